What follows belongs to an exercise in optimizing a design on an open flow for small area; a production flow would make more cautious choices. Where RTL was checked, it was by simulation tests only, not by an equivalence proof against the original. Order is by start time. A run may have started before the one above it ended, and the first run may already hold edits. The series may have gaps, and a smaller design here may also do less where the tests do not look. The RTL of run 12 was laid out without a check of its function. The clock cells of runs 8 to 16 come from the design's own scripts or RTL, not from TritonCTS. No driver is modelled on the clock port, so clock power and skew are understated where the tree is cut down; a real chip needs a root buffer or a tree.

==> design.v <==
module digit_display(number, seven_segment);
input [3:0] number;
output reg [7:0] seven_segment;
parameter ZERO = 8'b11000000, ONE = 8'b11111001, TWO = 8'b10100100 , THREE = 8'b10110000, FOUR = 8'b10011001,
FIVE = 8'b10010010, SIX = 8'b10000010, SEVEN = 8'b11111000, EIGHT = 8'b10000000, 
NINE = 8'b10010000;
always @(*) begin
  case (number)
  4'd0: begin
  seven_segment = ZERO;
  end
  4'd1: begin
  seven_segment = ONE;
  end
  4'd2: begin
  seven_segment = TWO;
  end
  4'd3: begin
  seven_segment = THREE;
  end
  4'd4: begin
  seven_segment = FOUR;
  end
  4'd5: begin
  seven_segment = FIVE;
  end
  4'd6: begin
  seven_segment = SIX;
  end
  4'd7: begin
  seven_segment = SEVEN;
  end
  4'd8: begin
  seven_segment = EIGHT;
  end
  4'd9: begin
  seven_segment = NINE;
  end
  default: begin
  seven_segment = ZERO;
  end
  endcase
end
endmodule
module detection_counter_keeper #(parameter STARTING_COUNT = 32'd0)(in_reset, in_count_increment,
displ0, displ1, displ2, displ3, displ4, displ5);
input in_reset, in_count_increment; 
output wire [7:0] displ0, displ1, displ2, displ3, displ4, displ5;
reg [3:0] dig1, dig2, dig3, dig4, dig5, dig6;
reg [31:0] counter;
always@(posedge in_count_increment or posedge in_reset) begin
    if (in_reset) begin
        counter <= STARTING_COUNT;
    end
    else begin
        counter <= ((counter + 32'd1) > 32'd999999) ? 32'd1 : counter + 32'd1;
    end
end
always@(counter) begin
    dig6 = counter / 32'd100000;
    dig5 = (counter % 32'd100000) / 32'd10000;
    dig4 = (counter % 32'd10000) / 32'd1000;
    dig3 = (counter % 32'd1000) / 32'd100;
    dig2 = (counter % 32'd100) / 32'd10;
    dig1 = (counter % 32'd10) / 32'd1;
end
digit_display d1(.number(dig1), .seven_segment(displ0));
digit_display d2(.number(dig2), .seven_segment(displ1));
digit_display d3(.number(dig3), .seven_segment(displ2));
digit_display d4(.number(dig4), .seven_segment(displ3));
digit_display d5(.number(dig5), .seven_segment(displ4));
digit_display d6(.number(dig6), .seven_segment(displ5));
endmodule    
==> run.sh <==
#!/bin/bash
# synth_recipe.tcl (not shown) runs the flow's synth.tcl, then flattens the netlist and writes it again
# the make line also repeats each setting of config.mk as NAME=value (left out here)
make -C /OpenROAD-flow-scripts/flow DESIGN_CONFIG=/design/flow/config.mk WORK_HOME=/design/flow/orfs CLKGATE_MAP_FILE= SYNTH_SCRIPT=/design/flow/synth_recipe.tcl finish
==> config.mk <==
export PLATFORM = sky130hd
export DESIGN_NAME = detection_counter_keeper
export DESIGN_NICKNAME = detection_counter_keeper
export VERILOG_FILES = /design/flow/design.v
export SDC_FILE = /design/flow/constraint.sdc
export NUM_CORES = 4
export LEC_CHECK = 0
export CAP_MARGIN = 20
export CORE_MARGIN = 2
export CORE_UTILIZATION = 40
export SLEW_MARGIN = 20
==> constraint.sdc <==
create_clock -name core_clock -period 50.0 [get_ports {in_count_increment}]
set_input_delay 10.0000 -clock core_clock [delete_from_list [all_inputs] [get_ports {in_count_increment}]]
set_output_delay 10.0000 -clock core_clock [all_outputs]
set_load 0.01 [all_outputs]
==> results of run 1 <==
[cell families (layout without fill, tap and decap cells)]
group                      after synthesis  count (layout)
AOI/OAI and AO/OA                     2171            2171
other                                    2              18
DFF                                     32              32
muxes                                  187             187
and+or+nand+nor                       2363            2363
adders and majority gates               72              72
buffers and inverters                  502             292
xor gates and xnor gates               459             459
[worst max-delay path by stage]
stage	slack, ns	endpoint	cells after the start	start
after detailed placement	9.27	displ3[3]	84	counter[31]
after global placement	9.93	displ4[3]	85	counter[29]
after global routing	5.75	displ4[4]	83	counter[29]
after CTS	8.89	displ3[3]	84	counter[31]
final	8.61	displ3[3]	84	counter[31]
after floorplan	16.27	displ3[3]	94	counter[25]
[cells in the mapped netlist (all sizes together) (29+ instances only)]
master     n  share of area (%)
and2     109                1.8
nand3    209                2.9
or3       76                1.3
nand2    566                5.7
nor3     250                3.5
o31a      38               0.89
o211a     36               0.98
a21o      69                1.4
maj3      44                1.2
a31o      31               0.72
a21oi    404                5.5
inv      158                1.6
and3      79                1.3
a2111oi   36                1.2
buf      115                1.6
o21bai    29               0.59
a21boi    36               0.73
o21a      84                1.7
o31ai     69                1.5
nor4      71                1.3
nand4     53               0.90
mux2i    131                3.5
a211oi    96                2.0
xor2      94                2.2
xnor2    361                8.6
clkbuf   224                2.3
a31oi    122                2.1
a22oi     33               0.71
a221oi    34               0.87
o2111ai   49                1.2
or4       36               0.75
nor2b     44               0.73
o22ai     52               0.97
o21ai    385                5.3
a211o     44                1.0
nand2b    70                1.2
nor2     605                6.1
or2       62                1.0
dfrtp     32                2.1
o311ai    35               0.95
nor3b     32               0.65
o211ai   124                2.5
a32oi     31               0.76
mux2      56                1.7
[area by class of cell]
cell class	instances	area [sq um]	share of cell area, %
Clock buffer	5	125.1	0.3221
Clock inverter	3	18.77	0.04831
Inverter	163	611.8	1.575
Multi-Input combinational cell	5270	34700	89.33
Sequential cell	32	804.5	2.071
Tap cell	1254	1569	4.039
Timing Repair Buffer	121	1016	2.615
[stage by stage]
stage	hold slack, ns	std cells	utilization, %
floorplan	0.6817	5804	-
global placement	0.7175	6840	41.58
detailed placement	0.7276	6840	41.58
CTS	0.7420	6848	41.74
global route	0.7981	6848	41.75
finish	0.7385	6848	41.75
[metal layers]
| layer | vias up | GRT usage, % |
|---|---|---|
| li1 | 21866 | - |
| met1 | 21140 | 36.91 |
| met2 | 1811 | 39.90 |
| met3 | 180 | 1.750 |
| met4 | 0 | 5.145 |
| met5 | - | 0 |
[worst max-delay path: cells and delay by family, from the launching register on]
| kind | cells | cell delay, ns |
|---|---|---|
| AOI/OAI and AO/OA | 48 | 18.96 |
| and+or+nand+nor | 18 | 5.53 |
| muxes | 8 | 2.72 |
| buffers and inverters | 5 | 1.60 |
| xor gates and xnor gates | 4 | 1.52 |
| DFF | 1 | 0.32 |
| adders and majority gates | 1 | 0.32 |
==> run notes, run 1 <==
- After routing the design area is 0.03885 sq mm.
- The worst slack at placement is between 9 and 10 ns.
- The final clock period utilization by the worst path is 82.77%.
- The final routed DRC violation total is 0.
- The number of distinct library cells after synthesis is 158.
- The overall global routing resource usage is 25.11%.
- The total count of hold-check failures in the final report is 0.
- Once the floorplan was initialized, standard cells occupied 40.27% of the core.
- For the worst-skew pair, the clock arrives at the later sink with an insertion delay of 0.29 ns.
- The data arrival at the endpoint of the critical path is 31.39 ns.
- The main combinational cell family by area after synthesis is compound AO/OA/AOI/OAI gates.
- The die outline area is 0.09613 sq mm.
- The area after detailed placement is 0.03869 sq mm.
- The number of global-route vias before repair came to 39248.
- The count of state elements after synthesis is 32.
- The required time at the endpoint of the critical path is about 40 ns.
- The fill cell total of the finished layout is 9921.
- The fraction of layout instances using a drive strength above 1 is 7.133%.
- The type of the tightest min-delay check is flop to flop.
- The flow ran to the end and the layout has no timing, DRC or antenna violations.
- The area of the mapped netlist is ~0.037 sq mm.
- Counting I/O delays and the setup requirement, the final critical path takes 41.39 ns.
- The source of the worst hold timing path is counter[1].
- The most flop-heavy register is counter.
- The worst-case clock skew is 0.003498 ns.
- The H-tree generated during clock tree synthesis spans 2 levels.
- The worst-case setup margin in the final layout is 8.615 ns.
- The simple-gate share of the synthesized area is 31.53%.
- The quantity of I/O buffers inserted on ports is 43.
- Buffers inserted to repair hold after CTS numbered 0.
- The post-route antenna net violation count is 0.
- The hold-critical path endpoint is counter[3].
- The count of clock tree sinks is 32.
- The half-perimeter wire length of the detailed placement result is between 90000 and 100000 um.
- Across all layers, the routed design uses 44997 vias.
- In the synthesized netlist the async set-or-reset flop fraction comes to 100.0%.
- The number of warnings issued by yosys is 2.
- The register with the most flip-flops in the layout has 32 of them.
- The accumulated negative setup slack is 0 ns.
- The first-pass GRT wire length is 206700 um.
- The final layout contains routed wiring with a total length of 128000 um.
- The measured slew at the worst slew-check pin is 1.161 ns.
- The mean area per synthesized cell is 6.473 sq um.
- The largest registers in the layout are counter x32.
- The worst setup path is captured at an output port.
- The slowest stage of the critical path is the nor3_2 cell.
- The number of detailed-route iterations in the first pass is 6.
- The peak fanout along the critical path is 44.
- Setup repair after global routing left no endpoint under its margin.
- The area added between synthesis and finish is 3.677%.
- After clock tree synthesis, the clock-pin slew on the worst setup and hold paths is 0.06 ns.
- The share of synthesized area spent on multiplexers is 5.256%.
- The area share of fa/ha/maj cells after synthesis is under 10%.
- Timing would allow up to 0.02416 GHz.
- The worst hold path was traced through 3 stages.
- The worst setup path is of the flop to output port kind.
- The final count of pins violating max slew was 0.
- The share of the synthesized area in compound gates (AO/OA/AOI/OAI) is 42.44%.
- After clock tree synthesis, the repair step resized 0 gates.
- On the worst path, the slowest cell contributes a delay of 0.93 ns.
- The count of maximum capacitance violations is 0.
- The number of flops mapped to enable cells by yosys is 0.
- For this run, the post-layout net count is 5623.
- The initial antenna violation count is 0.
- The DRC marker count from the first detailed-route iteration is 4771.
- From bottom edge to top edge, the die measures 310.1 um.
- Entering global routing, the biggest net connects 63 pins.
- The clock tree from TritonCTS is built.
- The startpoint identified for the worst register-to-register timing path is counter[7].
- The post-synthesis cell count is roughly 5800.
- The final setup violation count is 0.
- The detail-routed net length per standard cell is 18.70 um.
- The top cell types in the final layout, fill and taps aside, are nor2_1, nand2_1, a21oi_1.
- The capture instance of the worst register-to-register path is counter[0].
- The global placer's final weighted congestion is between 0.9 and 1.
- The flip-flop cell with the highest count after synthesis is dfrtp_1.
- The wire length on met3 is between 9000 and 10000 um.
- The floorplan has 112 rows.
- The remaining global-route overflow is 0.
- In the final routing, the length of wire on met1 measures 60280 um.
- The average vias per placed instance is between 6 and 7.
- Setup slack on the worst reg-to-reg path comes out at 45.11 ns.
- The part of the Yosys area used for sequential elements is 2.137%.
- The maximum count of clock buffers along a single path is 2.
- The most frequent standard cell in the layout excluding fill and tap cells is nor2_1.
- The headroom to the max-slew limit is 21.85%.
- 0 antenna diodes ended up in the layout.
- After detailed routing, no signal wire sits above met4.
- In the detailed route, the total length drawn on met2 is ~56000 um.
- The number of cells on the worst reg-to-reg path is 14.
- CTS placed an instance of clkbuf_16 at the clock tree root.
- During I/O placement, the number of pins put on the boundary was 50.
- Buffers inserted during clock tree synthesis total 5.
- The XOR/XNOR share of the synthesized area is 11.05%.
- After clock tree synthesis, the setup repair step added 0 buffers.
- STA classifies the critical path startpoint as a flop.
- The die is around 310 um wide.
- The core footprint is 0.09305 sq mm.
Power of run 1 is not shown: default switching activity piles up to over one toggle a cycle in this logic, so the estimate is an artifact.
==> run 2, diff against run 1 <==
==> design.v (replaced) <==
module digit_display(number, seven_segment);
parameter [111:0] SEG_TT = 112'd0;
input [3:0] number;
output wire [7:0] seven_segment;
genvar i;
generate
  for (i = 0; i < 7; i = i + 1) begin : seg
    assign seven_segment[i] = SEG_TT[16*i + number];
  end
endgenerate
assign seven_segment[7] = 1'b1;
endmodule
module detection_counter_keeper(in_reset, in_count_increment,
displ0, displ1, displ2, displ3, displ4, displ5);
input in_reset, in_count_increment;
output wire [7:0] displ0, displ1, displ2, displ3, displ4, displ5;
localparam [63:0] U_NEXT = 64'h55500fec0505ff00;
localparam [15:0] U_IS9  = 16'ha;
localparam [3:0]  U_ONE  = 4'd2;
localparam [63:0] M_TOG  = 64'h7777fac8ffffafaf;
localparam [15:0] M_IS9  = 16'hc000;
reg [3:0] dig1, dig2, dig3, dig4, dig5, dig6;
function [3:0] lut4x4;
  input [63:0] tt;
  input [3:0] s;
  integer b;
  begin
    for (b = 0; b < 4; b = b + 1) lut4x4[b] = tt[16*b + s];
  end
endfunction
wire c2 = U_IS9[dig1];
wire c3 = c2 & M_IS9[dig2];
wire c4 = c3 & M_IS9[dig3];
wire c5 = c4 & M_IS9[dig4];
wire c6 = c5 & M_IS9[dig5];
wire wrap = c6 & M_IS9[dig6];
always @(posedge in_count_increment or posedge in_reset) begin
    if (in_reset) begin
        dig1 <= 4'd0; dig2 <= 4'd0; dig3 <= 4'd0;
        dig4 <= 4'd0; dig5 <= 4'd0; dig6 <= 4'd0;
    end
    else begin
        dig1 <= lut4x4(U_NEXT, dig1) | ({4{wrap}} & U_ONE);
        dig2 <= dig2 ^ ({4{c2}} & lut4x4(M_TOG, dig2));
        dig3 <= dig3 ^ ({4{c3}} & lut4x4(M_TOG, dig3));
        dig4 <= dig4 ^ ({4{c4}} & lut4x4(M_TOG, dig4));
        dig5 <= dig5 ^ ({4{c5}} & lut4x4(M_TOG, dig5));
        dig6 <= dig6 ^ ({4{c6}} & lut4x4(M_TOG, dig6));
    end
end
digit_display #(.SEG_TT(112'h50555443f2e0f0c00c000300e0c)) d1(.number(dig1), .seven_segment(displ0));
digit_display #(.SEG_TT(112'h888b3c0ceeeeaaaa30000540aa00)) d2(.number(dig2), .seven_segment(displ1));
digit_display #(.SEG_TT(112'h888b3c0ceeeeaaaa30000540aa00)) d3(.number(dig3), .seven_segment(displ2));
digit_display #(.SEG_TT(112'h888b3c0ceeeeaaaa30000540aa00)) d4(.number(dig4), .seven_segment(displ3));
digit_display #(.SEG_TT(112'h888b3c0ceeeeaaaa30000540aa00)) d5(.number(dig5), .seven_segment(displ4));
digit_display #(.SEG_TT(112'h888b3c0ceeeeaaaa30000540aa00)) d6(.number(dig6), .seven_segment(displ5));
endmodule
--- a/config.mk
+++ b/config.mk
@@ -5,7 +5,9 @@
 export SDC_FILE = /design/flow/constraint.sdc
 export NUM_CORES = 4
 export LEC_CHECK = 0
+export ABC_AREA = 1
 export CAP_MARGIN = 20
 export CORE_MARGIN = 2
-export CORE_UTILIZATION = 40
+export CORE_UTILIZATION = 60
+export CTS_BUF_LIST = sky130_fd_sc_hd__clkbuf_16
 export SLEW_MARGIN = 20
==> run 2 against run 1 <==
Compared with the run above: still clean on timing, DRC and antenna; final area is 94% lower; sequential share of layout area up 25 points; sequential cell count is 8 lower; via count shrank 97%; critical path depth fell by 80; clock-buffer cell count down 2; first-iteration DRC count down 98%; register-to-register slack improved by 3.5 ns; non-clock buffer count is 78 lower; largest cell class unchanged.
==> run notes, run 2 <==
- The worst setup path is captured at an output port.
- The register-to-register setup slack is 48.56 ns.
- The maximum number of pins on one net before global-route repair is 25.
- The count of antenna diodes in the layout is 0.
- Wires add up to 3119 um.
- After the flow finishes, the layout carries non-filler instances totaling 295.
- The most frequent standard cell in the layout excluding fill and tap cells is nand2_1.
- The cell with the largest stage delay on the worst path is clkdlybuf4s50_1.
- The clock tree from TritonCTS is built.
- The final net count is 282.
- The die covers 0.003385 sq mm.
- The hold buffer count at cts is 0.
- The final setup violation count is 0.
- In the layout the commonest cells are nand2_1, clkdlybuf4s50_1, inv_1.
- Row generation in the floorplan step produced 19 rows.
- Averaged over all synthesized cells, the footprint is 7.761 sq um.
- The effective utilization at floorplan is a little under two thirds.
- In this run the worst path has a maximum fanout of 7.
- Setup repair after global routing left no endpoint under its margin.
- The count of state elements after synthesis is 24.
- For this run, the total global-route usage over all layers was measured as 19.76%.
- The clock drives 24 sinks.
- The clock passes through at most 2 buffers.
- The number of distinct library cells after synthesis is 29.
- The final route contains 1483 vias.
- After detailed routing, the number of remaining DRC violations is 0.
- At the end of routability-driven placement, the weighted congestion stood at around 0.85.
- The type of the tightest min-delay check is flop to flop.
- The critical path startpoint category is a flop.
- Input and output buffers added on the ports amount to 43.
- The post-cts resize count is 0.
- Adding up every negative setup slack in the final design gives 0 ns.
- The detail-routed net length per standard cell is 10.57 um.
- The total count of hold-check failures in the final report came to 0.
- The path depth of the worst reg2reg path is 6.
- The most common cell in the netlist is nand2_1.
- Across all setup checks in the final design, the least slack found is 38.18 ns.
- The number of flops mapped to enable cells by yosys is 0.
- The part of the Yosys area used for sequential elements is 34.09%.
- The clock-pin slew on the worst setup and hold paths is 0.06 ns.
- The width of the chip is ~58 um.
- For this design the top-level I/O count stands at 50.
- The worst-case clock skew is around 0.0036 ns.
- The critical path's largest stage delay is 0.55 ns.
- The number of detailed-route iterations in the first pass is 4.
- After synthesis, the most frequently instantiated cells are nand2_1, inv_1, dfrtp_1, ha_1, o21ai_0.
- At the worst endpoint, the required time is ~40 ns.
- The number of warnings issued by yosys is 1.
- In this run the most critical hold path is launched from dig1[3].
- The first global-routing pass estimated 5230 um of wire.
- Sorting the synthesized cells by area gives the leading types as dfrtp_1, nand2_1, ha_1.
- Compared with the post-synthesis result, the final layout area differs by 25.50%.
- The half-perimeter wire length of the detailed placement result is 2376 um.
- The tool flagged a number of max-cap violations equal to 0.
- Tracing the worst setup path back leads to its startpoint at dig4[1].
- The run finished with no timing, DRC or antenna violations.
- The total buffers and inverters traversed by the critical path is 2.
- The timing endpoint of the critical path is displ3[5].
- The tree is rooted in a clkbuf_16.
- The number of buffers added for setup after CTS is 0.
- The critical path goes through inv_1, ha_1, o21ai_0, clkdlybuf4s50_1.
- In this run the tightest slew margin relative to its limit is 39.17%.
- The initial antenna violation count is 0.
- The capture instance of the worst register-to-register path is dig6[0].
- The count of nets left with antenna violations once routing finished came out at 0.
- In this run the vertical extent of the chip is 58.19 um.
- The family with the most delay on the worst path is buffers and inverters.
- The largest area contributor in the netlist is dfrtp_1.
- The clock latency at the later pin of the worst-skew pair is about 0.25 ns.
- Counting tap cells, the placed design contains a total of 291 instances.
- The share of synthesized area in the top cell type comes to ~34%.
- The post-synthesis cell count is 227.
- For this block, the initial DRC count from the detailed router was between 80 and 90.
- In this run the critical register-to-register path is launched from dig4[2].
- Subtracting the final worst setup slack from the clock period gives 11.82 ns.
- The mapped netlist covers around 0.0018 sq mm.
- The cell depth of the worst min-delay path is 0.
- OpenSTA, run right after detailed placement, puts the worst setup slack at ~38 ns.
- The total stage count of the critical path is 4.
- The number of global-route vias before repair is 1246.
- The data arrival at the endpoint of the critical path is 1.82 ns.
- The region available for standard cell placement spans between 0.002 and 0.003 sq mm.
- Based on the critical path, the design can be clocked at up to 0.08463 GHz.
- The fraction of registers with async set or reset after synthesis is 100.0%.
- The TritonCTS buffer count is 3.
- The remaining global-route overflow is 0.
- The final count of pins violating max slew came to 0.
- In the finished design, the share of the clock period the worst path needs comes to 23.63%.
- In the final layout, the share of cells above drive strength 1 is slightly below 5%.
- The count of H-tree levels built during CTS is 1.
- The flip-flop cell with the highest count after synthesis is dfrtp_1.
- The measured slew at the worst slew-check pin is 0.9114 ns.
- The setup path with the least slack is of type flop to output port.
- The average vias per placed instance is a little over 5.
## run 2: cell count changes in the layout (fill, tap and decap cells not counted), sizes merged, moves of 248 or more
cell   delta
a21oi   -401
nand2   -507
nor2    -591
nor3    -248
o21ai   -368
xnor2   -361
## run 2: stage by stage
stage / util, % / instance area (sq um) / hold slack [ns]
after CTS: 79.49 / 2211 / 0.6030
after global placement: 76.65 / 2132 / 0.5802
after detailed placement: 76.65 / 2132 / 0.5850
after global routing: 79.49 / 2211 / 0.6276
after floorplan: - / 1780 / 0.5302
final: 79.49 / 2211 / 0.5979
## run 2: metal layers
metal / up-vias / global-route usage [%] / wire (um)
met1: 685 / 25.79 / 1426
met4: 0 / 4.983 / 10
li1: 762 / - / -
met3: 2 / 2.679 / 115
met5: - / 0 / 0
met2: 34 / 34.58 / 1567
## run 2: cells by family after synthesis
logic type	after synthesis	share of synthesized area, %
flops	24	34.09
compound gates	29	9.517
fa+ha+maj	15	10.65
simple gates	89	24.50
xor+xnor	10	4.971
buf+inv	59	16.05
other cells	1	0.2129
## run 2: worst min path at each step
stage	endpoint	slack, ns
after floorplan	dig3[0]	0.53
after global placement	dig4[1]	0.58
after detailed placement	dig4[1]	0.59
after CTS	dig1[0]	0.60
after global routing	dig3[0]	0.63
final	dig1[0]	0.60
## run 2: area by class of cell
class	count	area (sq um)
multi-input cells	149	897.1
fillers	212	570.5
clock inverters	1	3.754
clock buffers	3	75.07
inverters	44	165.2
repair buffers	43	430.4
well taps	31	38.79
flip-flops and latches	24	600.6
Power of run 2 is not shown: the default activity estimate is doubtful for this run.
==> run 3, diff against run 2 <==
--- a/design.v
+++ b/design.v
@@ -17,8 +17,8 @@
 localparam [63:0] U_NEXT = 64'h55500fec0505ff00;
 localparam [15:0] U_IS9  = 16'ha;
 localparam [3:0]  U_ONE  = 4'd2;
-localparam [63:0] M_TOG  = 64'h7777fac8ffffafaf;
-localparam [15:0] M_IS9  = 16'hc000;
+localparam [63:0] M_TOG  = 64'ha0a0c7c7aa00ffff;
+localparam [15:0] M_IS9  = 16'h8800;
 reg [3:0] dig1, dig2, dig3, dig4, dig5, dig6;
 function [3:0] lut4x4;
   input [63:0] tt;
@@ -49,9 +49,9 @@
     end
 end
 digit_display #(.SEG_TT(112'h50555443f2e0f0c00c000300e0c)) d1(.number(dig1), .seven_segment(displ0));
-digit_display #(.SEG_TT(112'h888b3c0ceeeeaaaa30000540aa00)) d2(.number(dig2), .seven_segment(displ1));
-digit_display #(.SEG_TT(112'h888b3c0ceeeeaaaa30000540aa00)) d3(.number(dig3), .seven_segment(displ2));
-digit_display #(.SEG_TT(112'h888b3c0ceeeeaaaa30000540aa00)) d4(.number(dig4), .seven_segment(displ3));
-digit_display #(.SEG_TT(112'h888b3c0ceeeeaaaa30000540aa00)) d5(.number(dig5), .seven_segment(displ4));
-digit_display #(.SEG_TT(112'h888b3c0ceeeeaaaa30000540aa00)) d6(.number(dig6), .seven_segment(displ5));
+digit_display #(.SEG_TT(112'hb333a0eaea00f01010000c0070)) d2(.number(dig2), .seven_segment(displ1));
+digit_display #(.SEG_TT(112'hb333a0eaea00f01010000c0070)) d3(.number(dig3), .seven_segment(displ2));
+digit_display #(.SEG_TT(112'hb333a0eaea00f01010000c0070)) d4(.number(dig4), .seven_segment(displ3));
+digit_display #(.SEG_TT(112'hb333a0eaea00f01010000c0070)) d5(.number(dig5), .seven_segment(displ4));
+digit_display #(.SEG_TT(112'hb333a0eaea00f01010000c0070)) d6(.number(dig6), .seven_segment(displ5));
 endmodule
==> flow/run.sh (new file) <==
#!/bin/bash
# Own layout flow: the standard ORFS flow with three changes:
#  - synthesis: Yosys's half/full adder extraction is skipped and ABC maps for
#    area without buffering/upsizing (flow/abc_area_plain.script);
#  - port buffering uses the smallest buffer (buf_1) instead of the default;
#  - CTS does not insert dummy loads.
# Each tool's output goes to its own log in this folder (and ORFS's logs).
set -euo pipefail
W=$(pwd)
F=$W/flow
export MY_ABC_SCRIPT=$F/abc_area_plain.script
export BUFFER_PORTS_ARGS="-buffer_cell sky130_fd_sc_hd__buf_1"
export CTS_ARGS="-sink_clustering_enable -repair_clock_nets -dont_use_dummy_load ${MY_CTS_EXTRA:-}"
make -C "$FLOW_HOME" DESIGN_CONFIG=$W/config.mk WORK_HOME=$W/orfs CLKGATE_MAP_FILE= \
  SYNTH_SCRIPT=$F/synth.tcl synth > $W/make_synth.log 2>&1
make -C "$FLOW_HOME" DESIGN_CONFIG=$W/config.mk WORK_HOME=$W/orfs CLKGATE_MAP_FILE= \
  SYNTH_SCRIPT=$F/synth.tcl finish > $W/make_finish.log 2>&1
R=$W/orfs/results/$FLOW_PLATFORM/detection_counter_keeper/base
: # left out here: write the final layout as DEF
==> flow/abc_area_plain.script (new file) <==
strash
dch
map -a
topo
==> flow/synth.tcl (new file) <==
# The standard flow's synthesis script (synth_recipe.tcl) with two overrides:
# extract_fa is skipped and abc gets this flow's area script.
proc synth {args} { yosys synth -nofsm -noshare {*}$args }
proc extract_fa {args} { puts "extract_fa skipped" }
proc abc {args} {
  set i [lsearch -exact $args -script]
  if { $i >= 0 } { lset args [expr {$i + 1}] $::env(MY_ABC_SCRIPT) }
  yosys abc {*}$args
}
source $::env(SCRIPTS_DIR)/synth.tcl
# left out here: clear keep_hierarchy, flatten, clean up, hide names made inside functions, write 1_2_yosys.v
==> standard.sh (new file) <==
#!/bin/bash
# synth_recipe.tcl (not shown) runs the flow's synth.tcl, then flattens the netlist and writes it again
# the make line also repeats each setting of config.mk as NAME=value (left out here)
make -C /OpenROAD-flow-scripts/flow DESIGN_CONFIG=/design/flow/config.mk WORK_HOME=/design/flow/orfs CLKGATE_MAP_FILE= SYNTH_SCRIPT=/design/flow/synth_recipe.tcl "${@:-finish}"
--- a/config.mk
+++ b/config.mk
@@ -9,5 +9,7 @@
 export CAP_MARGIN = 20
 export CORE_MARGIN = 2
 export CORE_UTILIZATION = 60
-export CTS_BUF_LIST = sky130_fd_sc_hd__clkbuf_16
+export CTS_BUF_LIST = sky130_fd_sc_hd__clkbuf_8
+export CTS_CLUSTER_DIAMETER = 200
+export CTS_CLUSTER_SIZE = 30
 export SLEW_MARGIN = 20
removed: run.sh
==> run 3 against run 2 <==
Compared with the run above: still clean; sequential share of layout area up 13 points; via count decreased by 20%; synthesized cell count is 29% lower; first-iteration DRC count down 86%; die area shrank 25%; final cell count decreased by 21%; critical path depth is 1 higher; routed wire length is 21% lower; worst setup slack gained 0.39 ns; clock-buffer cell count did not move; non-clock buffer count unchanged; clock skew shrank 0.0012 ns; critical path type unchanged.
==> run notes, run 3 <==
- The first detailed-routing pass ran for 2 iterations.
- After synthesis, flip-flops and latches occupy 46.42% of the total area.
- The detail route stage leaves a number of antenna-violating nets equal to 0.
- The global placer's final weighted congestion is 0.7861.
- Of all nets on the critical path, the largest fanout is 6.
- Input and output buffers added on the ports amount to 43.
- The fraction of layout instances using a drive strength above 1 is ~1.4%.
- The initial antenna violation count came to 0.
- The count of maximum capacitance violations is 0.
- The height of the die is 50.44 um.
- The worst slack at placement is ~39 ns.
- The headroom to the max-slew limit is ~43%.
- For the finished layout, the period the worst path requires is 11.43 ns.
- The maximum number of pins on one net before global-route repair is 25.
- On the worst path, the slowest cell contributes a delay of around 0.38 ns.
- The clock-pin slew on the worst setup and hold paths is 0.12 ns.
- The DRC marker count from the first detailed-route iteration is 12.
- The via count of the routed design is 1191.
- Counting flops and latches in the post-synthesis netlist gives 24.
- The critical path is of the flop to output port type.
- The top cell types in the final layout, fill and taps aside, are buf_1, clkinv_1, dfrtp_1.
- The number of antenna diodes in the final layout is 0.
- The post-synthesis cell count is 162.
- Each instance of the synthesized netlist takes up on average 7.986 sq um.
- The core footprint is 0.002002 sq mm.
- STA classifies the critical path endpoint as an output port.
- The number of distinct library cells after synthesis is 15.
- The top-level I/O count is 50.
- Setup total negative slack on the finished layout was measured at 0 ns.
- The commonest cells after synthesis are clkinv_1, dfrtp_1, nor2_1, nor3_1, o21ai_0.
- The worst hold path belongs to the class flop to flop.
- The final setup violation count is 0.
- The die outline area is 0.002544 sq mm.
- In this run, post-CTS hold repair placed 0 buffers.
- The cell with the largest stage delay on the worst path is dfrtp_1.
- The final net count is 211.
- In the synthesized netlist the dominant register cell turns out to be dfrtp_1.
- The family with the most delay on the worst path is buffers and inverters.
- In this run the horizontal extent of the chip is 50.44 um.
- The total count of hold-check failures in the final report is 0.
- For this run, the number of Yosys warnings is 1.
- The area share of the largest cell type after synthesis is between 40% and 50%.
- The worst-case setup margin in the final layout is 38.57 ns.
- The first-pass GRT wire length is 4119 um.
- The number of global-route vias before repair is 976.
- The final routed DRC violation total is 0.
- The required time at the endpoint of the critical path is 40.00 ns.
- Compared with the post-synthesis result, the final layout area differs by 14.80%.
- Counting both buffers and inverters, the worst setup path holds a total of 3.
- The clock latency at the later pin of the worst-skew pair is 0.31 ns.
- The largest total area in the synthesized netlist belongs to dfrtp_1.
- The half-perimeter wire length of the detailed placement result is 1873 um.
- The most common cell in the netlist is clkinv_1.
- By instance count, the cell type seen most on the critical path is clkinv_1.
- The number of buffers added for setup after CTS is 0.
- The overall global routing resource usage is 20.82%.
- The detail-routed net length per standard cell is between 10 and 15 um.
- The count of clock tree sinks is 24.
- For this block, the routed nets add up to 2453 um of wire.
- The average vias per placed instance is around 5.1.
- The data arrival at the endpoint of the critical path is 1.43 ns.
- In this run, post-CTS repair resized a total of 0 instances.
- The critical path startpoint category is a flop.
- In this run the number of H-tree levels came out at 1.
- The number of flops mapped to enable cells by yosys is 0.
- The flow ran to the end and the layout has no timing, DRC or antenna violations.
- The library cell used most frequently in the layout, excluding fill and tap cells, is buf_1.
- The root buffer cell chosen for the clock tree is clkbuf_4.
- The effective utilization at floorplan is 64.63%.
- For this run the aggregate overflow at the end of global routing stands at 0.
- The maximum count of clock buffers along a single path is 2.
- Row generation in the floorplan step produced 16 rows.
- The achievable clock frequency is 0.08749 GHz.
- Counting the buffers created by CTS gives 3.
- The mapped netlist covers 0.001294 sq mm.
- TritonCTS built the clock tree.
- The final clock period utilization by the worst path is around 23%.
- The final count of pins violating max slew is 0.
- The measured slew at the worst slew-check pin is 0.8482 ns.
- After synthesis, the share of flip-flops with an asynchronous set or reset is 100.0%.
- Walking the worst path, the cells encountered are clkinv_1, nor2_1, clkinv_1, o22ai_1, buf_1.
- Setup repair after global routing left no endpoint under its margin.
- By area the synthesized netlist is led by dfrtp_1, xor2_1, nor3_1.
- On the final layout, the worst clock skew is 0.002487 ns.
-- run 3: metal layers --
layer / GRT usage [%] / part of all wire, % / vias to the layer above
met5: 0 / 0 / -
met4: 6.306 / 1.4 / 0
met3: 3.571 / 4.6 / 4
met2: 36.18 / 47 / 33
met1: 26.53 / 47 / 531
li1: - / - / 623
-- run 3: kinds of logic (layout without fill, tap and decap cells) --
group / after synthesis / after routing / synth area share [%]
DFF: 24 / 24 / 46.42
and+or+nand+nor: 59 / 59 / 19.34
buffers and inverters: 31 / 71 / 10.73
other: 1 / 6 / 0.2899
xor gates and xnor gates: 12 / 12 / 8.124
AOI/OAI and AO/OA: 35 / 35 / 15.09
-- run 3: final timing paths --
kind	from	cells after the start	slack (ns)	end
hold / removal	dig1[3]	0	0.54	dig1[0]
min in group asynchronous	in_reset	2	9.71	dig3[2]
setup / recovery	dig4[2]	5	38.57	displ3[6]
max in group asynchronous	in_reset	2	39.89	dig6[0]
hold reg to reg	dig1[3]	0	0.54	dig1[0]
setup reg to reg	dig1[2]	12	47.40	dig6[1]
-- run 3: cell type report --
| cell class | instances | area [sq um] |
|---|---|---|
| Sequential cell | 24 | 600.6 |
| Clock buffer | 3 | 22.52 |
| Fill cell | 187 | 516.7 |
| Tap cell | 27 | 33.78 |
| Inverter | 25 | 93.84 |
| Timing Repair Buffer | 43 | 161.4 |
| Multi-Input combinational cell | 112 | 573.1 |
-- run 3: through the flow --
stage               cell area [sq um]  cells  utilization (%)  hold slack [ns]
finish                           1485    234            74.19           0.5392
detailed placement               1463    231            73.06           0.5221
CTS                              1485    234            74.19           0.5412
global route                     1485    234            74.19           0.5684
floorplan                        1313    167                -           0.4801
global placement                 1463    231            73.06           0.5247
Power of run 3 is not shown: the default activity estimate is doubtful for this run.
==> run 4, diff against run 3 <==
--- a/design.v
+++ b/design.v
@@ -17,8 +17,8 @@
 localparam [63:0] U_NEXT = 64'h55500fec0505ff00;
 localparam [15:0] U_IS9  = 16'ha;
 localparam [3:0]  U_ONE  = 4'd2;
-localparam [63:0] M_TOG  = 64'ha0a0c7c7aa00ffff;
-localparam [15:0] M_IS9  = 16'h8800;
+localparam [63:0] M_TOG  = 64'h7777fac8ffffafaf;
+localparam [15:0] M_IS9  = 16'hc000;
 reg [3:0] dig1, dig2, dig3, dig4, dig5, dig6;
 function [3:0] lut4x4;
   input [63:0] tt;
@@ -49,9 +49,9 @@
     end
 end
 digit_display #(.SEG_TT(112'h50555443f2e0f0c00c000300e0c)) d1(.number(dig1), .seven_segment(displ0));
-digit_display #(.SEG_TT(112'hb333a0eaea00f01010000c0070)) d2(.number(dig2), .seven_segment(displ1));
-digit_display #(.SEG_TT(112'hb333a0eaea00f01010000c0070)) d3(.number(dig3), .seven_segment(displ2));
-digit_display #(.SEG_TT(112'hb333a0eaea00f01010000c0070)) d4(.number(dig4), .seven_segment(displ3));
-digit_display #(.SEG_TT(112'hb333a0eaea00f01010000c0070)) d5(.number(dig5), .seven_segment(displ4));
-digit_display #(.SEG_TT(112'hb333a0eaea00f01010000c0070)) d6(.number(dig6), .seven_segment(displ5));
+digit_display #(.SEG_TT(112'h888b3c0ceeeeaaaa30000540aa00)) d2(.number(dig2), .seven_segment(displ1));
+digit_display #(.SEG_TT(112'h888b3c0ceeeeaaaa30000540aa00)) d3(.number(dig3), .seven_segment(displ2));
+digit_display #(.SEG_TT(112'h888b3c0ceeeeaaaa30000540aa00)) d4(.number(dig4), .seven_segment(displ3));
+digit_display #(.SEG_TT(112'h888b3c0ceeeeaaaa30000540aa00)) d5(.number(dig5), .seven_segment(displ4));
+digit_display #(.SEG_TT(112'h888b3c0ceeeeaaaa30000540aa00)) d6(.number(dig6), .seven_segment(displ5));
 endmodule
==> run.sh (new file) <==
#!/bin/bash
# synth_recipe.tcl (not shown) runs the flow's synth.tcl, then flattens the netlist and writes it again
# the make line also repeats each setting of config.mk as NAME=value (left out here)
make -C /OpenROAD-flow-scripts/flow DESIGN_CONFIG=/design/flow/config.mk WORK_HOME=/design/flow/orfs CLKGATE_MAP_FILE= SYNTH_SCRIPT=/design/flow/synth_recipe.tcl finish
--- a/config.mk
+++ b/config.mk
@@ -7,9 +7,9 @@
 export LEC_CHECK = 0
 export ABC_AREA = 1
 export CAP_MARGIN = 20
-export CORE_MARGIN = 2
-export CORE_UTILIZATION = 60
+export CORE_AREA = 3 3 72 72
 export CTS_BUF_LIST = sky130_fd_sc_hd__clkbuf_8
 export CTS_CLUSTER_DIAMETER = 200
 export CTS_CLUSTER_SIZE = 30
+export DIE_AREA = 0 0 75 75
 export SLEW_MARGIN = 20
removed: flow/run.sh
removed: flow/abc_area_plain.script
removed: flow/synth.tcl
removed: standard.sh
==> run 4 against run 3 <==
Compared with the run above: still clean on timing, DRC and antenna; final area is 48% higher; worst setup slack worse by 0.43 ns; global-route usage is 8.3 points lower; area after synthesis is 36% higher; die area is 120% higher; utilization is 25 points lower; critical path depth is 1 lower; via count is 20% higher; sequential cell count stayed put; maximum frequency is 3.6% lower; non-clock buffer count stayed put; critical path type unchanged.
==> run notes, run 4 <==
- In the layout the commonest cells are nand2_1, clkdlybuf4s50_1, inv_1.
- After legalization and detailed placement, the total HPWL measured between 2000 and 3000 um.
- The number of detailed-route iterations in the first pass is 4.
- The number of flops mapped to enable cells by yosys is 0.
- By area the synthesized netlist is led by dfrtp_1, nand2_1, ha_1.
- The fraction of layout instances using a drive strength above 1 is between 4 and 5%.
- Summing over every cut layer, the via total after detailed routing is 1430.
- The final net count is 282.
- The kind of cell with the highest combined delay along the critical path is buffers and inverters.
- The largest area contributor in the netlist is dfrtp_1.
- In this run, the number of DRC markers left after iteration 0 of detailed routing was 66.
- The standard-cell row count is 24.
- Counting instances in the post-synthesis netlist gives the leading cell types as nand2_1, inv_1, dfrtp_1, ha_1, o21ai_0.
- The quantity of I/O buffers inserted on ports is 43.
- The worst setup path is launched from a flop.
- The flow ran to the end and the layout has no timing, DRC or antenna violations.
- For the worst setup path, the data arrival time is 1.86 ns.
- The total count of hold-check failures in the final report was 0.
- The type of the tightest min-delay check is flop to flop.
- The count of maximum capacitance violations is 0.
- For met2 alone, demand over resource in global routing was between 10% and 20%.
- The first-pass GRT wire length is about 5600 um.
- The TritonCTS buffer count is 3.
- The die outline area is about 0.0056 sq mm.
- The measured slew at the worst slew-check pin is ~0.9 ns.
- The critical path class is flop to output port.
- The global placer's final weighted congestion is between 0.8 and 0.9.
- The accumulated negative setup slack is 0 ns.
- For this run, design rule violations remaining after detail routing come to 0.
- The critical path goes through inv_1, ha_1, o21ai_0, clkdlybuf4s50_1.
- The number of warnings issued by yosys is 1.
- For this run, the register share of the synthesized area comes to 34.09%.
- The cell count after synthesis came out at 227.
- STA puts the critical path data required time at 40.00 ns.
- For this run, the top clock speed supported by timing is roughly 0.084 GHz.
- The post-cts resize count is 0.
- The final setup violation count is 0.
- The mean area per synthesized cell is 7.761 sq um.
- The headroom to the max-slew limit is about 41%.
- For this configuration, the core starts out at a cell density of 39.37%.
- The time the final worst path needs with I/O delays and setup is ~12 ns.
- The critical path's largest stage delay is 0.56 ns.
- The cell with the largest stage delay on the worst path is clkdlybuf4s50_1.
- For this run, global-route usage on met1 was measured as 17.57%.
- The top-level I/O count is 50.
- From bottom edge to top edge, the die measures 75 um.
- Synthesis inferred 24 register bits.
- For this run, the total global-route usage over all layers was measured as 12.51%.
- Setup repair after global routing left no endpoint under its margin.
- The count of antenna diodes in the layout is 0.
- The aggregate routed wire length is 3259 um.
- The most common cell in the netlist is nand2_1.
- Counting flops with an async set or reset pin after synthesis yields a share of 100.0%.
- The number of global-route vias before repair was roughly 1300.
- The clock tree from TritonCTS is built.
- The mapped netlist covers 0.001762 sq mm.
- The initial antenna violation count was 0.
- The global-route met3 utilization is 2.804%.
- The worst setup path is captured at an output port.
- Across the routed clock network, the largest skew measured is 0.001262 ns.
- The root buffer cell is clkbuf_8.
- The number of buffers added for setup after CTS is 0.
- The core footprint is about 0.0045 sq mm.
- The number of buffers and inverters on the critical path is 2.
- The final count of pins violating max slew was 0.
- The remaining global-route overflow is 0.
- The average vias per placed instance is about 4.5.
- The flip-flop cell with the highest count after synthesis is dfrtp_1.
- Once detail routing completed, the nets flagged for antenna violations numbered 0.
- The peak fanout along the critical path is 6.
- The count of H-tree levels built during CTS is 1.
- The area added between synthesis and finish is 24.86%.
- The detail-routed net length per standard cell is 10.35 um.
- The hold buffer count at cts is 0.
- The global routing stage identified its most utilized layer as met2.
- The clock net in this run drives a total of 24 sinks.
- The later pin in the worst-skew pair is clocked with a latency of 0.25 ns.
- The final clock period utilization by the worst path is 23.71%.
- The width of the chip is between 70 and 80 um.
- The area share of the largest cell type after synthesis is between 30% and 40%.
- Entering global routing, the biggest net connects 25 pins.
- The synthesized netlist contains 29 unique library cells.
- Leaving out fill and tap cells, the most frequent cell in the layout is nand2_1.
- The maximum count of clock buffers along a single path is 2.
- Clock-pin slew was measured on the worst setup and hold paths at 0.08 ns.
[run 4: changes by cell type after synthesis, sizes merged, moves of 4 or more]
cell / previous run / this run
a211oi: 5 / 1
a21oi: 10 / 3
buf: 6 / 12
clkinv: 25 / 1
ha: 0 / 15
inv: 0 / 43
nand2: 14 / 59
nand3: 4 / 9
nand4: 0 / 5
nor2: 22 / 14
nor3: 19 / 2
[run 4: kinds of logic (layout without fill, tap and decap cells)]
| logic type | count (synthesis) | in the layout | share of synthesized area (%) |
|---|---|---|---|
| fa+ha+maj | 15 | 15 | 10.65 |
| other cells | 1 | 6 | 0.2129 |
| simple gates | 89 | 89 | 24.50 |
| flops | 24 | 24 | 34.09 |
| compound gates | 29 | 29 | 9.517 |
| xor+xnor | 10 | 10 | 4.971 |
| buf+inv | 59 | 90 | 16.05 |
[run 4: worst paths after layout]
kind | start | end | slack (ns) | cells after the start
min | dig1[3] | dig1[0] | 0.59 | 0
max | dig5[1] | displ4[5] | 38.14 | 4
max reg2reg | dig4[2] | dig5[2] | 48.54 | 8
max in group asynchronous | in_reset | dig6[0] | 39.23 | 2
min reg2reg | dig1[3] | dig1[0] | 0.59 | 0
min in group asynchronous | in_reset | dig4[2] | 10.23 | 2
[run 4: cell type report]
type	instances	area (sq um)
clock buffer	3	41.29
fill	438	2275
inverter	44	165.2
multi-input combinational	149	897.1
sequential	24	600.6
tap	52	65.06
timing repair buffer	43	430.4
[run 4: worst register-to-register path, delay by kind of cell, from the launching register on]
kind                     cells  cell delay, ns
flip-flops                   1            0.47
AND/OR/NAND/NOR              5            0.41
buffers and inverters        2            0.29
adder cells (fa/ha/maj)      1            0.19
[run 4: routing by layer]
metal  wire, um  up-vias  part of all wire [%]
met5          0        -                     0
met4         17        0                  0.52
met3        215        4                   6.6
met2       1447       49                    44
met1       1580      618                    48
li1           -      759                     -
[run 4: stage by stage]
step           instances  worst slack [ns]  instance area [sq um]  util [%]  hold slack (ns)
6_report             315             38.14                   2200     49.16           0.5938
3_3_place_gp         312             38.46                   2158     48.24           0.5799
5_1_grt              315             37.99                   2200     49.16           0.6108
3_5_place_dp         312             38.45                   2158     48.24           0.5789
4_1_cts              315             38.14                   2200     49.16           0.5901
2_1_floorplan        232             38.91                   1780         -           0.5302
Power of run 4 is not shown: the default activity estimate is doubtful for this run.
==> run 5, diff against run 4 <==
--- a/design.v
+++ b/design.v
@@ -17,8 +17,8 @@
 localparam [63:0] U_NEXT = 64'h55500fec0505ff00;
 localparam [15:0] U_IS9  = 16'ha;
 localparam [3:0]  U_ONE  = 4'd2;
-localparam [63:0] M_TOG  = 64'h7777fac8ffffafaf;
-localparam [15:0] M_IS9  = 16'hc000;
+localparam [63:0] M_TOG  = 64'ha0a0c7c7aa00ffff;
+localparam [15:0] M_IS9  = 16'h8800;
 reg [3:0] dig1, dig2, dig3, dig4, dig5, dig6;
 function [3:0] lut4x4;
   input [63:0] tt;
@@ -49,9 +49,9 @@
     end
 end
 digit_display #(.SEG_TT(112'h50555443f2e0f0c00c000300e0c)) d1(.number(dig1), .seven_segment(displ0));
-digit_display #(.SEG_TT(112'h888b3c0ceeeeaaaa30000540aa00)) d2(.number(dig2), .seven_segment(displ1));
-digit_display #(.SEG_TT(112'h888b3c0ceeeeaaaa30000540aa00)) d3(.number(dig3), .seven_segment(displ2));
-digit_display #(.SEG_TT(112'h888b3c0ceeeeaaaa30000540aa00)) d4(.number(dig4), .seven_segment(displ3));
-digit_display #(.SEG_TT(112'h888b3c0ceeeeaaaa30000540aa00)) d5(.number(dig5), .seven_segment(displ4));
-digit_display #(.SEG_TT(112'h888b3c0ceeeeaaaa30000540aa00)) d6(.number(dig6), .seven_segment(displ5));
+digit_display #(.SEG_TT(112'hb333a0eaea00f01010000c0070)) d2(.number(dig2), .seven_segment(displ1));
+digit_display #(.SEG_TT(112'hb333a0eaea00f01010000c0070)) d3(.number(dig3), .seven_segment(displ2));
+digit_display #(.SEG_TT(112'hb333a0eaea00f01010000c0070)) d4(.number(dig4), .seven_segment(displ3));
+digit_display #(.SEG_TT(112'hb333a0eaea00f01010000c0070)) d5(.number(dig5), .seven_segment(displ4));
+digit_display #(.SEG_TT(112'hb333a0eaea00f01010000c0070)) d6(.number(dig6), .seven_segment(displ5));
 endmodule
==> flow/run.sh (new file) <==
#!/bin/bash
# Own layout flow: the standard ORFS flow with three changes:
#  - synthesis: Yosys's half/full adder extraction is skipped and ABC maps for
#    area without buffering/upsizing (flow/abc_area_plain.script);
#  - port buffering uses the smallest buffer (buf_1) instead of the default;
#  - CTS does not insert dummy loads.
# Each tool's output goes to its own log in this folder (and ORFS's logs).
set -euo pipefail
W=$(pwd)
F=$W/flow
export MY_ABC_SCRIPT=$F/abc_area_plain.script
export BUFFER_PORTS_ARGS="-buffer_cell sky130_fd_sc_hd__buf_1"
export CTS_ARGS="-dont_use_dummy_load -buf_list sky130_fd_sc_hd__clkbuf_16 -root_buf sky130_fd_sc_hd__clkbuf_16 -repair_clock_nets"
make -C "$FLOW_HOME" DESIGN_CONFIG=$W/config.mk WORK_HOME=$W/orfs CLKGATE_MAP_FILE= \
  SYNTH_SCRIPT=$F/synth.tcl synth > $W/make_synth.log 2>&1
make -C "$FLOW_HOME" DESIGN_CONFIG=$W/config.mk WORK_HOME=$W/orfs CLKGATE_MAP_FILE= \
  SYNTH_SCRIPT=$F/synth.tcl finish > $W/make_finish.log 2>&1
R=$W/orfs/results/$FLOW_PLATFORM/detection_counter_keeper/base
: # left out here: write the final layout as DEF
==> flow/abc_area_plain.script (new file) <==
strash
dch
map -a
topo
==> flow/synth.tcl (new file) <==
# The standard flow's synthesis script (synth_recipe.tcl) with two overrides:
# extract_fa is skipped and abc gets this flow's area script.
proc synth {args} { yosys synth -nofsm -noshare {*}$args }
proc extract_fa {args} { puts "extract_fa skipped" }
proc abc {args} {
  set i [lsearch -exact $args -script]
  if { $i >= 0 } { lset args [expr {$i + 1}] $::env(MY_ABC_SCRIPT) }
  yosys abc {*}$args
}
source $::env(SCRIPTS_DIR)/synth.tcl
# left out here: clear keep_hierarchy, flatten, clean up, hide names made inside functions, write 1_2_yosys.v
==> standard.sh (new file) <==
#!/bin/bash
# synth_recipe.tcl (not shown) runs the flow's synth.tcl, then flattens the netlist and writes it again
# the make line also repeats each setting of config.mk as NAME=value (left out here)
make -C /OpenROAD-flow-scripts/flow DESIGN_CONFIG=/design/flow/config.mk WORK_HOME=/design/flow/orfs CLKGATE_MAP_FILE= SYNTH_SCRIPT=/design/flow/synth_recipe.tcl "${@:-finish}"
--- a/config.mk
+++ b/config.mk
@@ -8,8 +8,5 @@
 export ABC_AREA = 1
 export CAP_MARGIN = 20
 export CORE_AREA = 3 3 72 72
-export CTS_BUF_LIST = sky130_fd_sc_hd__clkbuf_8
-export CTS_CLUSTER_DIAMETER = 200
-export CTS_CLUSTER_SIZE = 30
 export DIE_AREA = 0 0 75 75
 export SLEW_MARGIN = 20
removed: run.sh
==> run 5 against run 4 <==
Compared with the run above: critical path type unchanged; worst setup slack better by 0.52 ns; hold slack worse by 0.058 ns; sequential share of layout area increased by 11 points; first-iteration DRC count decreased by 48%; still clean on timing, DRC and antenna; clock-buffer cell count unchanged; utilization shrank 14 points; die area stayed put; via count decreased by 17%; global-route usage fell by 2.7 points; maximum frequency up 4.6%.
==> run notes, run 5 <==
- The final layout contains routed wiring with a total length of 2696 um.
- The first detailed-routing pass ran for 4 iterations.
- Subtracting the final worst setup slack from the clock period gives 11.34 ns.
- At the pin with the least slew margin, the transition time is 0.8733 ns.
- The peak fanout along the critical path is 6.
- The netlist uses 15 different library cells.
- In the synthesized netlist, the cells that appear most often are clkinv_1, dfrtp_1, nor2_1, nor3_1, o21ai_0.
- The post-synthesis cell count is about 160.
- Yosys instantiated no cell more often than clkinv_1.
- After clock tree synthesis, the flow added hold-fix buffers numbering 0.
- The final setup violation count is 0.
- The total count of hold-check failures in the final report is 0.
- The final routed DRC violation total is 0.
- The later pin in the worst-skew pair is clocked with a latency of 0.25 ns.
- The quantity of I/O buffers inserted on ports is 43.
- The most frequent standard cell in the layout excluding fill and tap cells is buf_1.
- STA puts the critical path data arrival time at 1.34 ns.
- The largest area contributor in the netlist is dfrtp_1.
- The path class of the tightest hold or removal check is flop to flop.
- The final count of pins violating max slew is 0.
- For the final database, setup skew stands at 0.008108 ns.
- The worst pin sits at a relative slew slack of 41.42%.
- Post-CTS timing repair inserted 0 buffers for setup.
- The number of flops mapped to enable cells by yosys is 0.
- The fraction of layout instances using a drive strength above 1 is 1.449%.
- The area of the mapped netlist is 0.001294 sq mm.
- In this run, post-CTS repair resized a total of 0 instances.
- The TritonCTS buffer count is 3.
- The floorplan step set the die width to approximately 75 um.
- The area share of the largest cell type after synthesis is 46.42%.
- The count of non-filler cells in the finished layout is 259.
- The number of warnings issued by yosys is 1.
- Synthesis inferred 24 register bits.
- The worst hold-check slack is 0.5355 ns.
- Global routing used 9.809% of the available tracks.
- The via count of the routed design is 1181.
- The clock-pin slew on the worst setup and hold paths is 0.06 ns.
- Summed over all layers, the global routing overflow is 0.
- The fraction of registers with async set or reset after synthesis is 100.0%.
- The most used flip-flop cell after synthesis is dfrtp_1.
- The required time at the endpoint of the critical path is around 40 ns.
- The instance count after placement with tap cells included is ~260.
- In the final routed layout, each cell accounts on average for 10.41 um.
- After detailed placement, the total cell area comes to roughly 0.0015 sq mm.
- The floorplan step defined a core boundary enclosing 0.004474 sq mm.
- The final net count is 211.
- The tree built by TritonCTS fans out to 24 sinks.
- The first global-routing pass estimated 4374 um of wire.
- The die is between 70 and 80 um tall.
- Once layout is done, the placed cells without fillers occupy around 0.0016 sq mm.
- The achievable clock frequency is 0.08819 GHz.
- The half-perimeter wire length of the detailed placement result is 2072 um.
- For this configuration, the core starts out at a cell density of 28.91%.
- The area added between synthesis and finish is 21.28%.
- Max-cap violations in this run came to 0.
- In this run the register-to-register setup slack is between 40 and 50 ns.
- Adding up every negative setup slack in the final design gives 0 ns.
- In this run the core area contains 24 standard-cell rows.
- Yosys attributes the largest share of cell area to dfrtp_1, xor2_1, nor3_1.
- Dividing the synthesized area by the synthesized cell count gives around 8 sq um.
- The critical path class is flop to output port.
- Setup repair after global routing left no endpoint under its margin.
- Once detail routing completed, the nets flagged for antenna violations numbered 0.
- The worst setup path is captured at an output port.
- The share of the Yosys chip area taken by registers is 46.42%.
- The count of antenna diodes in the layout is 0.
- The final clock period utilization by the worst path is 22.68%.
- In the routed layout, each cell is associated on average with a via count of 4.560.
- The area of the multi-input gates is 573.1 sq um.
- Clock tree synthesis selected as its root buffer the cell clkbuf_16.
- The run finished with no timing, DRC or antenna violations.
- In the final layout, flip-flops and latches occupy 600.6 sq um.
- No sink is reached through more buffers than the 2 on the longest clock path.
- The global placer's final weighted congestion is 0.7648.
- The count of H-tree levels built during CTS is 1.
- The number of global-route vias before repair is 949.
- The initial antenna violation count is 0.
- STA classifies the critical path startpoint as a flop.
- The maximum number of pins on one net before global-route repair is 25.
- The die outline area is 0.005625 sq mm.
- The DRC marker count from the first detailed-route iteration is 34.
- The clock tree from TritonCTS is built.
- During I/O placement, the number of pins put on the boundary was 50.
- The fill cell total of the finished layout is 487.
- In the layout the commonest cells are buf_1, clkinv_1, dfrtp_1.
run 5: cell types whose count changed in the layout (fill, tap and decap cells not counted), sizes merged, moves of 5 or more:
cell           before  now
clkinv              1   25
nor3                2   19
nand3               9    4
a21oi               3   10
nor2               14   22
nand4               5    0
clkdlybuf4s50      43    0
inv                43    0
ha                 15    0
nand2              59   14
buf                 0   43
run 5: logic make-up (layout without fill, tap and decap cells):
| family | count (synthesis) | after routing | share of synthesized area, % |
|---|---|---|---|
| AOI/OAI and AO/OA | 35 | 35 | 15.09 |
| xor gates and xnor gates | 12 | 12 | 8.124 |
| buffers and inverters | 31 | 71 | 10.73 |
| DFF | 24 | 24 | 46.42 |
| other | 1 | 6 | 0.2899 |
| and+or+nand+nor | 59 | 59 | 19.34 |
run 5: final timing paths:
check,from,to,depth (start not counted)
worst min register to register,dig1[0],dig1[3],1
worst max-delay path,dig4[2],displ3[6],5
worst min-delay path,dig1[0],dig1[3],1
max in group asynchronous,in_reset,dig5[2],2
min in group asynchronous,in_reset,dig6[1],2
worst max register to register,dig1[2],dig6[1],12
run 5: critical path, stage by stage, from the launching register on:
cell and delay, ns:
dfrtp_1 0.34, clkinv_1 0.14, nor2_1 0.16, clkinv_1 0.14, o22ai_1 0.13, buf_1 0.17
run 5: cell type report:
| class | count | share of cell area [%] |
|---|---|---|
| clock buffers | 3 | 4.785 |
| inverters | 25 | 5.981 |
| multi-input cells | 112 | 36.52 |
| flip-flops and latches | 24 | 38.28 |
| well taps | 52 | 4.147 |
| repair buffers | 43 | 10.29 |
run 5: metrics by stage:
step	util, %	setup WS [ns]
after detailed placement	33.39	38.92
after global routing	35.07	38.50
after floorplan	-	38.95
after global placement	33.39	38.94
final	35.07	38.66
after CTS	35.07	38.64
run 5: layer usage:
metal / up-vias / track usage, % / routed length (um)
met4: 0 / 1.186 / 11
met2: 45 / 14.22 / 1148
met1: 510 / 14.60 / 1341
met5: - / 0 / 0
li1: 624 / - / -
met3: 2 / 3.204 / 194
Power of run 5 is not shown: the default activity estimate is doubtful for this run.
==> run 6, diff against run 5 <==
--- a/flow/run.sh
+++ b/flow/run.sh
@@ -10,7 +10,7 @@
 F=$W/flow
 export MY_ABC_SCRIPT=$F/abc_area_plain.script
 export BUFFER_PORTS_ARGS="-buffer_cell sky130_fd_sc_hd__buf_1"
-export CTS_ARGS="-dont_use_dummy_load -buf_list sky130_fd_sc_hd__clkbuf_16 -root_buf sky130_fd_sc_hd__clkbuf_16 -repair_clock_nets"
+export CTS_ARGS="-sink_clustering_enable -sink_clustering_size 30 -sink_clustering_max_diameter 200 -dont_use_dummy_load -buf_list sky130_fd_sc_hd__clkbuf_8 -root_buf sky130_fd_sc_hd__clkbuf_8 -repair_clock_nets"
 make -C "$FLOW_HOME" DESIGN_CONFIG=$W/config.mk WORK_HOME=$W/orfs CLKGATE_MAP_FILE= \
   SYNTH_SCRIPT=$F/synth.tcl synth > $W/make_synth.log 2>&1
 make -C "$FLOW_HOME" DESIGN_CONFIG=$W/config.mk WORK_HOME=$W/orfs CLKGATE_MAP_FILE= \
==> run 6 against run 5 <==
Compared with the run above: final area fell by 2.2%; clock skew rose by 0.0023 ns; via count rose by 0.59%; worst setup slack got worse by 0.013 ns; final cell count did not move; sequential share of layout area rose by 0.84 points; utilization fell by 0.76 points; first-iteration DRC count rose by 2.9%; area after synthesis did not move; routed wire length fell by 0.78%; global-route usage barely moved; clock-buffer cell count did not move; critical path type unchanged; highest routed layer unchanged.
==> run notes, run 6 <==
- In this run the biggest area consumer among cell types represents between 40% and 50% of the synthesized area.
- The remaining global-route overflow is 0.
- The clock net in this run drives a total of 24 sinks.
- The XOR/XNOR share of the synthesized area is 8.124%.
- The top cell types in the final layout, fill and taps aside, are buf_1, clkinv_1, dfrtp_1.
- Gates resized during post-CTS repair numbered 0.
- Counting instances in the post-synthesis netlist gives the leading cell types as clkinv_1, dfrtp_1, nor2_1, nor3_1, o21ai_0.
- The die outline area is 0.005625 sq mm.
- For this run, the number of Yosys warnings is 1.
- The critical path startpoint category is a flop.
- At the worst endpoint, the arrival time is 1.35 ns.
- The core footprint is approximately 0.0045 sq mm.
- Detailed routing inserted a total of between 1000 and 1500 vias.
- The final net count is 211.
- The clock tree from TritonCTS is built.
- Of the post-synthesis cell area, the part taken by muxes is 0%.
- The global placer's final weighted congestion is approximately 0.76.
- The final setup violation count is 0.
- The maximum count of clock buffers along a single path is 2.
- The number of antenna diodes in the final layout is 0.
- The first detailed-routing pass took 4 iterations.
- Post-CTS timing repair inserted 0 buffers for setup.
- The root buffer cell is clkbuf_8.
- The cell count after synthesis came out at 162.
- The required time at the endpoint of the critical path is 40.00 ns.
- Dividing the synthesized area by the synthesized cell count gives 7.986 sq um.
- The largest area contributor in the netlist is dfrtp_1.
- The post-route netlist has between 1 and 1.5% of its cells at a drive strength greater than 1.
- Leaving out fill and tap cells, the most frequent cell in the layout is buf_1.
- The fill cell total of the finished layout is approximately 500.
- The initial antenna violation count is 0.
- The overall global routing resource usage is 9.781%.
- Once detailed placement completed, the half-perimeter wirelength came to 2072 um.
- The number of flops mapped to enable cells by yosys is 0.
- The headroom to the max-slew limit is 41.64%.
- The cell area that synthesis handed to floorplanning was approximately 0.0013 sq mm.
- The worst setup path is captured at an output port.
- Setup repair after global routing left no endpoint under its margin.
- The aggregate routed wire length is 2675 um.
- The floorplan step set the die width to 75 um.
- From bottom edge to top edge, the die measures approximately 75 um.
- The area share of fa/ha/maj cells after synthesis is 0%.
- The number of global-route vias before repair is 943.
- The top-level I/O count is 50.
- The flip-flop cell with the highest count after synthesis is dfrtp_1.
- In the final timing run, aggregate negative setup slack is 0 ns.
- Entering global routing, the biggest net connects 25 pins.
- The total count of hold-check failures in the final report came to 0.
- The clock latency at the later pin of the worst-skew pair is around 0.26 ns.
- From synthesis to final layout, the design area changed by 18.67%.
- Based on the critical path, the design can be clocked at up to 0.08809 GHz.
- In this run the tool buffered the top-level ports with 43 buffer cells.
- In this run, synthesis produced a sequential element count of 24.
- Of all nets on the critical path, the largest fanout is 6.
- The average vias per placed instance is roughly 4.6.
- clkinv_1 is the most common cell in the netlist.
- The count of maximum capacitance violations is 0.
- The critical path class is flop to output port.
- After floorplanning, the core was divided into 24 placement rows.
- The fraction of registers with async set or reset after synthesis is 100.0%.
- The effective utilization at floorplan is about 29%.
- The count of H-tree levels built during CTS is 1.
- The DRC marker count from the first detailed-route iteration is 35.
- The share of the synthesized area in compound gates (AO/OA/AOI/OAI) is about 15%.
- Once detail routing completed, the nets flagged for antenna violations numbered 0.
- The first global-routing pass estimated 4367 um of wire.
- The number of distinct library cells after synthesis is 15.
- Between clock sinks in the finished design, the worst skew comes to 0.01043 ns.
- Clock tree synthesis inserted a total of 3 buffers.
- The final routed DRC violation total is 0.
- The final count of pins violating max slew is 0.
- The clock-pin slew on the worst setup and hold paths is 0.09 ns.
- The final clock period utilization by the worst path is 22.70%.
- After Yosys synthesis, and, or, nand and nor cells account for between 10% and 20% of the synthesized area.
- At the pin with the least slew margin, the transition time is 0.8700 ns.
- The worst hold path belongs to the class flop to flop.
- Ranked by total cell area, the synthesized netlist is headed by dfrtp_1, xor2_1, nor3_1.
- In this run, post-CTS hold repair placed 0 buffers.
- The flow ran to the end and the layout has no timing, DRC or antenna violations.
- The share of the Yosys chip area taken by registers is 46.42%.
- The main combinational cell family by area after synthesis is simple AND/OR/NAND/NOR gates.
- After detailed routing, the average wire length per cell comes to 10.33 um.
- The worst path in the final design needs a cycle of around 11 ns, including I/O delays and setup.
==> run 6: cell count changes in the layout (fill, tap and decap cells not counted) <==
cell / delta
clkbuf_8: +3
clkbuf_16: -3
==> run 6: cell families after synthesis <==
family | after synthesis
DFF | 24
buffers and inverters | 31
xor gates and xnor gates | 12
and+or+nand+nor | 59
other | 1
AOI/OAI and AO/OA | 35
==> run 6: layer usage <==
metal  track usage, %  wire length, um
met4            1.186               11
met3            3.204              193
met2            13.93             1135
met1            14.77             1335
met5                0                0
==> run 6: critical path, stage by stage (launching register included) <==
cell	delay, ns
dfrtp_1	0.35
clkinv_1	0.14
nor2_1	0.16
clkinv_1	0.14
o22ai_1	0.13
buf_1	0.17
==> run 6: path summary, 6_finish.rpt <==
| kind | slack, ns | end | cells past startpoint | from |
|---|---|---|---|---|
| setup reg to reg | 47.34 | dig6[1] | 12 | dig1[2] |
| hold reg to reg | 0.54 | dig1[3] | 1 | dig1[0] |
| min in group asynchronous | 9.78 | dig1[3] | 2 | in_reset |
| max in group asynchronous | 39.81 | dig4[1] | 2 | in_reset |
| hold / removal | 0.54 | dig1[3] | 1 | dig1[0] |
| setup / recovery | 38.65 | displ3[6] | 5 | dig4[2] |
==> run 6: cell type report <==
class                   instances  area, sq um  area share, %
flip-flops and latches         24        600.6          39.12
inverters                      25        93.84          6.112
clock buffers                   3        41.29          2.689
repair buffers                 43        161.4          10.51
well taps                      52        65.06          4.238
multi-input cells             112        573.1          37.33
==> run 6: stage by stage <==
| step | cells | util [%] | area (sq um) | setup WS, ns | hold WS (ns) |
|---|---|---|---|---|---|
| after floorplan | 167 | - | 1313 | 38.95 | 0.4801 |
| after global placement | 256 | 33.39 | 1494 | 38.94 | 0.5320 |
| after detailed placement | 256 | 33.39 | 1494 | 38.92 | 0.5279 |
| after CTS | 259 | 34.31 | 1535 | 38.63 | 0.5408 |
| after global routing | 259 | 34.31 | 1535 | 38.48 | 0.5685 |
| final | 259 | 34.31 | 1535 | 38.65 | 0.5365 |
Power of run 6 is not shown: the default activity estimate is doubtful for this run.
==> run 7, diff against run 6 <==
--- a/flow/run.sh
+++ b/flow/run.sh
@@ -10,7 +10,7 @@
 F=$W/flow
 export MY_ABC_SCRIPT=$F/abc_area_plain.script
 export BUFFER_PORTS_ARGS="-buffer_cell sky130_fd_sc_hd__buf_1"
-export CTS_ARGS="-sink_clustering_enable -sink_clustering_size 30 -sink_clustering_max_diameter 200 -dont_use_dummy_load -buf_list sky130_fd_sc_hd__clkbuf_8 -root_buf sky130_fd_sc_hd__clkbuf_8 -repair_clock_nets"
+export CTS_ARGS="-sink_clustering_enable -sink_clustering_size 30 -sink_clustering_max_diameter 500 -sink_clustering_levels 1 -dont_use_dummy_load -buf_list sky130_fd_sc_hd__clkbuf_8 -root_buf sky130_fd_sc_hd__clkbuf_8 -repair_clock_nets"
 make -C "$FLOW_HOME" DESIGN_CONFIG=$W/config.mk WORK_HOME=$W/orfs CLKGATE_MAP_FILE= \
   SYNTH_SCRIPT=$F/synth.tcl synth > $W/make_synth.log 2>&1
 make -C "$FLOW_HOME" DESIGN_CONFIG=$W/config.mk WORK_HOME=$W/orfs CLKGATE_MAP_FILE= \
==> run 7 against run 6 <==
Compared with the run above: die area unchanged; via count unchanged; critical path depth unchanged; critical path type unchanged; highest routed layer unchanged; first-iteration DRC count unchanged; clock-buffer cell count unchanged; still clean; critical endpoint unchanged; final cell count unchanged; routed wire length unchanged; sequential cell count stayed put; maximum frequency did not move; synthesized cell count is the same; largest cell class unchanged; clock skew stayed put.
==> run notes, run 7 <==
- The flow ran to the end and the layout has no timing, DRC or antenna violations.
- In the final routed layout, each cell accounts on average for 10.33 um.
- After the first detailed-routing iteration, the DRC count stood at 35.
- The width of the chip is 75 um.
- The instance count after placement with tap cells included is approximately 260.
- On the worst path, the slowest cell contributes a delay of 0.35 ns.
- The count of maximum capacitance violations is 0.
- The tree is rooted in a clkbuf_8.
- Setup repair after global routing left no endpoint under its margin.
- In the final timing run, aggregate negative setup slack is 0 ns.
- The core footprint is ~0.0045 sq mm.
- The headroom to the max-slew limit is approximately two fifths.
- The critical path goes through clkinv_1, nor2_1, clkinv_1, o22ai_1, buf_1.
- At the worst endpoint, the arrival time is 1.35 ns.
- The maximum count of clock buffers along a single path is 2.
- After synthesis the cells add up to between 0.001 and 0.0015 sq mm.
- The count of clock tree sinks is 24.
- Clock tree synthesis inserted a total of 3 buffers.
- The source of the worst hold timing path is dig1[0].
- The standard-cell row count is 24.
- The effective utilization at floorplan is 28.91%.
- The number of distinct library cells after synthesis is 15.
- The count of non-filler cells in the finished layout is 259.
- Ranked by instance count, the synthesized netlist is headed by clkinv_1, dfrtp_1, nor2_1, nor3_1, o21ai_0.
- The overall global routing resource usage is 9.781%.
- The peak fanout along the critical path is 6.
- The flip-flop cell with the highest count after synthesis is dfrtp_1.
- The final count of pins violating max slew was 0.
- The most frequent standard cell in the layout excluding fill and tap cells is buf_1.
- The number of buffers added for setup after CTS is 0.
- In this run the critical register-to-register path is launched from dig1[2].
- The aggregate routed wire length is ~2700 um.
- Based on the critical path, the design can be clocked at up to 0.08809 GHz.
- The average vias per placed instance is 4.587.
- After synthesis, the share of flip-flops with an asynchronous set or reset is 100.0%.
- Of the synthesized area, sequential elements account for 46.42%.
- The first detailed-routing pass ran for 4 iterations.
- The main combinational cell family by area after synthesis is simple AND/OR/NAND/NOR gates.
- The required time at the endpoint of the critical path is 40.00 ns.
- Summed over all instances, the cell type with the most area after synthesis is dfrtp_1.
- clkinv_1 is the most common cell in the netlist.
- For this run, design rule violations remaining after detail routing come to 0.
- The area share of the largest cell type after synthesis is 46.42%.
- The count of state elements after synthesis is 24.
- The initial antenna violation count is 0.
- The area share of fa/ha/maj cells after synthesis is 0%.
- The first-pass GRT wire length is 4367 um.
- Dividing the final minimum period by the clock period gives between 20% and 30%.
- The worst hold path belongs to the class flop to flop.
- The worst setup path is of the flop to output port kind.
- In this run the worst setup path begins at dig4[2].
- Once detail routing completed, the nets flagged for antenna violations numbered 0.
- The time the final worst path needs with I/O delays and setup is 11.35 ns.
- The clock-pin slew on the worst setup and hold paths is ~0.09 ns.
- The area added between synthesis and finish is 18.67%.
- The slowest stage of the critical path is the dfrtp_1 cell.
- The critical path startpoint category is a flop.
- The post-route netlist has 1.449% of its cells at a drive strength greater than 1.
- The count of buffers added on input and output ports is 43.
- The XOR/XNOR share of the synthesized area is 8.124%.
- Yosys mapped a number of flops with a built-in enable equal to 0.
- The global placer's final weighted congestion is 0.7648.
- The mean area per synthesized cell is approximately 8 sq um.
- The maximum number of pins on one net before global-route repair is 25.
- Multiplexer cells account for 0% of the synthesized area.
- The via count of the routed design is approximately 1200.
- The total count of hold-check failures in the final report is 0.
- Summed over all layers, the global routing overflow is 0.
- Summing the areas of all compound-gate instances in the mapped netlist gives 15.09% of the synthesized area.
- The hold buffer count at cts is 0.
- The repair_antennas step left the layout with diodes totalling 0.
- The height of the die is between 70 and 80 um.
- The post-cts resize count is 0.
- The worst hold-check slack is between 0.5 and 0.6 ns.
- The half-perimeter wire length of the detailed placement result is ~2100 um.
- The worst-case clock skew is ~0.010 ns.
- The final standard cell area without fillers is 0.001535 sq mm.
- The top-level I/O count is 50.
- Setup violations remaining at the end of the flow were counted as 0.
- The simple-gate share of the synthesized area is 19.34%.
- The clock latency at the later pin of the worst-skew pair is 0.26 ns.
- In the post-synthesis netlist, the biggest area contributors are dfrtp_1, xor2_1, nor3_1.
- The most common cell type on the critical path is clkinv_1.
- For the pin with the worst max-slew slack, the measured transition is 0.8700 ns.
- CTS built an H-tree with a depth of 1.
- The final net count is roughly 210.
- In the synthesized netlist, the number of instances is 162.
- The die outline area is 0.005625 sq mm.
- The number of warnings issued by yosys is 1.
- TritonCTS built the clock tree.
- The kind of end point of the critical path is an output port.
- The number of global-route vias before repair was 943.
- The library cells used most frequently in the layout, excluding fill and tap cells, are buf_1, clkinv_1, dfrtp_1.
- The area after detailed placement is 0.001494 sq mm.
## run 7: cell counts after synthesis
Identical to the previous run, type by type.
## run 7: cells by family after synthesis
| kind of cell | after synthesis |
|---|---|
| DFF | 24 |
| xor gates and xnor gates | 12 |
| AOI/OAI and AO/OA | 35 |
| and+or+nand+nor | 59 |
| buffers and inverters | 31 |
| other | 1 |
## run 7: through the flow
step / setup slack, ns / utilization (%)
5_1_grt: 38.48 / 34.31
2_1_floorplan: 38.95 / -
4_1_cts: 38.63 / 34.31
3_5_place_dp: 38.92 / 33.39
6_report: 38.65 / 34.31
3_3_place_gp: 38.94 / 33.39
## run 7: per-layer routing
layer / global-route usage (%) / part of all wire, % / up-vias
met5: 0 / 0 / -
met4: 1.186 / 0.41 / 0
met3: 3.204 / 7.2 / 2
met2: 13.93 / 42 / 47
met1: 14.77 / 50 / 518
li1: - / - / 621
## run 7: worst max-delay path, delay by kind of cell, from the launching register on
family | cells | cell delay (ns)
AO/OA/AOI/OAI | 1 | 0.13
AND/OR/NAND/NOR | 1 | 0.16
buffers and inverters | 3 | 0.45
flip-flops | 1 | 0.35
## run 7: final timing paths
| kind | slack (ns) | depth (start not counted) | to |
|---|---|---|---|
| setup / recovery | 38.65 | 5 | displ3[6] |
| hold / removal | 0.54 | 1 | dig1[3] |
| setup reg to reg | 47.34 | 12 | dig6[1] |
| hold reg to reg | 0.54 | 1 | dig1[3] |
| max in group asynchronous | 39.81 | 2 | dig4[1] |
| min in group asynchronous | 9.78 | 2 | dig1[3] |
## run 7: final cells by class
| class | count | area, sq um |
|---|---|---|
| Inverter | 25 | 93.84 |
| Multi-Input combinational cell | 112 | 573.1 |
| Timing Repair Buffer | 43 | 161.4 |
| Tap cell | 52 | 65.06 |
| Sequential cell | 24 | 600.6 |
| Fill cell | 488 | 2939 |
| Clock buffer | 3 | 41.29 |
Power of run 7 is not shown: the default activity estimate is doubtful for this run.
==> run 8, diff against run 7 <==
--- a/flow/run.sh
+++ b/flow/run.sh
@@ -10,7 +10,8 @@
 F=$W/flow
 export MY_ABC_SCRIPT=$F/abc_area_plain.script
 export BUFFER_PORTS_ARGS="-buffer_cell sky130_fd_sc_hd__buf_1"
-export CTS_ARGS="-sink_clustering_enable -sink_clustering_size 30 -sink_clustering_max_diameter 500 -sink_clustering_levels 1 -dont_use_dummy_load -buf_list sky130_fd_sc_hd__clkbuf_8 -root_buf sky130_fd_sc_hd__clkbuf_8 -repair_clock_nets"
+export CTS_ARGS="-sink_clustering_enable -dont_use_dummy_load -buf_list sky130_fd_sc_hd__clkbuf_16 -root_buf sky130_fd_sc_hd__clkbuf_16 -repair_clock_nets"
+export POST_CTS_TCL=$F/post_cts.tcl
 make -C "$FLOW_HOME" DESIGN_CONFIG=$W/config.mk WORK_HOME=$W/orfs CLKGATE_MAP_FILE= \
   SYNTH_SCRIPT=$F/synth.tcl synth > $W/make_synth.log 2>&1
 make -C "$FLOW_HOME" DESIGN_CONFIG=$W/config.mk WORK_HOME=$W/orfs CLKGATE_MAP_FILE= \
==> flow/post_cts.tcl (new file) <==
# After CTS: replace the small clock tree CTS built (a root buffer and leaf
# buffers) by one clkbuf_16 that drives every flip-flop clock pin, placed at
# the flip-flops' centre. All registers keep the same clock arrival.
set block [ord::get_db_block]
set db [ord::get_db]
set clk_port in_count_increment
set root_net [[$block findBTerm $clk_port] getNet]

set cts_insts {}
set cts_nets {}
foreach inst [$block getInsts] {
  set n [$inst getName]
  if { [string match "clkbuf_*_$clk_port" $n] || [string match "clkload*" $n] } {
    lappend cts_insts $inst
    set xt [$inst findITerm X]
    if { $xt != "NULL" && [$xt getNet] != "NULL" } { lappend cts_nets [$xt getNet] }
  }
}
set sinks {}
set sx 0
set sy 0
foreach inst [$block getInsts] {
  set ck [$inst findITerm CLK]
  if { $ck != "NULL" && [$ck getNet] != "NULL" } {
    lappend sinks $ck
    set b [$inst getBBox]
    set sx [expr {$sx + ([$b xMin] + [$b xMax]) / 2}]
    set sy [expr {$sy + ([$b yMin] + [$b yMax]) / 2}]
  }
}
set ns [llength $sinks]
puts "single clock buffer: removing [llength $cts_insts] CTS cells, $ns sinks"
foreach ck $sinks { $ck disconnect }
foreach inst $cts_insts {
  foreach it [$inst getITerms] { if { [$it getNet] != "NULL" } { $it disconnect } }
  odb::dbInst_destroy $inst
}
foreach net $cts_nets { odb::dbNet_destroy $net }

set master [$db findMaster sky130_fd_sc_hd__clkbuf_16]
set buf [odb::dbInst_create $block $master clkbuf_single_$clk_port]
set net [odb::dbNet_create $block clknet_single_$clk_port]
$net setSigType CLOCK
$root_net setSigType CLOCK
[$buf findITerm A] connect $root_net
[$buf findITerm X] connect $net
foreach ck $sinks { $ck connect $net }
$buf setLocation [expr {$sx / $ns}] [expr {$sy / $ns}]
$buf setPlacementStatus PLACED
detailed_placement
check_placement -verbose
estimate_parasitics -placement
report_clock_skew
==> run 8 against run 7 <==
Compared with the run above: critical path depth is the same; die area is the same; area after synthesis is the same; register-to-register slack is essentially flat; synthesized cell count is the same; worst setup slack gained 0.087 ns; sequential share of layout area grew 0.42 points; critical path type unchanged; global-route usage shrank 0.22 points.
==> run notes, run 8 <==
- The number of warnings issued by yosys is 1.
- The kind of end point of the critical path is an output port.
- In this run, the number of DRC markers left after iteration 0 of detailed routing was 38.
- In this run the register-to-register setup slack is 47.35 ns.
- The final count of pins violating max slew was 0.
- The average vias per placed instance is approximately 4.6.
- The type of the tightest min-delay check is flop to flop.
- The final net count is 209.
- The total count of hold-check failures in the final report is 0.
- The area added between synthesis and finish is 17.41%.
- The first detailed-routing pass ran for 4 iterations.
- For hold timing, the worst endpoint is dig1[3].
- The measured slew at the worst slew-check pin is 0.8717 ns.
- For the worst setup path, the data arrival time is 1.26 ns.
- Multiplexer cells account for 0% of the synthesized area.
- On the final layout, the worst clock skew is 0.002053 ns.
- The die outline area is 0.005625 sq mm.
- The main combinational cell family by area after synthesis is simple AND/OR/NAND/NOR gates.
- For met3 alone, demand over resource in global routing was roughly 2%.
- The tree built by TritonCTS fans out to 24 sinks.
- The busiest metal layer after global routing is met1.
- The overall global routing resource usage is under 10%.
- The commonest cells after synthesis are clkinv_1, dfrtp_1, nor2_1, nor3_1, o21ai_0.
- In the global route stage, met1 resource usage came out at 14.77%.
- The initial antenna violation count came to 0.
- The aggregate routed wire length is ~2700 um.
- The synthesized netlist contains 15 unique library cells.
- In the synthesized netlist the dominant register cell turns out to be dfrtp_1.
- After Yosys synthesis, and, or, nand and nor cells account for between 10% and 20% of the synthesized area.
- The number of antenna diodes in the final layout is 0.
- In this run, synthesis inferred 0 flip-flops with an integrated enable.
- The peak fanout along the critical path is 6.
- The synthesized netlist devotes 15.09% of its cell area to compound gates.
- The post-synthesis cell count is approximately 160.
- The most common cell in the netlist is clkinv_1.
- STA classifies the critical path startpoint as a flop.
- At the worst endpoint, the required time is roughly 40 ns.
- Entering global routing, the biggest net connects 25 pins.
- The area share of the largest cell type after synthesis is 46.42%.
- Clock-pin slew was measured on the worst setup and hold paths at 0.09 ns.
- The first-pass GRT wire length is 4347 um.
- In this run the remaining antenna-violating nets after routing total 0.
- The time the final worst path needs with I/O delays and setup is ~11 ns.
- The number of global-route vias before repair is 936.
- The path depth of the worst reg2reg path is 12.
- The final clock period utilization by the worst path is 22.53%.
- The fraction of registers with async set or reset after synthesis is 100.0%.
- The achievable clock frequency is 0.08877 GHz.
- Dividing the detail-routed wire length by the instance count gives 10.39 um.
- By startpoint and endpoint, the worst setup path is classified as flop to output port.
- The width of the chip is 75 um.
- The height of the die is 75 um.
- The effective utilization at floorplan is about 29%.
- The run finished with no timing, DRC or antenna violations.
- The synthesized design contains 24 register bits.
- The capture instance of the worst register-to-register path is dig6[1].
- The layout has 489 filler cells.
- The area of the mapped netlist is 0.001294 sq mm.
- The global placer's final weighted congestion is 0.7648.
- The source of the worst hold timing path is dig1[0].
- The fraction of layout instances using a drive strength above 1 is less than 1%.
- Counting instances, the worst hold path has a depth of 1.
- The core footprint is 0.004474 sq mm.
- The clock latency at the later pin of the worst-skew pair is 0.16 ns.
- The total overflow left after global routing is 0.
- The floorplan has 24 rows.
- The largest area contributor in the netlist is dfrtp_1.
- The XOR/XNOR share of the synthesized area is roughly 8.1%.
- The headroom to the max-slew limit is 41.52%.
- The count of maximum capacitance violations is 0.
- The half-perimeter wire length of the detailed placement result is roughly 2100 um.
- In the post-synthesis netlist, the biggest area contributors are dfrtp_1, xor2_1, nor3_1.
- Input and output buffers added on the ports amount to 43.
- After routing, the total negative slack on setup checks comes to 0 ns.
- Detailed routing inserted a total of 1179 vias.
- After synthesis, the mean cell area works out to between 7 and 8 sq um.
- In the layout the commonest cells are buf_1, clkinv_1, dfrtp_1.
- 50 I/O pins were placed.
- The most frequent standard cell in the layout excluding fill and tap cells is buf_1.
- The final setup violation count is 0.
- Global routing used 14.02% of the available met2 tracks.
- Setup repair after global routing left no endpoint under its margin.
- In this run the critical register-to-register path is launched from dig1[2].
- For this run, design rule violations remaining after detail routing come to 0.
- The area share of fa/ha/maj cells after synthesis is 0%.
- Sequential cells were found to cover 46.42% of the synthesized design area.
## run 8: how the worst max path moves through the flow
stage | start | end | slack, ns
floorplan | dig4[2] | displ3[5] | 38.95
global placement | dig4[2] | displ3[6] | 38.94
detailed placement | dig4[2] | displ3[5] | 38.92
global route | dig4[2] | displ3[5] | 38.57
finish | dig4[2] | displ3[6] | 38.74
## run 8: cells by family (layout without fill, tap and decap cells)
family          after synthesis  in the layout
flops                        24             24
simple gates                 59             59
other cells                   1              6
buf+inv                      31             69
compound gates               35             35
xor+xnor                     12             12
## run 8: stage by stage
stage / instance area (sq um) / instances / worst slack (ns) / utilization [%] / hold slack [ns]
6_report: 1519 / 257 / 38.74 / 33.95 / 0.5376
5_1_grt: 1519 / 257 / 38.57 / 33.95 / 0.5724
3_5_place_dp: 1494 / 256 / 38.92 / 33.39 / 0.5279
3_3_place_gp: 1494 / 256 / 38.94 / 33.39 / 0.5320
2_1_floorplan: 1313 / 167 / 38.95 / - / 0.4801
## run 8: final cells by class
cell class / instances / area (sq um) / share of cell area [%]
Buffer: 1 / 25.02 / 1.647
Inverter: 25 / 93.84 / 6.178
Multi-Input combinational cell: 112 / 573.1 / 37.73
Sequential cell: 24 / 600.6 / 39.54
Tap cell: 52 / 65.06 / 4.283
Timing Repair Buffer: 43 / 161.4 / 10.63
## run 8: per-layer routing
layer / vias up / share of wire [%]
li1: 619 / -
met1: 511 / 50
met2: 47 / 42
met3: 2 / 7.2
met4: 0 / 0.49
met5: - / 0
## run 8: critical path, cell delays in order (launching register included)
cell and delay [ns]:
dfrtp_1 0.36, clkinv_1 0.14, nor2_1 0.16, clkinv_1 0.14, o22ai_1 0.13, buf_1 0.17
Power of run 8 is not shown: the default activity estimate is doubtful for this run.
==> run 9, diff against run 8 <==
--- a/flow/run.sh
+++ b/flow/run.sh
@@ -12,6 +12,8 @@
 export BUFFER_PORTS_ARGS="-buffer_cell sky130_fd_sc_hd__buf_1"
 export CTS_ARGS="-sink_clustering_enable -dont_use_dummy_load -buf_list sky130_fd_sc_hd__clkbuf_16 -root_buf sky130_fd_sc_hd__clkbuf_16 -repair_clock_nets"
 export POST_CTS_TCL=$F/post_cts.tcl
+export SKIP_REPAIR_TIE_FANOUT=1
+export SYNTH_INSBUF=0
 make -C "$FLOW_HOME" DESIGN_CONFIG=$W/config.mk WORK_HOME=$W/orfs CLKGATE_MAP_FILE= \
   SYNTH_SCRIPT=$F/synth.tcl synth > $W/make_synth.log 2>&1
 make -C "$FLOW_HOME" DESIGN_CONFIG=$W/config.mk WORK_HOME=$W/orfs CLKGATE_MAP_FILE= \
==> run 9 against run 8 <==
Compared with the run above: via count is 3.9% lower; register-to-register slack better by 0.03 ns; global-route usage hardly changed; worst setup slack better by 0.015 ns; die area stayed put; hold slack better by 0.012 ns; synthesized cell count is 3.7% lower; sequential share of layout area is 0.49 points higher; first-iteration DRC count is 37% lower; clock skew hardly changed.
==> run notes, run 9 <==
- The count of state elements after synthesis is 24.
- After synthesis, the largest family of logic cells by area is simple AND/OR/NAND/NOR gates.
- The number of global-route vias before repair was 954.
- In the final routed layout, each cell accounts on average for between 10 and 15 um.
- Data on the critical path is required at its endpoint by 40.00 ns.
- The measured slew at the worst slew-check pin is 0.8953 ns.
- The final net count is 204.
- The count of antenna diodes in the layout is 0.
- The half-perimeter wire length of the detailed placement result is 2018 um.
- The worst setup path is captured at an output port.
- The most common cell in the netlist is clkinv_1.
- The flip-flop cell with the highest count after synthesis is dfrtp_1.
- For the worst-skew pair, the clock arrives at the later sink with an insertion delay of ~0.16 ns.
- The worst setup path is launched from a flop.
- The critical path is of the flop to output port type.
- The global placer's final weighted congestion is approximately 0.75.
- The count of maximum capacitance violations is 0.
- The average vias per placed instance is 4.496.
- The met1 routed wirelength after detailed routing is 1369 um.
- The quantity of I/O buffers inserted on ports is 43.
- Between clock sinks in the finished design, the worst skew comes to ~0.0017 ns.
- The post-route antenna net violation count is 0.
- The wire length on met2 is 1174 um.
- The largest area contributor in the netlist is dfrtp_1.
- The initial utilization of the core area, before any placement, comes to about 28%.
- The family with the most delay on the worst path is buffers and inverters.
- The critical path's largest stage delay is around 0.36 ns.
- The type of the tightest min-delay check is flop to flop.
- Summing the areas of all and, or, nand and nor instances in the mapped netlist gives between 20% and 30% of the synthesized area.
- The post-synthesis cell count is 156.
- The headroom to the max-slew limit is 39.94%.
- Global routing consumed, over all layers together, a little under a tenth of the routing resources.
- The standard-cell row count is 24.
- The time the final worst path needs with I/O delays and setup is 11.25 ns.
- Counting flops with a built-in enable in the synthesized netlist gives 0.
- The share of synthesized area spent on multiplexers is 0%.
- The final count of pins violating max slew came to 0.
- The synthesized design devotes to its leading area cell type 48.10% of total area.
- Summing the areas of all compound-gate instances in the mapped netlist gives 15.63% of the synthesized area.
- After detailed routing, the number of remaining DRC violations is 0.
- In the final timing run, aggregate negative setup slack is 0 ns.
- The DRC marker count from the first detailed-route iteration is 24.
- The routed layout has 1133 vias.
- The first-pass GRT wire length is 4319 um.
- The clock-pin slew on the worst setup and hold paths is 0.10 ns.
- Summing the areas of all fa, ha and maj instances in the mapped netlist gives 0% of the synthesized area.
- By area the synthesized netlist is led by dfrtp_1, xor2_1, nor3_1.
- Pin placement for this block handled 50 I/O pins.
- Setup violations remaining at the end of the flow were counted as 0.
- The number of detailed-route iterations in the first pass is 4.
- The die outline area is 0.005625 sq mm.
- The part of the Yosys area used for sequential elements is 48.10%.
- The area added between synthesis and finish is 20.14%.
- After synthesis the cells add up to 0.001249 sq mm.
- The post-route netlist has 0.5000% of its cells at a drive strength greater than 1.
- Setup repair after global routing left no endpoint under its margin.
- STA puts the critical path data arrival time at 1.25 ns.
- The total buffers and inverters traversed by the critical path is 3.
- For this design, the sink count on the clock tree is 24.
- The core footprint is between 0.004 and 0.005 sq mm.
- Leaving out fill and tap cells, the most frequent cells in the layout are buf_1, clkinv_1, dfrtp_1.
- The synthesized netlist contains 14 unique library cells.
- In this run the mean area of a mapped cell was 8.004 sq um.
- Entering global routing, the biggest net connects 25 pins.
- The initial antenna violation count is 0.
- The critical path goes through clkinv_1, nor2_1, clkinv_1, o22ai_1, buf_1.
- The remaining global-route overflow is 0.
- The register-to-register setup slack is 47.38 ns.
- The run finished with no timing, DRC or antenna violations.
- The highest metal layer carrying signal wires in the routed design is met4.
- Summed over all layers, the routed wires come to 2696 um.
- Of the available clock period, the critical path in the final layout requires ~22%.
- The fraction of registers with async set or reset after synthesis is 100.0%.
- The total count of hold-check failures in the final report was 0.
- Derived from the worst setup path, the maximum achievable clock frequency is ~0.089 GHz.
- The floorplan step set the die height to about 75 um.
- The wire length on met3 is 144 um.
- By count the netlist is led by clkinv_1, dfrtp_1, nor2_1, nor3_1, o21ai_0.
- The peak fanout along the critical path is 6.
- For this run, the number of Yosys warnings is 1.
- The library cell used most frequently in the layout, excluding fill and tap cells, is buf_1.
- Among the stages of the critical path, the cell type that occurs most often is clkinv_1.
- The XOR/XNOR share of the synthesized area is 8.417%.
- After filler insertion, the fill cell instance count of the layout stands at 488.
- The width of the chip is 75 um.
- The cell with the largest stage delay on the worst path is dfrtp_1.
## run 9: logic make-up (layout without fill, tap and decap cells)
| logic type | Yosys count | after routing |
|---|---|---|
| DFF | 24 | 24 |
| AOI/OAI and AO/OA | 35 | 35 |
| and+or+nand+nor | 59 | 59 |
| buffers and inverters | 25 | 69 |
| xor gates and xnor gates | 12 | 12 |
| other | 1 | 1 |
## run 9: final timing paths
path | cells past startpoint | from | endpoint
min | 0 | dig1[3] | dig1[0]
max | 5 | dig4[2] | displ3[5]
min in group asynchronous | 2 | in_reset | dig1[2]
max in group asynchronous | 2 | in_reset | dig2[0]
max reg2reg | 13 | dig1[2] | dig1[1]
min reg2reg | 0 | dig1[3] | dig1[0]
## run 9: through the flow
stage / hold WS [ns] / worst slack, ns / area, sq um / util (%) / cells
after floorplan: 0.4801 / 38.95 / 1249 / - / 156
after global placement: 0.5325 / 38.98 / 1475 / 32.97 / 251
after detailed placement: 0.5372 / 38.95 / 1475 / 32.97 / 251
after global routing: 0.5712 / 38.56 / 1500 / 33.53 / 252
final: 0.5495 / 38.75 / 1500 / 33.53 / 252
## run 9: cell type report
cell class	count	area, sq um	share of cell area (%)
tap	52	65.06	4.337
multi-input combinational	107	554.3	36.95
timing repair buffer	43	161.4	10.76
inverter	25	93.84	6.255
sequential	24	600.6	40.03
buffer	1	25.02	1.668
## run 9: routing by layer
| layer | GRT usage, % | up-vias |
|---|---|---|
| met5 | 0 | - |
| met4 | 1.383 | 0 |
| met3 | 2.003 | 2 |
| met2 | 15.28 | 29 |
| met1 | 13.55 | 489 |
| li1 | - | 613 |
Power of run 9 is not shown: the default activity estimate is doubtful for this run.
==> run 10, diff against run 9 <==
--- a/flow/run.sh
+++ b/flow/run.sh
@@ -1,7 +1,7 @@
 #!/bin/bash
 # Own layout flow: the standard ORFS flow with three changes:
 #  - synthesis: Yosys's half/full adder extraction is skipped and ABC maps for
-#    area without buffering/upsizing (flow/abc_area_plain.script);
+#    area (deepsyn, then amap) without buffering or upsizing (flow/abc_area_plain.script);
 #  - port buffering uses the smallest buffer (buf_1) instead of the default;
 #  - CTS does not insert dummy loads.
 # Each tool's output goes to its own log in this folder (and ORFS's logs).
==> flow/abc_area_plain.script (replaced) <==
strash
&get -n
&deepsyn -T 60 -S 1
&put
dch -f
amap
topo
==> run 10 against run 9 <==
Compared with the run above: routed wire length fell by 2.4%; area after synthesis fell by 1.5%; first-iteration DRC count fell by 8.3%; critical endpoint is now displ2[5]; global-route usage rose by 0.15 points; final cell count rose by 1.6%; sequential share of layout area rose by 0.51 points; still clean on timing, DRC and antenna; via count rose by 4.5%; maximum frequency fell by 0.93%; clock skew rose by 0.0022 ns.
==> run notes, run 10 <==
- The final count of pins violating max slew is 0.
- The critical path's largest stage delay is 0.38 ns.
- The headroom to the max-slew limit is 40.59%.
- The via count of the routed design is 1184.
- dfrtp_1 takes more of the synthesized area than any other cell.
- The routed design has around 2600 um of wire.
- The clock latency at the later pin of the worst-skew pair is between 0.15 and 0.2 ns.
- By area the synthesized netlist is led by dfrtp_1, nor2_1, clkinv_1.
- Summed over all failing endpoints, the final setup total negative slack is 0 ns.
- Counting stages on the worst path, the most repeated cell is clkinv_1.
- The number of global-route vias before repair is 983.
- The count of clock tree sinks is 24.
- The height of the die is 75 um.
- The initial antenna violation count came to 0.
- The overall global routing resource usage is roughly a tenth.
- Of the available clock period, the critical path in the final layout requires 22.71%.
- Along the worst path, the maximum fanout reaches 5.
- The fill cell total of the finished layout is 479.
- The time the final worst path needs with I/O delays and setup is 11.35 ns.
- The count of antenna diodes in the layout is 0.
- The commonest cells after synthesis are nor2_1, clkinv_1, dfrtp_1, o22ai_1, o21ai_0.
- The average vias per placed instance is 4.625.
- The area of the multi-input gates is 505.5 sq um.
- The critical path startpoint category is a flop.
- Synthesis instantiated 14 different standard cells from the library.
- The part of the Yosys area used for sequential elements is 48.83%.
- The achievable clock frequency is between 0.08 and 0.09 GHz.
- After clock tree synthesis, the clock-pin slew on the worst setup and hold paths is 0.10 ns.
- For the pin with the worst max-slew slack, the measured transition is 0.8857 ns.
- The cell area that synthesis handed to floorplanning was 0.001230 sq mm.
- Once detailed placement completed, the half-perimeter wirelength came to 2017 um.
- 50 I/O pins were placed.
- The required time at the endpoint of the critical path is 40.00 ns.
- The count of state elements after synthesis is 24.
- The first global-routing pass estimated 4305 um of wire.
- The floorplan step set the die width to ~75 um.
- The signal on the critical path passes through clkinv_1, nor2_1, clkinv_1, o22ai_1, buf_1.
- The effective utilization at floorplan is 27.49%.
- The worst setup path is captured at an output port.
- The final routed DRC violation total is 0.
- The most frequent standard cell in the layout excluding fill and tap cells is buf_1.
- Setup repair after global routing left no endpoint under its margin.
- The most common cell in the netlist is nor2_1.
- The worst-case clock skew is 0.003946 ns.
- The number of detailed-route iterations in the first pass is 4.
- The first routing iteration left 22 violations.
- The core footprint is about 0.0045 sq mm.
- In the final design database the tool counted 208 nets.
- The share of synthesized area in the top cell type comes to 48.83%.
- STA puts the critical path data arrival time at 1.35 ns.
- The maximum number of pins on one net before global-route repair is 25.
- The min-delay analysis places its worst path in the category flop to flop.
- The largest individual stage delay along the critical path comes from the cell dfrtp_1.
- The post-route antenna net violation count is 0.
- The die outline area is 0.005625 sq mm.
- The global placer's final weighted congestion is 0.7733.
- The flow ran to the end and the layout has no timing, DRC or antenna violations.
- The number of warnings issued by yosys is 1.
- The fraction of registers with async set or reset after synthesis is 100.0%.
- The final setup violation count is 0.
- The total count of hold-check failures in the final report is 0.
- The critical path class is flop to output port.
- The count of maximum capacitance violations is 0.
- The fraction of layout instances using a drive strength above 1 is 0.4902%.
- Yosys mapped a number of flops with a built-in enable equal to 0.
- Port buffering added 43 buffers.
- A synthesized cell averages 7.687 sq um.
- The floorplan has 24 rows.
- The remaining global-route overflow is 0.
- The post-synthesis cell count is 160.
- The flip-flop cell with the highest count after synthesis is dfrtp_1.
- In the layout the commonest cells are buf_1, nor2_1, clkinv_1.
- The sequential cell area in the final layout is 600.6 sq um.
- The detail-routed net length per standard cell is about 10 um.
- Relative to the synthesized area, the layout overhead comes to 20.45%.
==> run 10: final timing paths <==
kind	start	endpoint	depth (start not counted)	slack, ns
max	dig3[2]	displ2[5]	5	38.65
min	dig1[3]	dig1[0]	0	0.48
max reg2reg	dig1[0]	dig1[1]	22	46.63
min reg2reg	dig1[3]	dig1[0]	0	0.48
max in group asynchronous	in_reset	dig1[3]	2	39.72
min in group asynchronous	in_reset	dig4[0]	2	9.87
==> run 10: cell type report <==
cell class	count	share of cell area, %
Sequential cell	24	40.54
Multi-Input combinational cell	103	34.12
Timing Repair Buffer	43	10.90
Inverter	33	8.362
Tap cell	52	4.392
Buffer	1	1.689
==> run 10: kinds of logic (layout without fill, tap and decap cells) <==
group	after synthesis	count (layout)	synth area share, %
AO/OA/AOI/OAI	46	46	22.69
buffers and inverters	33	77	10.07
flip-flops	24	24	48.83
other	1	1	0.3049
AND/OR/NAND/NOR	56	56	18.11
==> run 10: critical path: cells and delay by family, from the launching register on <==
kind                   cells  cell delay [ns]
AOI/OAI and AO/OA          1             0.19
and+or+nand+nor            1             0.17
buffers and inverters      3             0.46
DFF                        1             0.38
==> run 10: metal layers <==
metal  part of all wire, %  routed length (um)  global-route usage, %  vias up
li1                      -                   -                      -      628
met1                    48                1273                  13.75      526
met2                    45                1182                  15.38       28
met3                   6.0                 159                  2.003        2
met4                  0.65                  17                  1.779        0
met5                     0                   0                      0        -
==> run 10: stage by stage <==
stage                     instances  util, %  setup slack (ns)  hold slack, ns  area, sq um
after global placement          255    32.55             38.86          0.4506         1456
final                           256    33.11             38.65          0.4781         1481
after detailed placement        255    32.55             38.82          0.4599         1456
after global routing            256    33.11             38.48          0.5113         1481
after floorplan                 160        -             38.89          0.4081         1230
Power of run 10 is not shown: the default activity estimate is doubtful for this run.
==> run 11, diff against run 10 <==
==> design.v (replaced) <==
module digit_units(s, wrap, seg, n, is9);
input [3:0] s;
input wrap;
output [6:0] seg;
output [3:0] n;
output is9;
localparam [111:0] SEG  = 112'h50555443f2e0f0c00c000300e0c;
localparam [63:0]  NEXT = 64'h55500fec0505ff00;
localparam [15:0]  IS9  = 16'ha;
genvar i;
generate
  for (i = 0; i < 7; i = i + 1) begin : g
    assign seg[i] = SEG[16*i + s];
  end
endgenerate
assign n[0] = NEXT[0 + s];
assign n[1] = NEXT[16 + s] | wrap;
assign n[2] = NEXT[32 + s];
assign n[3] = NEXT[48 + s];
assign is9 = IS9[s];
endmodule
module digit_upper(s, cin, seg, n, cout);
input [3:0] s;
input cin;
output [6:0] seg;
output [3:0] n;
output cout;
localparam [111:0] SEG = 112'hb333a0eaea00f01010000c0070;
localparam [63:0]  TOG = 64'ha0a0c7c7aa00ffff;
localparam [15:0]  IS9 = 16'h8800;
genvar i;
generate
  for (i = 0; i < 7; i = i + 1) begin : g
    assign seg[i] = SEG[16*i + s];
  end
  for (i = 0; i < 4; i = i + 1) begin : t
    assign n[i] = s[i] ^ (cin & TOG[16*i + s]);
  end
endgenerate
assign cout = cin & IS9[s];
endmodule
module detection_counter_keeper(in_reset, in_count_increment,
displ0, displ1, displ2, displ3, displ4, displ5);
input in_reset, in_count_increment;
output wire [7:0] displ0, displ1, displ2, displ3, displ4, displ5;
reg [3:0] dig1, dig2, dig3, dig4, dig5, dig6;
wire [3:0] n1, n2, n3, n4, n5, n6;
wire c2, c3, c4, c5, c6, wrap;
always @(posedge in_count_increment or posedge in_reset) begin
    if (in_reset) begin
        dig1 <= 4'd0; dig2 <= 4'd0; dig3 <= 4'd0;
        dig4 <= 4'd0; dig5 <= 4'd0; dig6 <= 4'd0;
    end
    else begin
        dig1 <= n1; dig2 <= n2; dig3 <= n3;
        dig4 <= n4; dig5 <= n5; dig6 <= n6;
    end
end
digit_units d1(.s(dig1), .wrap(wrap), .seg(displ0[6:0]), .n(n1), .is9(c2));
digit_upper d2(.s(dig2), .cin(c2), .seg(displ1[6:0]), .n(n2), .cout(c3));
digit_upper d3(.s(dig3), .cin(c3), .seg(displ2[6:0]), .n(n3), .cout(c4));
digit_upper d4(.s(dig4), .cin(c4), .seg(displ3[6:0]), .n(n4), .cout(c5));
digit_upper d5(.s(dig5), .cin(c5), .seg(displ4[6:0]), .n(n5), .cout(c6));
digit_upper d6(.s(dig6), .cin(c6), .seg(displ5[6:0]), .n(n6), .cout(wrap));
assign displ0[7] = 1'b1;
assign displ1[7] = 1'b1;
assign displ2[7] = 1'b1;
assign displ3[7] = 1'b1;
assign displ4[7] = 1'b1;
assign displ5[7] = 1'b1;
endmodule
--- a/config.mk
+++ b/config.mk
@@ -10,3 +10,5 @@
 export CORE_AREA = 3 3 72 72
 export DIE_AREA = 0 0 75 75
 export SLEW_MARGIN = 20
+export SYNTH_HIERARCHICAL = 1
+export SYNTH_MINIMUM_KEEP_SIZE = 0
==> run 11 against run 10 <==
Compared with the run above: still clean on timing, DRC and antenna; hold slack lost 0.012 ns; synthesized cell count shrank 8.1%; final cell count shrank 5.1%; critical path type unchanged; highest routed layer unchanged.
==> run notes, run 11 <==
- The flow ran to the end and the layout has no timing, DRC or antenna violations.
- The most common cell in the netlist is clkinv_1.
- The first routing iteration left 33 violations.
- The worst path meets setup with 38.69 ns of slack.
- The count of clock tree sinks is 24.
- The total overflow left after global routing is 0.
- The first-pass GRT wire length is 4422 um.
- The total buffers and inverters traversed by the critical path is 3.
- Across the run, the number of max-cap violations was 0.
- The mapped netlist covers roughly 0.0012 sq mm.
- For this run, the leading register cell type out of synthesis is dfrtp_1.
- The standard-cell row count is 24.
- The top-level I/O count is 50.
- The first detailed-routing pass ran for 4 iterations.
- The initial antenna violation count is 0.
- The headroom to the max-slew limit is 41.46%.
- After detailed routing, the number of vias per cell comes to 4.745.
- The data arrival at the endpoint of the critical path is 1.31 ns.
- Setup repair after global routing left no endpoint under its margin.
- The number of global-route vias before repair is 1011.
- The count of state elements after synthesis is 24.
- Multiplexer cells account for 0% of the synthesized area.
- The count of antenna diodes in the layout is 0.
- The most frequent standard cell in the layout excluding fill and tap cells is buf_1.
- After synthesis, the largest family of logic cells by area is compound AO/OA/AOI/OAI gates.
- The width of the chip is 75 um.
- Adding up every negative setup slack in the final design gives 0 ns.
- The number of warnings issued by yosys is 7.
- The area share of the largest cell type after synthesis is 50.42%.
- The slowest stage of the critical path belongs to the cell dfrtp_1.
- The family with the most delay on the worst path is buffers and inverters.
- The critical path startpoint category is a flop.
- After layout, the worst path uses 22.62% of the clock period.
- Each instance of the synthesized netlist takes up on average 8.103 sq um.
- Summing the areas of all xor and xnor instances in the mapped netlist gives 0% of the synthesized area.
- At the pin with the least slew margin, the transition time is roughly 0.87 ns.
- The fraction of registers with async set or reset after synthesis is between 90% and 100%.
- The synthesized netlist devotes 22.16% of its cell area to compound gates.
- The via count of the routed design is 1153.
- The detail-routed net length per standard cell is 10.66 um.
- The final net count is 195.
- The peak fanout along the critical path is 5.
- Sorting the synthesized cells by area gives the leading types as dfrtp_1, clkinv_1, nor2_1.
- Prior to clock tree synthesis, the placed netlist has a worst setup slack of just under 40 ns.
- The signal on the critical path passes through clkinv_1, nor2_1, clkinv_1, o22ai_1, buf_1.
- The final count of pins violating max slew is 0.
- The part of the Yosys area used for sequential elements is 50.42%.
- The clock latency at the later pin of the worst-skew pair is between 0.15 and 0.2 ns.
- Clock-pin slew was measured on the worst setup and hold paths at 0.10 ns.
- The core footprint is between 0.004 and 0.005 sq mm.
- The quantity of I/O buffers inserted on ports is between 40 and 50.
- Counting stages on the worst path, the most repeated cell is clkinv_1.
- The overall global routing resource usage is 9.762%.
- The biggest area contributor in the post-synthesis netlist is dfrtp_1.
- The half-perimeter wire length of the detailed placement result is between 1500 and 2000 um.
- The register-to-register setup slack is roughly 47 ns.
- The critical path class is flop to output port.
- Compared with the post-synthesis result, the final layout area differs by 21.11%.
- The path class of the tightest hold or removal check is flop to flop.
- The top cell types in the final layout, fill and taps aside, are buf_1, clkinv_1, nor2_1.
- The number of flops mapped to enable cells by yosys is 0.
- The aggregate routed wire length is between 2000 and 3000 um.
- By count the netlist is led by clkinv_1, nor2_1, dfrtp_1, o22ai_1, a21oi_1.
- The post-synthesis cell count is 147.
- Of the total synthesized cell area, the portion taken by full adders, half adders and majority gates is 0%.
- The required time at the endpoint of the critical path is 40.00 ns.
- The time the final worst path needs with I/O delays and setup is roughly 11 ns.
- For this configuration, the core starts out at a cell density of 26.62%.
- The post-route antenna net violation count is 0.
- The kind of end point of the critical path is an output port.
- The die outline area is about 0.0056 sq mm.
- The achievable clock frequency is 0.08842 GHz.
- The critical path's largest stage delay is approximately 0.36 ns.
- The total count of hold-check failures in the final report is 0.
- Setup violations remaining at the end of the flow were counted as 0.
- The worst-case clock skew is 0.005416 ns.
- The congestion estimate from routability-driven global placement came to 0.7868.
- The final routed DRC violation total is 0.
- The number of distinct library cells after synthesis is 15.
- Summing the areas of all and, or, nand and nor instances in the mapped netlist gives 17.02% of the synthesized area.
- Measured along the y axis, the die boundary spans approximately 75 um.
- The maximum number of pins on one net before global-route repair is 25.
- The post-route netlist has 0.5236% of its cells at a drive strength greater than 1.
run 11: worst register-to-register path, cell delays in order, from the launching register on:
cell	delay [ns]
dfrtp_1	0.47
nor3_1	0.52
nand3_1	0.20
nor2_1	0.33
nand3_1	0.16
nor2_1	0.32
nand3_1	0.15
nor2_1	0.32
nand3_1	0.15
nor2_1	0.32
nand3_1	0.15
nor2_1	0.14
or2_0	0.12
run 11: kinds of logic (layout without fill, tap and decap cells):
logic type / count (synthesis) / in the layout
other cells: 1 / 1
buf+inv: 32 / 76
simple gates: 48 / 48
flops: 24 / 24
compound gates: 42 / 42
run 11: cell type report:
type                            count  area [sq um]
Timing Repair Buffer               43         161.4
Sequential cell                    24         600.6
Inverter                           32         120.1
Multi-Input combinational cell     91         470.5
Tap cell                           52         65.06
Buffer                              1         25.02
Fill cell                         480          3032
run 11: worst paths after layout:
kind                           from         to  depth (start not counted)
hold reg to reg             dig1[3]    dig1[0]                          0
max in group asynchronous  in_reset    dig2[1]                          2
min in group asynchronous  in_reset    dig6[3]                          2
hold / removal              dig1[3]    dig1[0]                          0
setup / recovery            dig6[2]  displ5[5]                          5
setup reg to reg            dig1[2]    dig1[1]                         12
run 11: Yosys stat by module (local to each module, per instance):
module / cells inside / flops+latches
digit_upper: 21 / 0
detection_counter_keeper: 26 / 24
digit_units: 16 / 0
run 11: metrics by stage:
stage	hold slack (ns)	cell area (sq um)	instances	util, %
global route	0.4901	1443	243	32.24
detailed placement	0.4453	1418	242	31.68
floorplan	0.4081	1191	147	-
finish	0.4663	1443	243	32.24
global placement	0.4458	1418	242	31.68
run 11: layer usage:
layer	up-vias	track usage [%]	part of all wire, %
met3	2	2.270	6.3
met5	-	0	0
met2	33	15.38	43
li1	606	-	-
met4	0	1.779	0.46
met1	512	13.81	50
Power of run 11 is not shown: the default activity estimate is doubtful for this run.
==> run 12, diff against run 11 <==
--- a/design.v
+++ b/design.v
@@ -4,7 +4,7 @@
 output [6:0] seg;
 output [3:0] n;
 output is9;
-localparam [111:0] SEG  = 112'h50555443f2e0f0c00c000300e0c;
+localparam [111:0] SEG  = 112'h50555443f2e0f0c00c000300e04;
 localparam [63:0]  NEXT = 64'h55500fec0505ff00;
 localparam [15:0]  IS9  = 16'ha;
 genvar i;
@@ -25,8 +25,8 @@
 output [6:0] seg;
 output [3:0] n;
 output cout;
-localparam [111:0] SEG = 112'hb333a0eaea00f01010000c0070;
-localparam [63:0]  TOG = 64'ha0a0c7c7aa00ffff;
+localparam [111:0] SEG = 112'hb333a0fafa00f00300000c0070;
+localparam [63:0]  TOG = 64'ha0b0c7f5aa00ffff;
 localparam [15:0]  IS9 = 16'h8800;
 genvar i;
 generate
==> run 12 against run 11 <==
Compared with the run above: still clean on timing, DRC and antenna; utilization grew 0.14 points; critical path depth shrank 1; sequential share of layout area shrank 0.18 points; area after synthesis grew 0.53%; clock skew shrank 0.0029 ns; final area grew 0.43%; first-iteration DRC count shrank 42%; die area is the same; synthesized cell count grew 3.4%; worst setup slack lost 0.031 ns; routed wire length shrank 5.5%; critical path type unchanged; critical endpoint is now displ0[0]; highest routed layer unchanged.
==> run notes, run 12 <==
- The fraction of registers with async set or reset after synthesis is 100.0%.
- The count of antenna diodes in the layout is 0.
- After synthesis, the largest area contributor takes up 50.16% of total cell area.
- In the global route stage, overall resource usage came out at 9.414%.
- Summing the areas of all xor and xnor instances in the mapped netlist gives 0% of the synthesized area.
- Data arrives at the worst endpoint at 1.34 ns.
- The top cell types in the final layout, fill and taps aside, are buf_1, nor2_1, dfrtp_1.
- Traced cell by cell, the critical path runs through nor2_1, and2_0, nor3_1, buf_1.
- The top-level I/O count is 50.
- The first-pass GRT wire length is roughly 4200 um.
- The cell family contributing the most delay on the critical path is simple AND/OR/NAND/NOR gates.
- The worst-case clock skew is 0.002466 ns.
- Global routing used 14.70% of the available met2 tracks.
- The flip-flop cell with the highest count after synthesis is dfrtp_1.
- The post-synthesis cell count is 152.
- The share of synthesized area spent on multiplexers is 0%.
- Clock-pin slew was measured on the worst setup and hold paths at around 0.09 ns.
- The final setup violation count is 0.
- At the end of routability-driven placement, the weighted congestion stood at 0.7380.
- For this run, the post-layout net count is 200.
- The post-route antenna net violation count is 0.
- The later pin in the worst-skew pair is clocked with a latency of 0.15 ns.
- Summing the areas of all compound-gate instances in the mapped netlist gives approximately 16% of the synthesized area.
- The core footprint is 0.004474 sq mm.
- The time the final worst path needs with I/O delays and setup is around 11 ns.
- The die is about 75 um tall.
- Yosys instantiated no cell more often than nor2_1.
- The final route contains 1144 vias.
- The most frequent standard cell in the layout excluding fill and tap cells is buf_1.
- The average vias per placed instance is 4.613.
- The width of the chip is 75 um.
- The maximum number of pins on one net before global-route repair is 25.
- The achievable clock frequency is 0.08818 GHz.
- The die outline area is between 0.005 and 0.006 sq mm.
- The fraction of layout instances using a drive strength above 1 is 0.5102%.
- The simple-gate share of the synthesized area is 28.42%.
- The count of state elements after synthesis is 24.
- The accumulated negative setup slack is 0 ns.
- Setup repair after global routing left no endpoint under its margin.
- In this run, the number of DRC markers left after iteration 0 of detailed routing was 19.
- For this run, design rule violations remaining after detail routing come to 0.
- The quantity of I/O buffers inserted on ports is 43.
- The standard-cell row count is 24.
- The busiest metal layer after global routing is met2.
- The total count of hold-check failures in the final report is 0.
- The global-route met3 utilization is between 2 and 2.5%.
- For this run, the register share of the synthesized area comes to approximately half.
- The area added between synthesis and finish is 21.00%.
- The run finished with no timing, DRC or antenna violations.
- The global-route met1 utilization is 13.54%.
- The initial antenna violation count was 0.
- The cell with the largest stage delay on the worst path is dfrtp_1.
- By area the synthesized netlist is led by dfrtp_1, nor2_1, nand2_1.
- The half-perimeter wire length of the detailed placement result is 1917 um.
- For the pin with the worst max-slew slack, the measured transition is 0.8534 ns.
- The aggregate routed wire length is ~2400 um.
- The area of the mapped netlist is 0.001197 sq mm.
- The number of flops mapped to enable cells by yosys is 0.
- Counting both buffers and inverters, the worst setup path holds a total of 1.
- The critical path startpoint category is a flop.
- The final count of pins violating max slew is 0.
- Max-cap violations in this run came to 0.
- The pre-antenna-repair detailed-routing pass consisted of 4 iterations.
- In this design, the stage delay of the slowest critical-path cell is 0.45 ns.
- The mean area per synthesized cell is 7.878 sq um.
- The critical path is of the flop to output port type.
- The number of distinct library cells after synthesis is 17.
- In the final routed layout, each cell accounts on average for just under 10 um.
- The synthesized netlist devotes 0% of its cell area to adder and majority cells.
- The path class of the tightest hold or removal check is flop to flop.
- In this run the tightest slew margin relative to its limit is 42.75%.
- For this run the aggregate overflow at the end of global routing stands at 0.
- The number of warnings issued by yosys is 7.
- The required time at the endpoint of the critical path is 40.00 ns.
- STA classifies the critical path endpoint as an output port.
- The peak fanout along the critical path is 7.
- By area, the combinational part of the netlist is dominated by simple AND/OR/NAND/NOR gates.
- By count the netlist is led by nor2_1, dfrtp_1, nand2_1, clkinv_1.
- The final clock period utilization by the worst path is a little under a quarter.
- The largest area contributor in the netlist is dfrtp_1.
- The number of global-route vias before repair is around 950.
- The count of clock tree sinks is 24.
- The initial utilization of the core area, before any placement, comes to a little over a quarter.
## run 12: Yosys stat by module, one instance, submodules excluded
module | times used | flip-flops and latches | area (sq um)
digit_units | 1 | 0 | 76.32
detection_counter_keeper | 1 | 24 | 608.1
digit_upper | 5 | 0 | 102.6
## run 12: metrics by stage
step | hold slack, ns | utilization, % | area [sq um] | worst slack [ns] | std cells
floorplan | 0.4078 | - | 1197 | 39.01 | 152
global placement | 0.4368 | 31.82 | 1424 | 38.89 | 247
detailed placement | 0.4371 | 31.82 | 1424 | 38.85 | 247
global route | 0.4778 | 32.38 | 1449 | 38.52 | 248
finish | 0.4604 | 32.38 | 1449 | 38.66 | 248
## run 12: final timing paths
kind / startpoint / endpoint / slack (ns) / depth (start not counted)
max: dig1[2] / displ0[0] / 38.66 / 4
min: dig1[3] / dig1[0] / 0.46 / 0
max reg2reg: dig1[2] / dig1[1] / 46.56 / 13
min reg2reg: dig1[3] / dig1[0] / 0.46 / 0
max in group asynchronous: in_reset / dig3[1] / 39.72 / 2
min in group asynchronous: in_reset / dig5[1] / 9.87 / 2
## run 12: worst register-to-register path: stages (launching register included)
cell	delay [ns]
dfrtp_1	0.45
nor2_1	0.16
and2_0	0.34
nand3_1	0.15
nor2_1	0.34
nand3_1	0.16
nor2_1	0.35
nand3_1	0.16
nor2_1	0.36
nand3_1	0.16
nor2_1	0.35
nand3_1	0.15
nor2_1	0.15
or2_0	0.12
## run 12: cell type report
cell class | instances | area [sq um]
Fill cell | 496 | 3025
Sequential cell | 24 | 600.6
Multi-Input combinational cell | 112 | 536.8
Timing Repair Buffer | 43 | 161.4
Tap cell | 52 | 65.06
Inverter | 16 | 60.06
Buffer | 1 | 25.02
## run 12: cells by family after synthesis
group	count (synthesis)
and+or+nand+nor	79
other	1
buffers and inverters	16
DFF	24
AOI/OAI and AO/OA	32
## run 12: routing by layer
metal | part of all wire, % | wire (um) | vias to the layer above
met5 | 0 | 0 | -
met4 | 0.69 | 17 | 0
met3 | 6.4 | 156 | 2
met2 | 43 | 1041 | 33
met1 | 50 | 1233 | 504
li1 | - | - | 605
Power of run 12 is not shown: the default activity estimate is doubtful for this run.
==> run 13, diff against run 12 <==
--- a/design.v
+++ b/design.v
@@ -26,7 +26,7 @@
 output [3:0] n;
 output cout;
 localparam [111:0] SEG = 112'hb333a0fafa00f00300000c0070;
-localparam [63:0]  TOG = 64'ha0b0c7f5aa00ffff;
+localparam [63:0]  TOG = 64'ha0a0c7f5aa00ffff;
 localparam [15:0]  IS9 = 16'h8800;
 genvar i;
 generate
--- a/flow/run.sh
+++ b/flow/run.sh
@@ -1,9 +1,10 @@
 #!/bin/bash
-# Own layout flow: the standard ORFS flow with three changes:
-#  - synthesis: Yosys's half/full adder extraction is skipped and ABC maps for
-#    area (deepsyn, then amap) without buffering or upsizing (flow/abc_area_plain.script);
+# Own layout flow: the standard ORFS flow (same config.mk, make targets and
+# synthesis script) with these changes:
 #  - port buffering uses the smallest buffer (buf_1) instead of the default;
-#  - CTS does not insert dummy loads.
+#  - the constant decimal-point outputs share one tie cell;
+#  - after CTS, flow/post_cts.tcl replaces the small clock tree by a single
+#    clkbuf_16 driving every flip-flop (all registers see the same clock).
 # Each tool's output goes to its own log in this folder (and ORFS's logs).
 set -euo pipefail
 W=$(pwd)
==> flow/abc_area_plain.script (replaced) <==
strash
&get -n
&deepsyn -T 10 -S 1
&put
dch -f
amap
topo
==> run 13 against run 12 <==
Compared with the run above: worst setup slack gained 0.080 ns; maximum frequency up 0.71%; hold slack worse by 0.014 ns; final area is 1.7% lower; critical path type unchanged; clock skew rose by 0.0055 ns; synthesized cell count shrank 6.6%; sequential share of layout area rose by 0.73 points; sequential cell count unchanged; area after synthesis decreased by 2.1%; first-iteration DRC count is 140% higher; global-route usage shrank 0.094 points.
==> run notes, run 13 <==
- Relative to the synthesized area, the layout overhead comes to 21.45%.
- Setup violations remaining at the end of the flow were counted as 0.
- The filler cells instantiated in the layout total between 400 and 500.
- Summing the sequential cell areas from Yosys gives 51.23% of the chip area.
- The headroom to the max-slew limit is 40.79%.
- In this design, the stage delay of the slowest critical-path cell is 0.45 ns.
- The number of detailed-route iterations in the first pass is 4.
- The half-perimeter wire length of the detailed placement result is ~1900 um.
- The met1 routed wirelength after detailed routing is 1221 um.
- The DRC marker count from the first detailed-route iteration is 46.
- The average vias per placed instance is about 4.6.
- The die covers 0.005625 sq mm.
- In the synthesized netlist, the number of instances is 142.
- The final count of pins violating max slew is 0.
- The clock-pin slew on the worst setup and hold paths is about 0.10 ns.
- The post-route antenna net violation count is 0.
- The aggregate routed wire length is 2520 um.
- The width of the chip is around 75 um.
- After synthesis, the mean cell area works out to 8.256 sq um.
- The largest individual stage delay along the critical path comes from the cell dfrtp_1.
- The maximum number of pins on one net before global-route repair is 25.
- The mapped netlist covers 0.001172 sq mm.
- The final route contains 1097 vias.
- Of the post-synthesis cell area, the dominant cell type holds 51.23%.
- The total buffers and inverters traversed by the critical path is 1.
- STA classifies the critical path startpoint as a flop.
- The repair_antennas step left the layout with diodes totalling 0.
- The flip-flop cell with the highest count after synthesis is dfrtp_1.
- The detail-routed net length per standard cell is 10.59 um.
- In the detailed route, the total length drawn on met2 is 1156 um.
- The first global-routing pass estimated 4229 um of wire.
- The top cell types in the final layout, fill and taps aside, are buf_1, nor2_1, dfrtp_1.
- The number of distinct library cells after synthesis is 18.
- After detailed routing, the number of remaining DRC violations is 0.
- The wire length on met3 is 132 um.
- The core region is 0.004474 sq mm.
- Setup repair after global routing left no endpoint under its margin.
- The kind of end point of the critical path is an output port.
- The number of flops mapped to enable cells by yosys is 0.
- Routed signal wires occupy layers up through met4.
- The type of the tightest min-delay check is flop to flop.
- The fraction of layout instances using a drive strength above 1 is less than 1%.
- The overall global routing resource usage is 9.320%.
- The run finished with no timing, DRC or antenna violations.
- Among all cell types in the netlist, the one instantiated most often is nor2_1.
- In the synthesized netlist, the cells that appear most often are nor2_1, dfrtp_1, nand2_1, clkinv_1, o21ai_0.
- In this run the vertical extent of the chip is 75 um.
- The later pin in the worst-skew pair is clocked with a latency of ~0.16 ns.
- In this run the tool buffered the top-level ports with 43 buffer cells.
- Counting flops and latches in the post-synthesis netlist gives 24.
- The count of clock tree sinks is 24.
- For the pin with the worst max-slew slack, the measured transition is 0.8827 ns.
- The peak fanout along the critical path is 7.
- The number of warnings issued by yosys is 7.
- The critical path is of the flop to output port type.
- Data arrives at the worst endpoint at 1.26 ns.
- The most frequent standard cell in the layout excluding fill and tap cells is buf_1.
- On the final layout, the worst clock skew is slightly below 0.008 ns.
- The effective utilization at floorplan is 26.20%.
- The time the final worst path needs with I/O delays and setup is 11.26 ns.
- The number of global-route vias before repair is between 900 and 1000.
- After global routing the overflow that remains totals 0.
- The count of maximum capacitance violations is 0.
- The final net count is 190.
- After synthesis, the share of flip-flops with an asynchronous set or reset is 100.0%.
- Walking the worst path, the cells encountered are nor2_1, and2_0, nor3_1, buf_1.
- Timing would allow up to 0.08880 GHz.
- By area the synthesized netlist is led by dfrtp_1, nor2_1, nand2_1.
- During I/O placement, the number of pins put on the boundary was 50.
- The initial antenna violation count came to 0.
- The required time at the endpoint of the critical path is 40.00 ns.
- At the end of routability-driven placement, the weighted congestion stood at 0.7428.
- The floorplan has 24 rows.
- The largest area contributor in the netlist is dfrtp_1.
- The final clock period utilization by the worst path is 22.52%.
- The family with the most delay on the worst path is simple AND/OR/NAND/NOR gates.
- In the final timing run, aggregate negative setup slack is 0 ns.
- The total count of hold-check failures in the final report is 0.
-- run 13: modules after synthesis, one instance, submodules excluded --
module	flip-flops and latches	cells	area, sq um	times used
detection_counter_keeper	24	26	608.1	1
digit_upper	0	20	97.59	5
digit_units	0	16	76.32	1
-- run 13: worst register-to-register path: stages (launching register included) --
cell,delay [ns]
dfrtp_1,0.45
nor2_1,0.15
and2_0,0.29
nand3_1,0.14
nor2_1,0.31
nand3_1,0.16
nor2_1,0.30
nand3_1,0.15
nor2_1,0.32
nand3_1,0.15
nor2_1,0.32
nand2_1,0.14
o21ai_0,0.17
o31ai_1,0.09
-- run 13: final timing paths --
kind	startpoint	end	slack, ns	cells after the start
setup reg to reg	dig1[2]	dig6[3]	46.74	13
min in group asynchronous	in_reset	dig5[0]	9.87	2
hold / removal	dig1[3]	dig1[0]	0.45	0
max in group asynchronous	in_reset	dig1[1]	39.71	2
setup / recovery	dig1[2]	displ0[0]	38.74	4
hold reg to reg	dig1[3]	dig1[0]	0.45	0
-- run 13: logic make-up after synthesis --
| family | Yosys count | synth area share [%] |
|---|---|---|
| flip-flops | 24 | 51.23 |
| other | 1 | 0.3199 |
| AND/OR/NAND/NOR | 69 | 25.29 |
| AO/OA/AOI/OAI | 37 | 19.64 |
| buffers and inverters | 11 | 3.522 |
-- run 13: final cells by class --
type	count	area (sq um)	area share, %
repair buffers	43	161.4	11.34
well taps	52	65.06	4.569
multi-input cells	107	530.5	37.26
plain buffers	1	25.02	1.757
flip-flops and latches	24	600.6	42.18
inverters	11	41.29	2.900
-- run 13: routing by layer --
| metal | global-route usage (%) | vias up |
|---|---|---|
| met3 | 2.270 | 2 |
| met1 | 12.67 | 495 |
| met5 | 0 | - |
| li1 | - | 578 |
| met2 | 15.47 | 22 |
| met4 | 1.186 | 0 |
-- run 13: per-stage QoR --
step	setup WS [ns]	area [sq um]	util [%]	instances	hold WS, ns
after global routing	38.58	1424	31.82	238	0.4709
final	38.74	1424	31.82	238	0.4463
after detailed placement	38.91	1399	31.26	237	0.4273
after global placement	38.94	1399	31.26	237	0.4216
after floorplan	39.03	1172	-	142	0.4078
Power of run 13 is not shown: the default activity estimate is doubtful for this run.
==> run 14, diff against run 13 <==
--- a/flow/post_cts.tcl
+++ b/flow/post_cts.tcl
@@ -1,5 +1,5 @@
 # After CTS: replace the small clock tree CTS built (a root buffer and leaf
-# buffers) by one clkbuf_16 that drives every flip-flop clock pin, placed at
+# buffers) by one buf_12 that drives every flip-flop clock pin, placed at
 # the flip-flops' centre. All registers keep the same clock arrival.
 set block [ord::get_db_block]
 set db [ord::get_db]
@@ -37,7 +37,7 @@
 }
 foreach net $cts_nets { odb::dbNet_destroy $net }
 
-set master [$db findMaster sky130_fd_sc_hd__clkbuf_16]
+set master [$db findMaster sky130_fd_sc_hd__buf_12]
 set buf [odb::dbInst_create $block $master clkbuf_single_$clk_port]
 set net [odb::dbNet_create $block clknet_single_$clk_port]
 $net setSigType CLOCK
==> run 14 against run 13 <==
Compared with the run above: highest routed layer unchanged; global-route usage grew 0.083 points; critical path depth unchanged; still clean; utilization fell by 0.11 points; clock skew decreased by 0.0031 ns; final area down 0.35%; register-to-register slack about the same; worst setup slack improved by 0.022 ns; maximum frequency up 0.20%.
==> run notes, run 14 <==
- The flow ran to the end and the layout has no timing, DRC or antenna violations.
- The count of state elements after synthesis is 24.
- Static timing analysis puts the maximum clock frequency at 0.08898 GHz.
- Setup repair after global routing left no endpoint under its margin.
- At the end of routability-driven placement, the weighted congestion stood at ~0.74.
- At the worst endpoint, the required time is 40.00 ns.
- The overall global routing resource usage is under 10%.
- The detail-routed net length per standard cell is 10.65 um.
- For the final database, setup skew stands at 0.004872 ns.
- Entering global routing, the biggest net connects 25 pins.
- After synthesis, the most frequently instantiated cells are nor2_1, dfrtp_1, nand2_1, clkinv_1, o21ai_0.
- The standard-cell row count is 24.
- Of the synthesized area, sequential elements account for between 50% and 60%.
- The average vias per placed instance is 4.597.
- The area share of the largest cell type after synthesis is 51.23%.
- The number of global-route vias before repair came to 948.
- On the critical path, the stage with the largest delay is an instance of dfrtp_1.
- The critical path's largest stage delay is approximately 0.46 ns.
- The most common cell in the netlist is nor2_1.
- The half-perimeter wire length of the detailed placement result is 1932 um.
- Counting flops with a built-in enable in the synthesized netlist gives 0.
- The worst register-to-register path begins at dig1[2].
- Clock-pin slew was measured on the worst setup and hold paths at 0.10 ns.
- The final count of pins violating max slew is 0.
- The initial antenna violation count is 0.
- The critical path class is flop to output port.
- The post-route antenna net violation count is 0.
- The critical path goes through nor2_1, and2_0, nor3_1, buf_1.
- In the synthesized netlist, the number of instances is 142.
- The fraction of registers with async set or reset after synthesis is 100.0%.
- The DRC marker count from the first detailed-route iteration is 44.
- The top cell types in the final layout, fill and taps aside, are buf_1, nor2_1, dfrtp_1.
- After floorplanning, the core was sized to cover 0.004474 sq mm.
- The remaining global-route overflow is 0.
- The count of clock tree sinks is 24.
- The type of the tightest min-delay check is flop to flop.
- Dividing the synthesized area by the synthesized cell count gives roughly 8.3 sq um.
- The die is 75 um tall.
- Buffers placed on the I/O ports in this run total 43.
- Among all flip-flop cells after synthesis, the most frequent one is dfrtp_1.
- The aggregate routed wire length is 2534 um.
- Yosys attributes the largest share of cell area to dfrtp_1, nor2_1, nand2_1.
- The startpoint identified for the worst hold timing path is dig1[3].
- The area growth from synthesis to layout is 21.02%.
- The count of antenna diodes in the layout is 0.
- For this block, the via count after detailed routing is 1094.
- Of the cells placed in the final design, the portion with a size suffix greater than 1 is 0.5376%.
- Max-cap violations in this run came to 0.
- For the worst-skew pair, the clock arrives at the later sink with an insertion delay of 0.13 ns.
- The number of warnings issued by yosys is 7.
- 50 I/O pins were placed.
- The measured slew at the worst slew-check pin is 0.8835 ns.
- The largest area contributor in the netlist is dfrtp_1.
- The pre-antenna-repair detailed-routing pass consisted of 4 iterations.
- For the finished layout, the period the worst path requires is 11.24 ns.
- The effective utilization at floorplan is 26.20%.
- Measured against its own limit, the worst slew margin works out to 40.74%.
- In this run the register-to-register setup slack is approximately 47 ns.
- The peak fanout along the critical path is 7.
- The first global-routing pass estimated around 4200 um of wire.
- The worst setup path startpoint is dig1[2].
- The number of different library cells used by synthesis comes to 18.
- The final net count is 190.
- The worst setup path is captured at an output port.
- The width of the chip is 75 um.
- After detailed routing, the number of remaining DRC violations is 0.
- The critical path startpoint category is a flop.
- The data arrival at the endpoint of the critical path is 1.24 ns.
- Leaving out fill and tap cells, the most frequent cell in the layout is buf_1.
- The accumulated negative setup slack is 0 ns.
- The area of the mapped netlist is 0.001172 sq mm.
- The final clock period utilization by the worst path is between 20 and 25%.
- The filler cells instantiated in the layout total 487.
- The total count of hold-check failures in the final report came to 0.
- The die outline area is 0.005625 sq mm.
- Setup violations remaining at the end of the flow were counted as 0.
## run 14: cell types whose count changed in the layout (fill, tap and decap cells not counted), sizes merged
| cell | change |
|---|---|
| buf | +1 |
| clkbuf | -1 |
## run 14: final cells by class
class	count	area, sq um	share of cell area [%]
inverters	11	41.29	2.910
flip-flops and latches	24	600.6	42.33
repair buffers	43	161.4	11.38
plain buffers	1	20.02	1.411
well taps	52	65.06	4.586
multi-input cells	107	530.5	37.39
## run 14: kinds of logic after synthesis
group | synth area share, %
AND/OR/NAND/NOR | 25.29
AO/OA/AOI/OAI | 19.64
flip-flops | 51.23
buffers and inverters | 3.522
other | 0.3199
## run 14: routing by layer
metal	global-route usage (%)	up-vias	part of all wire, %
li1	-	577	-
met1	12.67	493	48
met2	15.47	22	46
met3	2.270	2	5.2
met4	1.779	0	0.67
met5	0	-	0
## run 14: per-module statistics from Yosys (local to each module, per instance)
module | flops+latches | area [sq um] | copies in the design
detection_counter_keeper | 24 | 608.1 | 1
digit_upper | 0 | 97.59 | 5
digit_units | 0 | 76.32 | 1
## run 14: worst paths after layout
check | to | depth (start not counted)
max | displ0[0] | 4
min | dig1[0] | 0
max reg2reg | dig6[3] | 13
min reg2reg | dig1[0] | 0
max in group asynchronous | dig1[1] | 2
min in group asynchronous | dig5[0] | 2
## run 14: worst max-delay path, delay by kind of cell (launching register included)
family / cells / cell delay (ns)
DFF: 1 / 0.46
buffers and inverters: 1 / 0.17
and+or+nand+nor: 3 / 0.48
## run 14: per-stage QoR
stage	utilization, %	cell area (sq um)	hold WS (ns)	setup WS (ns)	std cells
after floorplan	-	1172	0.4078	39.03	142
after global placement	31.26	1399	0.4216	38.94	237
after global routing	31.71	1419	0.4723	38.61	238
final	31.71	1419	0.4471	38.76	238
after detailed placement	31.26	1399	0.4273	38.91	237
Power of run 14 is not shown: the default activity estimate is doubtful for this run.
==> run 15, diff against run 14 <==
--- a/design.v
+++ b/design.v
@@ -4,9 +4,9 @@
 output [6:0] seg;
 output [3:0] n;
 output is9;
-localparam [111:0] SEG  = 112'h50555443f2e0f0c00c000300e04;
-localparam [63:0]  NEXT = 64'h55500fec0505ff00;
-localparam [15:0]  IS9  = 16'ha;
+localparam [111:0] SEG  = 112'hf0c5ceecc44cc0050a0a04444;
+localparam [63:0]  NEXT = 64'h5858cccc4c33f0f0;
+localparam [15:0]  IS9  = 16'h202;
 genvar i;
 generate
   for (i = 0; i < 7; i = i + 1) begin : g
@@ -25,9 +25,9 @@
 output [6:0] seg;
 output [3:0] n;
 output cout;
-localparam [111:0] SEG = 112'hb333a0fafa00f00300000c0070;
-localparam [63:0]  TOG = 64'ha0a0c7f5aa00ffff;
-localparam [15:0]  IS9 = 16'h8800;
+localparam [111:0] SEG = 112'h733350f5f500f00300000c00b0;
+localparam [63:0]  TOG = 64'h5050cbfa5500ffff;
+localparam [15:0]  IS9 = 16'h4400;
 genvar i;
 generate
   for (i = 0; i < 7; i = i + 1) begin : g
@@ -48,8 +48,8 @@
 wire c2, c3, c4, c5, c6, wrap;
 always @(posedge in_count_increment or posedge in_reset) begin
     if (in_reset) begin
-        dig1 <= 4'd0; dig2 <= 4'd0; dig3 <= 4'd0;
-        dig4 <= 4'd0; dig5 <= 4'd0; dig6 <= 4'd0;
+        dig1 <= 4'd0; dig2 <= 4'd1; dig3 <= 4'd1;
+        dig4 <= 4'd1; dig5 <= 4'd1; dig6 <= 4'd1;
     end
     else begin
         dig1 <= n1; dig2 <= n2; dig3 <= n3;
--- a/flow/run.sh
+++ b/flow/run.sh
@@ -4,7 +4,7 @@
 #  - port buffering uses the smallest buffer (buf_1) instead of the default;
 #  - the constant decimal-point outputs share one tie cell;
 #  - after CTS, flow/post_cts.tcl replaces the small clock tree by a single
-#    clkbuf_16 driving every flip-flop (all registers see the same clock).
+#    buf_12 driving every flip-flop (all registers see the same clock).
 # Each tool's output goes to its own log in this folder (and ORFS's logs).
 set -euo pipefail
 W=$(pwd)
==> run 15 against run 14 <==
Compared with the run above: sequential share of layout area is 0.86 points higher; synthesized cell count is 2.8% higher; area after synthesis is 1.2% lower; critical path type unchanged; maximum frequency is 0.49% lower; sequential cell count stayed put; still clean on timing, DRC and antenna.
==> run notes, run 15 <==
- In the layout the commonest cells are buf_1, clkinv_1, nor2_1.
- The accumulated negative setup slack is 0 ns.
- Between clock sinks in the finished design, the worst skew comes to 0.002894 ns.
- The flip-flop cell with the highest count after synthesis is dfrtp_1.
- Setup repair after global routing left no endpoint under its margin.
- The final net count is 194.
- The total overflow left after global routing is 0.
- The floorplan step defined a die boundary enclosing 0.005625 sq mm.
- The number of warnings issued by yosys is 7.
- The initial antenna violation count is 0.
- Counting flops and latches in the post-synthesis netlist gives 24.
- In this run the tool buffered the top-level ports with between 40 and 50 buffer cells.
- At the end of the flow the core is filled with cells to a little under a third.
- The global placer's final weighted congestion is between 0.7 and 0.8.
- STA classifies the critical path endpoint as an output port.
- The min-delay analysis places its worst path in the category flop to flop.
- Hold is met by between 0.4 and 0.5 ns.
- The headroom to the max-slew limit is 40.66%.
- The detail-routed net length per standard cell is 11.33 um.
- The average vias per placed instance is 4.682.
- The clock latency at the later pin of the worst-skew pair is roughly 0.13 ns.
- The core region is between 0.004 and 0.005 sq mm.
- After synthesis, the share of flip-flops with an asynchronous set or reset is 100.0%.
- Summing all non-filler instances in the final layout gives an area of 0.001405 sq mm.
- The biggest area contributor in the post-synthesis netlist is dfrtp_1.
- The fraction of layout instances using a drive strength above 1 is 3.158%.
- The DRC marker count from the first detailed-route iteration is 55.
- The run finished with no timing, DRC or antenna violations.
- The time the final worst path needs with I/O delays and setup is 11.29 ns.
- The standard-cell row count is 24.
- The overall global routing resource usage is 9.892%.
- For this design, the sink count on the clock tree is 24.
- Yosys attributes the largest share of cell area to dfrtp_1, dfstp_2, o21ai_0.
- The synthesized design devotes to its leading area cell type 41.04% of total area.
- Once detail routing completed, the nets flagged for antenna violations numbered 0.
- The final setup violation count is 0.
- The mean area per synthesized cell is 7.936 sq um.
- The final clock period utilization by the worst path is 22.59%.
- Synthesis produced 146 cells.
- In this run the count of I/O pins placed on the die edge is 50.
- The effective utilization at floorplan is 25.89%.
- The peak fanout along the critical path is 4.
- The part of the Yosys area used for sequential elements is about 52%.
- Before antenna repair, the detailed router went through 4 iterations.
- The data arrival at the endpoint of the critical path is approximately 1.3 ns.
- The die is about 75 um wide.
- The final routed DRC violation total is 0.
- After synthesis the cells add up to 0.001159 sq mm.
- Synthesis instantiated 15 different standard cells from the library.
- The number of antenna diodes in the final layout is 0.
- Entering global routing, the biggest net connects 25 pins.
- The die is 75 um tall.
- STA classifies the critical path startpoint as a flop.
- By startpoint and endpoint, the worst setup path is classified as flop to output port.
- The detailed router placed about 1100 vias in this run.
- The total count of hold-check failures in the final report is 0.
- After synthesis, the most frequently instantiated cells are clkinv_1, nor2_1, o21ai_0, dfrtp_1, nand2_1.
- Once detailed placement completed, the half-perimeter wirelength came to 2144 um.
- Yosys instantiated no cell more often than clkinv_1.
- The number of global-route vias before repair is 992.
- The final count of pins violating max slew came to 0.
- The count of maximum capacitance violations is 0.
- Leaving out fill and tap cells, the most frequent cell in the layout is buf_1.
- The achievable clock frequency is 0.08854 GHz.
- The clock-pin slew on the worst setup and hold paths is 0.10 ns.
- The aggregate routed wire length is 2743 um.
- The area added between synthesis and finish is 21.27%.
- The first-pass GRT wire length is 4353 um.
- In this run, synthesis inferred 0 flip-flops with an integrated enable.
- Data on the critical path is required at its endpoint by 40.00 ns.
- The placed instances occupy a cell area of 0.001385 sq mm.
- The measured slew at the worst slew-check pin is 0.8847 ns.
-- run 15: cell types whose count changed in the layout (fill, tap and decap cells not counted), sizes merged, moves of 4 or more --
cell    before  now
nor2        28   23
o21a         5    0
clkinv      11   25
or2          6    0
dfrtp       24   19
o21ai       10   21
nand2       20   15
a21oi        6   12
o22ai        1    5
dfstp        0    5
o31ai        5    1
a211oi       5    0
-- run 15: layer usage --
metal / vias up / routed length, um / share of wire [%] / track usage [%]
met5: - / 0 / 0 / 0
met4: 0 / 31 / 1.1 / 1.779
met3: 5 / 121 / 4.4 / 2.270
met2: 24 / 1321 / 48 / 16.63
met1: 515 / 1268 / 46 / 13.14
li1: 589 / - / - / -
-- run 15: logic make-up after synthesis --
group	Yosys count	share of synthesized area, %
buffers and inverters	25	8.099
flip-flops	24	52.38
AND/OR/NAND/NOR	50	17.49
other	1	0.3237
AO/OA/AOI/OAI	46	21.71
-- run 15: critical path, cell delays in order, from the launching register on --
cell	delay [ns]
dfrtp_1	0.41
clkinv_1	0.11
nor2_1	0.15
clkinv_1	0.13
o22ai_1	0.19
buf_1	0.18
-- run 15: per-module statistics from Yosys (local to each module, per instance) --
module                    cell area [sq um]  cells inside  times used
digit_upper                           93.84            21           5
digit_units                           75.07            15           1
detection_counter_keeper              614.3            26           1
-- run 15: metrics by stage --
stage	setup slack [ns]	std cells
finish	38.71	242
global route	38.51	242
detailed placement	38.87	241
global placement	38.90	241
floorplan	38.87	146
-- run 15: worst paths after layout --
path | end | cells after the start | startpoint | slack, ns
min in group asynchronous | dig4[1] | 2 | in_reset | 9.90
max in group asynchronous | dig1[2] | 2 | in_reset | 39.68
worst max-delay path | displ4[6] | 5 | dig5[2] | 38.71
worst min register to register | dig1[2] | 0 | dig1[1] | 0.42
worst min-delay path | dig1[2] | 0 | dig1[1] | 0.42
worst max register to register | dig1[1] | 14 | dig1[0] | 46.49
-- run 15: layout make-up --
type                            instances  area (sq um)
Sequential cell                        24         606.8
Fill cell                             503          3069
Timing Repair Buffer                   43         161.4
Multi-Input combinational cell         97         457.9
Buffer                                  1         20.02
Tap cell                               52         65.06
Inverter                               25         93.84
Power of run 15 is not shown: the default activity estimate is doubtful for this run.
==> run 16, diff against run 15 <==
--- a/design.v
+++ b/design.v
@@ -4,8 +4,8 @@
 output [6:0] seg;
 output [3:0] n;
 output is9;
-localparam [111:0] SEG  = 112'hf0c5ceecc44cc0050a0a04444;
-localparam [63:0]  NEXT = 64'h5858cccc4c33f0f0;
+localparam [111:0] SEG  = 112'hf0c5ccecc44cc0050a0a04444;
+localparam [63:0]  NEXT = 64'h5858cccc4c73f0f0;
 localparam [15:0]  IS9  = 16'h202;
 genvar i;
 generate
==> run 16 against run 15 <==
Compared with the run above: still clean on timing, DRC and antenna; area after synthesis shrank 0.11%; final cell count is the same; final area is essentially flat; critical path depth is the same; sequential cell count is the same; sequential share of layout area is essentially flat; synthesized cell count is the same; highest routed layer unchanged.
==> run notes, run 16 <==
- After legalization and detailed placement, the total HPWL measured 1993 um.
- Setup repair after global routing left no endpoint under its margin.
- Walking the worst path, the cells encountered are clkinv_1, nor2_1, clkinv_1, o22ai_1, buf_1.
- Summed over its instances, the top area cell type makes up 41.08% of the synthesized netlist area.
- In this run, the number of DRC markers left after iteration 0 of detailed routing was 40.
- The part of the Yosys area used for sequential elements is 52.43%.
- For this run the aggregate overflow at the end of global routing stands at 0.
- Compared with the post-synthesis result, the final layout area differs by 21.30%.
- The count of maximum capacitance violations is 0.
- The most common cell type on the critical path is clkinv_1.
- The worst register-to-register path begins at dig1[2].
- The post-route antenna net violation count is 0.
- Across the routed clock network, the largest skew measured is 0.002978 ns.
- For flop-to-flop paths, the worst setup slack is 46.73 ns.
- The cell depth of the worst min-delay path is 0.
- Routability-driven placement finished with a final weighted congestion of 0.7372.
- The run finished with no timing, DRC or antenna violations.
- The path depth of the worst reg2reg path is 15.
- The area after detailed placement is around 0.0014 sq mm.
- The final net count is slightly below 200.
- The headroom to the max-slew limit is 41.66%.
- Counting instances in the post-synthesis netlist gives the leading cell types as clkinv_1, nor2_1, o21ai_0, dfrtp_1, nand2_1.
- Buffers placed on the I/O ports in this run total 43.
- The slowest stage of the critical path is the dfrtp_1 cell.
- The largest area contributor in the netlist is dfrtp_1.
- The final clock period utilization by the worst path is 22.59%.
- The final standard cell area without fillers is 0.001404 sq mm.
- The count of clock tree sinks is 24.
- In the layout the commonest cells are buf_1, clkinv_1, nor2_1.
- The number of global-route vias before repair is roughly 960.
- In this run the vertical extent of the chip is about 75 um.
- The initial utilization of the core area, before any placement, comes to 25.87%.
- The critical path's largest stage delay is 0.40 ns.
- After synthesis the netlist holds a flip-flop and latch count of 24.
- Among all flip-flop cells after synthesis, the most frequent one is dfrtp_1.
- The number of detailed-route iterations in the first pass is 5.
- Entering global routing, the biggest net connects 25 pins.
- The later pin in the worst-skew pair is clocked with a latency of 0.13 ns.
- The worst setup path is launched from a flop.
- Summing over every cut layer, the via total after detailed routing is 1114.
- The number of distinct library cells after synthesis is 15.
- The most common cell in the netlist is clkinv_1.
- The post-synthesis cell count is roughly 150.
- The total count of hold-check failures in the final report is 0.
- The number of flops mapped to enable cells by yosys is 0.
- The required time at the endpoint of the critical path is ~40 ns.
- The worst hold-check slack is about 0.42 ns.
- The critical path class is flop to output port.
- Along the worst path, the maximum fanout reaches 4.
- The smallest clock period supported by the final layout is computed as between 10 and 15 ns.
- At the pin with the least slew margin, the transition time is 0.8697 ns.
- Dividing the detail-routed via count by the number of cells gives 4.603.
- The data arrival at the endpoint of the critical path is 1.30 ns.
- Setup violations remaining at the end of the flow were counted as 0.
- The mean area per synthesized cell is slightly below 8 sq um.
- The worst hold path belongs to the class flop to flop.
- The final routed DRC violation total is 0.
- The aggregate routed wire length is 2578 um.
- 50 I/O pins were placed.
- Yosys attributes the largest share of cell area to dfrtp_1, dfstp_2, o21ai_0.
- The synthesized netlist occupies a cell area of about 0.0012 sq mm.
- For this run, asynchronously set or reset flops after synthesis account for 100.0%.
- The hold-critical path endpoint is dig1[2].
- For this run, the total global-route usage over all layers was measured as 9.336%.
- The source of the worst hold timing path is dig1[1].
- At the end of the flow the core is filled with cells to between 30% and 40%.
- The die covers roughly 0.0056 sq mm.
- The worst setup path is captured at an output port.
- The count of antenna diodes in the layout is 0.
- The most frequent standard cell in the layout excluding fill and tap cells is buf_1.
- The worst register-to-register path ends at dig1[1].
- After detailed routing, the average wire length per cell comes to 10.65 um.
- Clock-pin slew was measured on the worst setup and hold paths at approximately 0.1 ns.
- The first-pass GRT wire length is between 4000 and 5000 um.
- The accumulated negative setup slack is 0 ns.
- Of the cells placed in the final design, the portion with a size suffix greater than 1 is 3.158%.
- Measured along the x axis, the die boundary spans between 70 and 80 um.
- The final count of pins violating max slew is 0.
- Row generation in the floorplan step produced 24 rows.
- The initial antenna violation count is 0.
- In this run the standard cell core region covers 0.004474 sq mm.
- For this run, the top clock speed supported by timing is 0.08853 GHz.
- The number of warnings issued by yosys is 7.
run 16: through the flow:
step / worst slack (ns) / std cells
3_5_place_dp: 38.87 / 241
3_3_place_gp: 38.90 / 241
5_1_grt: 38.52 / 242
6_report: 38.70 / 242
2_1_floorplan: 38.87 / 146
run 16: metal layers:
layer  up-vias  track usage (%)  routed length (um)  part of all wire, %
met4         0            1.779                  19                 0.74
li1        582                -                   -                    -
met1       507            13.14                1264                   49
met5         -                0                   0                    0
met3         2            2.136                 134                  5.2
met2        23            14.80                1159                   45
run 16: cells by family (layout without fill, tap and decap cells):
kind of cell,after synthesis,in the layout,synth area share (%)
compound gates,46,46,21.51
simple gates,51,51,17.95
other cells,1,1,0.3240
flops,24,24,52.43
buf+inv,24,68,7.784
run 16: Yosys stat by module, one instance, submodules excluded:
module / times used / cells inside / area (sq um)
detection_counter_keeper: 1 / 26 / 614.3
digit_units: 1 / 15 / 73.82
digit_upper: 5 / 21 / 93.84
run 16: area by class of cell:
| cell class | count | area [sq um] |
|---|---|---|
| plain buffers | 1 | 20.02 |
| repair buffers | 43 | 161.4 |
| well taps | 52 | 65.06 |
| multi-input cells | 98 | 460.4 |
| flip-flops and latches | 24 | 606.8 |
| fillers | 503 | 3070 |
| inverters | 24 | 90.09 |
run 16: worst max-delay path by stage:
stage	start	endpoint	slack, ns	cells after the start
5_1_grt	dig5[2]	displ4[5]	38.52	5
2_1_floorplan	dig2[2]	displ1[5]	38.87	4
3_3_place_gp	dig5[2]	displ4[6]	38.90	5
3_5_place_dp	dig6[2]	displ5[6]	38.87	5
6_report	dig5[2]	displ4[6]	38.70	5
run 16: worst max-delay path: cells and delay by family, from the launching register on:
kind / cells / cell delay (ns)
flip-flops: 1 / 0.40
AND/OR/NAND/NOR: 1 / 0.15
AO/OA/AOI/OAI: 1 / 0.20
buffers and inverters: 3 / 0.42
Power of run 16 is not shown: the default activity estimate is doubtful for this run.

-- afterwards: timing with drivers on the ports --
In the flow no input, the clock included, has a driving cell. The finished layouts below were timed again as built, in two steps. Step 1 assumes that a clkbuf_16 drives the clock port and a buf_2 every other input. Step 2, shift: input delay + t, output delay - t, t = (earliest + latest rising clock arrival at the registers) / 2. This alone moves slack from input paths to output paths. Slacks: ideal / step 1 / step 2; pairs: ideal / step 1.
run | t, ns | setup WS [ns] | worst hold slack (ns) | worst setup path after step 2 | slew at the worst register clock pin (ns)
run 1 | 0.329 | 8.615 / 8.575 / 8.903 | 0.739 / 0.739 / 0.739 | register to output | 0.06 / 0.06
run 2 | 0.280 | 38.185 / 38.157 / 38.436 | 0.598 / 0.598 / 0.598 | register to output | 0.06 / 0.06
run 3 | 0.325 | 38.571 / 38.552 / 38.876 | 0.539 / 0.539 / 0.539 | register to output | 0.12 / 0.12
run 4 | 0.279 | 38.144 / 38.119 / 38.398 | 0.594 / 0.594 / 0.594 | register to output | 0.08 / 0.08
run 5 | 0.276 | 38.661 / 38.633 / 38.909 | 0.535 / 0.535 / 0.535 | register to output | 0.06 / 0.06
run 6 | 0.279 | 38.648 / 38.625 / 38.904 | 0.537 / 0.537 / 0.537 | register to output | 0.09 / 0.09
run 7 | 0.279 | 38.648 / 38.625 / 38.904 | 0.537 / 0.537 / 0.537 | register to output | 0.09 / 0.09
run 8 | 0.184 | 38.735 / 38.706 / 38.890 | 0.538 / 0.538 / 0.538 | register to output | 0.09 / 0.09
run 9 | 0.187 | 38.750 / 38.722 / 38.909 | 0.550 / 0.550 / 0.550 | register to output | 0.10 / 0.10
run 10 | 0.190 | 38.645 / 38.616 / 38.806 | 0.478 / 0.478 / 0.478 | register to output | 0.10 / 0.10
run 11 | 0.185 | 38.690 / 38.661 / 38.846 | 0.466 / 0.466 / 0.466 | register to output | 0.10 / 0.10
run 12 | 0.182 | 38.659 / 38.630 / 38.812 | 0.460 / 0.460 / 0.460 | register to output | 0.09 / 0.09
run 13 | 0.185 | 38.739 / 38.711 / 38.896 | 0.446 / 0.446 / 0.446 | register to output | 0.10 / 0.10
run 14 | 0.164 | 38.761 / 38.729 / 38.893 | 0.447 / 0.447 / 0.447 | register to output | 0.10 / 0.10
run 15 | 0.162 | 38.705 / 38.674 / 38.835 | 0.415 / 0.415 / 0.415 | register to output | 0.10 / 0.10
run 16 | 0.161 | 38.705 / 38.673 / 38.833 | 0.418 / 0.418 / 0.418 | register to output | 0.10 / 0.10
After both steps every run listed still meets setup and hold.
